This design comes from an exercise in tuning for small area, a short achievable clock period and few clock cycles on the open sky130 flow, not from production work.
Where RTL was checked, it was by simulation tests only, not by an equivalence proof against the original.
Runs are listed by start time; runs that overlapped did not see each other's results, and the first one shown may already differ from the original design.
The series may have gaps, and a smaller design here may also do less where the tests do not look.
No functional check of the RTL was part of run 1.
Power figures rest on the tool's default switching activity, not on a simulated workload.

<file path="flow/config.mk">
export PLATFORM = sky130hd
export DESIGN_NAME = mvprod_top
export DESIGN_NICKNAME = mvprod_top
export VERILOG_FILES = /design/flow/design.v
export SDC_FILE = /design/flow/constraint.sdc
export NUM_CORES = 4
export LEC_CHECK = 0
export CAP_MARGIN = 20
export CORE_MARGIN = 2
export CORE_UTILIZATION = 40
export PLACE_DENSITY = 0.6
export SLEW_MARGIN = 20
export SYNTH_MEMORY_MAX_BITS = 16384
</file>
<file path="flow/constraint.sdc">
create_clock -name core_clock -period 6.0 [get_ports {clk}]
set_input_delay 1.2000 -clock core_clock [delete_from_list [all_inputs] [get_ports {clk}]]
set_output_delay 1.2000 -clock core_clock [all_outputs]
set_load 0.01 [all_outputs]
</file>
<file path="flow/design.v">
`timescale 1ns / 1ps
`default_nettype none
module WeightROM (
  input wire [4:0] col,
  output logic [31:0][7:0] w
);
  always_comb begin
    case (col)
      5'd0: w = {8'he1, 8'hb2, 8'ha2, 8'hfc, 8'h36, 8'h0d, 8'h2f, 8'h8b, 8'h70, 8'h4d, 8'h09, 8'h42, 8'hc3, 8'h53, 8'hc4, 8'h43, 8'h5e, 8'hdb, 8'h5f, 8'h9e, 8'h4e, 8'hf2, 8'hf0, 8'hdf, 8'h98, 8'hf3, 8'h8c, 8'h2a, 8'h35, 8'h35, 8'h37, 8'h08};
      5'd1: w = {8'hc4, 8'h12, 8'haf, 8'hca, 8'h0b, 8'h87, 8'h59, 8'h1d, 8'h73, 8'hec, 8'h3d, 8'h6b, 8'h62, 8'h9d, 8'h08, 8'h39, 8'h05, 8'h6c, 8'haf, 8'h87, 8'he6, 8'hc9, 8'h8d, 8'h99, 8'h8a, 8'h47, 8'h0d, 8'h8b, 8'had, 8'hde, 8'hc9, 8'h7a};
      5'd2: w = {8'h70, 8'h46, 8'ha7, 8'h4e, 8'hf8, 8'h9f, 8'h95, 8'hfb, 8'hd3, 8'hb2, 8'hdf, 8'h24, 8'h48, 8'hbd, 8'h20, 8'h65, 8'hfd, 8'h50, 8'h04, 8'h3f, 8'hdb, 8'h45, 8'h58, 8'h07, 8'hc2, 8'hf6, 8'h10, 8'h2f, 8'hc0, 8'h0d, 8'he6, 8'he0};
      5'd3: w = {8'hef, 8'hb2, 8'h96, 8'he5, 8'h75, 8'hbe, 8'h89, 8'h8a, 8'hd0, 8'had, 8'h5c, 8'hd7, 8'h68, 8'h31, 8'hd2, 8'hb6, 8'h0f, 8'h74, 8'h7e, 8'h9c, 8'h20, 8'hc9, 8'h25, 8'h0f, 8'hb1, 8'hba, 8'h58, 8'h54, 8'h0c, 8'he0, 8'h5a, 8'h00};
      5'd4: w = {8'he5, 8'h09, 8'h8e, 8'h82, 8'h0b, 8'hf0, 8'hdc, 8'h1e, 8'hd1, 8'he7, 8'he8, 8'h94, 8'h6f, 8'h1a, 8'h9f, 8'hf5, 8'h8f, 8'h6b, 8'hd4, 8'h4e, 8'hf4, 8'hea, 8'h74, 8'he9, 8'h08, 8'h84, 8'h3b, 8'hda, 8'h35, 8'h37, 8'h74, 8'h9b};
      5'd5: w = {8'h51, 8'h5c, 8'h55, 8'h03, 8'h69, 8'h04, 8'h1a, 8'hc7, 8'h17, 8'hae, 8'hbe, 8'h8b, 8'h6e, 8'ha3, 8'h3b, 8'hde, 8'h87, 8'h1d, 8'h54, 8'h41, 8'h3f, 8'h4b, 8'hd7, 8'ha5, 8'h19, 8'h59, 8'hca, 8'hc5, 8'h87, 8'h00, 8'haa, 8'ha4};
      5'd6: w = {8'h76, 8'hab, 8'h02, 8'hb8, 8'hdc, 8'h72, 8'he5, 8'h8b, 8'hfc, 8'h61, 8'h89, 8'hcb, 8'h64, 8'h65, 8'h92, 8'hcc, 8'h1a, 8'h93, 8'hf2, 8'h2d, 8'hf5, 8'h30, 8'hc3, 8'h7c, 8'h53, 8'h57, 8'h57, 8'h30, 8'h32, 8'hab, 8'h9f, 8'h3e};
      5'd7: w = {8'h98, 8'hb6, 8'hee, 8'hc3, 8'h5d, 8'h29, 8'h4c, 8'haa, 8'h10, 8'he8, 8'h1e, 8'h90, 8'h8b, 8'h4e, 8'h7c, 8'h04, 8'h45, 8'hb2, 8'h19, 8'h78, 8'h69, 8'hdd, 8'he9, 8'h6c, 8'h9e, 8'h99, 8'h97, 8'h66, 8'h0b, 8'h4d, 8'he1, 8'h37};
      5'd8: w = {8'h59, 8'h9b, 8'h75, 8'h3e, 8'h5e, 8'ha5, 8'h85, 8'hb4, 8'he4, 8'h15, 8'h4a, 8'h97, 8'h7c, 8'hf1, 8'h3a, 8'h0a, 8'h7b, 8'h5a, 8'h86, 8'hf6, 8'h31, 8'hbd, 8'hd4, 8'h14, 8'h22, 8'h12, 8'h8a, 8'hb3, 8'h32, 8'h77, 8'h16, 8'ha9};
      5'd9: w = {8'h74, 8'h67, 8'ha8, 8'hef, 8'h03, 8'hc9, 8'h42, 8'hf2, 8'hb8, 8'ha1, 8'h49, 8'h65, 8'he2, 8'he7, 8'h03, 8'h1b, 8'h10, 8'ha5, 8'h7c, 8'h5b, 8'heb, 8'hd4, 8'hb2, 8'h87, 8'h76, 8'h5c, 8'hf9, 8'hc1, 8'h5b, 8'h96, 8'h9b, 8'hff};
      5'd10: w = {8'h91, 8'hdc, 8'h99, 8'h58, 8'he3, 8'h75, 8'hde, 8'h54, 8'h52, 8'hb5, 8'hcb, 8'ha7, 8'h5d, 8'h2f, 8'h1f, 8'hfa, 8'h40, 8'h94, 8'hed, 8'h8b, 8'h9d, 8'h26, 8'ha7, 8'h99, 8'h71, 8'h79, 8'h0b, 8'h6f, 8'h7c, 8'he6, 8'hd6, 8'h41};
      5'd11: w = {8'hb8, 8'h74, 8'hfa, 8'h10, 8'h1c, 8'h49, 8'h72, 8'hb6, 8'hbb, 8'h2b, 8'h5f, 8'h74, 8'hf6, 8'h3f, 8'h7d, 8'hbc, 8'he8, 8'h07, 8'h4f, 8'h0a, 8'hf6, 8'h30, 8'hbf, 8'h97, 8'h40, 8'hf6, 8'h53, 8'h59, 8'hfa, 8'h0b, 8'hf7, 8'hbc};
      5'd12: w = {8'h5e, 8'h9e, 8'h3f, 8'h85, 8'hb4, 8'h2b, 8'h83, 8'hc0, 8'hce, 8'hc0, 8'ha7, 8'hb9, 8'h36, 8'hfc, 8'hc3, 8'he4, 8'hbd, 8'hcd, 8'h90, 8'h33, 8'h4f, 8'h59, 8'h2f, 8'h1a, 8'hdb, 8'h86, 8'h12, 8'h7c, 8'hbe, 8'h3b, 8'hc5, 8'h63};
      5'd13: w = {8'hed, 8'h24, 8'h6e, 8'h52, 8'hde, 8'h69, 8'hd3, 8'h15, 8'h64, 8'hca, 8'ha3, 8'h90, 8'h06, 8'h94, 8'h80, 8'hc7, 8'hee, 8'hc3, 8'h37, 8'ha0, 8'hb9, 8'h7f, 8'h55, 8'h42, 8'h7d, 8'hd7, 8'h1d, 8'h60, 8'hbb, 8'hb0, 8'h1d, 8'hca};
      5'd14: w = {8'hde, 8'h57, 8'h29, 8'hbc, 8'hbf, 8'h69, 8'h27, 8'h7c, 8'hea, 8'h9e, 8'h59, 8'h23, 8'hef, 8'h52, 8'h43, 8'h2c, 8'h20, 8'h3b, 8'h94, 8'h02, 8'hfc, 8'h93, 8'h8c, 8'h92, 8'hbb, 8'h51, 8'hdf, 8'h76, 8'h8d, 8'hef, 8'hbd, 8'hc2};
      5'd15: w = {8'h6d, 8'h9d, 8'h33, 8'h1c, 8'h33, 8'h75, 8'had, 8'h2a, 8'h41, 8'hea, 8'h46, 8'hc9, 8'h8b, 8'hc2, 8'ha1, 8'h99, 8'h20, 8'ha2, 8'he1, 8'h1e, 8'h6a, 8'h38, 8'hd3, 8'h96, 8'h83, 8'h8d, 8'h40, 8'hd3, 8'h02, 8'h66, 8'h73, 8'h60};
      5'd16: w = {8'hbb, 8'hf7, 8'hde, 8'h9a, 8'hd1, 8'h44, 8'h91, 8'h5b, 8'h00, 8'h7d, 8'h74, 8'h33, 8'h49, 8'h4b, 8'h5b, 8'h3d, 8'h79, 8'h01, 8'h25, 8'hcc, 8'h9f, 8'h23, 8'h01, 8'h3a, 8'he0, 8'hb4, 8'h60, 8'hb3, 8'hf6, 8'hbf, 8'hb6, 8'h25};
      5'd17: w = {8'h40, 8'hee, 8'h42, 8'h40, 8'h8f, 8'hb1, 8'hc9, 8'ha2, 8'hd1, 8'hcc, 8'h09, 8'hfb, 8'he1, 8'h30, 8'h0f, 8'he2, 8'hf4, 8'h59, 8'hb6, 8'ha7, 8'h2c, 8'h52, 8'h3b, 8'hb0, 8'h19, 8'h1b, 8'hb3, 8'h09, 8'hd7, 8'he7, 8'h04, 8'h7c};
      5'd18: w = {8'ha5, 8'h85, 8'h90, 8'hf7, 8'hb6, 8'h43, 8'h89, 8'hec, 8'h7c, 8'hae, 8'hd5, 8'hd0, 8'h6e, 8'h22, 8'h7e, 8'h54, 8'h1b, 8'hea, 8'h18, 8'h37, 8'he4, 8'h37, 8'h7d, 8'h71, 8'h4f, 8'hc5, 8'h65, 8'h74, 8'h14, 8'h08, 8'hb9, 8'h71};
      5'd19: w = {8'hd5, 8'h02, 8'he6, 8'hea, 8'h8c, 8'hc4, 8'h92, 8'h21, 8'hfb, 8'h1c, 8'hdf, 8'hd4, 8'hc2, 8'h3b, 8'h16, 8'he2, 8'h8b, 8'he1, 8'h7c, 8'h57, 8'h50, 8'h87, 8'h99, 8'h4c, 8'h53, 8'h18, 8'h23, 8'h1c, 8'he9, 8'h4d, 8'hd6, 8'h1e};
      5'd20: w = {8'hb8, 8'h08, 8'hac, 8'h2d, 8'h28, 8'h08, 8'h0a, 8'h1a, 8'hf1, 8'h4b, 8'h92, 8'h5f, 8'hcc, 8'h03, 8'haa, 8'h8f, 8'hfb, 8'hbd, 8'h16, 8'h11, 8'h25, 8'hc8, 8'he4, 8'hac, 8'h8a, 8'he0, 8'hf4, 8'h2a, 8'he8, 8'h9d, 8'hb6, 8'hef};
      5'd21: w = {8'hcf, 8'h68, 8'hdc, 8'ha8, 8'h8b, 8'h14, 8'hc3, 8'h72, 8'h38, 8'h98, 8'h3b, 8'h1f, 8'h1d, 8'hf0, 8'hf6, 8'h55, 8'h04, 8'h48, 8'h07, 8'h8e, 8'h51, 8'he5, 8'hd3, 8'hdd, 8'h67, 8'h9a, 8'h7b, 8'h66, 8'h79, 8'h96, 8'h7e, 8'h77};
      5'd22: w = {8'h4a, 8'h08, 8'h9d, 8'h3e, 8'h4e, 8'hc7, 8'h95, 8'had, 8'hc2, 8'h4b, 8'hc1, 8'h64, 8'haf, 8'h9f, 8'hd4, 8'h65, 8'had, 8'h1e, 8'h59, 8'hbc, 8'h16, 8'h91, 8'hc7, 8'h39, 8'h77, 8'hcd, 8'haf, 8'hea, 8'h5d, 8'h7e, 8'h14, 8'h4a};
      5'd23: w = {8'h45, 8'h6c, 8'hb4, 8'h56, 8'h4c, 8'hdf, 8'h69, 8'h09, 8'h9c, 8'h3b, 8'h1c, 8'h34, 8'hb8, 8'hca, 8'h1f, 8'h50, 8'h86, 8'hef, 8'h6a, 8'h41, 8'heb, 8'h60, 8'hd2, 8'h2f, 8'hab, 8'h12, 8'h94, 8'h20, 8'h74, 8'hb0, 8'hfe, 8'hee};
      5'd24: w = {8'h89, 8'ha4, 8'h31, 8'h51, 8'h27, 8'h7d, 8'h7e, 8'hc7, 8'hf5, 8'hba, 8'h89, 8'hda, 8'h5e, 8'h18, 8'h49, 8'h78, 8'h7e, 8'hda, 8'hfd, 8'h09, 8'h69, 8'ha9, 8'h10, 8'h13, 8'he9, 8'h87, 8'h78, 8'h4b, 8'h96, 8'h68, 8'h08, 8'hdf};
      5'd25: w = {8'hf3, 8'h8e, 8'h93, 8'h40, 8'hca, 8'h91, 8'hef, 8'h44, 8'h9a, 8'hf9, 8'h20, 8'ha2, 8'hde, 8'h03, 8'h39, 8'ha8, 8'hb0, 8'h11, 8'h84, 8'h80, 8'h87, 8'h35, 8'h4d, 8'hf7, 8'hbb, 8'h1b, 8'h8e, 8'h56, 8'h3f, 8'h3c, 8'h92, 8'hef};
      5'd26: w = {8'h12, 8'h25, 8'h49, 8'heb, 8'hfa, 8'ha5, 8'hd2, 8'h98, 8'h20, 8'h5d, 8'h0e, 8'h09, 8'h1e, 8'h92, 8'h71, 8'h0f, 8'h6f, 8'h21, 8'h7f, 8'h48, 8'h8c, 8'h53, 8'h5a, 8'h66, 8'he5, 8'hb2, 8'h85, 8'h6d, 8'hfb, 8'had, 8'he1, 8'h8b};
      5'd27: w = {8'h13, 8'h52, 8'hb0, 8'hff, 8'hfc, 8'hc5, 8'h8c, 8'hc6, 8'h20, 8'hb3, 8'hff, 8'h80, 8'h7c, 8'h72, 8'hd8, 8'ha1, 8'h8f, 8'hd0, 8'he1, 8'h9a, 8'hab, 8'hd4, 8'h22, 8'hce, 8'hf4, 8'h22, 8'h34, 8'h86, 8'hd7, 8'heb, 8'hda, 8'h9c};
      5'd28: w = {8'h41, 8'hf5, 8'h79, 8'h3b, 8'hb2, 8'h9e, 8'hbd, 8'hde, 8'h6e, 8'h9a, 8'h6d, 8'h0b, 8'h39, 8'hf4, 8'hfd, 8'hfc, 8'h24, 8'hc7, 8'h54, 8'h00, 8'h0c, 8'h2d, 8'h96, 8'h83, 8'hd3, 8'h97, 8'h3e, 8'h47, 8'hba, 8'hc1, 8'h4a, 8'hdb};
      5'd29: w = {8'hb8, 8'ha6, 8'hc1, 8'hc4, 8'h07, 8'h3c, 8'h6a, 8'hdd, 8'hd2, 8'h84, 8'h3f, 8'h89, 8'h00, 8'hed, 8'h7f, 8'h18, 8'hfe, 8'hba, 8'hf3, 8'he8, 8'hd9, 8'h4a, 8'hc5, 8'h57, 8'h26, 8'he0, 8'hbc, 8'h9c, 8'h83, 8'h88, 8'h07, 8'ha7};
      5'd30: w = {8'h29, 8'h19, 8'h04, 8'h22, 8'h67, 8'hf7, 8'h19, 8'hef, 8'h27, 8'h2c, 8'hb2, 8'hb6, 8'h2d, 8'h64, 8'ha2, 8'h07, 8'h55, 8'h95, 8'hda, 8'hd1, 8'h27, 8'hff, 8'h55, 8'h7c, 8'h61, 8'ha8, 8'hc4, 8'h9f, 8'hc3, 8'h01, 8'h30, 8'hb6};
      5'd31: w = {8'ha3, 8'ha0, 8'haf, 8'h56, 8'h1c, 8'h07, 8'h22, 8'h00, 8'hd0, 8'he9, 8'hf9, 8'h8e, 8'h2d, 8'h4f, 8'hd9, 8'he1, 8'h41, 8'h7e, 8'h67, 8'h20, 8'h25, 8'hb5, 8'h92, 8'h61, 8'h88, 8'h1d, 8'h2a, 8'hef, 8'hf8, 8'h21, 8'h68, 8'hf2};
      default: w = '0;
    endcase
  end
endmodule
`default_nettype wire
`timescale 1ns / 1ps
`default_nettype none
module mvprod_top (
  input  wire       clk,
  input  wire       rst,
  input  wire       in_wr,
  input  wire [7:0] in_data,
  input  wire       start,
  output logic      out_valid,
  output logic [7:0] out_data,
  output logic      out_last
);
  logic       xv;
  logic [7:0] x;
  logic       st;
  logic [4:0] col;
  logic [31:0][7:0] w;
  logic [31:0][7:0] acc;
  logic [31:0][7:0] osh;
  logic [4:0] ocnt;
  WeightROM rom (.col(col), .w(w));
  always_ff @(posedge clk) begin
    x <= in_data;
    if (rst) begin
      xv <= 1'b0;
      st <= 1'b0;
      col <= '0;
      out_valid <= 1'b0;
      out_last <= 1'b0;
      ocnt <= '0;
    end else begin
      xv <= in_wr;
      st <= start;
      if (xv) col <= col + 5'd1;
      if (st) begin
        out_valid <= 1'b1;
        out_last <= 1'b0;
        ocnt <= '0;
      end else begin
        if (ocnt == 5'd31) out_valid <= 1'b0;
        out_last <= out_valid && ocnt == 5'd30;
        ocnt <= ocnt + {4'd0, out_valid};
      end
    end
  end
  always_ff @(posedge clk) begin
    for (int r = 0; r < 32; r++) begin
      if (xv) acc[r] <= (col == 5'd0 ? 8'd0 : acc[r]) + w[r] * x;
      osh[r] <= st ? acc[r] : (r == 31 ? acc[r] : osh[r+1]);
    end
  end
  assign out_data = osh[0];
endmodule
`default_nettype wire
</file>
<file path="flow/run.sh">
#!/bin/bash
# synth_recipe.tcl (not shown) runs the flow's synth.tcl, then flattens the netlist and writes it again
# the make line also repeats each setting of config.mk as NAME=value (left out here)
make -C /OpenROAD-flow-scripts/flow DESIGN_CONFIG=/design/flow/config.mk WORK_HOME=/design/flow/orfs CLKGATE_MAP_FILE= SYNTH_SCRIPT=/design/flow/synth_recipe.tcl finish
</file>
==> results of run 1 <==
[area by class of cell]
type	count	area, µm²	share of cell area (%)
Antenna cell	13	32.5	0.0438
Sequential cell	790	18400	24.8
Timing Repair Buffer	450	3910	5.27
Multi-Input combinational cell	4832	42100	56.6
Inverter	1030	3880	5.22
Clock inverter	45	412	0.554
Tap cell	2189	2740	3.69
Clock buffer	139	2860	3.84
[through the flow]
step                power, µW  cells  hold slack (ns)
finish                  23400   9488            0.366
global route            25100   9477            0.375
CTS                     23600   9475            0.368
detailed placement      17400   9291            0.358
global placement        17200   9291            0.352
floorplan               14800   7057            0.339
[worst max path at each step]
stage / from / to / slack [ns] / cells after the start
floorplan: col[0] / acc[223] / 0.44 / 24
global placement: rst / w[45] / 0.92 / 10
detailed placement: col[1] / acc[127] / 0.90 / 19
CTS: col[1] / acc[127] / 0.86 / 19
global route: col[1] / acc[167] / 0.56 / 18
finish: col[1] / w[5] / 0.61 / 13
[logic make-up after synthesis]
| logic type | Yosys count | synth area share (%) |
|---|---|---|
| buffers and inverters | 1435 | 8.79 |
| adder cells (fa/ha/maj) | 1148 | 28.2 |
| flip-flops | 790 | 27.8 |
| XOR/XNOR | 560 | 7.95 |
| AND/OR/NAND/NOR | 1922 | 13.2 |
| multiplexers | 269 | 4.58 |
| AO/OA/AOI/OAI | 933 | 9.46 |
[registers in the layout, indices dropped and copies added (netlist names)]
name / count
x: 8
xv: 1
out_last: 1
osh: 256
w: 256
acc: 256
st: 1
ocnt: 5
out_valid: 1
col: 5
[power groups by stage]
stage / clock network, µW / registers (µW) / logic [µW]
2_1_floorplan: 0 / 7530 / 7230
3_3_place_gp: 0 / 8000 / 9170
3_5_place_dp: 0 / 8000 / 9420
4_1_cts: 6170 / 7910 / 9550
5_1_grt: 6370 / 8010 / 10700
6_report: 6010 / 7910 / 9490
[routing by layer]
metal / track usage (%) / vias to the layer above / routed length [µm]
li1: - / 23100 / -
met1: 41.9 / 26600 / 111000
met2: 46.1 / 2433 / 111000
met3: 7.77 / 711 / 23400
met4: 17.2 / 22 / 17100
met5: 0 / - / 152
[cells in the mapped netlist (all sizes together) (68+ instances only)]
| library cell | count |
|---|---|
| nor3 | 78 |
| nand2 | 1162 |
| xor2 | 124 |
| a21o | 68 |
| inv | 1028 |
| clkbuf | 226 |
| fa | 576 |
| xnor2 | 411 |
| dfxtp | 534 |
| edfxtp | 256 |
| ha | 572 |
| mux2 | 249 |
| o21ai | 176 |
| buf | 179 |
| nor2 | 147 |
| a21oi | 264 |
| and2 | 419 |
==> impl_summary.log, run 1 <==
INFO  metric mostFrequentLayoutCells = 1154 x sky130_fd_sc_hd__nand2_1, 1024 x sky130_fd_sc_hd__inv_1, 576 x sky130_fd_sc_hd__fa_1, 571 x sky130_fd_sc_hd__ha_1, 524 x sky130_fd_sc_hd__dfxtp_1
INFO  metric drtAntennaViolNets = 0
INFO  metric cp-end-kind = flip-flop
INFO  metric cts_setup_buffers = 0
INFO  metric portBuffers = 21
INFO  metric power_switching_share = between 30 and 40%
INFO  metric drtIter0Drc = roughly 5400
INFO  metric gp_congestion = 1.12
INFO  metric vias = around 53000
INFO  metric postLayoutCoreUtil = ~45%
INFO  metric dpl_cell_area = roughly 71000 µm²
INFO  metric synth.net_count = approximately 8200
INFO  metric cts.repair.resized = 0
INFO  metric seq_area_frac_synth = 27.8%
INFO  metric synth_seq_cells = 790
INFO  metric power_per_cell_area = about 310 nW/µm²
INFO  metric worstPathCellList = inv_1 > ha_1 > mux2i_1 > or2_1 > inv_2 > buf_4 > ha_1 > buf_4 > inv_1 > buf_4 > nor2_1 > o41ai_1 > buf_4
INFO  metric power_leakage = 0.0340 µW
INFO  metric synthesized_instance_count = ~7100
INFO  metric peakVddDrop = about 0.26 mV
INFO  metric mappedNetlistArea = ~66000 µm²
INFO  metric worst_path_dominant_cell_family = buffers and inverters
INFO  metric power.internal = between 15000 and 20000 µW
INFO  metric num_io_pins = 22
INFO  metric cts_max_path_buffers = 3
INFO  metric layout_area_growth_over_synthesis = 12.2%
INFO  metric placeableCoreArea = 165000 µm²
INFO  metric layout-drive-gt1-share = 12.9%
INFO  metric setup-tns-final = 0 ns
INFO  metric timing.max_slew.rel_slack = 18.2%
INFO  metric ctsHtreeMaxLevel = 3
INFO  metric initial_core_utilization = between 40% and 50%
INFO  metric postLayoutSetupSlackWorst = about 0.6 ns
INFO  metric die_w = 411 µm
INFO  metric holdBufCountCts = 0
INFO  metric synthDominantAreaCellType = sky130_fd_sc_hd__fa_1
INFO  metric insertion_delay = 0.77 ns
INFO  metric reg2reg_depth = 13
INFO  metric synth_cell_types = 113
INFO  metric finalClockSkew = ~0.038 ns
INFO  metric final_design_area_no_fill = between 70000 and 80000 µm²
INFO  metric rsz0062_at_grt = no
INFO  metric r2r_setup_slack = roughly 0.61 ns
INFO  metric fillCellCount = about 16000
INFO  metric yosysWarningCount = 2
INFO  metric grt_first_pass_wirelength = just under 400000 µm
INFO  metric critical-path-max-stage-delay = 0.71 ns
INFO  metric cts.sink_count = 790
INFO  metric timing.setup.critical_path_class = flip-flop to flip-flop
INFO  metric crit_buf_inv = 7
INFO  metric asyncSetResetFlopFracSynth = 0%
INFO  metric p_switching = slightly above 8000 µW
INFO  metric seq_power_share = roughly 34%
INFO  metric total_routed_length = between 200000 and 300000 µm
INFO  metric maxClockFrequency = between 0.15 and 0.2 GHz
INFO  metric finalNetCount = roughly 8400
INFO  metric die-height = 411 µm
INFO  metric critPathRequiredTime = ~6.7 ns
INFO  metric cp_max_fo = 11
INFO  metric final_common_cell = sky130_fd_sc_hd__nand2_1
INFO  metric grt_remaining_overflow = 0
INFO  metric grt_start_max_net_pins = 142
INFO  metric floorplan_die_area = ~170000 µm²
INFO  metric cap_viol_max_count = 0
INFO  metric element_type_at_the_critical_path_start = flip-flop
INFO  metric setup_viol = 0
INFO  metric cpMostUsedCell = sky130_fd_sc_hd__buf_4
INFO  metric clock_power_share = 25.7%
INFO  metric timing.final.crit_period = ~5.4 ns
INFO  metric timing.critical_path.slowest_stage_cell = sky130_fd_sc_hd__o41ai_1
INFO  metric final-max-slew-violation-count = 0
INFO  metric worstHoldStart = acc[248]
INFO  metric vias_per_cell = 5.57
INFO  metric worst_pin_slew = around 1.2 ns
INFO  metric final_hold_viol_count = 0
INFO  metric status = timing/DRC/antenna clean
INFO  metric yosysTopAreaCellShare = between 10% and 20%
INFO  metric timing.critical_path.arrival = around 6.1 ns
INFO  metric firstDrtPassIters = 8
INFO  metric synth-edff-count = between 200 and 300
INFO  metric cell_types_occupying_the_most_area_after_synthesis = sky130_fd_sc_hd__fa_1 17%, sky130_fd_sc_hd__dfxtp_1 16%, sky130_fd_sc_hd__edfxtp_1 12%, sky130_fd_sc_hd__ha_1 11%, sky130_fd_sc_hd__nand2_1 6.5%
INFO  metric hold_class = flip-flop to flip-flop
INFO  metric wire_per_inst = 27.7 µm
INFO  metric worstHoldEndpoint = osh[248]
INFO  metric detail_route.drc_violations = 0
INFO  metric rows = approximately 150
INFO  metric timing.rr.end = w[5]
INFO  metric number_of_antenna_violations_at_the_first_check_in_global_routing = 23
INFO  metric clk_root_buffer_cell = sky130_fd_sc_hd__clkbuf_16
INFO  metric comb_power_share = about two fifths
INFO  metric cts_tree = yes
INFO  metric cts.reportedPaths.clkPinSlew = 0.06 ns
INFO  metric timing.hold.worst_path_depth = 0
INFO  metric post_synth.cell_area_avg = approximately 9.4 µm²
INFO  metric preCtsSetupSlack = 0.897 ns
INFO  metric critical_path.reg2reg.startpoint = col[1]
INFO  metric synth_ff_type = sky130_fd_sc_hd__dfxtp_1
INFO  metric period_share = between 80 and 90%
INFO  metric global_route_usage_over_all_layers = 31.3%
INFO  metric cts_inserted_buffers = 97
INFO  metric first_global_vias = ~54000
INFO  metric half_perimeter_wire_length_after_detailed_placement = 194000 µm
==> run 2, diff against run 1 <==
==> flow/design.v (replaced) <==
`timescale 1ns / 1ps
`default_nettype none
module WeightROM (
  input wire [4:0] col,
  output logic [31:0][7:0] w
);
  localparam logic [31:0] T_0_0 = 32'h37351790;
  assign w[0][0] = T_0_0[col];
  localparam logic [31:0] T_0_1 = 32'hf7f872d2;
  assign w[0][1] = T_0_1[col];
  localparam logic [31:0] T_0_2 = 32'h6bbb0ae0;
  assign w[0][2] = T_0_2[col];
  localparam logic [31:0] T_0_3 = 32'h1fda2b53;
  assign w[0][3] = T_0_3[col];
  localparam logic [31:0] T_0_4 = 32'hd92e0ad2;
  assign w[0][4] = T_0_4[col];
  localparam logic [31:0] T_0_5 = 32'he2b79be6;
  assign w[0][5] = T_0_5[col];
  localparam logic [31:0] T_0_6 = 32'h93f6f606;
  assign w[0][6] = T_0_6[col];
  localparam logic [31:0] T_0_7 = 32'hff906b34;
  assign w[0][7] = T_0_7[col];
  localparam logic [31:0] T_1_0 = 32'h2404fac3;
  assign w[1][0] = T_1_0[col];
  localparam logic [31:0] T_1_1 = 32'h3ab98f6d;
  assign w[1][1] = T_1_1[col];
  localparam logic [31:0] T_1_2 = 32'h20fb7d55;
  assign w[1][2] = T_1_2[col];
  localparam logic [31:0] T_1_3 = 32'h99a4626a;
  assign w[1][3] = T_1_3[col];
  localparam logic [31:0] T_1_4 = 32'h4afdef59;
  assign w[1][4] = T_1_4[col];
  localparam logic [31:0] T_1_5 = 32'hc4b5c8b5;
  assign w[1][5] = T_1_5[col];
  localparam logic [31:0] T_1_6 = 32'h9ca89c9e;
  assign w[1][6] = T_1_6[col];
  localparam logic [31:0] T_1_7 = 32'h0e9d5ee6;
  assign w[1][7] = T_1_7[col];
  localparam logic [31:0] T_2_0 = 32'hdc1b59d5;
  assign w[2][0] = T_2_0[col];
  localparam logic [31:0] T_2_1 = 32'h0863df52;
  assign w[2][1] = T_2_1[col];
  localparam logic [31:0] T_2_2 = 32'h067bc797;
  assign w[2][2] = T_2_2[col];
  localparam logic [31:0] T_2_3 = 32'h2f5d58c6;
  assign w[2][3] = T_2_3[col];
  localparam logic [31:0] T_2_4 = 32'h02f13313;
  assign w[2][4] = T_2_4[col];
  localparam logic [31:0] T_2_5 = 32'h8fc3f559;
  assign w[2][5] = T_2_5[col];
  localparam logic [31:0] T_2_6 = 32'h194ac58a;
  assign w[2][6] = T_2_6[col];
  localparam logic [31:0] T_2_7 = 32'h3cb3664a;
  assign w[2][7] = T_2_7[col];
  localparam logic [31:0] T_3_0 = 32'h6e6a62b3;
  assign w[3][0] = T_3_0[col];
  localparam logic [31:0] T_3_1 = 32'h7f03bbe0;
  assign w[3][1] = T_3_1[col];
  localparam logic [31:0] T_3_2 = 32'h0bc7543b;
  assign w[3][2] = T_3_2[col];
  localparam logic [31:0] T_3_3 = 32'h96787e8a;
  assign w[3][3] = T_3_3[col];
  localparam logic [31:0] T_3_4 = 32'h9fe73f51;
  assign w[3][4] = T_3_4[col];
  localparam logic [31:0] T_3_5 = 32'h96b93d53;
  assign w[3][5] = T_3_5[col];
  localparam logic [31:0] T_3_6 = 32'hccfb0e04;
  assign w[3][6] = T_3_6[col];
  localparam logic [31:0] T_3_7 = 32'hfd1b7826;
  assign w[3][7] = T_3_7[col];
  localparam logic [31:0] T_4_0 = 32'hd5038f26;
  assign w[4][0] = T_4_0[col];
  localparam logic [31:0] T_4_1 = 32'hdb71c597;
  assign w[4][1] = T_4_1[col];
  localparam logic [31:0] T_4_2 = 32'hfe2c54ac;
  assign w[4][2] = T_4_2[col];
  localparam logic [31:0] T_4_3 = 32'he55a1c17;
  assign w[4][3] = T_4_3[col];
  localparam logic [31:0] T_4_4 = 32'h620dd958;
  assign w[4][4] = T_4_4[col];
  localparam logic [31:0] T_4_5 = 32'h84f575c5;
  assign w[4][5] = T_4_5[col];
  localparam logic [31:0] T_4_6 = 32'h9764feb8;
  assign w[4][6] = T_4_6[col];
  localparam logic [31:0] T_4_7 = 32'he8418332;
  assign w[4][7] = T_4_7[col];
  localparam logic [31:0] T_5_0 = 32'h046e6ed2;
  assign w[5][0] = T_5_0[col];
  localparam logic [31:0] T_5_1 = 32'h926a5df0;
  assign w[5][1] = T_5_1[col];
  localparam logic [31:0] T_5_2 = 32'h7ed460c3;
  assign w[5][2] = T_5_2[col];
  localparam logic [31:0] T_5_3 = 32'hb360673b;
  assign w[5][3] = T_5_3[col];
  localparam logic [31:0] T_5_4 = 32'h39b27adc;
  assign w[5][4] = T_5_4[col];
  localparam logic [31:0] T_5_5 = 32'hb97f0210;
  assign w[5][5] = T_5_5[col];
  localparam logic [31:0] T_5_6 = 32'h4135ca68;
  assign w[5][6] = T_5_6[col];
  localparam logic [31:0] T_5_7 = 32'h66d243a1;
  assign w[5][7] = T_5_7[col];
  localparam logic [31:0] T_6_0 = 32'h9346e4e3;
  assign w[6][0] = T_6_0[col];
  localparam logic [31:0] T_6_1 = 32'h1fa2394f;
  assign w[6][1] = T_6_1[col];
  localparam logic [31:0] T_6_2 = 32'h9145ba56;
  assign w[6][2] = T_6_2[col];
  localparam logic [31:0] T_6_3 = 32'hc26a86a8;
  assign w[6][3] = T_6_3[col];
  localparam logic [31:0] T_6_4 = 32'h96ab6fed;
  assign w[6][4] = T_6_4[col];
  localparam logic [31:0] T_6_5 = 32'h6c110c0d;
  assign w[6][5] = T_6_5[col];
  localparam logic [31:0] T_6_6 = 32'h20546e67;
  assign w[6][6] = T_6_6[col];
  localparam logic [31:0] T_6_7 = 32'h7575b89d;
  assign w[6][7] = T_6_7[col];
  localparam logic [31:0] T_7_0 = 32'h57eef468;
  assign w[7][0] = T_7_0[col];
  localparam logic [31:0] T_7_1 = 32'h32fcd3c6;
  assign w[7][1] = T_7_1[col];
  localparam logic [31:0] T_7_2 = 32'h2c642280;
  assign w[7][2] = T_7_2[col];
  localparam logic [31:0] T_7_3 = 32'h839670b3;
  assign w[7][3] = T_7_3[col];
  localparam logic [31:0] T_7_4 = 32'h1a4a76e9;
  assign w[7][4] = T_7_4[col];
  localparam logic [31:0] T_7_5 = 32'h6fe16708;
  assign w[7][5] = T_7_5[col];
  localparam logic [31:0] T_7_6 = 32'h5d6d3e44;
  assign w[7][6] = T_7_6[col];
  localparam logic [31:0] T_7_7 = 32'h9f91d08f;
  assign w[7][7] = T_7_7[col];
  localparam logic [31:0] T_8_0 = 32'hb3e40e3f;
  assign w[8][0] = T_8_0[col];
  localparam logic [31:0] T_8_1 = 32'h3f81fa0d;
  assign w[8][1] = T_8_1[col];
  localparam logic [31:0] T_8_2 = 32'h6eb88bed;
  assign w[8][2] = T_8_2[col];
  localparam logic [31:0] T_8_3 = 32'h48f914db;
  assign w[8][3] = T_8_3[col];
  localparam logic [31:0] T_8_4 = 32'h6367dd43;
  assign w[8][4] = T_8_4[col];
  localparam logic [31:0] T_8_5 = 32'hc6d700f0;
  assign w[8][5] = T_8_5[col];
  localparam logic [31:0] T_8_6 = 32'hee2c20d1;
  assign w[8][6] = T_8_6[col];
  localparam logic [31:0] T_8_7 = 32'h1a32ce33;
  assign w[8][7] = T_8_7[col];
  localparam logic [31:0] T_9_0 = 32'h626fbcea;
  assign w[9][0] = T_9_0[col];
  localparam logic [31:0] T_9_1 = 32'h9ce29e60;
  assign w[9][1] = T_9_1[col];
  localparam logic [31:0] T_9_2 = 32'h72547d3a;
  assign w[9][2] = T_9_2[col];
  localparam logic [31:0] T_9_3 = 32'h060e5886;
  assign w[9][3] = T_9_3[col];
  localparam logic [31:0] T_9_4 = 32'hd5aeab35;
  assign w[9][4] = T_9_4[col];
  localparam logic [31:0] T_9_5 = 32'h08161e99;
  assign w[9][5] = T_9_5[col];
  localparam logic [31:0] T_9_6 = 32'h66f4a1f5;
  assign w[9][6] = T_9_6[col];
  localparam logic [31:0] T_9_7 = 32'hb0f8cfe3;
  assign w[9][7] = T_9_7[col];
  localparam logic [31:0] T_10_0 = 32'hd76d71ae;
  assign w[10][0] = T_10_0[col];
  localparam logic [31:0] T_10_1 = 32'h640f6431;
  assign w[10][1] = T_10_1[col];
  localparam logic [31:0] T_10_2 = 32'hda2c2784;
  assign w[10][2] = T_10_2[col];
  localparam logic [31:0] T_10_3 = 32'h7110b1ba;
  assign w[10][3] = T_10_3[col];
  localparam logic [31:0] T_10_4 = 32'hce46fbc1;
  assign w[10][4] = T_10_4[col];
  localparam logic [31:0] T_10_5 = 32'hd3a5ad51;
  assign w[10][5] = T_10_5[col];
  localparam logic [31:0] T_10_6 = 32'h6cb232bf;
  assign w[10][6] = T_10_6[col];
  localparam logic [31:0] T_10_7 = 32'hc978439b;
  assign w[10][7] = T_10_7[col];
  localparam logic [31:0] T_11_0 = 32'hebb137e4;
  assign w[11][0] = T_11_0[col];
  localparam logic [31:0] T_11_1 = 32'h4ac19a27;
  assign w[11][1] = T_11_1[col];
  localparam logic [31:0] T_11_2 = 32'hd6575c73;
  assign w[11][2] = T_11_2[col];
  localparam logic [31:0] T_11_3 = 32'h3d83f6a5;
  assign w[11][3] = T_11_3[col];
  localparam logic [31:0] T_11_4 = 32'h20696d74;
  assign w[11][4] = T_11_4[col];
  localparam logic [31:0] T_11_5 = 32'hc996ebfa;
  assign w[11][5] = T_11_5[col];
  localparam logic [31:0] T_11_6 = 32'h21acdad7;
  assign w[11][6] = T_11_6[col];
  localparam logic [31:0] T_11_7 = 32'h2e856e56;
  assign w[11][7] = T_11_7[col];
  localparam logic [31:0] T_12_0 = 32'h419e1666;
  assign w[12][0] = T_12_0[col];
  localparam logic [31:0] T_12_1 = 32'h082edf17;
  assign w[12][1] = T_12_1[col];
  localparam logic [31:0] T_12_2 = 32'h006f815f;
  assign w[12][2] = T_12_2[col];
  localparam logic [31:0] T_12_3 = 32'h2d618edd;
  assign w[12][3] = T_12_3[col];
  localparam logic [31:0] T_12_4 = 32'h485c938d;
  assign w[12][4] = T_12_4[col];
  localparam logic [31:0] T_12_5 = 32'ha04631c4;
  assign w[12][5] = T_12_5[col];
  localparam logic [31:0] T_12_6 = 32'h648903b0;
  assign w[12][6] = T_12_6[col];
  localparam logic [31:0] T_12_7 = 32'h6a63250b;
  assign w[12][7] = T_12_7[col];
  localparam logic [31:0] T_13_0 = 32'had61ac83;
  assign w[13][0] = T_13_0[col];
  localparam logic [31:0] T_13_1 = 32'he4b2294b;
  assign w[13][1] = T_13_1[col];
  localparam logic [31:0] T_13_2 = 32'h973b6f3f;
  assign w[13][2] = T_13_2[col];
  localparam logic [31:0] T_13_3 = 32'h45cc0e8b;
  assign w[13][3] = T_13_3[col];
  localparam logic [31:0] T_13_4 = 32'h755e72f9;
  assign w[13][4] = T_13_4[col];
  localparam logic [31:0] T_13_5 = 32'had8ba64a;
  assign w[13][5] = T_13_5[col];
  localparam logic [31:0] T_13_6 = 32'hfdc88e79;
  assign w[13][6] = T_13_6[col];
  localparam logic [31:0] T_13_7 = 32'h6b02d552;
  assign w[13][7] = T_13_7[col];
  localparam logic [31:0] T_14_0 = 32'h569b7a71;
  assign w[14][0] = T_14_0[col];
  localparam logic [31:0] T_14_1 = 32'hb1c4e9d1;
  assign w[14][1] = T_14_1[col];
  localparam logic [31:0] T_14_2 = 32'hd0d01e2a;
  assign w[14][2] = T_14_2[col];
  localparam logic [31:0] T_14_3 = 32'ha1f65133;
  assign w[14][3] = T_14_3[col];
  localparam logic [31:0] T_14_4 = 32'heb5245ed;
  assign w[14][4] = T_14_4[col];
  localparam logic [31:0] T_14_5 = 32'ha49cc29a;
  assign w[14][5] = T_14_5[col];
  localparam logic [31:0] T_14_6 = 32'h99ae311f;
  assign w[14][6] = T_14_6[col];
  localparam logic [31:0] T_14_7 = 32'h799cb6c1;
  assign w[14][7] = T_14_7[col];
  localparam logic [31:0] T_15_0 = 32'hcc5d11be;
  assign w[15][0] = T_15_0[col];
  localparam logic [31:0] T_15_1 = 32'h2d9c2179;
  assign w[15][1] = T_15_1[col];
  localparam logic [31:0] T_15_2 = 32'h7de230bf;
  assign w[15][2] = T_15_2[col];
  localparam logic [31:0] T_15_3 = 32'h2d5d395d;
  assign w[15][3] = T_15_3[col];
  localparam logic [31:0] T_15_4 = 32'h63171345;
  assign w[15][4] = T_15_4[col];
  localparam logic [31:0] T_15_5 = 32'h3753f904;
  assign w[15][5] = T_15_5[col];
  localparam logic [31:0] T_15_6 = 32'he5132d85;
  assign w[15][6] = T_15_6[col];
  localparam logic [31:0] T_15_7 = 32'h2ada3834;
  assign w[15][7] = T_15_7[col];
  localparam logic [31:0] T_16_0 = 32'hcc71a217;
  assign w[16][0] = T_16_0[col];
  localparam logic [31:0] T_16_1 = 32'h441a2729;
  assign w[16][1] = T_16_1[col];
  localparam logic [31:0] T_16_2 = 32'h547578fc;
  assign w[16][2] = T_16_2[col];
  localparam logic [31:0] T_16_3 = 32'h3711cf62;
  assign w[16][3] = T_16_3[col];
  localparam logic [31:0] T_16_4 = 32'h31a58e3a;
  assign w[16][4] = T_16_4[col];
  localparam logic [31:0] T_16_5 = 32'h9b4b5c1e;
  assign w[16][5] = T_16_5[col];
  localparam logic [31:0] T_16_6 = 32'h91ee3475;
  assign w[16][6] = T_16_6[col];
  localparam logic [31:0] T_16_7 = 32'h9a1abc78;
  assign w[16][7] = T_16_7[col];
  localparam logic [31:0] T_17_0 = 32'hb783de30;
  assign w[17][0] = T_17_0[col];
  localparam logic [31:0] T_17_1 = 32'h60bf5778;
  assign w[17][1] = T_17_1[col];
  localparam logic [31:0] T_17_2 = 32'h30ee0c91;
  assign w[17][2] = T_17_2[col];
  localparam logic [31:0] T_17_3 = 32'hbb970db2;
  assign w[17][3] = T_17_3[col];
  localparam logic [31:0] T_17_4 = 32'hbeed0df8;
  assign w[17][4] = T_17_4[col];
  localparam logic [31:0] T_17_5 = 32'h763489a4;
  assign w[17][5] = T_17_5[col];
  localparam logic [31:0] T_17_6 = 32'hbd655889;
  assign w[17][6] = T_17_6[col];
  localparam logic [31:0] T_17_7 = 32'hd870b059;
  assign w[17][7] = T_17_7[col];
  localparam logic [31:0] T_18_0 = 32'ha2590f6f;
  assign w[18][0] = T_18_0[col];
  localparam logic [31:0] T_18_1 = 32'h8eddceb1;
  assign w[18][1] = T_18_1[col];
  localparam logic [31:0] T_18_2 = 32'hf0403ec6;
  assign w[18][2] = T_18_2[col];
  localparam logic [31:0] T_18_3 = 32'ha1c91c96;
  assign w[18][3] = T_18_3[col];
  localparam logic [31:0] T_18_4 = 32'h1d6a791f;
  assign w[18][4] = T_18_4[col];
  localparam logic [31:0] T_18_5 = 32'h782e1f6c;
  assign w[18][5] = T_18_5[col];
  localparam logic [31:0] T_18_6 = 32'hf8a1d3c1;
  assign w[18][6] = T_18_6[col];
  localparam logic [31:0] T_18_7 = 32'h34e0b326;
  assign w[18][7] = T_18_7[col];
  localparam logic [31:0] T_19_0 = 32'hd063c491;
  assign w[19][0] = T_19_0[col];
  localparam logic [31:0] T_19_1 = 32'h074cfab3;
  assign w[19][1] = T_19_1[col];
  localparam logic [31:0] T_19_2 = 32'hcf747d70;
  assign w[19][2] = T_19_2[col];
  localparam logic [31:0] T_19_3 = 32'hdff5c5bc;
  assign w[19][3] = T_19_3[col];
  localparam logic [31:0] T_19_4 = 32'h1fa01d00;
  assign w[19][4] = T_19_4[col];
  localparam logic [31:0] T_19_5 = 32'hd8c65b7a;
  assign w[19][5] = T_19_5[col];
  localparam logic [31:0] T_19_6 = 32'h0b1f4f7f;
  assign w[19][6] = T_19_6[col];
  localparam logic [31:0] T_19_7 = 32'h02daca81;
  assign w[19][7] = T_19_7[col];
  localparam logic [31:0] T_20_0 = 32'h3433d76a;
  assign w[20][0] = T_20_0[col];
  localparam logic [31:0] T_20_1 = 32'hd333456b;
  assign w[20][1] = T_20_1[col];
  localparam logic [31:0] T_20_2 = 32'hc0f80f1c;
  assign w[20][2] = T_20_2[col];
  localparam logic [31:0] T_20_3 = 32'hb5329062;
  assign w[20][3] = T_20_3[col];
  localparam logic [31:0] T_20_4 = 32'h41bf3998;
  assign w[20][4] = T_20_4[col];
  localparam logic [31:0] T_20_5 = 32'h42c35e06;
  assign w[20][5] = T_20_5[col];
  localparam logic [31:0] T_20_6 = 32'h015e8a4b;
  assign w[20][6] = T_20_6[col];
  localparam logic [31:0] T_20_7 = 32'heb0eb5f8;
  assign w[20][7] = T_20_7[col];
  localparam logic [31:0] T_21_0 = 32'hb96e7e47;
  assign w[21][0] = T_21_0[col];
  localparam logic [31:0] T_21_1 = 32'h6c38bda4;
  assign w[21][1] = T_21_1[col];
  localparam logic [31:0] T_21_2 = 32'h3c8d98ae;
  assign w[21][2] = T_21_2[col];
  localparam logic [31:0] T_21_3 = 32'hbdaa4fff;
  assign w[21][3] = T_21_3[col];
  localparam logic [31:0] T_21_4 = 32'he8bd48ae;
  assign w[21][4] = T_21_4[col];
  localparam logic [31:0] T_21_5 = 32'hfa213032;
  assign w[21][5] = T_21_5[col];
  localparam logic [31:0] T_21_6 = 32'h984dcf1c;
  assign w[21][6] = T_21_6[col];
  localparam logic [31:0] T_21_7 = 32'hc95c3474;
  assign w[21][7] = T_21_7[col];
  localparam logic [31:0] T_22_0 = 32'h8ed10f59;
  assign w[22][0] = T_22_0[col];
  localparam logic [31:0] T_22_1 = 32'h19d4e834;
  assign w[22][1] = T_22_1[col];
  localparam logic [31:0] T_22_2 = 32'h640f453b;
  assign w[22][2] = T_22_2[col];
  localparam logic [31:0] T_22_3 = 32'hd7ffe8ab;
  assign w[22][3] = T_22_3[col];
  localparam logic [31:0] T_22_4 = 32'h1fa94504;
  assign w[22][4] = T_22_4[col];
  localparam logic [31:0] T_22_5 = 32'hcb858efe;
  assign w[22][5] = T_22_5[col];
  localparam logic [31:0] T_22_6 = 32'h8653b0d3;
  assign w[22][6] = T_22_6[col];
  localparam logic [31:0] T_22_7 = 32'hbb26f6be;
  assign w[22][7] = T_22_7[col];
  localparam logic [31:0] T_23_0 = 32'h411a8836;
  assign w[23][0] = T_23_0[col];
  localparam logic [31:0] T_23_1 = 32'h72485c26;
  assign w[23][1] = T_23_1[col];
  localparam logic [31:0] T_23_2 = 32'h51843160;
  assign w[23][2] = T_23_2[col];
  localparam logic [31:0] T_23_3 = 32'h12ac5a40;
  assign w[23][3] = T_23_3[col];
  localparam logic [31:0] T_23_4 = 32'ha3be0eff;
  assign w[23][4] = T_23_4[col];
  localparam logic [31:0] T_23_5 = 32'h5d3c6b43;
  assign w[23][5] = T_23_5[col];
  localparam logic [31:0] T_23_6 = 32'hb15ef55f;
  assign w[23][6] = T_23_6[col];
  localparam logic [31:0] T_23_7 = 32'ha3da5b5c;
  assign w[23][7] = T_23_7[col];
  localparam logic [31:0] T_24_0 = 32'h61c92067;
  assign w[24][0] = T_24_0[col];
  localparam logic [31:0] T_24_1 = 32'h59338afd;
  assign w[24][1] = T_24_1[col];
  localparam logic [31:0] T_24_2 = 32'h7b446d32;
  assign w[24][2] = T_24_2[col];
  localparam logic [31:0] T_24_3 = 32'h74d5c0df;
  assign w[24][3] = T_24_3[col];
  localparam logic [31:0] T_24_4 = 32'h34316f16;
  assign w[24][4] = T_24_4[col];
  localparam logic [31:0] T_24_5 = 32'h406ecb84;
  assign w[24][5] = T_24_5[col];
  localparam logic [31:0] T_24_6 = 32'h7b255624;
  assign w[24][6] = T_24_6[col];
  localparam logic [31:0] T_24_7 = 32'h7d461bed;
  assign w[24][7] = T_24_7[col];
  localparam logic [31:0] T_25_0 = 32'h52e7f14f;
  assign w[25][0] = T_25_0[col];
  localparam logic [31:0] T_25_1 = 32'ha7387e21;
  assign w[25][1] = T_25_1[col];
  localparam logic [31:0] T_25_2 = 32'h1b40c5d5;
  assign w[25][2] = T_25_2[col];
  localparam logic [31:0] T_25_3 = 32'h7b9684bb;
  assign w[25][3] = T_25_3[col];
  localparam logic [31:0] T_25_4 = 32'h55492c36;
  assign w[25][4] = T_25_4[col];
  localparam logic [31:0] T_25_5 = 32'hb380c841;
  assign w[25][5] = T_25_5[col];
  localparam logic [31:0] T_25_6 = 32'h27a22ed2;
  assign w[25][6] = T_25_6[col];
  localparam logic [31:0] T_25_7 = 32'h1e6fb55c;
  assign w[25][7] = T_25_7[col];
  localparam logic [31:0] T_26_0 = 32'hcfc6ff87;
  assign w[26][0] = T_26_0[col];
  localparam logic [31:0] T_26_1 = 32'hd0c4104e;
  assign w[26][1] = T_26_1[col];
  localparam logic [31:0] T_26_2 = 32'hfde9852f;
  assign w[26][2] = T_26_2[col];
  localparam logic [31:0] T_26_3 = 32'h31907a8d;
  assign w[26][3] = T_26_3[col];
  localparam logic [31:0] T_26_4 = 32'h73a2845c;
  assign w[26][4] = T_26_4[col];
  localparam logic [31:0] T_26_5 = 32'h6502f5d8;
  assign w[26][5] = T_26_5[col];
  localparam logic [31:0] T_26_6 = 32'h49cdee50;
  assign w[26][6] = T_26_6[col];
  localparam logic [31:0] T_26_7 = 32'h5eca031e;
  assign w[26][7] = T_26_7[col];
  localparam logic [31:0] T_27_0 = 32'h6123c6ba;
  assign w[27][0] = T_27_0[col];
  localparam logic [31:0] T_27_1 = 32'h7766e713;
  assign w[27][1] = T_27_1[col];
  localparam logic [31:0] T_27_2 = 32'he9ce79c9;
  assign w[27][2] = T_27_2[col];
  localparam logic [31:0] T_27_3 = 32'h8efa69f6;
  assign w[27][3] = T_27_3[col];
  localparam logic [31:0] T_27_4 = 32'h9c05f9cd;
  assign w[27][4] = T_27_4[col];
  localparam logic [31:0] T_27_5 = 32'h5d14d42d;
  assign w[27][5] = T_27_5[col];
  localparam logic [31:0] T_27_6 = 32'h4ec125ec;
  assign w[27][6] = T_27_6[col];
  localparam logic [31:0] T_27_7 = 32'h1e2f7444;
  assign w[27][7] = T_27_7[col];
  localparam logic [31:0] T_28_0 = 32'h1d1412a8;
  assign w[28][0] = T_28_0[col];
  localparam logic [31:0] T_28_1 = 32'hdccd23b6;
  assign w[28][1] = T_28_1[col];
  localparam logic [31:0] T_28_2 = 32'ha8d4d30d;
  assign w[28][2] = T_28_2[col];
  localparam logic [31:0] T_28_3 = 32'h1c79c747;
  assign w[28][3] = T_28_3[col];
  localparam logic [31:0] T_28_4 = 32'h99c5ed41;
  assign w[28][4] = T_28_4[col];
  localparam logic [31:0] T_28_5 = 32'h5c7c4349;
  assign w[28][5] = T_28_5[col];
  localparam logic [31:0] T_28_6 = 32'haf8e268f;
  assign w[28][6] = T_28_6[col];
  localparam logic [31:0] T_28_7 = 32'h2c2d52db;
  assign w[28][7] = T_28_7[col];
  localparam logic [31:0] T_29_0 = 32'hb740d526;
  assign w[29][0] = T_29_0[col];
  localparam logic [31:0] T_29_1 = 32'h820bb8df;
  assign w[29][1] = T_29_1[col];
  localparam logic [31:0] T_29_2 = 32'hc0f931be;
  assign w[29][2] = T_29_2[col];
  localparam logic [31:0] T_29_3 = 32'h94717e92;
  assign w[29][3] = T_29_3[col];
  localparam logic [31:0] T_29_4 = 32'h1be59d28;
  assign w[29][4] = T_29_4[col];
  localparam logic [31:0] T_29_5 = 32'h9998fb87;
  assign w[29][5] = T_29_5[col];
  localparam logic [31:0] T_29_6 = 32'h342b29a0;
  assign w[29][6] = T_29_6[col];
  localparam logic [31:0] T_29_7 = 32'haafd0e9f;
  assign w[29][7] = T_29_7[col];
  localparam logic [31:0] T_30_0 = 32'h5405c350;
  assign w[30][0] = T_30_0[col];
  localparam logic [31:0] T_30_1 = 32'h2a0b53cf;
  assign w[30][1] = T_30_1[col];
  localparam logic [31:0] T_30_2 = 32'h3787fea4;
  assign w[30][2] = T_30_2[col];
  localparam logic [31:0] T_30_3 = 32'h42f29570;
  assign w[30][3] = T_30_3[col];
  localparam logic [31:0] T_30_4 = 32'h5801ddab;
  assign w[30][4] = T_30_4[col];
  localparam logic [31:0] T_30_5 = 32'hb5a32ac9;
  assign w[30][5] = T_30_5[col];
  localparam logic [31:0] T_30_6 = 32'h18a34e24;
  assign w[30][6] = T_30_6[col];
  localparam logic [31:0] T_30_7 = 32'hb30795c9;
  assign w[30][7] = T_30_7[col];
  localparam logic [31:0] T_31_0 = 32'hdbada539;
  assign w[31][0] = T_31_0[col];
  localparam logic [31:0] T_31_1 = 32'h8e615048;
  assign w[31][1] = T_31_1[col];
  localparam logic [31:0] T_31_2 = 32'h00acf25a;
  assign w[31][2] = T_31_2[col];
  localparam logic [31:0] T_31_3 = 32'h6171f988;
  assign w[31][3] = T_31_3[col];
  localparam logic [31:0] T_31_4 = 32'h2e195fe4;
  assign w[31][4] = T_31_4[col];
  localparam logic [31:0] T_31_5 = 32'he215aa5d;
  assign w[31][5] = T_31_5[col];
  localparam logic [31:0] T_31_6 = 32'h12eaf37f;
  assign w[31][6] = T_31_6[col];
  localparam logic [31:0] T_31_7 = 32'ha33d6c9b;
  assign w[31][7] = T_31_7[col];
endmodule
`default_nettype wire
`timescale 1ns / 1ps
`default_nettype none
module MacRow (
  input  wire clk_in,
  input  wire clr,
  input  wire [7:0] x1,
  input  wire [7:0] x3,
  input  wire [7:0] w,
  output logic [7:0] nacc
);
  wire [7:0] x2 = {x1[6:0], 1'b0};
  wire [7:0] a = nacc | {8{clr}};
  wire s01 = w[0] & ~w[1];
  wire s02 = ~w[0] & w[1];
  wire s03 = w[0] & w[1];
  wire [7:0] p0 = ~(({8{s01}} & x1[7:0]) | ({8{s02}} & x2[7:0]) | ({8{s03}} & x3[7:0]));
  wire s11 = w[2] & ~w[3];
  wire s12 = ~w[2] & w[3];
  wire s13 = w[2] & w[3];
  wire [5:0] p1 = ~(({6{s11}} & x1[5:0]) | ({6{s12}} & x2[5:0]) | ({6{s13}} & x3[5:0]));
  wire s21 = w[4] & ~w[5];
  wire s22 = ~w[4] & w[5];
  wire s23 = w[4] & w[5];
  wire [3:0] p2 = ~(({4{s21}} & x1[3:0]) | ({4{s22}} & x2[3:0]) | ({4{s23}} & x3[3:0]));
  wire s31 = w[6] & ~w[7];
  wire s32 = ~w[6] & w[7];
  wire s33 = w[6] & w[7];
  wire [1:0] p3 = ~(({2{s31}} & x1[1:0]) | ({2{s32}} & x2[1:0]) | ({2{s33}} & x3[1:0]));
  wire t1 = ~(a[0] ^ p0[0]);
  wire t2 = a[0] | p0[0];
  wire t3 = a[1] ^ p0[1] ^ t2;
  wire t4 = (a[1] & p0[1]) | (a[1] & t2) | (p0[1] & t2);
  wire t5 = a[2] ^ p0[2] ^ p1[0];
  wire t6 = (a[2] & p0[2]) | (a[2] & p1[0]) | (p0[2] & p1[0]);
  wire t7 = ~(t5 ^ t4);
  wire t8 = t5 | t4;
  wire t9 = a[3] ^ p0[3] ^ p1[1];
  wire t10 = (a[3] & p0[3]) | (a[3] & p1[1]) | (p0[3] & p1[1]);
  wire t11 = t6 ^ t9 ^ t8;
  wire t12 = (t6 & t9) | (t6 & t8) | (t9 & t8);
  wire t13 = a[4] ^ p0[4] ^ p1[2];
  wire t14 = (a[4] & p0[4]) | (a[4] & p1[2]) | (p0[4] & p1[2]);
  wire t15 = p2[0] ^ t10 ^ t13;
  wire t16 = (p2[0] & t10) | (p2[0] & t13) | (t10 & t13);
  wire t17 = ~(t15 ^ t12);
  wire t18 = t15 | t12;
  wire t19 = a[5] ^ p0[5] ^ p1[3];
  wire t20 = (a[5] & p0[5]) | (a[5] & p1[3]) | (p0[5] & p1[3]);
  wire t21 = p2[1] ^ t14 ^ t19;
  wire t22 = (p2[1] & t14) | (p2[1] & t19) | (t14 & t19);
  wire t23 = t16 ^ t21 ^ t18;
  wire t24 = (t16 & t21) | (t16 & t18) | (t21 & t18);
  wire t25 = a[6] ^ p0[6] ^ p1[4];
  wire t26 = (a[6] & p0[6]) | (a[6] & p1[4]) | (p0[6] & p1[4]);
  wire t27 = p2[2] ^ p3[0] ^ t20;
  wire t28 = (p2[2] & p3[0]) | (p2[2] & t20) | (p3[0] & t20);
  wire t29 = t25 ^ t27 ^ t22;
  wire t30 = (t25 & t27) | (t25 & t22) | (t27 & t22);
  wire t31 = ~(t29 ^ t24);
  wire t32 = t29 | t24;
  wire t33 = a[7] ^ p0[7] ^ p1[5];
  wire t34 = p2[3] ^ p3[1] ^ t26;
  wire t35 = t33 ^ t28 ^ t34;
  wire t36 = t35 ^ t30 ^ t32;
  wire [7:0] nxt = {t36, t31, t23, t17, t11, t7, t3, t1};
  always_ff @(posedge clk_in) nacc <= nxt;
endmodule
`default_nettype wire
`timescale 1ns / 1ps
`default_nettype none
module MVProd (
  input  wire clk_in,
  input  wire clr,
  input  wire [7:0] x1,
  input  wire [7:0] x3,
  input  wire [31:0][7:0] w,
  output logic [31:0][7:0] nacc
);
  for (genvar r = 0; r < 32; r++) begin : g_row
    MacRow row (.clk_in(clk_in), .clr(clr), .x1(x1), .x3(x3), .w(w[r]), .nacc(nacc[r]));
  end
endmodule
`default_nettype wire
`timescale 1ns / 1ps
`default_nettype none
module mvprod_top (
  input  wire       clk,
  input  wire       rst,
  input  wire       in_wr,
  input  wire [7:0] in_data,
  input  wire       start,
  output logic      out_valid,
  output logic [7:0] out_data,
  output logic      out_last
);
  logic [4:0] wcnt;             
  logic       clr;              
  logic [7:0] x1, x3;           
  logic [31:0][7:0] wcol, w;    
  logic       st;
  logic [31:0][7:0] nacc;        
  logic [31:0][7:0] osh;
  logic [4:0] ocnt;
  WeightROM rom (.col(wcnt), .w(wcol));
  always_ff @(posedge clk) begin
    x1 <= (in_wr && !rst) ? in_data : 8'd0;
    x3 <= (in_wr && !rst) ? in_data + {in_data[6:0], 1'b0} : 8'd0;
    clr <= in_wr && !rst && wcnt == 5'd0;
    w <= wcol;
    if (rst) begin
      wcnt <= '0;
      st <= 1'b0;
      out_valid <= 1'b0;
      out_last <= 1'b0;
      ocnt <= '0;
    end else begin
      if (in_wr) wcnt <= wcnt + 5'd1;
      st <= start;
      if (st) begin
        out_valid <= 1'b1;
        out_last <= 1'b0;
        ocnt <= '0;
      end else begin
        if (ocnt == 5'd31) out_valid <= 1'b0;
        out_last <= out_valid && ocnt == 5'd30;
        ocnt <= ocnt + {4'd0, out_valid};
      end
    end
  end
  MVProd rows (.clk_in(clk), .clr(clr), .x1(x1), .x3(x3), .w(w), .nacc(nacc));
  always_ff @(posedge clk) begin
    for (int r = 0; r < 32; r++)
      osh[r] <= st ? nacc[r] : (r == 31 ? nacc[r] : osh[r+1]);
  end
  assign out_data = ~osh[0];    
endmodule
`default_nettype wire
--- a/flow/config.mk
+++ b/flow/config.mk
@@ -6,4 +6,5 @@
 export NUM_CORES = 4
 export LEC_CHECK = 0
+export ABC_AREA = 1
 export CAP_MARGIN = 20
 export CORE_MARGIN = 2
==> impl_summary.log, run 2 <==
INFO  metric clk_root_buffer_cell = sky130_fd_sc_hd__clkbuf_16
INFO  metric timing.max_slew.rel_slack = 18.6% (+0.39 points)
INFO  metric worst_pin_slew = 1.21 ns (-0.00925 ns)
INFO  metric synth.net_count = 7847 (-4.5%)
INFO  metric gp_congestion = 1.17 (+5.0%)
INFO  metric cts_max_path_buffers = 3 (unchanged)
INFO  metric cp_max_fo = 47 (+36)
INFO  metric insertion_delay = 0.74 ns (-0.03 ns)
INFO  metric layout-drive-gt1-share = 6.76% (-6.2 points)
INFO  metric worst_path_dominant_cell_family = adder cells
INFO  metric synth_cell_types = 54 (-52%)
INFO  metric synth_seq_cells = 797 (+0.89%)
INFO  metric global_route_usage_over_all_layers = 38.9% (+7.6 points)
INFO  metric comb_power_share = 36.8% (-3.7 points)
INFO  metric post_synth.cell_area_avg = 7.32 µm² (-22%)
INFO  metric cell_types_occupying_the_most_area_after_synthesis = sky130_fd_sc_hd__dfxtp_1 30%, sky130_fd_sc_hd__fa_1 14%, sky130_fd_sc_hd__nand2_1 13%, sky130_fd_sc_hd__inv_1 9.5%, sky130_fd_sc_hd__nand3_1 4.2%
INFO  metric power_leakage = 0.0301 µW (-12%)
INFO  metric worstPathCellList = clkinv_2 > buf_4 > o22ai_1 > a21oi_1 > fa_1 > inv_1 > ha_1 > inv_1 > fa_1 > inv_1 > ha_1 > inv_1 > fa_1 > inv_1 > ha_1 > xor2_1 > or2_2 > nand3_1 > nand2_1 > nand2_1 > nand2_1 > nand2_1 > nand2_1
INFO  metric holdBufCountCts = 0 (unchanged)
INFO  metric finalClockSkew = 0.0475 ns (+0.00961 ns)
INFO  metric portBuffers = 21 (unchanged)
INFO  metric number_of_antenna_violations_at_the_first_check_in_global_routing = 42 (+83%)
INFO  metric firstDrtPassIters = 6 (-2)
INFO  metric clock_power_share = 27.9% (+2.2 points)
INFO  metric cts.repair.resized = 0 (unchanged)
INFO  metric seq_area_frac_synth = 29.9% (+2.2 points)
INFO  metric rows = 133 (-11%)
INFO  metric num_io_pins = 22 (unchanged)
INFO  metric cts_setup_buffers = 0 (unchanged)
INFO  metric cts_tree = yes
INFO  metric hold_class = flip-flop to flip-flop
INFO  metric synth_ff_type = sky130_fd_sc_hd__dfxtp_1
INFO  metric drtAntennaViolNets = 0 (unchanged)
INFO  metric r2r_setup_slack = 1.32 ns (+0.71 ns)
INFO  metric power_per_cell_area = 389 nW/µm² (+24%)
INFO  metric die-height = 369 µm (-10%)
INFO  metric cts.reportedPaths.clkPinSlew = 0.06 ns (about the same)
INFO  metric die_w = 369 µm (-10%)
INFO  metric half_perimeter_wire_length_after_detailed_placement = 202000 µm (+4.3%)
INFO  metric setup-tns-final = 0 ns (unchanged)
INFO  metric timing.setup.critical_path_class = flip-flop to flip-flop
INFO  metric peakVddDrop = 0.297 mV (+14%)
INFO  metric yosysWarningCount = 2 (unchanged)
INFO  metric power_switching_share = 39.4% (+4.0 points)
INFO  metric timing.final.crit_period = 4.68 ns (-0.712 ns)
INFO  metric wire_per_inst = 29.7 µm (+7.3%)
INFO  metric critPathRequiredTime = 6.63 ns (-0.09 ns)
INFO  metric final_common_cell = sky130_fd_sc_hd__nand2_1
INFO  metric rsz0062_at_grt = no
INFO  metric total_routed_length = 269000 µm (+2.4%)
INFO  metric maxClockFrequency = 0.214 GHz (+15%)
INFO  metric timing.critical_path.arrival = 5.31 ns (-0.80 ns)
INFO  metric cap_viol_max_count = 0 (unchanged)
INFO  metric asyncSetResetFlopFracSynth = 0% (unchanged)
INFO  metric postLayoutSetupSlackWorst = 1.32 ns (+0.712 ns)
INFO  metric first_global_vias = 49500 (-9.0%)
INFO  metric p_switching = 9060 µW (+9.5%)
INFO  metric grt_start_max_net_pins = 140 (-1.4%)
INFO  metric crit_buf_inv = 7 (unchanged)
INFO  metric period_share = 78.0% (-12 points)
INFO  metric timing.critical_path.slowest_stage_cell = sky130_fd_sc_hd__dfxtp_4
INFO  metric synthesized_instance_count = 7286 (+3.2%)
INFO  metric preCtsSetupSlack = 1.41 ns (+0.511 ns)
INFO  metric synth-edff-count = 0 (-100%)
INFO  metric cts_inserted_buffers = 94 (-3.1%)
INFO  metric finalNetCount = 7773 (-7.0%)
INFO  metric drtIter0Drc = 5988 (+11%)
INFO  metric mostFrequentLayoutCells = 1783 x sky130_fd_sc_hd__nand2_1, 1350 x sky130_fd_sc_hd__inv_1, 777 x sky130_fd_sc_hd__dfxtp_1, 585 x sky130_fd_sc_hd__nor2_1, 444 x sky130_fd_sc_hd__nand3_1
INFO  metric grt_first_pass_wirelength = 373000 µm (-3.0%)
INFO  metric placeableCoreArea = 132000 µm² (-20%)
INFO  metric cp-end-kind = flip-flop
INFO  metric mappedNetlistArea = 53300 µm² (-19%)
INFO  metric power.internal = 13900 µW (-7.8%)
INFO  metric synthDominantAreaCellType = sky130_fd_sc_hd__dfxtp_1
INFO  metric p_total = 23000 µW (-1.7%)
INFO  metric cts.sink_count = 797 (+0.89%)
INFO  metric fillCellCount = 13500 (-15%)
INFO  metric critical-path-max-stage-delay = 0.72 ns (about the same)
INFO  metric synth.top_cells.by_count = 1783 x sky130_fd_sc_hd__nand2_1, 1351 x sky130_fd_sc_hd__inv_1, 797 x sky130_fd_sc_hd__dfxtp_1
INFO  metric layout_area_growth_over_synthesis = 11.0%
INFO  metric synth.most_common_cell = sky130_fd_sc_hd__nand2_1
INFO  metric final_hold_viol_count = 0 (unchanged)
INFO  metric element_type_at_the_critical_path_start = flip-flop
INFO  metric status = timing/DRC/antenna clean
INFO  metric floorplan_die_area = 136000 µm² (-19%)
INFO  metric vias = 51600 (-2.3%)
INFO  metric vias_per_cell = 5.70 (+2.4%)
INFO  metric yosysTopAreaCellShare = 29.9% (+13 points)
INFO  metric seq_power_share = 35.3% (+1.5 points)
INFO  metric grt_remaining_overflow = 0 (unchanged)
INFO  metric detail_route.drc_violations = 0 (unchanged)
INFO  metric setup_viol = 0 (unchanged)
INFO  metric final-max-slew-violation-count = 0 (unchanged)
INFO  metric initial_core_utilization = 40.4% (+0.22 points)
INFO  metric ctsHtreeMaxLevel = 3 (unchanged)
[run 2: changes by cell type in the layout (fill, tap and decap cells not counted), sizes merged, moves of 369 or more]
| cell | before | now |
|---|---|---|
| nor2 | 147 | 625 |
| nand3 | 48 | 444 |
| and2 | 419 | 0 |
| nand2 | 1162 | 1803 |
| xnor2 | 411 | 42 |
| ha | 572 | 164 |
[run 2: metrics by stage]
step           hold slack, ns  cells  util (%)  instance area, µm²
2_1_floorplan           0.323   7286         -               53300
3_3_place_gp            0.336   8870      42.2               55600
3_5_place_dp            0.336   8870      42.2               55600
4_1_cts                 0.349   9044      44.8               59100
5_1_grt                 0.351   9045      44.8               59100
6_report                0.345   9058      44.9               59100
[run 2: cell families after synthesis]
family / count (synthesis) / share of synthesized area (%)
simple gates: 2983 / 23.0
buf+inv: 1764 / 13.1
compound gates: 1036 / 13.1
flops: 797 / 29.9
fa+ha+maj: 549 / 18.3
xor+xnor: 157 / 2.59
[run 2: power by group through the flow]
| stage | clock network [µW] | logic, µW | registers, µW |
|---|---|---|---|
| final | 6420 | 8470 | 8120 |
| after detailed placement | 0 | 8360 | 8200 |
| after CTS | 6520 | 8420 | 8100 |
| after global routing | 6720 | 9630 | 8270 |
| after floorplan | 0 | 5840 | 7760 |
| after global placement | 0 | 8200 | 8170 |
[run 2: area by class of cell]
class	count	area, µm²	area share (%)
clock buffers	127	2680	4.53
diodes	13	32.5	0.0550
multi-input cells	4725	30300	51.3
repair buffers	196	1820	3.08
flip-flops and latches	797	16000	27.1
clock inverters	47	798	1.35
inverters	1398	5270	8.90
well taps	1755	2200	3.71
[run 2: worst reg2reg max path: stages, from the launching register on]
cell and delay, ns:
sky130_fd_sc_hd__dfxtp_4 0.72, sky130_fd_sc_hd__clkinv_2 0.33, sky130_fd_sc_hd__buf_4 0.42, sky130_fd_sc_hd__o22ai_1 0.35, sky130_fd_sc_hd__a21oi_1 0.09, sky130_fd_sc_hd__fa_1 0.49, sky130_fd_sc_hd__inv_1 0.07, sky130_fd_sc_hd__ha_1 0.15
sky130_fd_sc_hd__inv_1 0.05, sky130_fd_sc_hd__fa_1 0.35, sky130_fd_sc_hd__inv_1 0.06, sky130_fd_sc_hd__ha_1 0.13, sky130_fd_sc_hd__inv_1 0.05, sky130_fd_sc_hd__fa_1 0.35, sky130_fd_sc_hd__inv_1 0.06, sky130_fd_sc_hd__ha_1 0.16
sky130_fd_sc_hd__xor2_1 0.07, sky130_fd_sc_hd__or2_2 0.29, sky130_fd_sc_hd__nand3_1 0.12, sky130_fd_sc_hd__nand2_1 0.07, sky130_fd_sc_hd__nand2_1 0.07, sky130_fd_sc_hd__nand2_1 0.05, sky130_fd_sc_hd__nand2_1 0.05, sky130_fd_sc_hd__nand2_1 0.05
[run 2: worst paths after layout]
check	start	endpoint	cells after the start
worst max-delay path	x1[1]	rows.g_row[20].row.nacc[7]	23
worst max register to register	x1[1]	rows.g_row[20].row.nacc[7]	23
worst min register to register	rows.g_row[31].row.nacc[2]	osh[250]	0
worst min-delay path	rows.g_row[31].row.nacc[2]	osh[250]	0
[run 2: per-layer routing]
metal | vias up | global-route usage, % | part of all wire (%)
met2 | 2998 | 57.8 | 42
met1 | 25000 | 50.6 | 41
li1 | 22900 | - | -
met4 | 34 | 24.3 | 7.1
met3 | 767 | 9.63 | 10
met5 | - | 0 | 0.083
Testbench counts for the RTL of run 2, summed over its fixed seeds: cycles 6,592.
==> run 3, diff against run 2 <==
--- a/flow/config.mk
+++ b/flow/config.mk
@@ -6,9 +6,8 @@
 export NUM_CORES = 4
 export LEC_CHECK = 0
-export ABC_AREA = 1
 export CAP_MARGIN = 20
 export CORE_MARGIN = 2
-export CORE_UTILIZATION = 40
-export PLACE_DENSITY = 0.6
+export CORE_UTILIZATION = 55
+export PLACE_DENSITY = 0.65
 export SLEW_MARGIN = 20
 export SYNTH_MEMORY_MAX_BITS = 16384
==> impl_summary.log, run 3 <==
INFO  metric critPathRequiredTime = 6.58 ns (-0.05 ns)
INFO  metric ctsHtreeMaxLevel = 3 (unchanged)
INFO  metric timing.max_slew.rel_slack = 9.66% (-9.0 points)
INFO  metric grt_remaining_overflow = 0 (unchanged)
INFO  metric gp_congestion = 1.13 (-3.6%)
INFO  metric asyncSetResetFlopFracSynth = 0% (unchanged)
INFO  metric crit_buf_inv = 6 (-1)
INFO  metric cp-end-kind = flip-flop
INFO  metric cell_types_occupying_the_most_area_after_synthesis = sky130_fd_sc_hd__dfxtp_1 29%, sky130_fd_sc_hd__mux2_2 15%, sky130_fd_sc_hd__fa_1 14%, sky130_fd_sc_hd__ha_1 3.7%, sky130_fd_sc_hd__xnor2_1 3.7%
INFO  metric synth_ff_type = sky130_fd_sc_hd__dfxtp_1
INFO  metric finalNetCount = 6087 (-22%)
INFO  metric synth.top_cells.by_count = 797 x sky130_fd_sc_hd__dfxtp_1, 750 x sky130_fd_sc_hd__mux2_2, 537 x sky130_fd_sc_hd__inv_1
INFO  metric cts_tree = yes
INFO  metric final-max-slew-violation-count = 0 (unchanged)
INFO  metric firstDrtPassIters = 8 (+2)
INFO  metric met2_wirelength = 92600 µm (-18%)
INFO  metric cts.reportedPaths.clkPinSlew = 0.06 ns (about the same)
INFO  metric die_w = 321 µm (-13%)
INFO  metric seq_area_frac_synth = 28.8% (-1.1 points)
INFO  metric grt_first_pass_wirelength = 314000 µm (-16%)
INFO  metric timing.critical_path.arrival = 5.06 ns (-0.25 ns)
INFO  metric worst_path_dominant_cell_family = adder cells
INFO  metric cts.sink_count = 797 (unchanged)
INFO  metric synth_cell_types = 78 (+44%)
INFO  metric rows = 116 (-13%)
INFO  metric die-height = 321 µm (-13%)
INFO  metric wire_per_inst = 31.4 µm (+5.8%)
INFO  metric synthesized_instance_count = 5801 (-20%)
INFO  metric yosysTopAreaCellShare = 28.8% (-1.1 points)
INFO  metric mappedNetlistArea = 55400 µm² (+3.9%)
INFO  metric first_global_vias = 44200 (-11%)
INFO  metric timing.rr.end = rows.g_row[15].row.nacc[7]
INFO  metric period_share = 74.6% (-3.4 points)
INFO  metric maxClockFrequency = 0.223 GHz (+4.5%)
INFO  metric combinational_family_with_the_most_area_after_synthesis = adder cells
INFO  metric finalClockSkew = 0.0275 ns (-0.0200 ns)
INFO  metric drtAntennaViolNets = 0 (unchanged)
INFO  metric worst_pin_slew = 1.35 ns (+0.138 ns)
INFO  metric postLayoutCoreUtil = 59.1% (+14 points)
INFO  metric timing.critical_path.slowest_stage_cell = sky130_fd_sc_hd__dfxtp_4
INFO  metric vias = 44500 (-14%)
INFO  metric worstHoldStart = rows.g_row[31].row.nacc[5]
INFO  metric critical_path.reg2reg.startpoint = x1[1]
INFO  metric multiplexer_area_fraction_after_synthesis = 15.7% (+16 points)
INFO  metric highest-signal-layer = met5
INFO  metric cp_max_fo = 64 (+36%)
INFO  metric portBuffers = 21 (unchanged)
INFO  metric xor_xnor_cell_area_share_of_the_yosys_netlist = 4.19% (+1.6 points)
INFO  metric cpMostUsedCell = sky130_fd_sc_hd__inv_1
INFO  metric element_type_at_the_critical_path_start = flip-flop
INFO  metric yosysWarningCount = 2 (unchanged)
INFO  metric cts.repair.resized = 0 (unchanged)
INFO  metric compound_cell_area_share_of_the_yosys_netlist = 15.3% (+2.2 points)
INFO  metric r2r_setup_slack = 1.52 ns (+0.20 ns)
INFO  metric synth-edff-count = 0 (unchanged)
INFO  metric final_common_cell = sky130_fd_sc_hd__dfxtp_1
INFO  metric floorplan_die_area = 103000 µm² (-24%)
INFO  metric final_hold_viol_count = 0 (unchanged)
INFO  metric preCtsSetupSlack = 1.61 ns (+0.205 ns)
INFO  metric timing.setup.critical_path_class = flip-flop to flip-flop
INFO  metric layout_area_growth_over_synthesis = 6.75%
INFO  metric half_perimeter_wire_length_after_detailed_placement = 153000 µm (-24%)
INFO  metric cts_inserted_buffers = 89 (-5.3%)
INFO  metric worstHoldEndpoint = osh[253]
INFO  metric hold_class = flip-flop to flip-flop
INFO  metric cts_max_path_buffers = 3 (unchanged)
INFO  metric detail_route.drc_violations = 0 (unchanged)
INFO  metric rsz0062_at_grt = no
INFO  metric setup-tns-final = 0 ns (unchanged)
INFO  metric synth.net_count = 6362 (-19%)
INFO  metric synth-adder-area-share = 17.6% (-0.68 points)
INFO  metric timing.hold.worst_path_depth = 0 (unchanged)
INFO  metric synthDominantAreaCellType = sky130_fd_sc_hd__dfxtp_1
INFO  metric number_of_antenna_violations_at_the_first_check_in_global_routing = 24 (-43%)
INFO  metric total_routed_length = 217000 µm (-19%)
INFO  metric cap_viol_max_count = 0 (unchanged)
INFO  metric status = timing/DRC/antenna clean
INFO  metric insertion_delay = 0.69 ns (-0.05 ns)
INFO  metric power_leakage = 0.0251 µW (-16%)
INFO  metric critical-path-max-stage-delay = 0.90 ns (+0.18 ns)
INFO  metric setup_viol = 0 (unchanged)
INFO  metric global_route_usage_over_all_layers = 41.8% (+2.9 points)
INFO  metric num_io_pins = 22 (unchanged)
INFO  metric peakVddDrop = 0.371 mV (+25%)
INFO  metric initial_core_utilization = 55.4% (+15 points)
INFO  metric power_per_cell_area = 369 nW/µm² (-5.3%)
INFO  metric worstPathCellList = buf_4 > mux2_2 > a22oi_1 > fa_1 > inv_1 > ha_1 > inv_1 > fa_1 > inv_1 > ha_1 > inv_1 > fa_1 > inv_1 > ha_1 > xor2_1 > xnor2_1 > xnor2_1 > xnor2_1
INFO  metric synth.most_common_cell = sky130_fd_sc_hd__dfxtp_1
INFO  metric postLayoutSetupSlackWorst = 1.52 ns (+0.202 ns)
INFO  metric synth_seq_cells = 797 (unchanged)
INFO  metric vias_per_cell = 6.44 (+13%)
INFO  metric drtIter0Drc = 5116 (-15%)
INFO  metric grt_start_max_net_pins = 130 (-7.1%)
INFO  metric layout-drive-gt1-share = 23.2% (+16 points)
INFO  metric cts_setup_buffers = 0 (unchanged)
INFO  metric clk_root_buffer_cell = sky130_fd_sc_hd__clkbuf_16
INFO  metric met3_wirelength = 22400 µm (-17%)
INFO  metric mostFrequentLayoutCells = 778 x sky130_fd_sc_hd__dfxtp_1, 750 x sky130_fd_sc_hd__mux2_2, 536 x sky130_fd_sc_hd__inv_1, 385 x sky130_fd_sc_hd__fa_1, 356 x sky130_fd_sc_hd__nor2_1
INFO  metric post_synth.cell_area_avg = 9.55 µm² (+30%)
INFO  metric synth_simple_gate_area_share = 10.2% (-13 points)
INFO  metric timing.final.crit_period = 4.48 ns (-0.202 ns)
INFO  metric reg2reg_depth = 18 (-22%)
INFO  metric placeableCoreArea = 100000 µm² (-24%)
INFO  metric route.layer.met1.wl = 88000 µm (-20%)
INFO  metric holdBufCountCts = 0 (unchanged)
run 3: cell count changes after synthesis, sizes merged, moves of 111 or more:
cell   change
a22o     +190
and2     +112
nor2     -263
nand2   -1483
o22ai    -129
or2      +111
xnor2    +189
mux2     +762
nand3    -384
inv      -854
a22oi    +262
run 3: how the worst max path moves through the flow:
stage                     startpoint                         end  slack, ns  cells after the start
after floorplan                x1[1]  rows.g_row[20].row.nacc[7]       2.25                     21
after global placement         x1[1]  rows.g_row[15].row.nacc[7]       1.68                     18
after detailed placement       x1[1]  rows.g_row[12].row.nacc[7]       1.61                     18
after CTS                      x1[1]  rows.g_row[15].row.nacc[7]       1.60                     18
after global routing           x1[1]  rows.g_row[12].row.nacc[7]       1.19                     18
final                          x1[1]  rows.g_row[15].row.nacc[7]       1.52                     18
run 3: stage by stage:
stage	instances	power, µW	cell area (µm²)	hold WS [ns]
5_1_grt	6895	23100	59100	0.354
3_3_place_gp	6732	15700	56000	0.330
6_report	6907	21800	59100	0.346
4_1_cts	6893	21800	59100	0.348
3_5_place_dp	6732	16000	56000	0.331
2_1_floorplan	5801	13600	55400	0.323
run 3: power by group:
part,switching [µW],internal [µW],total [µW],leakage (µW)
combinational,4030,3470,7500,0.0170
clock,2310,3390,5700,0.00150
sequential,1280,7310,8580,0.00667
run 3: cell families (layout without fill, tap and decap cells):
kind of cell,after synthesis,count (layout)
adders and majority gates,549,549
xor gates and xnor gates,265,265
AOI/OAI and AO/OA,1187,1187
buffers and inverters,1048,843
and+or+nand+nor,1186,1186
DFF,797,797
other,0,13
muxes,769,769
run 3: layer usage:
layer / GRT usage (%) / vias to the layer above
met5: 0 / -
met4: 22.8 / 14
met3: 12.0 / 649
met2: 61.8 / 2551
met1: 54.9 / 22200
li1: - / 19100
run 3: cell type report:
cell class / instances / area (µm²)
antenna: 13 / 32.5
clock buffer: 127 / 2610
clock inverter: 34 / 455
fill: 8477 / 40900
inverter: 540 / 2030
multi-input combinational: 3956 / 34900
sequential: 797 / 16000
tap: 1298 / 1620
timing repair buffer: 142 / 1400
==> run 4: too many edits to list; what changed since run 3 <==
flow/design.v: 657 -> 2398 lines; modules unchanged: 0
  WeightROM: edited, 517 -> 2142 lines, shown in part
  G_a31oi: new, 3 lines
  G_inv: new, 3 lines
  G_nand2: new, 3 lines
  G_nand2b: new, 3 lines
  G_nand3: new, 3 lines
  G_nand4: new, 3 lines
  G_nor2: new, 3 lines
  G_o21ai: new, 3 lines
  G_o22ai: new, 3 lines
  FullAdd: new, 4 lines
  Xor2: new, 3 lines
  Xnor2: new, 3 lines
  Nand2: new, 3 lines
  Or2: new, 3 lines
  DigitDecode: new, 5 lines
  SelectN: new, 3 lines
  MacTree: new, 127 lines
  MVProd: edited, 12 -> 13 lines
  mvprod_top: edited, 51 -> 53 lines
  removed: MacRow
==> module WeightROM as of run 4, first 117 of 2142 lines <==
module WeightROM (col, w);
  input wire [4:0] col;
  output wire [255:0] w;
  wire _0000_;
  wire _0001_;
  wire _0002_;
  wire _0003_;
  wire _0004_;
  wire _0005_;
  wire _0006_;
  wire _0007_;
  wire _0008_;
  wire _0009_;
  wire _0010_;
  wire _0011_;
  wire _0012_;
  wire _0013_;
  wire _0014_;
  wire _0015_;
  wire _0016_;
  wire _0017_;
  wire _0018_;
  wire _0019_;
  wire _0020_;
  wire _0021_;
  wire _0022_;
  wire _0023_;
  wire _0024_;
  wire _0025_;
  wire _0026_;
  wire _0027_;
  wire _0028_;
  wire _0029_;
  wire _0030_;
  wire _0031_;
  wire _0032_;
  wire _0033_;
  wire _0034_;
  wire _0035_;
  wire _0036_;
  wire _0037_;
  wire _0038_;
  wire _0039_;
  wire _0040_;
  wire _0041_;
  wire _0042_;
  wire _0043_;
  wire _0044_;
  wire _0045_;
  wire _0046_;
  wire _0047_;
  wire _0048_;
  wire _0049_;
  wire _0050_;
  wire _0051_;
  wire _0052_;
  wire _0053_;
  wire _0054_;
  wire _0055_;
  wire _0056_;
  wire _0057_;
  wire _0058_;
  wire _0059_;
  wire _0060_;
  wire _0061_;
  wire _0062_;
  wire _0063_;
  wire _0064_;
  wire _0065_;
  wire _0066_;
  wire _0067_;
  wire _0068_;
  wire _0069_;
  wire _0070_;
  wire _0071_;
  wire _0072_;
  wire _0073_;
  wire _0074_;
  wire _0075_;
  wire _0076_;
  wire _0077_;
  wire _0078_;
  wire _0079_;
  wire _0080_;
  wire _0081_;
  wire _0082_;
  wire _0083_;
  wire _0084_;
  wire _0085_;
  wire _0086_;
  wire _0087_;
  wire _0088_;
  wire _0089_;
  wire _0090_;
  wire _0091_;
  wire _0092_;
  wire _0093_;
  wire _0094_;
  wire _0095_;
  wire _0096_;
  wire _0097_;
  wire _0098_;
  wire _0099_;
  wire _0100_;
  wire _0101_;
  wire _0102_;
  wire _0103_;
  wire _0104_;
  wire _0105_;
  wire _0106_;
  wire _0107_;
  wire _0108_;
  wire _0109_;
  wire _0110_;
  wire _0111_;
  wire _0112_;
  wire _0113_;
==> module G_a31oi as of run 4 <==
module G_a31oi (input wire A1, input wire A2, input wire A3, input wire B1, output wire Y);
  assign Y = (~A1&~B1) | (~A2&~B1) | (~A3&~B1);
endmodule
==> module G_inv as of run 4 <==
module G_inv (input wire A, output wire Y);
  assign Y = (~A);
endmodule
==> module G_nand2 as of run 4 <==
module G_nand2 (input wire A, input wire B, output wire Y);
  assign Y = (~A) | (~B);
endmodule
==> module G_nand2b as of run 4 <==
module G_nand2b (input wire A_N, input wire B, output wire Y);
  assign Y = (A_N) | (~B);
endmodule
==> module G_nand3 as of run 4 <==
module G_nand3 (input wire A, input wire B, input wire C, output wire Y);
  assign Y = (~A) | (~B) | (~C);
endmodule
==> module G_nand4 as of run 4 <==
module G_nand4 (input wire A, input wire B, input wire C, input wire D, output wire Y);
  assign Y = (~A) | (~B) | (~C) | (~D);
endmodule
==> module G_nor2 as of run 4 <==
module G_nor2 (input wire A, input wire B, output wire Y);
  assign Y = (~A&~B);
endmodule
==> module G_o21ai as of run 4 <==
module G_o21ai (input wire A1, input wire A2, input wire B1, output wire Y);
  assign Y = (~A1&~A2) | (~B1);
endmodule
==> module G_o22ai as of run 4 <==
module G_o22ai (input wire A1, input wire A2, input wire B1, input wire B2, output wire Y);
  assign Y = (~B1&~B2) | (~A1&~A2);
endmodule
==> module FullAdd as of run 4 <==
module FullAdd (input wire a, input wire b, input wire c, output wire s, output wire co);
  assign s = a ^ b ^ c;
  assign co = (a & b) | (a & c) | (b & c);
endmodule
==> module Xor2 as of run 4 <==
module Xor2 (input wire a, input wire b, output wire y);
  assign y = a ^ b;
endmodule
==> module Xnor2 as of run 4 <==
module Xnor2 (input wire a, input wire b, output wire y);
  assign y = ~(a ^ b);
endmodule
==> module Nand2 as of run 4 <==
module Nand2 (input wire a, input wire b, output wire y);
  assign y = ~(a & b);
endmodule
==> module Or2 as of run 4 <==
module Or2 (input wire a, input wire b, output wire y);
  assign y = a | b;
endmodule
==> module DigitDecode as of run 4 <==
module DigitDecode (input wire w0, input wire w1, output wire s1, output wire s2, output wire s3);
  assign s1 = w0 & ~w1;
  assign s2 = ~w0 & w1;
  assign s3 = w0 & w1;
endmodule
==> module SelectN as of run 4 <==
module SelectN (input wire s1, input wire s2, input wire s3, input wire a1, input wire a2, input wire a3, output wire y);
  assign y = ~((s1 & a1) | (s2 & a2) | (s3 & a3));
endmodule
==> module MacTree as of run 4 <==
module MacTree (
  input  wire [7:0] nacc,
  input  wire clr,
  input  wire [7:0] w,
  input  wire [7:0] x1,
  input  wire [7:0] x2,
  input  wire [7:0] x3,
  output wire [7:0] nnxt
);
  wire na0;
  Or2 u1 (.a(nacc[0]), .b(clr), .y(na0));
  wire na1;
  Or2 u2 (.a(nacc[1]), .b(clr), .y(na1));
  wire na2;
  Or2 u3 (.a(nacc[2]), .b(clr), .y(na2));
  wire na3;
  Or2 u4 (.a(nacc[3]), .b(clr), .y(na3));
  wire na4;
  Or2 u5 (.a(nacc[4]), .b(clr), .y(na4));
  wire na5;
  Or2 u6 (.a(nacc[5]), .b(clr), .y(na5));
  wire na6;
  Or2 u7 (.a(nacc[6]), .b(clr), .y(na6));
  wire na7;
  Or2 u8 (.a(nacc[7]), .b(clr), .y(na7));
  wire s01, s02, s03;
  DigitDecode u9 (.w0(w[0]), .w1(w[1]), .s1(s01), .s2(s02), .s3(s03));
  wire np0_0;
  Nand2 u10 (.a(w[0]), .b(x1[0]), .y(np0_0));
  wire np0_1;
  SelectN u11 (.s1(s01), .s2(s02), .s3(s03), .a1(x1[1]), .a2(x2[1]), .a3(x3[1]), .y(np0_1));
  wire np0_2;
  SelectN u12 (.s1(s01), .s2(s02), .s3(s03), .a1(x1[2]), .a2(x2[2]), .a3(x3[2]), .y(np0_2));
  wire np0_3;
  SelectN u13 (.s1(s01), .s2(s02), .s3(s03), .a1(x1[3]), .a2(x2[3]), .a3(x3[3]), .y(np0_3));
  wire np0_4;
  SelectN u14 (.s1(s01), .s2(s02), .s3(s03), .a1(x1[4]), .a2(x2[4]), .a3(x3[4]), .y(np0_4));
  wire np0_5;
  SelectN u15 (.s1(s01), .s2(s02), .s3(s03), .a1(x1[5]), .a2(x2[5]), .a3(x3[5]), .y(np0_5));
  wire np0_6;
  SelectN u16 (.s1(s01), .s2(s02), .s3(s03), .a1(x1[6]), .a2(x2[6]), .a3(x3[6]), .y(np0_6));
  wire np0_7;
  SelectN u17 (.s1(s01), .s2(s02), .s3(s03), .a1(x1[7]), .a2(x2[7]), .a3(x3[7]), .y(np0_7));
  wire s11, s12, s13;
  DigitDecode u18 (.w0(w[2]), .w1(w[3]), .s1(s11), .s2(s12), .s3(s13));
  wire np1_0;
  Nand2 u19 (.a(w[2]), .b(x1[0]), .y(np1_0));
  wire np1_1;
  SelectN u20 (.s1(s11), .s2(s12), .s3(s13), .a1(x1[1]), .a2(x2[1]), .a3(x3[1]), .y(np1_1));
  wire np1_2;
  SelectN u21 (.s1(s11), .s2(s12), .s3(s13), .a1(x1[2]), .a2(x2[2]), .a3(x3[2]), .y(np1_2));
  wire np1_3;
  SelectN u22 (.s1(s11), .s2(s12), .s3(s13), .a1(x1[3]), .a2(x2[3]), .a3(x3[3]), .y(np1_3));
  wire np1_4;
  SelectN u23 (.s1(s11), .s2(s12), .s3(s13), .a1(x1[4]), .a2(x2[4]), .a3(x3[4]), .y(np1_4));
  wire np1_5;
  SelectN u24 (.s1(s11), .s2(s12), .s3(s13), .a1(x1[5]), .a2(x2[5]), .a3(x3[5]), .y(np1_5));
  wire s21, s22, s23;
  DigitDecode u25 (.w0(w[4]), .w1(w[5]), .s1(s21), .s2(s22), .s3(s23));
  wire np2_0;
  Nand2 u26 (.a(w[4]), .b(x1[0]), .y(np2_0));
  wire np2_1;
  SelectN u27 (.s1(s21), .s2(s22), .s3(s23), .a1(x1[1]), .a2(x2[1]), .a3(x3[1]), .y(np2_1));
  wire np2_2;
  SelectN u28 (.s1(s21), .s2(s22), .s3(s23), .a1(x1[2]), .a2(x2[2]), .a3(x3[2]), .y(np2_2));
  wire np2_3;
  SelectN u29 (.s1(s21), .s2(s22), .s3(s23), .a1(x1[3]), .a2(x2[3]), .a3(x3[3]), .y(np2_3));
  wire np3_0;
  Nand2 u30 (.a(w[6]), .b(x1[0]), .y(np3_0));
  wire np3_1;
  Nand2 u31 (.a(w[6]), .b(x1[1]), .y(np3_1));
  wire np3_2;
  Nand2 u32 (.a(w[7]), .b(x1[0]), .y(np3_2));
  wire t2;
  Xnor2 u33 (.a(na0), .b(np0_0), .y(nnxt[0]));
  Or2 u34 (.a(na0), .b(np0_0), .y(t2));
  wire t4;
  FullAdd u35 (.a(na1), .b(np0_1), .c(t2), .s(nnxt[1]), .co(t4));
  wire t5, t6;
  FullAdd u36 (.a(na2), .b(np0_2), .c(np1_0), .s(t5), .co(t6));
  wire t8;
  Xnor2 u37 (.a(t5), .b(t4), .y(nnxt[2]));
  Or2 u38 (.a(t5), .b(t4), .y(t8));
  wire t9, t10;
  FullAdd u39 (.a(na3), .b(np0_3), .c(np1_1), .s(t9), .co(t10));
  wire t12;
  FullAdd u40 (.a(t6), .b(t9), .c(t8), .s(nnxt[3]), .co(t12));
  wire t13, t14;
  FullAdd u41 (.a(na4), .b(np0_4), .c(np1_2), .s(t13), .co(t14));
  wire t15, t16;
  FullAdd u42 (.a(np2_0), .b(t10), .c(t13), .s(t15), .co(t16));
  wire t18;
  Xnor2 u43 (.a(t15), .b(t12), .y(nnxt[4]));
  Or2 u44 (.a(t15), .b(t12), .y(t18));
  wire t19, t20;
  FullAdd u45 (.a(na5), .b(np0_5), .c(np1_3), .s(t19), .co(t20));
  wire t21, t22;
  FullAdd u46 (.a(np2_1), .b(t14), .c(t19), .s(t21), .co(t22));
  wire t24;
  FullAdd u47 (.a(t16), .b(t21), .c(t18), .s(nnxt[5]), .co(t24));
  wire t25, t26;
  FullAdd u48 (.a(na6), .b(np3_0), .c(np0_6), .s(t25), .co(t26));
  wire t27, t28;
  FullAdd u49 (.a(np1_4), .b(np2_2), .c(t20), .s(t27), .co(t28));
  wire t29, t30;
  FullAdd u50 (.a(t25), .b(t27), .c(t22), .s(t29), .co(t30));
  wire t32;
  Xnor2 u51 (.a(t29), .b(t24), .y(nnxt[6]));
  Or2 u52 (.a(t29), .b(t24), .y(t32));
  wire t33;
  Xor2 u53 (.a(na7), .b(np3_1), .y(t33));
  wire t34;
  Xor2 u54 (.a(np3_2), .b(np0_7), .y(t34));
  wire t35;
  Xor2 u55 (.a(np1_5), .b(np2_3), .y(t35));
  wire t36;
  Xor2 u56 (.a(t33), .b(t34), .y(t36));
  wire t37;
  Xor2 u57 (.a(t35), .b(t26), .y(t37));
  wire t38;
  Xor2 u58 (.a(t36), .b(t37), .y(t38));
  wire t39;
  Xor2 u59 (.a(t38), .b(t28), .y(t39));
  wire t40;
  Xor2 u60 (.a(t39), .b(t30), .y(t40));
  Xnor2 u61 (.a(t40), .b(t32), .y(nnxt[7]));
endmodule
==> module MVProd as of run 4 <==
module MVProd (
  input  wire clr,
  input  wire [7:0] x1,
  input  wire [7:0] x3,
  input  wire [31:0][7:0] w,
  input  wire [31:0][7:0] nacc,
  output wire [31:0][7:0] nnxt
);
  wire [7:0] x2 = {x1[6:0], 1'b0};
  for (genvar r = 0; r < 32; r++) begin : g_row
    MacTree row (.nacc(nacc[r]), .clr(clr), .w(w[r]), .x1(x1), .x2(x2), .x3(x3), .nnxt(nnxt[r]));
  end
endmodule
==> module mvprod_top, changes in run 4 <==
@@ -14,6 +14,7 @@
   logic [31:0][7:0] wcol, w;    
   logic       st;
-  logic [31:0][7:0] nacc;        
-  logic [31:0][7:0] osh;
+  logic [31:0][7:0] nacc;       
+  logic [31:0][7:0] nnxt;
+  logic [31:0][7:0] osh;        
   logic [4:0] ocnt;
   WeightROM rom (.col(wcnt), .w(wcol));
@@ -43,9 +44,10 @@
     end
   end
-  MVProd rows (.clk_in(clk), .clr(clr), .x1(x1), .x3(x3), .w(w), .nacc(nacc));
+  MVProd rows (.clr(clr), .x1(x1), .x3(x3), .w(w), .nacc(nacc), .nnxt(nnxt));
   always_ff @(posedge clk) begin
+    nacc <= nnxt;
     for (int r = 0; r < 32; r++)
       osh[r] <= st ? nacc[r] : (r == 31 ? nacc[r] : osh[r+1]);
   end
-  assign out_data = ~osh[0];    
+  assign out_data = ~osh[0];
 endmodule
--- a/flow/config.mk
+++ b/flow/config.mk
@@ -8,6 +8,10 @@
 export CAP_MARGIN = 20
 export CORE_MARGIN = 2
-export CORE_UTILIZATION = 55
-export PLACE_DENSITY = 0.65
+export CORE_UTILIZATION = 70
+export CTS_CLUSTER_DIAMETER = 60
+export CTS_CLUSTER_SIZE = 30
+export PLACE_DENSITY = 0.75
+export SETUP_SLACK_MARGIN = 2.6
 export SLEW_MARGIN = 20
+export SYNTH_HIERARCHICAL = 1
 export SYNTH_MEMORY_MAX_BITS = 16384
==> impl_summary.log, run 4 <==
INFO  metric clk_root_buffer_cell = sky130_fd_sc_hd__clkbuf_16
INFO  metric grt_start_max_net_pins = around 130
INFO  metric post_synth.cell_area_avg = 10.4 µm² (+8.8%)
INFO  metric mappedNetlistArea = 46900 µm² (-15%)
INFO  metric error_line = [ERROR GRT-0116] Global routing finished with congestion. Check the congestion regions in the DRC Viewer.
INFO  metric half_perimeter_wire_length_after_detailed_placement = 136000 µm (-11%)
INFO  metric yosysWarningCount = 7 (+5)
INFO  metric die-height = 263 µm (-18%)
INFO  metric grt_remaining_overflow = 9
INFO  metric initial_core_utilization = 71.0% (+16 points)
INFO  metric gp_congestion = 1.60 (+41%)
INFO  metric rows = 94 (-19%)
INFO  metric status = did not finish
INFO  metric place_inst = 5461 (-19%)
INFO  metric flow.stopped_at = global routing (5_1_grt)
INFO  metric holdBufCountCts = 0 (unchanged)
INFO  metric portBuffers = 21 (unchanged)
INFO  metric synthesized_instance_count = 4512 (-22%)
INFO  metric cts_max_path_buffers = 3 (unchanged)
INFO  metric synth.net_count = 4919 (-23%)
INFO  metric cts_inserted_buffers = 53 (-40%)
INFO  metric cts.sink_count = 797 (unchanged)
INFO  metric first_global_vias = around 50000
INFO  metric die_w = 263 µm (-18%)
INFO  metric preCtsSetupSlack = 2.16 ns (+0.547 ns)
INFO  metric ctsHtreeMaxLevel = 2 (-1)
INFO  metric grt_first_pass_wirelength = roughly 350000 µm
INFO  metric global_route_usage_over_all_layers = 70.5%
INFO  metric num_io_pins = 22 (unchanged)
run 4: timing repair:
action / in CTS
pin swaps: 94
gates cloned: 11
endpoints found under the setup margin: 123
buffers inserted: 81
resized for setup: 61
run 4: layer usage:
layer	GRT usage (%)	GRT overflow
met1	72.7	0
met3	53.5	1
met4	65.2	5
met2	88.3	3
met5	24.9	0
run 4: worst max-delay path by stage:
stage,endpoint,startpoint,slack (ns),depth (start not counted)
floorplan,nacc[103],x3[0],2.07,9
global placement,w[31],wcnt[3],2.00,13
detailed placement,w[31],wcnt[3],2.16,13
CTS,nacc[143],x1[2],2.52,11
run 4: per-stage QoR:
| stage | area, µm² | utilization (%) |
|---|---|---|
| global placement | 49100 | 74.4 |
| CTS | 52400 | 79.5 |
| detailed placement | 49100 | 74.4 |
| floorplan | 47100 | - |
run 4: power groups by stage:
stage | Combinational [µW] | Sequential, µW | Clock (µW)
floorplan | 5740 | 7960 | 0
global placement | 7000 | 8310 | 0
detailed placement | 7430 | 8430 | 0
CTS | 7980 | 8360 | 4070
Testbench counts for the RTL of run 4, summed over its fixed seeds: cycles 6,592.
--- run 5: outline of the changes from run 4 ---
flow/design.v: 2398 -> 2692 lines; modules unchanged: 18
  WeightROM: edited, 2142 -> 4 lines
  RomGroup0: new, 1214 lines, shown in part
  RomGroup1: new, 1212 lines, not shown
  G_a22oi: new, 3 lines
  G_mux2i: new, 3 lines
  G_o31ai: new, 3 lines
  removed: G_nand2b
==> module WeightROM as of run 5 <==
module WeightROM (input wire [4:0] col, output wire [31:0][7:0] w);
  RomGroup0 u_group0 (.col(col), .w(w[15:0]));
  RomGroup1 u_group1 (.col(col), .w(w[31:16]));
endmodule
==> module RomGroup0 as of run 5, first 117 of 1214 lines <==
module RomGroup0 (col, w);
  input wire [4:0] col;
  output wire [127:0] w;
  wire _0000_;
  wire _0001_;
  wire _0002_;
  wire _0003_;
  wire _0004_;
  wire _0005_;
  wire _0006_;
  wire _0007_;
  wire _0008_;
  wire _0009_;
  wire _0010_;
  wire _0011_;
  wire _0012_;
  wire _0013_;
  wire _0014_;
  wire _0015_;
  wire _0016_;
  wire _0017_;
  wire _0018_;
  wire _0019_;
  wire _0020_;
  wire _0021_;
  wire _0022_;
  wire _0023_;
  wire _0024_;
  wire _0025_;
  wire _0026_;
  wire _0027_;
  wire _0028_;
  wire _0029_;
  wire _0030_;
  wire _0031_;
  wire _0032_;
  wire _0033_;
  wire _0034_;
  wire _0035_;
  wire _0036_;
  wire _0037_;
  wire _0038_;
  wire _0039_;
  wire _0040_;
  wire _0041_;
  wire _0042_;
  wire _0043_;
  wire _0044_;
  wire _0045_;
  wire _0046_;
  wire _0047_;
  wire _0048_;
  wire _0049_;
  wire _0050_;
  wire _0051_;
  wire _0052_;
  wire _0053_;
  wire _0054_;
  wire _0055_;
  wire _0056_;
  wire _0057_;
  wire _0058_;
  wire _0059_;
  wire _0060_;
  wire _0061_;
  wire _0062_;
  wire _0063_;
  wire _0064_;
  wire _0065_;
  wire _0066_;
  wire _0067_;
  wire _0068_;
  wire _0069_;
  wire _0070_;
  wire _0071_;
  wire _0072_;
  wire _0073_;
  wire _0074_;
  wire _0075_;
  wire _0076_;
  wire _0077_;
  wire _0078_;
  wire _0079_;
  wire _0080_;
  wire _0081_;
  wire _0082_;
  wire _0083_;
  wire _0084_;
  wire _0085_;
  wire _0086_;
  wire _0087_;
  wire _0088_;
  wire _0089_;
  wire _0090_;
  wire _0091_;
  wire _0092_;
  wire _0093_;
  wire _0094_;
  wire _0095_;
  wire _0096_;
  wire _0097_;
  wire _0098_;
  wire _0099_;
  wire _0100_;
  wire _0101_;
  wire _0102_;
  wire _0103_;
  wire _0104_;
  wire _0105_;
  wire _0106_;
  wire _0107_;
  wire _0108_;
  wire _0109_;
  wire _0110_;
  wire _0111_;
  wire _0112_;
  wire _0113_;
==> module G_a22oi as of run 5 <==
module G_a22oi (input wire A1, input wire A2, input wire B1, input wire B2, output wire Y);
  assign Y = (~A1&~B1) | (~A1&~B2) | (~A2&~B1) | (~A2&~B2);
endmodule
==> module G_mux2i as of run 5 <==
module G_mux2i (input wire A0, input wire A1, input wire S, output wire Y);
  assign Y = (~A0&~S) | (~A1&S);
endmodule
==> module G_o31ai as of run 5 <==
module G_o31ai (input wire A1, input wire A2, input wire A3, input wire B1, output wire Y);
  assign Y = (~A1&~A2&~A3) | (~B1);
endmodule
--- a/flow/config.mk
+++ b/flow/config.mk
@@ -8,8 +8,8 @@
 export CAP_MARGIN = 20
 export CORE_MARGIN = 2
-export CORE_UTILIZATION = 70
+export CORE_UTILIZATION = 55
 export CTS_CLUSTER_DIAMETER = 60
 export CTS_CLUSTER_SIZE = 30
-export PLACE_DENSITY = 0.75
+export PLACE_DENSITY = 0.65
 export SETUP_SLACK_MARGIN = 2.6
 export SLEW_MARGIN = 20
==> impl_summary.log, run 5 <==
INFO  metric status = timing/DRC/antenna clean
INFO  metric cap_viol_max_count = 0
INFO  metric cts_inserted_buffers = 74 (+40%)
INFO  metric die-height = 301 µm (+15%)
INFO  metric timing.critical_path.slowest_stage_cell = sky130_fd_sc_hd__a222oi_1
INFO  metric critPathRequiredTime = roughly 6.6 ns
INFO  metric finalNetCount = between 5000 and 6000
INFO  metric cts_tree = yes
INFO  metric synth.net_count = 5059 (+2.8%)
INFO  metric peakVddDrop = approximately 0.4 mV
INFO  metric rsz0062_at_grt = yes
INFO  metric number_of_antenna_violations_at_the_first_check_in_global_routing = 15
INFO  metric num_io_pins = 22 (unchanged)
INFO  metric comb_power_share = roughly two fifths
INFO  metric element_type_at_the_critical_path_start = flip-flop
INFO  metric power.internal = 14000 µW
INFO  metric worst_path_dominant_cell_family = adder cells
INFO  metric vias_per_cell = about 7
INFO  metric synthesized_instance_count = 4652 (+3.1%)
INFO  metric cp-end-kind = flip-flop
INFO  metric detail_route.drc_violations = 0
INFO  metric grt_first_pass_wirelength = 284000 µm
INFO  metric holdBufCountCts = 0 (unchanged)
INFO  metric grt_start_max_net_pins = 110
INFO  metric firstDrtPassIters = 17
INFO  metric floorplan_die_area = 90600 µm²
INFO  metric timing.setup.critical_path_class = flip-flop to flip-flop
INFO  metric first_global_vias = 41400
INFO  metric rows = 108 (+15%)
INFO  metric cts_max_path_buffers = 3 (unchanged)
INFO  metric seq_power_share = about 38%
INFO  metric cts.reportedPaths.clkPinSlew = 0.10 ns
INFO  metric cts.sink_count = 797 (unchanged)
INFO  metric half_perimeter_wire_length_after_detailed_placement = 133000 µm (-2.1%)
INFO  metric timing.rr.end = nacc[215]
INFO  metric postLayoutCoreUtil = between 60% and 70%
INFO  metric hold_class = flip-flop to flip-flop
INFO  metric highest-signal-layer = met5
INFO  metric timing.critical_path.arrival = between 4 and 5 ns
INFO  metric post_synth.cell_area_avg = 10.4 µm² (+0.42%)
INFO  metric portBuffers = 21 (unchanged)
INFO  metric grt_remaining_overflow = 0
INFO  metric mostFrequentLayoutCells = 776 x sky130_fd_sc_hd__dfxtp_1, 480 x sky130_fd_sc_hd__a222oi_1, 444 x sky130_fd_sc_hd__nor2_1, 431 x sky130_fd_sc_hd__nand2_1, 382 x sky130_fd_sc_hd__or2_1
INFO  metric final_hold_viol_count = 0
INFO  metric timing.hold.worst_path_depth = 0
INFO  metric r2r_setup_slack = around 2.4 ns
INFO  metric period_share = ~60%
INFO  metric final_design_area_no_fill = roughly 55000 µm²
INFO  metric power_per_cell_area = ~400 nW/µm²
INFO  metric drtIter0Drc = slightly below 10000
INFO  metric p_switching = just over 8000 µW
INFO  metric clock_power_share = a little under a quarter
INFO  metric layout_area_growth_over_synthesis = 13.9%
INFO  metric setup_viol = 0
INFO  metric gp_congestion = 1.10 (-32%)
INFO  metric layout-drive-gt1-share = a little over a fifth
INFO  metric yosysWarningCount = 7 (unchanged)
INFO  metric drtAntennaViolNets = 0
INFO  metric met3_wirelength = approximately 29000 µm
INFO  metric final-max-slew-violation-count = 0
INFO  metric route.layer.met1.wl = between 80000 and 90000 µm
INFO  metric vias = 42700
INFO  metric critical-path-max-stage-delay = roughly 0.56 ns
INFO  metric power_leakage = slightly below 0.02 µW
INFO  metric setup-tns-final = 0 ns
INFO  metric total_routed_length = approximately 200000 µm
INFO  metric global_route_usage_over_all_layers = approximately 43%
INFO  metric finalClockSkew = 0.0466 ns
INFO  metric timing.final.crit_period = 3.59 ns
INFO  metric dpl_cell_area = 51200 µm² (+4.2%)
INFO  metric p_total = 22200 µW
INFO  metric ctsHtreeMaxLevel = 3 (+1)
INFO  metric final_worst_hold_slack = between 0.3 and 0.4 ns
INFO  metric mappedNetlistArea = 48500 µm² (+3.5%)
INFO  metric wire_per_inst = roughly 33 µm
INFO  metric insertion_delay = around 0.68 ns
INFO  metric reg2reg_depth = 9
INFO  metric met2_wirelength = between 80000 and 90000 µm
INFO  metric timing.max_slew.rel_slack = 23.2%
INFO  metric final_common_cell = sky130_fd_sc_hd__dfxtp_1
INFO  metric worstHoldStart = nacc[255]
INFO  metric worst_pin_slew = 1.15 ns
INFO  metric maxClockFrequency = between 0.2 and 0.3 GHz
INFO  metric crit_buf_inv = 2
INFO  metric worstPathCellList = buf_8 > buf_16 > a222oi_1 > fa_1 > fa_1 > or2_1 > fa_2 > or2_1 > xnor2_1
INFO  metric worstHoldEndpoint = osh[255]
INFO  metric initial_core_utilization = 55.7% (-15 points)
INFO  metric placeableCoreArea = approximately 87000 µm²
INFO  metric cp_max_fo = 28
INFO  metric power_switching_share = 36.8%
INFO  metric clk_root_buffer_cell = sky130_fd_sc_hd__clkbuf_16
INFO  metric critical_path.reg2reg.startpoint = x1[2]
INFO  metric die_w = 301 µm (+15%)
-- run 5: worst max-delay path by stage --
| stage | start | to | slack (ns) | cells past startpoint |
|---|---|---|---|---|
| after floorplan | x3[0] | nacc[103] | 2.07 | 9 |
| after global placement | clr | nacc[7] | 2.14 | 9 |
| after detailed placement | clr | nacc[7] | 2.06 | 9 |
| after CTS | x1[2] | nacc[207] | 2.50 | 9 |
| after global routing | x1[2] | nacc[223] | 2.40 | 11 |
| final | x1[2] | nacc[215] | 2.41 | 9 |
-- run 5: per-stage QoR --
stage,setup WS [ns],instances
final,2.41,6120
after global routing,2.40,6117
after CTS,2.50,6058
after detailed placement,2.06,5884
after global placement,2.14,5884
after floorplan,2.07,4652
-- run 5: area by class of cell --
cell class                      count  area (µm²)
Sequential cell                   797       16000
Clock inverter                     53         677
Inverter                          225         848
Multi-Input combinational cell   3599       31800
Fill cell                        6852       31900
Tap cell                         1155        1450
Timing Repair Buffer              204        2450
Antenna cell                        4        10.0
Clock buffer                       83        1990
-- run 5: power by group through the flow --
stage / clock [µW] / combinational (µW) / sequential (µW)
finish: 5150 / 8580 / 8430
global route: 5370 / 9170 / 8560
CTS: 5200 / 8160 / 8390
detailed placement: 0 / 7880 / 8500
global placement: 0 / 7620 / 8440
floorplan: 0 / 6000 / 7960
-- run 5: metal layers --
layer	vias to the layer above	track usage, %
met5	-	0
li1	17400	-
met4	12	19.8
met2	3662	60.7
met3	760	13.1
met1	20800	59.5
-- run 5: timing repair --
action	CTS	global route
gates cloned	6	4
endpoints found under the setup margin	103	38
pin swaps	20	99
buffers inserted	32	54
gates resized for setup	12	36
Testbench counts for the RTL of run 5, summed over its fixed seeds: cycles 6,592.
==> run 6, diff against run 5 <==
--- a/flow/design.v
+++ b/flow/design.v
@@ -2498,5 +2498,7 @@
   input  wire [7:0] x2,
   input  wire [7:0] x3,
-  output wire [7:0] nnxt
+  output wire [7:0] nnxt,
+  input  wire [1:0] ncar,
+  output wire [1:0] nco
 );
   wire na0;
@@ -2574,52 +2576,55 @@
   Xnor2 u37 (.a(t5), .b(t4), .y(nnxt[2]));
   Or2 u38 (.a(t5), .b(t4), .y(t8));
-  wire t9, t10;
-  FullAdd u39 (.a(na3), .b(np0_3), .c(np1_1), .s(t9), .co(t10));
-  wire t12;
-  FullAdd u40 (.a(t6), .b(t9), .c(t8), .s(nnxt[3]), .co(t12));
+  wire t9;
+  FullAdd u39 (.a(na3), .b(np0_3), .c(np1_1), .s(t9), .co(nco[0]));
+  FullAdd u40 (.a(t6), .b(t9), .c(t8), .s(nnxt[3]), .co(nco[1]));
+  wire nc0;
+  Or2 u41 (.a(ncar[0]), .b(clr), .y(nc0));
+  wire nc1;
+  Or2 u42 (.a(ncar[1]), .b(clr), .y(nc1));
   wire t13, t14;
-  FullAdd u41 (.a(na4), .b(np0_4), .c(np1_2), .s(t13), .co(t14));
+  FullAdd u43 (.a(na4), .b(nc0), .c(nc1), .s(t13), .co(t14));
   wire t15, t16;
-  FullAdd u42 (.a(np2_0), .b(t10), .c(t13), .s(t15), .co(t16));
+  FullAdd u44 (.a(np0_4), .b(np1_2), .c(np2_0), .s(t15), .co(t16));
   wire t18;
-  Xnor2 u43 (.a(t15), .b(t12), .y(nnxt[4]));
-  Or2 u44 (.a(t15), .b(t12), .y(t18));
+  Xnor2 u45 (.a(t13), .b(t15), .y(nnxt[4]));
+  Or2 u46 (.a(t13), .b(t15), .y(t18));
   wire t19, t20;
-  FullAdd u45 (.a(na5), .b(np0_5), .c(np1_3), .s(t19), .co(t20));
+  FullAdd u47 (.a(na5), .b(np0_5), .c(np1_3), .s(t19), .co(t20));
   wire t21, t22;
-  FullAdd u46 (.a(np2_1), .b(t14), .c(t19), .s(t21), .co(t22));
+  FullAdd u48 (.a(np2_1), .b(t14), .c(t16), .s(t21), .co(t22));
   wire t24;
-  FullAdd u47 (.a(t16), .b(t21), .c(t18), .s(nnxt[5]), .co(t24));
+  FullAdd u49 (.a(t19), .b(t18), .c(t21), .s(nnxt[5]), .co(t24));
   wire t25, t26;
-  FullAdd u48 (.a(na6), .b(np3_0), .c(np0_6), .s(t25), .co(t26));
+  FullAdd u50 (.a(na6), .b(np3_0), .c(np0_6), .s(t25), .co(t26));
   wire t27, t28;
-  FullAdd u49 (.a(np1_4), .b(np2_2), .c(t20), .s(t27), .co(t28));
+  FullAdd u51 (.a(np1_4), .b(np2_2), .c(t20), .s(t27), .co(t28));
   wire t29, t30;
-  FullAdd u50 (.a(t25), .b(t27), .c(t22), .s(t29), .co(t30));
+  FullAdd u52 (.a(t25), .b(t22), .c(t27), .s(t29), .co(t30));
   wire t32;
-  Xnor2 u51 (.a(t29), .b(t24), .y(nnxt[6]));
-  Or2 u52 (.a(t29), .b(t24), .y(t32));
+  Xnor2 u53 (.a(t24), .b(t29), .y(nnxt[6]));
+  Or2 u54 (.a(t24), .b(t29), .y(t32));
   wire t33;
-  Xor2 u53 (.a(na7), .b(np3_1), .y(t33));
+  Xor2 u55 (.a(na7), .b(np3_1), .y(t33));
   wire t34;
-  Xor2 u54 (.a(np3_2), .b(np0_7), .y(t34));
+  Xor2 u56 (.a(np3_2), .b(np0_7), .y(t34));
   wire t35;
-  Xor2 u55 (.a(np1_5), .b(np2_3), .y(t35));
+  Xor2 u57 (.a(np1_5), .b(np2_3), .y(t35));
   wire t36;
-  Xor2 u56 (.a(t33), .b(t34), .y(t36));
+  Xor2 u58 (.a(t33), .b(t34), .y(t36));
   wire t37;
-  Xor2 u57 (.a(t35), .b(t26), .y(t37));
+  Xor2 u59 (.a(t35), .b(t26), .y(t37));
   wire t38;
-  Xor2 u58 (.a(t36), .b(t37), .y(t38));
+  Xor2 u60 (.a(t36), .b(t37), .y(t38));
   wire t39;
-  Xor2 u59 (.a(t38), .b(t28), .y(t39));
+  Xor2 u61 (.a(t38), .b(t28), .y(t39));
   wire t40;
-  Xor2 u60 (.a(t39), .b(t30), .y(t40));
-  Xnor2 u61 (.a(t40), .b(t32), .y(nnxt[7]));
+  Xor2 u62 (.a(t39), .b(t30), .y(t40));
+  Xnor2 u63 (.a(t40), .b(t32), .y(nnxt[7]));
 endmodule
 `default_nettype wire
 `timescale 1ns / 1ps
 `default_nettype none
-module MVProd (
+module MVProd #(parameter NC = 2) (
   input  wire clr,
   input  wire [7:0] x1,
@@ -2627,9 +2632,12 @@
   input  wire [31:0][7:0] w,
   input  wire [31:0][7:0] nacc,
-  output wire [31:0][7:0] nnxt
+  input  wire [31:0][NC-1:0] ncar,
+  output wire [31:0][7:0] nnxt,
+  output wire [31:0][NC-1:0] nco
 );
   wire [7:0] x2 = {x1[6:0], 1'b0};
   for (genvar r = 0; r < 32; r++) begin : g_row
-    MacTree row (.nacc(nacc[r]), .clr(clr), .w(w[r]), .x1(x1), .x2(x2), .x3(x3), .nnxt(nnxt[r]));
+    MacTree row (.nacc(nacc[r]), .ncar(ncar[r]), .clr(clr), .w(w[r]), .x1(x1), .x2(x2), .x3(x3),
+                 .nnxt(nnxt[r]), .nco(nco[r]));
   end
 endmodule
@@ -2647,4 +2655,6 @@
   output logic      out_last
 );
+  localparam NC = 2;
+  localparam CUT = 4;
   logic [4:0] wcnt;             
   logic       clr;              
@@ -2652,8 +2662,16 @@
   logic [31:0][7:0] wcol, w;    
   logic       st;
-  logic [31:0][7:0] nacc;       
-  logic [31:0][7:0] nnxt;
-  logic [31:0][7:0] osh;        
+  logic [31:0][7:0] nacc, nnxt;
+  logic [31:0][NC-1:0] ncar, nco;
+  logic [31:1][NC+7:0] osh;     
+  logic [7:0] osh0;             
   logic [4:0] ocnt;
+  function automatic logic [7:0] row_sum(input logic [NC+7:0] v);
+    logic [7:0] s;
+    s = ~v[7:0];
+    for (integer i = 0; i < NC; i = i + 1)
+      if (!v[8+i]) s = s + (8'd1 << CUT);
+    row_sum = s;
+  endfunction
   WeightROM rom (.col(wcnt), .w(wcol));
   always_ff @(posedge clk) begin
@@ -2682,11 +2700,13 @@
     end
   end
-  MVProd rows (.clr(clr), .x1(x1), .x3(x3), .w(w), .nacc(nacc), .nnxt(nnxt));
+  MVProd #(.NC(NC)) rows (.clr(clr), .x1(x1), .x3(x3), .w(w), .nacc(nacc), .ncar(ncar), .nnxt(nnxt), .nco(nco));
   always_ff @(posedge clk) begin
     nacc <= nnxt;
-    for (int r = 0; r < 32; r++)
-      osh[r] <= st ? nacc[r] : (r == 31 ? nacc[r] : osh[r+1]);
+    ncar <= nco;
+    osh0 <= row_sum(st ? {ncar[0], nacc[0]} : osh[1]);
+    for (int r = 1; r < 32; r++)
+      osh[r] <= st ? {ncar[r], nacc[r]} : (r == 31 ? {ncar[r], nacc[r]} : osh[r+1]);
   end
-  assign out_data = ~osh[0];
+  assign out_data = osh0;
 endmodule
 `default_nettype wire
--- a/flow/config.mk
+++ b/flow/config.mk
@@ -12,5 +12,5 @@
 export CTS_CLUSTER_SIZE = 30
 export PLACE_DENSITY = 0.65
-export SETUP_SLACK_MARGIN = 2.6
+export SETUP_SLACK_MARGIN = 3.0
 export SLEW_MARGIN = 20
 export SYNTH_HIERARCHICAL = 1
==> impl_summary.log, run 6 <==
INFO  metric status = timing/DRC/antenna clean
INFO  metric final_design_area_no_fill = 59100 µm² (+6.9%)
INFO  metric worstPathCellList = clkinvlp_4 > nor2_2 > inv_1 > nor2_1 > nor2_1 > a31oi_1
INFO  metric number_of_antenna_violations_at_the_first_check_in_global_routing = 15 (unchanged)
INFO  metric power_leakage = 0.0202 µW (+3.1%)
INFO  metric rows = 112 (+3.7%)
INFO  metric number_of_flip_flops_in_the_largest_register = 310
INFO  metric cp-end-kind = flip-flop
INFO  metric post_synth.cell_area_avg = 10.5 µm² (+0.64%)
INFO  metric timing.critical_path.arrival = 3.67 ns (-0.52 ns)
INFO  metric power.internal = 14700 µW (+5.1%)
INFO  metric ff_latch_area = 18500 µm² (+16%)
INFO  metric cts_tree = yes
INFO  metric postLayoutSetupSlackWorst = 2.85 ns (+0.442 ns)
INFO  metric cpMostUsedCell = sky130_fd_sc_hd__nor2_1
INFO  metric crit_buf_inv = 2 (unchanged)
INFO  metric synthesized_instance_count = 4930 (+6.0%)
INFO  metric power_per_cell_area = 390 nW/µm² (-2.6%)
INFO  metric cts_max_path_buffers = 3 (unchanged)
INFO  metric critical-path-max-stage-delay = 0.64 ns (+0.08 ns)
INFO  metric peakVddDrop = 0.363 mV (-9.8%)
INFO  metric wire_per_inst = 33.3 µm (about the same)
INFO  metric portBuffers = 21 (unchanged)
INFO  metric mostFrequentLayoutCells = 898 x sky130_fd_sc_hd__dfxtp_1, 480 x sky130_fd_sc_hd__a222oi_1, 443 x sky130_fd_sc_hd__or2_1, 436 x sky130_fd_sc_hd__nand2_1, 432 x sky130_fd_sc_hd__nor2_1
INFO  metric die-height = 311 µm (+3.2%)
INFO  metric yosysWarningCount = 7 (unchanged)
INFO  metric final_hold_viol_count = 0 (unchanged)
INFO  metric worst_pin_slew = 1.18 ns (+0.0292 ns)
INFO  metric clock_power_share = 25.0% (+1.8 points)
INFO  metric cap_viol_max_count = 0 (unchanged)
INFO  metric num_io_pins = 22 (unchanged)
INFO  metric multi_input_area = 32700 µm² (+2.7%)
INFO  metric rsz0062_at_grt = yes
INFO  metric clk_root_buffer_cell = sky130_fd_sc_hd__clkbuf_16
INFO  metric final-max-slew-violation-count = 0 (unchanged)
INFO  metric preCtsSetupSlack = 2.57 ns (+0.511 ns)
INFO  metric hold_class = flip-flop to flip-flop
INFO  metric detail_route.drc_violations = 0 (unchanged)
INFO  metric timing.critical_path.slowest_stage_cell = sky130_fd_sc_hd__a31oi_1
INFO  metric power_switching_share = 36.2% (-0.55 points)
INFO  metric finalClockSkew = 0.0506 ns (+0.00406 ns)
INFO  metric worstSetupStartpoint = wcnt[3]
INFO  metric grt_first_pass_wirelength = 289000 µm (+1.7%)
INFO  metric final_worst_hold_slack = 0.350 ns (+0.0000500 ns)
INFO  metric layout-drive-gt1-share = 23.3% (+2.1 points)
INFO  metric setup_viol = 0 (unchanged)
INFO  metric timing.final.crit_period = 3.15 ns (-0.442 ns)
INFO  metric p_switching = 8350 µW (+2.6%)
INFO  metric layout_area_growth_over_synthesis = 14.2%
INFO  metric mappedNetlistArea = 51800 µm² (+6.7%)
INFO  metric initial_core_utilization = 55.5% (-0.22 points)
INFO  metric finalNetCount = 5578 (+5.1%)
INFO  metric critPathRequiredTime = 6.52 ns (-0.08 ns)
INFO  metric vias = 44600 (+4.6%)
INFO  metric worstSetupPathDepth = 6 (-3)
INFO  metric comb_power_share = 34.4% (-4.3 points)
INFO  metric floorplan_die_area = 96600 µm² (+6.6%)
INFO  metric element_type_at_the_critical_path_start = flip-flop
INFO  metric timing.hold.worst_path_depth = 0 (unchanged)
INFO  metric global_route_usage_over_all_layers = 40.2% (-2.5 points)
INFO  metric gp_congestion = 1.12 (+2.1%)
INFO  metric die_w = 311 µm (+3.2%)
INFO  metric ctsHtreeMaxLevel = 3 (unchanged)
INFO  metric drtAntennaViolNets = 0 (unchanged)
INFO  metric seq_power_share = 40.5% (+2.5 points)
INFO  metric dpl_cell_area = 54500 µm² (+6.6%)
INFO  metric critical_path.reg2reg.startpoint = wcnt[3]
INFO  metric cts_inserted_buffers = 77 (+4.1%)
INFO  metric insertion_delay = 0.69 ns (about the same)
INFO  metric grt_remaining_overflow = 0 (unchanged)
INFO  metric setup-tns-final = 0 ns (unchanged)
INFO  metric cts.sink_count = 923 (+16%)
INFO  metric period_share = 52.5% (-7.4 points)
INFO  metric synth.net_count = 5339 (+5.5%)
INFO  metric grt_start_max_net_pins = 161 (+46%)
INFO  metric worst_path_dominant_cell_family = simple AND/OR/NAND/NOR gates
INFO  metric largest_register = osh
INFO  metric timing.max_slew.rel_slack = 21.3% (-1.9 points)
INFO  metric reg2reg_depth = 6 (-3)
INFO  metric fillCellCount = 7559 (+10%)
INFO  metric firstDrtPassIters = 17 (unchanged)
INFO  metric half_perimeter_wire_length_after_detailed_placement = 138000 µm (+3.8%)
INFO  metric placeableCoreArea = 93300 µm² (+7.1%)
INFO  metric first_global_vias = 42300 (+2.2%)
INFO  metric drtIter0Drc = 10400 (+5.6%)
INFO  metric final_common_cell = sky130_fd_sc_hd__dfxtp_1
INFO  metric total_routed_length = 216000 µm (+6.1%)
INFO  metric maxClockFrequency = 0.317 GHz (+14%)
INFO  metric cp_max_fo = 18 (-36%)
INFO  metric vias_per_cell = 6.88 (-1.4%)
INFO  metric worstHoldStart = nacc[255]
INFO  metric timing.setup.critical_path_class = flip-flop to flip-flop
INFO  metric cts.reportedPaths.clkPinSlew = 0.09 ns (about the same)
[run 6: cell types whose count changed in the layout (fill, tap and decap cells not counted), moves of 8 or more]
cell	change
sky130_fd_sc_hd__mux2_2	+219
sky130_fd_sc_hd__mux2_4	-166
sky130_fd_sc_hd__dfxtp_1	+122
sky130_fd_sc_hd__fa_1	-68
sky130_fd_sc_hd__fa_2	+68
sky130_fd_sc_hd__or2_1	+61
sky130_fd_sc_hd__nor2b_1	-23
sky130_fd_sc_hd__nor2b_2	+23
sky130_fd_sc_hd__nor2_2	+14
sky130_fd_sc_hd__nor2_1	-12
sky130_fd_sc_hd__buf_4	-11
sky130_fd_sc_hd__clkbuf_16	+11
sky130_fd_sc_hd__inv_1	-8
sky130_fd_sc_hd__mux2i_1	+8
[run 6: repair_timing]
| action | 4_1_cts | 5_1_grt |
|---|---|---|
| hold buffers | 0 | 0 |
| gates resized for setup | 27 | 85 |
| cloned | 0 | 17 |
| endpoints found under the setup margin | 93 | 78 |
| setup buffers | 23 | 46 |
| pin swaps | 0 | 36 |
[run 6: layer usage]
layer	up-vias	global-route usage, %	routed length (µm)
met3	855	11.7	31500
li1	18300	-	-
met4	18	18.6	13800
met1	21800	57.3	85000
met5	-	0	117
met2	3738	56.2	86000
[run 6: worst paths after layout]
path | endpoint | slack, ns
min | osh[307] | 0.35
min reg2reg | osh[307] | 0.35
max reg2reg | w[242] | 2.85
max | w[242] | 2.85
[run 6: per-stage QoR]
step / utilization, % / power (µW) / instances
floorplan: - / 14500 / 4930
global placement: 58.4 / 16500 / 6258
detailed placement: 58.4 / 16800 / 6258
CTS: 62.0 / 22700 / 6424
global route: 63.3 / 24100 / 6488
finish: 63.3 / 23100 / 6492
[run 6: power groups by stage]
stage | clock [µW] | sequential, µW | combinational [µW]
floorplan | 0 | 8930 | 5570
global placement | 0 | 9350 | 7140
detailed placement | 0 | 9420 | 7350
CTS | 5810 | 9290 | 7560
global route | 6040 | 9500 | 8580
finish | 5780 | 9350 | 7950
[run 6: layout make-up]
type	count	share of cell area [%]
clock inverter	61	1.58
tap	1254	2.66
antenna	5	0.0212
sequential	923	31.4
inverter	221	1.45
timing repair buffer	199	4.20
clock buffer	82	3.38
multi-input combinational	3747	55.3
Testbench counts for the RTL of run 6, summed over its fixed seeds: cycles 6,592.
==> run 7, diff against run 6 <==
--- a/flow/config.mk
+++ b/flow/config.mk
@@ -9,6 +9,7 @@
 export CORE_MARGIN = 2
 export CORE_UTILIZATION = 55
-export CTS_CLUSTER_DIAMETER = 60
-export CTS_CLUSTER_SIZE = 30
+export CTS_BUF_LIST = sky130_fd_sc_hd__clkbuf_8
+export CTS_CLUSTER_DIAMETER = 50
+export CTS_CLUSTER_SIZE = 20
 export PLACE_DENSITY = 0.65
 export SETUP_SLACK_MARGIN = 3.0
==> impl_summary.log, run 7 <==
INFO  metric status = timing/DRC/antenna clean
INFO  metric cp-end-kind = flip-flop
INFO  metric finalClockSkew = 0.0461 ns (-0.00448 ns)
INFO  metric timing.final.crit_period = 3.16 ns (+0.0134 ns)
INFO  metric cp_max_fo = 18 (unchanged)
INFO  metric num_io_pins = 22 (unchanged)
INFO  metric grt_first_pass_wirelength = 290000 µm (+0.43%)
INFO  metric maxClockFrequency = 0.316 GHz (-0.42%)
INFO  metric portBuffers = 21 (unchanged)
INFO  metric rows = 112 (unchanged)
INFO  metric ff_latch_area = 18600 µm² (about the same)
INFO  metric vias_per_cell = 6.83 (-0.72%)
INFO  metric final_design_area_no_fill = 58500 µm² (-0.95%)
INFO  metric final-max-slew-violation-count = 0 (unchanged)
INFO  metric global_route_usage_over_all_layers = 40.5% (+0.25 points)
INFO  metric wire_per_inst = 32.6 µm (-2.2%)
INFO  metric number_of_antenna_violations_at_the_first_check_in_global_routing = 18 (+3)
INFO  metric vias = 44600 (-0.17%)
INFO  metric setup_viol = 0 (unchanged)
INFO  metric peakVddDrop = 0.321 mV (-11%)
INFO  metric element_type_at_the_critical_path_start = flip-flop
INFO  metric grt_start_max_net_pins = 149 (-7.5%)
INFO  metric worst_pin_slew = 1.21 ns (+0.0294 ns)
INFO  metric period_share = 52.7% (+0.22 points)
INFO  metric number_of_flip_flops_in_the_largest_register = 310 (unchanged)
INFO  metric ctsHtreeMaxLevel = 3 (unchanged)
INFO  metric non_filler_cells_in_the_finished_layout = 6528 (+0.55%)
INFO  metric mostFrequentLayoutCells = 895 x sky130_fd_sc_hd__dfxtp_1, 480 x sky130_fd_sc_hd__a222oi_1, 436 x sky130_fd_sc_hd__nand2_1, 434 x sky130_fd_sc_hd__nor2_1, 433 x sky130_fd_sc_hd__or2_1
INFO  metric fillCellCount = 7639 (+1.1%)
INFO  metric cts_tree = yes
INFO  metric cts_max_path_buffers = 3 (unchanged)
INFO  metric post_synth.cell_area_avg = 10.5 µm² (unchanged)
INFO  metric setup-tns-final = 0 ns (unchanged)
INFO  metric largest_register = osh
INFO  metric grt.busiest_layer = met1
INFO  metric first_global_vias = 42300 (-0.035%)
INFO  metric floorplan_die_area = 96600 µm² (unchanged)
INFO  metric grt_use_met3 = 11.4% (-0.23 points)
INFO  metric cts.reportedPaths.clkPinSlew = 0.10 ns (about the same)
INFO  metric clk_root_buffer_cell = sky130_fd_sc_hd__clkbuf_8
INFO  metric die-height = 311 µm (unchanged)
INFO  metric cap_viol_max_count = 0 (unchanged)
INFO  metric multi_input_area = 32700 µm² (+0.11%)
INFO  metric yosysWarningCount = 7 (unchanged)
INFO  metric synth.net_count = 5339 (unchanged)
INFO  metric layout_area_growth_over_synthesis = 13.1%
INFO  metric timing.critical_path.arrival = 3.79 ns (+0.12 ns)
INFO  metric holdBufCountCts = 0 (unchanged)
INFO  metric initial_core_utilization = 55.5% (unchanged)
INFO  metric cts_inserted_buffers = 103 (+34%)
INFO  metric drtIter0Drc = 10200 (-1.4%)
INFO  metric hold_class = flip-flop to flip-flop
INFO  metric r2r_setup_slack = 2.84 ns (about the same)
INFO  metric insertion_delay = 0.82 ns (+0.13 ns)
INFO  metric dpl_cell_area = 54500 µm² (unchanged)
INFO  metric timing.max_slew.rel_slack = 19.3% (-2.0 points)
INFO  metric detail_route.drc_violations = 0 (unchanged)
INFO  metric grt_util_met1 = 57.9% (+0.67 points)
INFO  metric total_routed_length = 213000 µm (-1.7%)
INFO  metric final_common_cell = sky130_fd_sc_hd__dfxtp_1
INFO  metric firstDrtPassIters = 14 (-3)
INFO  metric die_w = 311 µm (unchanged)
INFO  metric grt_remaining_overflow = 0 (unchanged)
INFO  metric place_inst = 6258 (unchanged)
INFO  metric finalNetCount = 5588 (+0.18%)
INFO  metric use_met2 = 56.7% (+0.50 points)
INFO  metric drtAntennaViolNets = 0 (unchanged)
INFO  metric gp_congestion = 1.12 (unchanged)
INFO  metric mappedNetlistArea = 51800 µm² (unchanged)
INFO  metric final_hold_viol_count = 0 (unchanged)
INFO  metric layout-drive-gt1-share = 24.0% (+0.75 points)
INFO  metric timing.setup.critical_path_class = flip-flop to flip-flop
INFO  metric critPathRequiredTime = 6.62 ns (+0.10 ns)
INFO  metric power_per_cell_area = 382 nW/µm² (-2.1%)
INFO  metric half_perimeter_wire_length_after_detailed_placement = 138000 µm (unchanged)
INFO  metric rsz0062_at_grt = yes
INFO  metric synthesized_instance_count = 4930 (unchanged)
INFO  metric placeableCoreArea = 93300 µm² (unchanged)
INFO  metric cts.sink_count = 923 (unchanged)
INFO  metric power_leakage = 0.0200 µW (-0.91%)
-- run 7: metal layers --
metal  wire length [µm]  vias to the layer above
li1                   -                    18300
met2              85900                     3701
met5                 56                        -
met1              84300                    21800
met4              11800                       12
met3              30800                      757
-- run 7: stage by stage --
step,hold WS [ns],utilization (%),total power (µW),setup slack [ns]
2_1_floorplan,0.324,-,14500,2.51
3_3_place_gp,0.329,58.4,16500,2.17
3_5_place_dp,0.331,58.4,16800,2.57
4_1_cts,0.346,61.7,22000,2.93
5_1_grt,0.356,62.7,23500,2.93
6_report,0.350,62.7,22400,2.84
-- run 7: layout make-up --
cell class | instances | area share, %
antenna | 5 | 0.0214
timing repair buffer | 183 | 3.79
clock buffer | 110 | 2.59
clock inverter | 85 | 1.84
tap | 1254 | 2.68
multi-input combinational | 3747 | 55.9
inverter | 221 | 1.46
sequential | 923 | 31.7
-- run 7: repair_timing --
action | in CTS | in global routing
gates resized for setup | 43 | 85
setup endpoints to repair | 101 | 70
pin swaps | 3 | 59
buffers inserted | 24 | 31
cloned | 2 | 13
-- run 7: final timing paths --
path / from / end / cells after the start
worst max-delay path: wcnt[3] / w[242] / 6
worst min-delay path: nacc[255] / osh[307] / 0
worst max register to register: wcnt[3] / w[242] / 6
worst min register to register: nacc[255] / osh[307] / 0
-- run 7: worst max-delay path, stage by stage (launching register included) --
cell and delay, ns:
sky130_fd_sc_hd__dfxtp_2 0.39, sky130_fd_sc_hd__clkinvlp_4 0.46, sky130_fd_sc_hd__nor2_2 0.59, sky130_fd_sc_hd__inv_1 0.17
sky130_fd_sc_hd__nor2_1 0.41, sky130_fd_sc_hd__nor2_1 0.32, sky130_fd_sc_hd__a31oi_1 0.63
-- run 7: where the power goes --
part           switching (µW)  internal (µW)  leakage [µW]
Sequential               1130           8220       0.00770
Clock                    2980           2140       0.00128
Combinational            4250           3670        0.0110
Total                    8350          14000        0.0200
==> run 8, diff against run 7 <==
--- a/flow/config.mk
+++ b/flow/config.mk
@@ -9,9 +9,8 @@
 export CORE_MARGIN = 2
 export CORE_UTILIZATION = 55
-export CTS_BUF_LIST = sky130_fd_sc_hd__clkbuf_8
-export CTS_CLUSTER_DIAMETER = 50
-export CTS_CLUSTER_SIZE = 20
+export CTS_CLUSTER_DIAMETER = 60
+export CTS_CLUSTER_SIZE = 30
 export PLACE_DENSITY = 0.65
-export SETUP_SLACK_MARGIN = 3.0
+export SETUP_SLACK_MARGIN = 3.2
 export SLEW_MARGIN = 20
 export SYNTH_HIERARCHICAL = 1
==> impl_summary.log, run 8 <==
INFO  metric status = timing/DRC/antenna clean
INFO  metric timing.final.crit_period = 3.27 ns (+0.101 ns)
INFO  metric finalClockSkew = 0.0477 ns (+0.00159 ns)
INFO  metric die-height = 311 µm (unchanged)
INFO  metric period_share = 54.4% (+1.7 points)
INFO  metric ctsHtreeMaxLevel = 3 (unchanged)
INFO  metric portBuffers = 21 (unchanged)
INFO  metric grt_remaining_overflow = 0 (unchanged)
INFO  metric timing.critical_path.arrival = 3.87 ns (+0.08 ns)
INFO  metric placeableCoreArea = 93300 µm² (unchanged)
INFO  metric power_per_cell_area = 389 nW/µm² (+1.7%)
INFO  metric final_hold_viol_count = 0 (unchanged)
INFO  metric final-max-slew-violation-count = 0 (unchanged)
INFO  metric rsz0062_at_grt = yes
INFO  metric grt_first_pass_wirelength = 331000 µm (+14%)
INFO  metric cp-end-kind = flip-flop
INFO  metric half_perimeter_wire_length_after_detailed_placement = 138000 µm (+0.33%)
INFO  metric post_synth.cell_area_avg = 10.5 µm² (unchanged)
INFO  metric postLayoutSetupSlackWorst = 2.73 ns (-0.101 ns)
INFO  metric mostFrequentLayoutCells = 900 x sky130_fd_sc_hd__dfxtp_1, 480 x sky130_fd_sc_hd__a222oi_1, 436 x sky130_fd_sc_hd__nand2_1, 418 x sky130_fd_sc_hd__or2_1, 417 x sky130_fd_sc_hd__nor2_1
INFO  metric largest_register = osh
INFO  metric vias_per_cell = 7.10 (+4.0%)
INFO  metric total_routed_length = 246000 µm (+15%)
INFO  metric mappedNetlistArea = 51800 µm² (unchanged)
INFO  metric gp_congestion = 1.09 (-2.9%)
INFO  metric grt_start_max_net_pins = 141 (-5.4%)
INFO  metric cts_tree = yes
INFO  metric timing.setup.critical_path_class = flip-flop to flip-flop
INFO  metric cts.sink_count = 923 (unchanged)
INFO  metric yosysWarningCount = 7 (unchanged)
INFO  metric drtIter0Drc = 11500 (+12%)
INFO  metric fillCellCount = 7066 (-7.5%)
INFO  metric r2r_setup_slack = 2.73 ns (-0.10 ns)
INFO  metric rows = 112 (unchanged)
INFO  metric timing.max_slew.rel_slack = 30.4% (+11 points)
INFO  metric critPathRequiredTime = 6.60 ns (-0.02 ns)
INFO  metric maxClockFrequency = 0.306 GHz (-3.1%)
INFO  metric cp_max_fo = 8 (-10)
INFO  metric worst_pin_slew = 1.04 ns (-0.167 ns)
INFO  metric detail_route.drc_violations = 0 (unchanged)
INFO  metric p_total = 23900 µW (+6.9%)
INFO  metric finalNetCount = 5713 (+2.2%)
INFO  metric num_io_pins = 22 (unchanged)
INFO  metric final_common_cell = sky130_fd_sc_hd__dfxtp_1
INFO  metric initial_core_utilization = 55.5% (unchanged)
INFO  metric power_leakage = 0.0214 µW (+6.8%)
INFO  metric cts_inserted_buffers = 80 (-22%)
INFO  metric setup-tns-final = 0 ns (unchanged)
INFO  metric element_type_at_the_critical_path_start = flip-flop
INFO  metric vias = 47100 (+5.7%)
INFO  metric number_of_antenna_violations_at_the_first_check_in_global_routing = 25 (+7)
INFO  metric preCtsSetupSlack = 2.35 ns (-0.219 ns)
INFO  metric floorplan_die_area = 96600 µm² (unchanged)
INFO  metric number_of_flip_flops_in_the_largest_register = 310 (unchanged)
INFO  metric setup_viol = 0 (unchanged)
INFO  metric ff_latch_area = 18500 µm² (about the same)
INFO  metric synth.net_count = 5339 (unchanged)
INFO  metric wire_per_inst = 37.0 µm (+14%)
INFO  metric synthesized_instance_count = 4930 (unchanged)
INFO  metric first_global_vias = 45400 (+7.2%)
INFO  metric layout_area_growth_over_synthesis = 18.9%
INFO  metric cap_viol_max_count = 0 (unchanged)
INFO  metric insertion_delay = 0.72 ns (-0.10 ns)
INFO  metric layout-drive-gt1-share = 26.7% (+2.7 points)
INFO  metric die_w = 311 µm (unchanged)
INFO  metric cts_max_path_buffers = 3 (unchanged)
INFO  metric clk_root_buffer_cell = sky130_fd_sc_hd__clkbuf_16
INFO  metric firstDrtPassIters = 17 (+3)
INFO  metric multi_input_area = 33000 µm² (+0.76%)
INFO  metric hold_class = flip-flop to flip-flop
INFO  metric global_route_usage_over_all_layers = 47.6% (+7.1 points)
INFO  metric drtAntennaViolNets = 0 (unchanged)
INFO  metric postLayoutCoreUtil = 65.9% (+3.2 points)
INFO  metric cts.reportedPaths.clkPinSlew = 0.10 ns (about the same)
INFO  metric peakVddDrop = 0.291 mV (-9.3%)
==> run 8: routing by layer <==
layer  global-route usage (%)  routed length [µm]
met4                     27.8               20100
met1                     62.1               90300
met2                     66.3               96800
met5                        0                 196
met3                     19.1               38300
==> run 8: final cells by class <==
type / count / area share (%)
antenna: 11 / 0.0447
clock buffer: 88 / 3.39
clock inverter: 59 / 1.32
inverter: 221 / 1.39
multi-input combinational: 3747 / 53.6
sequential: 923 / 30.1
tap: 1254 / 2.55
timing repair buffer: 331 / 7.58
==> run 8: final timing paths <==
check                           depth (start not counted)        end      start
worst min register to register                          0   osh[301]  nacc[249]
worst max-delay path                                    9  nacc[223]      x1[4]
worst min-delay path                                    0   osh[301]  nacc[249]
worst max register to register                          9  nacc[223]      x1[4]
==> run 8: timing repair <==
| item | 4_1_cts | 5_1_grt |
|---|---|---|
| buffers inserted | 120 | 45 |
| pin swaps | 193 | 140 |
| hold buffers | 0 | 0 |
| cloned | 39 | 16 |
| setup endpoints to repair | 274 | 177 |
| gates resized for setup | 189 | 103 |
==> run 8: power by group <==
group	leakage [µW]	internal, µW	switching (µW)	total, µW
sequential	0.00770	8220	1140	9360
combinational	0.0123	4120	4710	8840
clock	0.00140	2820	2900	5720
total	0.0214	15200	8750	23900
==> run 8: metrics by stage <==
step | std cells | hold slack (ns) | instance area [µm²]
floorplan | 4930 | 0.324 | 52200
global placement | 6256 | 0.328 | 54500
detailed placement | 6256 | 0.329 | 54500
CTS | 6562 | 0.347 | 60400
global route | 6627 | 0.349 | 61500
finish | 6634 | 0.349 | 61500
==> run 8: worst max-delay path, cell delays in order (launching register included) <==
cell and delay (ns):
sky130_fd_sc_hd__dfxtp_4 0.37, sky130_fd_sc_hd__buf_6 0.12, sky130_fd_sc_hd__buf_12 0.14, sky130_fd_sc_hd__buf_16 0.18, sky130_fd_sc_hd__a222oi_1 0.66, sky130_fd_sc_hd__fa_2 0.36, sky130_fd_sc_hd__fa_1 0.45, sky130_fd_sc_hd__fa_1 0.47
sky130_fd_sc_hd__or2_1 0.25, sky130_fd_sc_hd__xnor2_1 0.13
==> run 9: too many edits to list; what changed since run 8 <==
flow/design.v: 2712 -> 3099 lines; modules unchanged: 21
  WeightROM: edited, 4 -> 6 lines
  RomGroup0: edited, 1214 -> 704 lines, not shown
  RomGroup1: edited, 1212 -> 736 lines, shown in part
  RomGroup2: new, 676 lines
  RomGroup3: new, 692 lines, not shown
  G_nand2b: new, 3 lines
==> module WeightROM as of run 9 <==
module WeightROM (input wire [4:0] col, output wire [31:0][7:0] w);
  RomGroup0 u_group0 (.col(col), .w(w[7:0]));
  RomGroup1 u_group1 (.col(col), .w(w[15:8]));
  RomGroup2 u_group2 (.col(col), .w(w[23:16]));
  RomGroup3 u_group3 (.col(col), .w(w[31:24]));
endmodule
==> module RomGroup1 as of run 9, first 126 of 736 lines <==
module RomGroup1 (col, w);
  input wire [4:0] col;
  output wire [63:0] w;
  wire _000_;
  wire _001_;
  wire _002_;
  wire _003_;
  wire _004_;
  wire _005_;
  wire _006_;
  wire _007_;
  wire _008_;
  wire _009_;
  wire _010_;
  wire _011_;
  wire _012_;
  wire _013_;
  wire _014_;
  wire _015_;
  wire _016_;
  wire _017_;
  wire _018_;
  wire _019_;
  wire _020_;
  wire _021_;
  wire _022_;
  wire _023_;
  wire _024_;
  wire _025_;
  wire _026_;
  wire _027_;
  wire _028_;
  wire _029_;
  wire _030_;
  wire _031_;
  wire _032_;
  wire _033_;
  wire _034_;
  wire _035_;
  wire _036_;
  wire _037_;
  wire _038_;
  wire _039_;
  wire _040_;
  wire _041_;
  wire _042_;
  wire _043_;
  wire _044_;
  wire _045_;
  wire _046_;
  wire _047_;
  wire _048_;
  wire _049_;
  wire _050_;
  wire _051_;
  wire _052_;
  wire _053_;
  wire _054_;
  wire _055_;
  wire _056_;
  wire _057_;
  wire _058_;
  wire _059_;
  wire _060_;
  wire _061_;
  wire _062_;
  wire _063_;
  wire _064_;
  wire _065_;
  wire _066_;
  wire _067_;
  wire _068_;
  wire _069_;
  wire _070_;
  wire _071_;
  wire _072_;
  wire _073_;
  wire _074_;
  wire _075_;
  wire _076_;
  wire _077_;
  wire _078_;
  wire _079_;
  wire _080_;
  wire _081_;
  wire _082_;
  wire _083_;
  wire _084_;
  wire _085_;
  wire _086_;
  wire _087_;
  wire _088_;
  wire _089_;
  wire _090_;
  wire _091_;
  wire _092_;
  wire _093_;
  wire _094_;
  wire _095_;
  wire _096_;
  wire _097_;
  wire _098_;
  wire _099_;
  wire _100_;
  wire _101_;
  wire _102_;
  wire _103_;
  wire _104_;
  wire _105_;
  wire _106_;
  wire _107_;
  wire _108_;
  wire _109_;
  wire _110_;
  wire _111_;
  wire _112_;
  wire _113_;
  wire _114_;
  wire _115_;
  wire _116_;
  wire _117_;
  wire _118_;
  wire _119_;
  wire _120_;
  wire _121_;
  wire _122_;
==> module RomGroup2 as of run 9 <==
module RomGroup2 (col, w);
  input wire [4:0] col;
  output wire [63:0] w;
  wire _000_;
  wire _001_;
  wire _002_;
  wire _003_;
  wire _004_;
  wire _005_;
  wire _006_;
  wire _007_;
  wire _008_;
  wire _009_;
  wire _010_;
  wire _011_;
  wire _012_;
  wire _013_;
  wire _014_;
  wire _015_;
  wire _016_;
  wire _017_;
  wire _018_;
  wire _019_;
  wire _020_;
  wire _021_;
  wire _022_;
  wire _023_;
  wire _024_;
  wire _025_;
  wire _026_;
  wire _027_;
  wire _028_;
  wire _029_;
  wire _030_;
  wire _031_;
  wire _032_;
  wire _033_;
  wire _034_;
  wire _035_;
  wire _036_;
  wire _037_;
  wire _038_;
  wire _039_;
  wire _040_;
  wire _041_;
  wire _042_;
  wire _043_;
  wire _044_;
  wire _045_;
  wire _046_;
  wire _047_;
  wire _048_;
  wire _049_;
  wire _050_;
  wire _051_;
  wire _052_;
  wire _053_;
  wire _054_;
  wire _055_;
  wire _056_;
  wire _057_;
  wire _058_;
  wire _059_;
  wire _060_;
  wire _061_;
  wire _062_;
  wire _063_;
  wire _064_;
  wire _065_;
  wire _066_;
  wire _067_;
  wire _068_;
  wire _069_;
  wire _070_;
  wire _071_;
  wire _072_;
  wire _073_;
  wire _074_;
  wire _075_;
  wire _076_;
  wire _077_;
  wire _078_;
  wire _079_;
  wire _080_;
  wire _081_;
  wire _082_;
  wire _083_;
  wire _084_;
  wire _085_;
  wire _086_;
  wire _087_;
  wire _088_;
  wire _089_;
  wire _090_;
  wire _091_;
  wire _092_;
  wire _093_;
  wire _094_;
  wire _095_;
  wire _096_;
  wire _097_;
  wire _098_;
  wire _099_;
  wire _100_;
  wire _101_;
  wire _102_;
  wire _103_;
  wire _104_;
  wire _105_;
  wire _106_;
  wire _107_;
  wire _108_;
  wire _109_;
  wire _110_;
  wire _111_;
  wire _112_;
  wire _113_;
  wire _114_;
  wire _115_;
  wire _116_;
  wire _117_;
  wire _118_;
  wire _119_;
  wire _120_;
  wire _121_;
  wire _122_;
  wire _123_;
  wire _124_;
  wire _125_;
  wire _126_;
  wire _127_;
  wire _128_;
  wire _129_;
  wire _130_;
  wire _131_;
  wire _132_;
  wire _133_;
  wire _134_;
  wire _135_;
  wire _136_;
  wire _137_;
  wire _138_;
  wire _139_;
  wire _140_;
  wire _141_;
  wire _142_;
  wire _143_;
  wire _144_;
  wire _145_;
  wire _146_;
  wire _147_;
  wire _148_;
  wire _149_;
  wire _150_;
  wire _151_;
  wire _152_;
  wire _153_;
  wire _154_;
  wire _155_;
  wire _156_;
  wire _157_;
  wire _158_;
  wire _159_;
  wire _160_;
  wire _161_;
  wire _162_;
  wire _163_;
  wire _164_;
  wire _165_;
  wire _166_;
  wire _167_;
  wire _168_;
  wire _169_;
  wire _170_;
  wire _171_;
  wire _172_;
  wire _173_;
  wire _174_;
  wire _175_;
  wire _176_;
  wire _177_;
  wire _178_;
  wire _179_;
  wire _180_;
  wire _181_;
  wire _182_;
  wire _183_;
  wire _184_;
  wire _185_;
  wire _186_;
  wire _187_;
  wire _188_;
  wire _189_;
  wire _190_;
  wire _191_;
  wire _192_;
  wire _193_;
  wire _194_;
  wire _195_;
  wire _196_;
  wire _197_;
  wire _198_;
  wire _199_;
  wire _200_;
  wire _201_;
  wire _202_;
  wire _203_;
  wire _204_;
  wire _205_;
  wire _206_;
  wire _207_;
  wire _208_;
  wire _209_;
  wire _210_;
  wire _211_;
  wire _212_;
  wire _213_;
  wire _214_;
  wire _215_;
  wire _216_;
  wire _217_;
  wire _218_;
  wire _219_;
  wire _220_;
  wire _221_;
  wire _222_;
  wire _223_;
  wire _224_;
  wire _225_;
  wire _226_;
  wire _227_;
  wire _228_;
  wire _229_;
  wire _230_;
  wire _231_;
  wire _232_;
  wire _233_;
  wire _234_;
  wire _235_;
  wire _236_;
  wire _237_;
  wire _238_;
  wire _239_;
  wire _240_;
  wire _241_;
  wire _242_;
  wire _243_;
  wire _244_;
  wire _245_;
  wire _246_;
  wire _247_;
  wire _248_;
  wire _249_;
  wire _250_;
  wire _251_;
  wire _252_;
  wire _253_;
  wire _254_;
  wire _255_;
  wire _256_;
  wire _257_;
  wire _258_;
  wire _259_;
  wire _260_;
  wire _261_;
  wire _262_;
  wire _263_;
  wire _264_;
  wire _265_;
  wire _266_;
  wire _267_;
  wire _268_;
  wire _269_;
  wire _270_;
  wire _271_;
  wire _272_;
  wire _273_;
  wire _274_;
  wire _275_;
  wire _276_;
  wire _277_;
  wire _278_;
  wire _279_;
  wire _280_;
  wire _281_;
  wire _282_;
  wire _283_;
  wire _284_;
  wire _285_;
  wire _286_;
  wire _287_;
  wire _288_;
  wire _289_;
  wire _290_;
  wire _291_;
  wire _292_;
  wire _293_;
  wire _294_;
  wire _295_;
  wire _296_;
  wire _297_;
  wire _298_;
  wire _299_;
  wire _300_;
  wire _301_;
  wire _302_;
  wire _303_;
  G_inv _304_ (.A(col[0]), .Y(_275_));
  G_nor2 _305_ (.A(col[2]), .B(_275_), .Y(_276_));
  G_inv _306_ (.A(col[2]), .Y(_277_));
  G_nor2 _307_ (.A(col[0]), .B(_277_), .Y(_278_));
  G_nor2 _308_ (.A(_276_), .B(_278_), .Y(_279_));
  G_inv _309_ (.A(col[1]), .Y(_280_));
  G_nor2 _310_ (.A(col[0]), .B(_280_), .Y(_281_));
  G_nor2 _311_ (.A(col[3]), .B(_281_), .Y(_282_));
  G_nand2 _312_ (.A(_279_), .B(_282_), .Y(_283_));
  G_nor2 _313_ (.A(_275_), .B(_277_), .Y(_284_));
  G_inv _314_ (.A(col[3]), .Y(_285_));
  G_nor2 _315_ (.A(col[0]), .B(col[1]), .Y(_286_));
  G_nor2 _316_ (.A(_285_), .B(_286_), .Y(_287_));
  G_inv _317_ (.A(_287_), .Y(_288_));
  G_o21ai _318_ (.A1(_284_), .A2(_288_), .B1(_283_), .Y(_289_));
  G_o21ai _319_ (.A1(col[0]), .A2(col[4]), .B1(_289_), .Y(w[62]));
  G_inv _320_ (.A(_281_), .Y(_290_));
  G_nor2 _321_ (.A(col[1]), .B(col[2]), .Y(_291_));
  G_nor2 _322_ (.A(col[3]), .B(_291_), .Y(_292_));
  G_nand2 _323_ (.A(_290_), .B(_292_), .Y(_293_));
  G_inv _324_ (.A(col[4]), .Y(_294_));
  G_inv _325_ (.A(_279_), .Y(_295_));
  G_nand2 _326_ (.A(_295_), .B(_294_), .Y(_296_));
  G_o21ai _327_ (.A1(col[4]), .A2(_292_), .B1(_296_), .Y(_297_));
  G_nand2 _328_ (.A(_297_), .B(_293_), .Y(_298_));
  G_nor2 _329_ (.A(_280_), .B(_277_), .Y(_299_));
  G_nor2 _330_ (.A(_291_), .B(_299_), .Y(_300_));
  G_inv _331_ (.A(_300_), .Y(_301_));
  G_nor2 _332_ (.A(_275_), .B(_280_), .Y(_302_));
  G_inv _333_ (.A(_302_), .Y(_303_));
  G_nor2 _334_ (.A(_277_), .B(_303_), .Y(_000_));
  G_inv _335_ (.A(_000_), .Y(_001_));
  G_o21ai _336_ (.A1(col[0]), .A2(_301_), .B1(_001_), .Y(_002_));
  G_nor2 _337_ (.A(col[2]), .B(_280_), .Y(_003_));
  G_nor2 _338_ (.A(_285_), .B(_003_), .Y(_004_));
  G_inv _339_ (.A(_004_), .Y(_005_));
  G_o21ai _340_ (.A1(_275_), .A2(_005_), .B1(col[4]), .Y(_006_));
  G_inv _341_ (.A(_006_), .Y(_007_));
  G_o21ai _342_ (.A1(col[3]), .A2(_300_), .B1(_007_), .Y(_008_));
  G_o21ai _343_ (.A1(_002_), .A2(_298_), .B1(_008_), .Y(w[61]));
  G_nor2 _344_ (.A(col[0]), .B(col[2]), .Y(_009_));
  G_nor2 _345_ (.A(_009_), .B(_302_), .Y(_010_));
  G_nor2 _346_ (.A(_010_), .B(_005_), .Y(_011_));
  G_inv _347_ (.A(_011_), .Y(_012_));
  G_nor2 _348_ (.A(col[3]), .B(_275_), .Y(_013_));
  G_nor2 _349_ (.A(col[2]), .B(_281_), .Y(_014_));
  G_nor2 _350_ (.A(col[3]), .B(_299_), .Y(_015_));
  G_inv _351_ (.A(_015_), .Y(_016_));
  G_nor2 _352_ (.A(_014_), .B(_016_), .Y(_017_));
  G_nor2 _353_ (.A(_013_), .B(_017_), .Y(_018_));
  G_nor2 _354_ (.A(_285_), .B(_277_), .Y(_019_));
  G_inv _355_ (.A(_019_), .Y(_020_));
  G_nand2 _356_ (.A(_286_), .B(col[3]), .Y(_021_));
  G_nand2 _357_ (.A(_020_), .B(_021_), .Y(_022_));
  G_inv _358_ (.A(_022_), .Y(_023_));
  G_nor2 _359_ (.A(col[4]), .B(_023_), .Y(_024_));
  G_a31oi _360_ (.A1(_007_), .A2(_012_), .A3(_018_), .B1(_024_), .Y(w[60]));
  G_inv _361_ (.A(_278_), .Y(_025_));
  G_nor2 _362_ (.A(col[1]), .B(_277_), .Y(_026_));
  G_nand2 _363_ (.A(_026_), .B(col[3]), .Y(_027_));
  G_nand2 _364_ (.A(_027_), .B(_021_), .Y(_028_));
  G_nand2 _365_ (.A(_028_), .B(_025_), .Y(_029_));
  G_nor2 _366_ (.A(_285_), .B(_280_), .Y(_030_));
  G_nor2 _367_ (.A(_294_), .B(_030_), .Y(_031_));
  G_nor2 _368_ (.A(col[3]), .B(_003_), .Y(_032_));
  G_inv _369_ (.A(_032_), .Y(_033_));
  G_nor2 _370_ (.A(_284_), .B(_033_), .Y(_034_));
  G_inv _371_ (.A(_034_), .Y(_035_));
  G_nand3 _372_ (.A(_035_), .B(_029_), .C(_031_), .Y(_036_));
  G_o21ai _373_ (.A1(_282_), .A2(_296_), .B1(_036_), .Y(w[59]));
  G_nor2 _374_ (.A(col[3]), .B(_277_), .Y(_037_));
  G_nor2 _375_ (.A(_286_), .B(_302_), .Y(_038_));
  G_nand2 _376_ (.A(_038_), .B(_037_), .Y(_039_));
  G_nor2 _377_ (.A(col[4]), .B(_028_), .Y(_040_));
  G_nor2 _378_ (.A(col[0]), .B(_032_), .Y(_041_));
  G_nor2 _379_ (.A(col[2]), .B(_285_), .Y(_042_));
  G_inv _380_ (.A(_042_), .Y(_043_));
  G_nor2 _381_ (.A(_280_), .B(_043_), .Y(_044_));
  G_inv _382_ (.A(_044_), .Y(_045_));
  G_nand2 _383_ (.A(_045_), .B(_041_), .Y(_046_));
  G_inv _384_ (.A(_013_), .Y(_047_));
  G_inv _385_ (.A(_299_), .Y(_048_));
  G_nor2 _386_ (.A(_047_), .B(_048_), .Y(_049_));
  G_nor2 _387_ (.A(_294_), .B(_049_), .Y(_050_));
  G_a22oi _388_ (.A1(_040_), .A2(_039_), .B1(_046_), .B2(_050_), .Y(w[58]));
  G_nor2 _389_ (.A(col[3]), .B(col[1]), .Y(_051_));
  G_inv _390_ (.A(_009_), .Y(_052_));
  G_nand2 _391_ (.A(_052_), .B(_051_), .Y(_053_));
  G_nand2 _392_ (.A(_053_), .B(col[4]), .Y(_054_));
  G_inv _393_ (.A(_054_), .Y(_055_));
  G_nand2 _394_ (.A(_052_), .B(_285_), .Y(_056_));
  G_nor2 _395_ (.A(_056_), .B(_000_), .Y(_057_));
  G_o21ai _396_ (.A1(_010_), .A2(_057_), .B1(_055_), .Y(_058_));
  G_o21ai _397_ (.A1(_275_), .A2(_005_), .B1(_294_), .Y(_059_));
  G_inv _398_ (.A(_037_), .Y(_060_));
  G_inv _399_ (.A(_291_), .Y(_061_));
  G_nor2 _400_ (.A(col[1]), .B(_275_), .Y(_062_));
  G_a31oi _401_ (.A1(_060_), .A2(_061_), .A3(_047_), .B1(_062_), .Y(_063_));
  G_o21ai _402_ (.A1(_059_), .A2(_063_), .B1(_058_), .Y(w[57]));
  G_inv _403_ (.A(_282_), .Y(_064_));
  G_nor2 _404_ (.A(_279_), .B(_064_), .Y(_065_));
  G_nor2 _405_ (.A(col[0]), .B(_285_), .Y(_066_));
  G_inv _406_ (.A(_066_), .Y(_067_));
  G_o21ai _407_ (.A1(_067_), .A2(_300_), .B1(col[4]), .Y(_068_));
  G_nor2 _408_ (.A(_068_), .B(_065_), .Y(_069_));
  G_nor2 _409_ (.A(_302_), .B(_018_), .Y(_070_));
  G_o21ai _410_ (.A1(_285_), .A2(_303_), .B1(_294_), .Y(_071_));
  G_nor2 _411_ (.A(_071_), .B(_070_), .Y(_072_));
  G_nor2 _412_ (.A(_069_), .B(_072_), .Y(w[56]));
  G_nor2 _413_ (.A(_285_), .B(_281_), .Y(_073_));
  G_nor2 _414_ (.A(_294_), .B(_073_), .Y(_074_));
  G_inv _415_ (.A(_038_), .Y(_075_));
  G_nor2 _416_ (.A(_016_), .B(_075_), .Y(_076_));
  G_inv _417_ (.A(_076_), .Y(_077_));
  G_inv _418_ (.A(_276_), .Y(_078_));
  G_nand2 _419_ (.A(_037_), .B(_281_), .Y(_079_));
  G_nand3 _420_ (.A(_079_), .B(_078_), .C(_061_), .Y(_080_));
  G_nor2 _421_ (.A(col[4]), .B(_062_), .Y(_081_));
  G_inv _422_ (.A(_081_), .Y(_082_));
  G_nor2 _423_ (.A(_013_), .B(_082_), .Y(_083_));
  G_a22oi _424_ (.A1(_080_), .A2(_083_), .B1(_077_), .B2(_074_), .Y(w[55]));
  G_inv _425_ (.A(_026_), .Y(_084_));
  G_nand2 _426_ (.A(_276_), .B(col[1]), .Y(_085_));
  G_nand3 _427_ (.A(_085_), .B(_025_), .C(_084_), .Y(_086_));
  G_nor2 _428_ (.A(_288_), .B(_086_), .Y(_087_));
  G_o21ai _429_ (.A1(_034_), .A2(_087_), .B1(col[4]), .Y(_088_));
  G_nor2 _430_ (.A(col[4]), .B(_277_), .Y(_089_));
  G_nand2 _431_ (.A(_073_), .B(_089_), .Y(_090_));
  G_inv _432_ (.A(_003_), .Y(_091_));
  G_nand2 _433_ (.A(_026_), .B(_275_), .Y(_092_));
  G_a31oi _434_ (.A1(_092_), .A2(col[3]), .A3(_091_), .B1(col[4]), .Y(_093_));
  G_inv _435_ (.A(_286_), .Y(_094_));
  G_nand2 _436_ (.A(_300_), .B(_094_), .Y(_095_));
  G_nand2 _437_ (.A(_093_), .B(_095_), .Y(_096_));
  G_nand3 _438_ (.A(_088_), .B(_090_), .C(_096_), .Y(w[54]));
  G_inv _439_ (.A(_030_), .Y(_097_));
  G_nand2 _440_ (.A(_001_), .B(_027_), .Y(_098_));
  G_nor2 _441_ (.A(col[0]), .B(_026_), .Y(_099_));
  G_o22ai _442_ (.A1(_278_), .A2(_097_), .B1(_099_), .B2(_098_), .Y(_100_));
  G_o21ai _443_ (.A1(_292_), .A2(_100_), .B1(_294_), .Y(_101_));
  G_nor2 _444_ (.A(_285_), .B(_276_), .Y(_102_));
  G_nand2 _445_ (.A(_300_), .B(_102_), .Y(_103_));
  G_inv _446_ (.A(_103_), .Y(_104_));
  G_nor2 _447_ (.A(_294_), .B(_104_), .Y(_105_));
  G_inv _448_ (.A(_105_), .Y(_106_));
  G_o21ai _449_ (.A1(_057_), .A2(_106_), .B1(_101_), .Y(w[53]));
  G_nor2 _450_ (.A(col[2]), .B(_290_), .Y(_107_));
  G_o21ai _451_ (.A1(col[2]), .A2(_038_), .B1(col[4]), .Y(_108_));
  G_nor2 _452_ (.A(_026_), .B(_067_), .Y(_109_));
  G_o31ai _453_ (.A1(_107_), .A2(col[4]), .A3(_109_), .B1(_108_), .Y(_110_));
  G_nor2 _454_ (.A(_286_), .B(_020_), .Y(_111_));
  G_nor2 _455_ (.A(col[3]), .B(_286_), .Y(_112_));
  G_inv _456_ (.A(_112_), .Y(_113_));
  G_o21ai _457_ (.A1(col[2]), .A2(_113_), .B1(col[4]), .Y(_114_));
  G_nor2 _458_ (.A(_111_), .B(_114_), .Y(_115_));
  G_o21ai _459_ (.A1(col[3]), .A2(col[0]), .B1(_115_), .Y(_116_));
  G_nand2 _460_ (.A(_116_), .B(_110_), .Y(w[52]));
  G_nor2 _461_ (.A(_291_), .B(_056_), .Y(_117_));
  G_nor2 _462_ (.A(_294_), .B(_117_), .Y(_118_));
  G_nor2 _463_ (.A(_275_), .B(_301_), .Y(_119_));
  G_nor2 _464_ (.A(_111_), .B(_071_), .Y(_120_));
  G_nand2 _465_ (.A(_282_), .B(_025_), .Y(_121_));
  G_a22oi _466_ (.A1(_118_), .A2(_119_), .B1(_120_), .B2(_121_), .Y(w[51]));
  G_inv _467_ (.A(_109_), .Y(_122_));
  G_nand2 _468_ (.A(_282_), .B(_048_), .Y(_123_));
  G_inv _469_ (.A(_062_), .Y(_124_));
  G_nor2 _470_ (.A(_277_), .B(_124_), .Y(_125_));
  G_inv _471_ (.A(_125_), .Y(_126_));
  G_a31oi _472_ (.A1(_126_), .A2(col[3]), .A3(_290_), .B1(_037_), .Y(_127_));
  G_nor2 _473_ (.A(_294_), .B(_127_), .Y(_128_));
  G_a31oi _474_ (.A1(_294_), .A2(_122_), .A3(_123_), .B1(_128_), .Y(w[50]));
  G_inv _475_ (.A(_017_), .Y(_129_));
  G_inv _476_ (.A(_119_), .Y(_130_));
  G_nand2 _477_ (.A(_130_), .B(_292_), .Y(_131_));
  G_inv _478_ (.A(_284_), .Y(_132_));
  G_a31oi _479_ (.A1(_075_), .A2(col[3]), .A3(_132_), .B1(_294_), .Y(_133_));
  G_a22oi _480_ (.A1(_129_), .A2(_120_), .B1(_131_), .B2(_133_), .Y(w[49]));
  G_nor2 _481_ (.A(_299_), .B(_113_), .Y(_134_));
  G_nor2 _482_ (.A(col[3]), .B(_000_), .Y(_135_));
  G_inv _483_ (.A(_135_), .Y(_136_));
  G_nor2 _484_ (.A(_076_), .B(_136_), .Y(_137_));
  G_o21ai _485_ (.A1(_042_), .A2(_137_), .B1(_294_), .Y(_138_));
  G_o21ai _486_ (.A1(_013_), .A2(_022_), .B1(_303_), .Y(_139_));
  G_nand2 _487_ (.A(_139_), .B(col[4]), .Y(_140_));
  G_o21ai _488_ (.A1(_134_), .A2(_140_), .B1(_138_), .Y(w[48]));
  G_inv _489_ (.A(_068_), .Y(_141_));
  G_inv _490_ (.A(_107_), .Y(_142_));
  G_nor2 _491_ (.A(col[4]), .B(_026_), .Y(_143_));
  G_nand2 _492_ (.A(_142_), .B(_143_), .Y(_144_));
  G_inv _493_ (.A(_144_), .Y(_145_));
  G_nor2 _494_ (.A(_302_), .B(_060_), .Y(_146_));
  G_inv _495_ (.A(_146_), .Y(_147_));
  G_nor2 _496_ (.A(_285_), .B(_303_), .Y(_148_));
  G_inv _497_ (.A(_292_), .Y(_149_));
  G_nor2 _498_ (.A(_284_), .B(_149_), .Y(_150_));
  G_nor2 _499_ (.A(_148_), .B(_150_), .Y(_151_));
  G_a22oi _500_ (.A1(_141_), .A2(_151_), .B1(_145_), .B2(_147_), .Y(w[47]));
  G_o21ai _501_ (.A1(col[2]), .A2(_051_), .B1(_294_), .Y(_152_));
  G_a31oi _502_ (.A1(_285_), .A2(col[2]), .A3(_286_), .B1(_152_), .Y(_153_));
  G_nand2 _503_ (.A(_075_), .B(_037_), .Y(_154_));
  G_nand3 _504_ (.A(_154_), .B(_124_), .C(_122_), .Y(_155_));
  G_a22oi _505_ (.A1(_097_), .A2(_153_), .B1(_155_), .B2(col[4]), .Y(w[46]));
  G_o21ai _506_ (.A1(_285_), .A2(_009_), .B1(col[4]), .Y(_156_));
  G_a31oi _507_ (.A1(_078_), .A2(_051_), .A3(_025_), .B1(_156_), .Y(_157_));
  G_a31oi _508_ (.A1(_294_), .A2(_084_), .A3(_053_), .B1(_157_), .Y(w[45]));
  G_nand2 _509_ (.A(_047_), .B(_294_), .Y(_158_));
  G_nor2 _510_ (.A(_158_), .B(_134_), .Y(_159_));
  G_inv _511_ (.A(_010_), .Y(_160_));
  G_nor2 _512_ (.A(_026_), .B(_160_), .Y(_161_));
  G_inv _513_ (.A(_161_), .Y(_162_));
  G_a31oi _514_ (.A1(_162_), .A2(_067_), .A3(_043_), .B1(_294_), .Y(_163_));
  G_o22ai _515_ (.A1(_279_), .A2(_097_), .B1(_159_), .B2(_163_), .Y(w[44]));
  G_inv _516_ (.A(_090_), .Y(_164_));
  G_nand2 _517_ (.A(_162_), .B(col[3]), .Y(_165_));
  G_a31oi _518_ (.A1(_165_), .A2(col[4]), .A3(_047_), .B1(_164_), .Y(w[43]));
  G_nand2 _519_ (.A(_160_), .B(_005_), .Y(_166_));
  G_nor2 _520_ (.A(_020_), .B(_038_), .Y(_167_));
  G_nor2 _521_ (.A(_302_), .B(_167_), .Y(_168_));
  G_a22oi _522_ (.A1(_159_), .A2(_168_), .B1(_105_), .B2(_166_), .Y(w[42]));
  G_o21ai _523_ (.A1(_275_), .A2(_300_), .B1(_287_), .Y(_169_));
  G_a31oi _524_ (.A1(_048_), .A2(_292_), .A3(_052_), .B1(_294_), .Y(_170_));
  G_a22oi _525_ (.A1(_169_), .A2(_170_), .B1(_165_), .B2(_297_), .Y(w[41]));
  G_nor2 _526_ (.A(_285_), .B(_026_), .Y(_171_));
  G_inv _527_ (.A(_171_), .Y(_172_));
  G_nand2 _528_ (.A(_075_), .B(_032_), .Y(_173_));
  G_o21ai _529_ (.A1(_075_), .A2(_172_), .B1(_173_), .Y(_174_));
  G_nand3 _530_ (.A(_012_), .B(_294_), .C(_293_), .Y(_175_));
  G_o21ai _531_ (.A1(_294_), .A2(_174_), .B1(_175_), .Y(w[40]));
  G_inv _532_ (.A(_117_), .Y(_176_));
  G_inv _533_ (.A(_115_), .Y(_177_));
  G_nor2 _534_ (.A(_281_), .B(_043_), .Y(_178_));
  G_nor2 _535_ (.A(_178_), .B(_177_), .Y(_179_));
  G_nor2 _536_ (.A(_104_), .B(_011_), .Y(_180_));
  G_a31oi _537_ (.A1(_180_), .A2(_294_), .A3(_176_), .B1(_179_), .Y(w[39]));
  G_a31oi _538_ (.A1(_045_), .A2(_275_), .A3(_033_), .B1(_295_), .Y(_181_));
  G_o21ai _539_ (.A1(_060_), .A2(_303_), .B1(_143_), .Y(_182_));
  G_o22ai _540_ (.A1(_041_), .A2(_182_), .B1(_156_), .B2(_181_), .Y(w[38]));
  G_nor2 _541_ (.A(col[3]), .B(_026_), .Y(_183_));
  G_nand3 _542_ (.A(_142_), .B(_078_), .C(_183_), .Y(_184_));
  G_nor2 _543_ (.A(_284_), .B(_063_), .Y(_185_));
  G_nor2 _544_ (.A(col[4]), .B(_185_), .Y(_186_));
  G_a31oi _545_ (.A1(col[4]), .A2(_162_), .A3(_184_), .B1(_186_), .Y(w[37]));
  G_nor2 _546_ (.A(_278_), .B(_302_), .Y(_187_));
  G_nand3 _547_ (.A(_187_), .B(_067_), .C(_020_), .Y(_188_));
  G_nand2 _548_ (.A(_019_), .B(col[1]), .Y(_189_));
  G_a31oi _549_ (.A1(_188_), .A2(_290_), .A3(_189_), .B1(col[4]), .Y(_190_));
  G_a31oi _550_ (.A1(_141_), .A2(_047_), .A3(_016_), .B1(_190_), .Y(w[36]));
  G_inv _551_ (.A(_167_), .Y(_191_));
  G_a31oi _552_ (.A1(_032_), .A2(_094_), .A3(_303_), .B1(col[4]), .Y(_192_));
  G_a22oi _553_ (.A1(_191_), .A2(_192_), .B1(_180_), .B2(_055_), .Y(w[35]));
  G_a31oi _554_ (.A1(_176_), .A2(col[4]), .A3(_048_), .B1(_153_), .Y(w[34]));
  G_nand2b _555_ (.A_N(_002_), .B(_285_), .Y(_193_));
  G_inv _556_ (.A(_051_), .Y(_194_));
  G_nand2 _557_ (.A(_095_), .B(col[3]), .Y(_195_));
  G_nand3 _558_ (.A(_195_), .B(col[4]), .C(_194_), .Y(_196_));
  G_inv _559_ (.A(_196_), .Y(_197_));
  G_a31oi _560_ (.A1(_193_), .A2(_294_), .A3(_122_), .B1(_197_), .Y(w[33]));
  G_a31oi _561_ (.A1(_132_), .A2(col[3]), .A3(_303_), .B1(col[4]), .Y(_198_));
  G_nand2 _562_ (.A(_191_), .B(_056_), .Y(_199_));
  G_nand2 _563_ (.A(_199_), .B(_154_), .Y(_200_));
  G_a22oi _564_ (.A1(_194_), .A2(_105_), .B1(_200_), .B2(_198_), .Y(w[32]));
  G_o21ai _565_ (.A1(_284_), .A2(_113_), .B1(_021_), .Y(_201_));
  G_nor2 _566_ (.A(_285_), .B(_187_), .Y(_202_));
  G_nor2 _567_ (.A(_294_), .B(_202_), .Y(_203_));
  G_nand3 _568_ (.A(_203_), .B(_052_), .C(_126_), .Y(_204_));
  G_o21ai _569_ (.A1(_144_), .A2(_201_), .B1(_204_), .Y(w[31]));
  G_o22ai _570_ (.A1(_284_), .A2(_016_), .B1(_074_), .B2(_098_), .Y(w[30]));
  G_inv _571_ (.A(_202_), .Y(_205_));
  G_o21ai _572_ (.A1(_277_), .A2(_067_), .B1(_294_), .Y(_206_));
  G_nor2 _573_ (.A(_178_), .B(_206_), .Y(_207_));
  G_inv _574_ (.A(_207_), .Y(_208_));
  G_nor2 _575_ (.A(_057_), .B(_208_), .Y(_209_));
  G_o21ai _576_ (.A1(col[2]), .A2(_038_), .B1(_183_), .Y(_210_));
  G_a31oi _577_ (.A1(col[4]), .A2(_205_), .A3(_210_), .B1(_209_), .Y(w[29]));
  G_nand3 _578_ (.A(_116_), .B(_021_), .C(_045_), .Y(w[28]));
  G_a31oi _579_ (.A1(col[3]), .A2(_078_), .A3(_084_), .B1(_298_), .Y(_211_));
  G_a31oi _580_ (.A1(col[0]), .A2(col[4]), .A3(_127_), .B1(_211_), .Y(w[27]));
  G_o21ai _581_ (.A1(_026_), .A2(_064_), .B1(_027_), .Y(_212_));
  G_nor2 _582_ (.A(_062_), .B(_043_), .Y(_213_));
  G_inv _583_ (.A(_213_), .Y(_214_));
  G_nor2 _584_ (.A(_277_), .B(_302_), .Y(_215_));
  G_nor2 _585_ (.A(col[4]), .B(_215_), .Y(_216_));
  G_a22oi _586_ (.A1(_214_), .A2(_216_), .B1(_212_), .B2(col[4]), .Y(w[26]));
  G_nor2 _587_ (.A(_019_), .B(_148_), .Y(_217_));
  G_nand3 _588_ (.A(_217_), .B(_194_), .C(_132_), .Y(_218_));
  G_nand2 _589_ (.A(_218_), .B(_294_), .Y(_219_));
  G_o21ai _590_ (.A1(_081_), .A2(_218_), .B1(_219_), .Y(w[25]));
  G_a31oi _591_ (.A1(_303_), .A2(col[3]), .A3(_025_), .B1(_294_), .Y(_220_));
  G_nand3 _592_ (.A(_154_), .B(_220_), .C(_091_), .Y(_221_));
  G_o31ai _593_ (.A1(_276_), .A2(_082_), .A3(_201_), .B1(_221_), .Y(w[24]));
  G_nand2 _594_ (.A(_075_), .B(_004_), .Y(_222_));
  G_nor2 _595_ (.A(_286_), .B(_060_), .Y(_223_));
  G_nor2 _596_ (.A(_223_), .B(_106_), .Y(_224_));
  G_a31oi _597_ (.A1(_222_), .A2(_077_), .A3(_081_), .B1(_224_), .Y(w[23]));
  G_nand2 _598_ (.A(_184_), .B(_195_), .Y(_225_));
  G_nor2 _599_ (.A(col[4]), .B(_225_), .Y(_226_));
  G_a31oi _600_ (.A1(col[4]), .A2(_283_), .A3(_217_), .B1(_226_), .Y(w[22]));
  G_o22ai _601_ (.A1(_277_), .A2(_288_), .B1(_064_), .B2(_119_), .Y(_227_));
  G_nand2 _602_ (.A(_086_), .B(col[3]), .Y(_228_));
  G_nor2 _603_ (.A(_294_), .B(_134_), .Y(_229_));
  G_a22oi _604_ (.A1(_228_), .A2(_229_), .B1(_227_), .B2(_294_), .Y(w[21]));
  G_nor2 _605_ (.A(_003_), .B(_288_), .Y(_230_));
  G_a31oi _606_ (.A1(_285_), .A2(_275_), .A3(_048_), .B1(_230_), .Y(_231_));
  G_nand3 _607_ (.A(_231_), .B(col[4]), .C(_001_), .Y(_232_));
  G_o31ai _608_ (.A1(col[4]), .A2(_223_), .A3(_087_), .B1(_232_), .Y(w[20]));
  G_nor2 _609_ (.A(_275_), .B(_061_), .Y(_233_));
  G_o21ai _610_ (.A1(_233_), .A2(_193_), .B1(_093_), .Y(_234_));
  G_o21ai _611_ (.A1(_054_), .A2(_185_), .B1(_234_), .Y(w[19]));
  G_nand3 _612_ (.A(_064_), .B(col[2]), .C(col[4]), .Y(_235_));
  G_o22ai _613_ (.A1(_123_), .A2(_233_), .B1(_026_), .B2(_023_), .Y(_236_));
  G_o21ai _614_ (.A1(col[4]), .A2(_236_), .B1(_235_), .Y(w[18]));
  G_o21ai _615_ (.A1(_284_), .A2(_113_), .B1(_040_), .Y(_237_));
  G_nand2 _616_ (.A(_140_), .B(_237_), .Y(w[17]));
  G_inv _617_ (.A(_137_), .Y(_238_));
  G_a22oi _618_ (.A1(_039_), .A2(_089_), .B1(_238_), .B2(_007_), .Y(w[16]));
  G_nor2 _619_ (.A(col[4]), .B(_164_), .Y(_239_));
  G_a22oi _620_ (.A1(_203_), .A2(_147_), .B1(_238_), .B2(_239_), .Y(w[15]));
  G_nor2 _621_ (.A(_276_), .B(_136_), .Y(_240_));
  G_nand2 _622_ (.A(_240_), .B(_092_), .Y(_241_));
  G_nor2 _623_ (.A(_004_), .B(_010_), .Y(_242_));
  G_a31oi _624_ (.A1(_242_), .A2(_025_), .A3(_290_), .B1(_206_), .Y(_243_));
  G_a31oi _625_ (.A1(_241_), .A2(col[4]), .A3(_165_), .B1(_243_), .Y(w[14]));
  G_nand2 _626_ (.A(_075_), .B(_171_), .Y(_244_));
  G_inv _627_ (.A(_183_), .Y(_245_));
  G_o21ai _628_ (.A1(_107_), .A2(_245_), .B1(_244_), .Y(_246_));
  G_a22oi _629_ (.A1(_297_), .A2(_244_), .B1(col[4]), .B2(_246_), .Y(w[13]));
  G_o21ai _630_ (.A1(_213_), .A2(_117_), .B1(_294_), .Y(_247_));
  G_nor2 _631_ (.A(_069_), .B(_197_), .Y(_248_));
  G_nand2 _632_ (.A(_248_), .B(_247_), .Y(w[12]));
  G_o21ai _633_ (.A1(_099_), .A2(_033_), .B1(_214_), .Y(_249_));
  G_nor2 _634_ (.A(col[4]), .B(_249_), .Y(_250_));
  G_nand2 _635_ (.A(_130_), .B(_015_), .Y(_251_));
  G_a31oi _636_ (.A1(_251_), .A2(_001_), .A3(_074_), .B1(_250_), .Y(w[11]));
  G_nand2 _637_ (.A(_027_), .B(col[4]), .Y(_252_));
  G_nor2 _638_ (.A(_112_), .B(_252_), .Y(_253_));
  G_a31oi _639_ (.A1(_173_), .A2(_294_), .A3(_045_), .B1(_253_), .Y(w[10]));
  G_nand2 _640_ (.A(_086_), .B(_285_), .Y(_254_));
  G_nand2 _641_ (.A(_177_), .B(_303_), .Y(_255_));
  G_a22oi _642_ (.A1(_198_), .A2(_254_), .B1(_255_), .B2(_064_), .Y(w[9]));
  G_nor2 _643_ (.A(_097_), .B(_279_), .Y(_256_));
  G_nor2 _644_ (.A(_149_), .B(_000_), .Y(_257_));
  G_nand3 _645_ (.A(_029_), .B(_294_), .C(_245_), .Y(_258_));
  G_o31ai _646_ (.A1(_294_), .A2(_256_), .A3(_257_), .B1(_258_), .Y(w[8]));
  G_o21ai _647_ (.A1(_030_), .A2(_295_), .B1(col[4]), .Y(_259_));
  G_nand2 _648_ (.A(_206_), .B(_090_), .Y(_260_));
  G_o21ai _649_ (.A1(_030_), .A2(_086_), .B1(_260_), .Y(_261_));
  G_o21ai _650_ (.A1(_099_), .A2(_259_), .B1(_261_), .Y(w[7]));
  G_nor2 _651_ (.A(_144_), .B(_240_), .Y(_262_));
  G_a31oi _652_ (.A1(col[4]), .A2(_113_), .A3(_222_), .B1(_262_), .Y(w[6]));
  G_o21ai _653_ (.A1(_080_), .A2(_167_), .B1(col[4]), .Y(_263_));
  G_o21ai _654_ (.A1(_281_), .A2(_295_), .B1(_039_), .Y(_264_));
  G_o21ai _655_ (.A1(_059_), .A2(_264_), .B1(_263_), .Y(w[5]));
  G_nor2 _656_ (.A(_028_), .B(_259_), .Y(_265_));
  G_nor2 _657_ (.A(col[4]), .B(_100_), .Y(_266_));
  G_nor2 _658_ (.A(_265_), .B(_266_), .Y(w[4]));
  G_a22oi _659_ (.A1(_220_), .A2(_094_), .B1(_172_), .B2(_192_), .Y(w[3]));
  G_o21ai _660_ (.A1(col[0]), .A2(_291_), .B1(col[4]), .Y(_267_));
  G_nor2 _661_ (.A(_267_), .B(_240_), .Y(_268_));
  G_a31oi _662_ (.A1(_294_), .A2(_149_), .A3(_228_), .B1(_268_), .Y(w[2]));
  G_o21ai _663_ (.A1(col[0]), .A2(_097_), .B1(col[4]), .Y(_269_));
  G_nor2 _664_ (.A(_269_), .B(_065_), .Y(_270_));
  G_a31oi _665_ (.A1(_131_), .A2(_205_), .A3(_210_), .B1(col[4]), .Y(_271_));
  G_nor2 _666_ (.A(_270_), .B(_271_), .Y(w[1]));
  G_inv _667_ (.A(_059_), .Y(_272_));
  G_nand2 _668_ (.A(_240_), .B(_091_), .Y(_273_));
  G_a22oi _669_ (.A1(_272_), .A2(_251_), .B1(_273_), .B2(_031_), .Y(w[0]));
  G_nor2 _670_ (.A(_150_), .B(_208_), .Y(_274_));
  G_a31oi _671_ (.A1(_204_), .A2(_007_), .A3(_012_), .B1(_274_), .Y(w[63]));
endmodule
==> module G_nand2b as of run 9 <==
module G_nand2b (input wire A_N, input wire B, output wire Y);
  assign Y = (A_N) | (~B);
endmodule
--- a/flow/config.mk
+++ b/flow/config.mk
@@ -9,8 +9,9 @@
 export CORE_MARGIN = 2
 export CORE_UTILIZATION = 55
-export CTS_CLUSTER_DIAMETER = 60
-export CTS_CLUSTER_SIZE = 30
+export CTS_BUF_LIST = sky130_fd_sc_hd__clkbuf_8
+export CTS_CLUSTER_DIAMETER = 50
+export CTS_CLUSTER_SIZE = 20
 export PLACE_DENSITY = 0.65
-export SETUP_SLACK_MARGIN = 3.2
+export SETUP_SLACK_MARGIN = 3.1
 export SLEW_MARGIN = 20
 export SYNTH_HIERARCHICAL = 1
==> impl_summary.log, run 9 <==
INFO  metric clk_root_buffer_cell = sky130_fd_sc_hd__clkbuf_8
INFO  metric comb_power_share = 35.9% (-1.0 points)
INFO  metric first_global_vias = 43400 (-4.4%)
INFO  metric timing.max_slew.rel_slack = 35.3% (+4.8 points)
INFO  metric cts_max_path_buffers = 3 (unchanged)
INFO  metric grt_first_pass_wirelength = 279000 µm (-16%)
INFO  metric critical_path.reg2reg.startpoint = x1[2]
INFO  metric grt_start_max_net_pins = 113 (-20%)
INFO  metric clock_power_share = 22.2% (-1.7 points)
INFO  metric floorplan_die_area = 97700 µm² (+1.1%)
INFO  metric placeableCoreArea = 94700 µm² (+1.5%)
INFO  metric ctsHtreeMaxLevel = 3 (unchanged)
INFO  metric fillCellCount = 7791 (+10%)
INFO  metric mostFrequentLayoutCells = 899 x sky130_fd_sc_hd__dfxtp_1, 498 x sky130_fd_sc_hd__nor2_1, 480 x sky130_fd_sc_hd__a222oi_1, 436 x sky130_fd_sc_hd__or2_1, 428 x sky130_fd_sc_hd__nand2_1
INFO  metric setup_viol = 0 (unchanged)
INFO  metric portBuffers = 21 (unchanged)
INFO  metric p_total = 22100 µW (-7.6%)
INFO  metric cp-end-kind = flip-flop
INFO  metric cts.sink_count = 923 (unchanged)
INFO  metric cts_inserted_buffers = 98 (+23%)
INFO  metric drtIter0Drc = 10900 (-5.2%)
INFO  metric rows = 113 (+0.89%)
INFO  metric period_share = 51.3% (-3.1 points)
INFO  metric worst_path_dominant_cell_family = adder cells
INFO  metric postLayoutSetupSlackWorst = 2.92 ns (+0.187 ns)
INFO  metric reg2reg_depth = 8 (-1)
INFO  metric cts.reportedPaths.clkPinSlew = 0.11 ns (about the same)
INFO  metric final_common_cell = sky130_fd_sc_hd__dfxtp_1
INFO  metric layout-drive-gt1-share = 23.9% (-2.8 points)
INFO  metric holdBufCountCts = 0 (unchanged)
INFO  metric hold_class = flip-flop to flip-flop
INFO  metric synth.net_count = 5526 (+3.5%)
INFO  metric wire_per_inst = 30.6 µm (-17%)
INFO  metric power_per_cell_area = 366 nW/µm² (-5.9%)
INFO  metric multi_input_area = 33200 µm² (+0.76%)
INFO  metric element_type_at_the_critical_path_start = flip-flop
INFO  metric critPathRequiredTime = 6.72 ns (+0.12 ns)
INFO  metric timing.setup.critical_path_class = flip-flop to flip-flop
INFO  metric cap_viol_max_count = 0 (unchanged)
INFO  metric worstSetupStartpoint = x1[2]
INFO  metric worstPathCellList = buf_12 > buf_16 > a222oi_1 > fa_2 > or2_1 > fa_2 > or2_1 > xnor2_1
INFO  metric worstSetupEndpoint = nacc[183]
INFO  metric rsz0062_at_grt = yes
INFO  metric power_leakage = 0.0209 µW (-2.2%)
INFO  metric die-height = 313 µm (+0.57%)
INFO  metric largest_register = osh
INFO  metric critical-path-max-stage-delay = 0.55 ns (-0.11 ns)
INFO  metric power_switching_share = 36.8% (+0.24 points)
INFO  metric half_perimeter_wire_length_after_detailed_placement = 119000 µm (-14%)
INFO  metric seq_power_share = 42.0% (+2.9 points)
INFO  metric number_of_flip_flops_in_the_largest_register = 310 (unchanged)
INFO  metric die_w = 313 µm (+0.57%)
INFO  metric num_io_pins = 22 (unchanged)
INFO  metric preCtsSetupSlack = 2.30 ns (-0.0573 ns)
INFO  metric final_hold_viol_count = 0 (unchanged)
INFO  metric status = timing/DRC/antenna clean
INFO  metric setup-tns-final = 0 ns (unchanged)
INFO  metric final_worst_hold_slack = 0.347 ns (-0.00194 ns)
INFO  metric grt_remaining_overflow = 0 (unchanged)
INFO  metric insertion_delay = 0.82 ns (+0.10 ns)
INFO  metric crit_buf_inv = 2 (-1)
INFO  metric finalClockSkew = 0.0599 ns (+0.0122 ns)
INFO  metric ff_latch_area = 18600 µm² (about the same)
INFO  metric detail_route.drc_violations = 0 (unchanged)
INFO  metric mappedNetlistArea = 52400 µm² (+1.2%)
INFO  metric initial_core_utilization = 55.3% (-0.19 points)
INFO  metric timing.final.crit_period = 3.08 ns (-0.187 ns)
INFO  metric worstSetupPathDepth = 8 (-1)
INFO  metric firstDrtPassIters = 14 (-3)
INFO  metric global_route_usage_over_all_layers = 37.9% (-9.6 points)
INFO  metric vias = 45500 (-3.4%)
INFO  metric gp_congestion = 1.05 (-3.8%)
INFO  metric number_of_antenna_violations_at_the_first_check_in_global_routing = 11 (-56%)
INFO  metric synthesized_instance_count = 5117 (+3.8%)
INFO  metric worst_pin_slew = 0.971 ns (-0.0727 ns)
INFO  metric timing.rr.end = nacc[183]
INFO  metric vias_per_cell = 6.71 (-5.5%)
INFO  metric cp_max_fo = 17 (+9)
INFO  metric timing.critical_path.slowest_stage_cell = sky130_fd_sc_hd__fa_2
INFO  metric layout_area_growth_over_synthesis = 15.4%
INFO  metric yosysWarningCount = 7 (unchanged)
INFO  metric cts_tree = yes
INFO  metric place_inst = 6422 (+2.7%)
INFO  metric total_routed_length = 208000 µm (-15%)
INFO  metric post_synth.cell_area_avg = 10.2 µm² (-2.5%)
INFO  metric drtAntennaViolNets = 0 (unchanged)
INFO  metric r2r_setup_slack = 2.92 ns (+0.19 ns)
INFO  metric finalNetCount = 5836 (+2.2%)
INFO  metric peakVddDrop = 0.355 mV (+22%)
INFO  metric timing.critical_path.arrival = 3.80 ns (-0.07 ns)
INFO  metric maxClockFrequency = 0.325 GHz (+6.1%)
INFO  metric non_filler_cells_in_the_finished_layout = 6782 (+2.2%)
INFO  metric power.internal = 14000 µW (-8.0%)
INFO  metric final-max-slew-violation-count = 0 (unchanged)
INFO  metric p_switching = 8140 µW (-7.0%)
## run 9: worst min path at each step
stage	start	end	slack [ns]	cells after the start
6_report	nacc[250]	osh[302]	0.35	0
5_1_grt	nacc[248]	osh[300]	0.36	0
2_1_floorplan	nacc[248]	osh[300]	0.32	0
4_1_cts	nacc[248]	osh[300]	0.35	0
3_5_place_dp	nacc[248]	osh[300]	0.33	0
3_3_place_gp	nacc[248]	osh[300]	0.32	0
## run 9: layout make-up
class	instances	area share (%)
Antenna cell	5	0.0207
Clock buffer	102	2.32
Clock inverter	83	1.68
Inverter	273	1.74
Multi-Input combinational cell	3882	55.0
Sequential cell	923	30.7
Tap cell	1265	2.62
Timing Repair Buffer	248	5.92
Timing Repair inverter	1	0.00828
## run 9: repair_timing
item                                    CTS  global route
gates cloned                              7            28
pin swaps                                 3           111
buffers inserted                         56            78
resized for setup                        62           100
endpoints found under the hold margin     0             0
endpoints found under the setup margin  199            83
## run 9: power by group through the flow
| stage | Combinational, µW | Clock (µW) | Sequential, µW |
|---|---|---|---|
| final | 7920 | 4900 | 9280 |
| after global routing | 8590 | 5200 | 9440 |
| after global placement | 7020 | 0 | 9380 |
| after CTS | 7470 | 4950 | 9250 |
| after detailed placement | 7180 | 0 | 9420 |
| after floorplan | 5610 | 0 | 8930 |
## run 9: per-layer routing
layer | part of all wire [%] | GRT usage [%] | up-vias
met4 | 6.5 | 20.0 | 4
met3 | 14 | 9.20 | 835
met2 | 42 | 55.8 | 3748
li1 | - | - | 19100
met1 | 38 | 51.8 | 21900
met5 | 0.012 | 0 | -
## run 9: metrics by stage
stage / util, % / area (µm²)
global route: 63.8 / 60400
global placement: 58.1 / 55000
CTS: 61.9 / 58600
detailed placement: 58.1 / 55000
floorplan: - / 52900
finish: 63.8 / 60400
Testbench counts for the RTL of run 9, summed over its fixed seeds: cycles 6,592.
==> run 10, diff against run 9 <==
==> flow/design.v: back to that of run 6 <==
--- a/flow/config.mk
+++ b/flow/config.mk
@@ -13,5 +13,5 @@
 export CTS_CLUSTER_SIZE = 20
 export PLACE_DENSITY = 0.65
-export SETUP_SLACK_MARGIN = 3.1
+export SETUP_SLACK_MARGIN = 2.9
 export SLEW_MARGIN = 20
 export SYNTH_HIERARCHICAL = 1
==> impl_summary.log, run 10 <==
INFO  metric status = timing/DRC/antenna clean
INFO  metric number_of_antenna_violations_at_the_first_check_in_global_routing = 22 (+11)
INFO  metric gp_congestion = 1.13 (+8.3%)
INFO  metric global_route_usage_over_all_layers = 40.3% (+2.4 points)
INFO  metric grt_first_pass_wirelength = 289000 µm (+3.4%)
INFO  metric mostFrequentLayoutCells = 903 x sky130_fd_sc_hd__dfxtp_1, 480 x sky130_fd_sc_hd__a222oi_1, 448 x sky130_fd_sc_hd__nor2_1, 444 x sky130_fd_sc_hd__or2_1, 436 x sky130_fd_sc_hd__nand2_1
INFO  metric total_routed_length = 205000 µm (-1.5%)
INFO  metric post_synth.cell_area_avg = 10.5 µm² (+2.6%)
INFO  metric final_hold_viol_count = 0 (unchanged)
INFO  metric final_common_cell = sky130_fd_sc_hd__dfxtp_1
INFO  metric initial_core_utilization = 55.5% (+0.19 points)
INFO  metric cap_viol_max_count = 0 (unchanged)
INFO  metric cts.sink_count = 923 (unchanged)
INFO  metric p_switching = 7950 µW (-2.3%)
INFO  metric drtAntennaViolNets = 0 (unchanged)
INFO  metric grt_start_max_net_pins = 240 (+110%)
INFO  metric placeableCoreArea = 93300 µm² (-1.5%)
INFO  metric clock_power_share = 22.0% (-0.2 points)
INFO  metric timing.setup.critical_path_class = flip-flop to flip-flop
INFO  metric cts_inserted_buffers = 96 (-2.0%)
INFO  metric layout_area_growth_over_synthesis = 11.5%
INFO  metric rsz0062_at_grt = yes
INFO  metric hold_class = flip-flop to flip-flop
INFO  metric die_w = 311 µm (-0.57%)
INFO  metric critPathRequiredTime = 6.60 ns (-0.12 ns)
INFO  metric power_per_cell_area = 378 nW/µm² (+3.3%)
INFO  metric detail_route.drc_violations = 0 (unchanged)
INFO  metric final-max-slew-violation-count = 0 (unchanged)
INFO  metric cts_tree = yes
INFO  metric power.internal = 13900 µW (-0.77%)
INFO  metric finalNetCount = 5560 (-4.7%)
INFO  metric drtIter0Drc = 9593 (-12%)
INFO  metric insertion_delay = 0.79 ns (-0.03 ns)
INFO  metric clk_root_buffer_cell = sky130_fd_sc_hd__clkbuf_8
INFO  metric synth.net_count = 5339 (-3.4%)
INFO  metric power_leakage = 0.0196 µW (-6.0%)
INFO  metric cp-end-kind = flip-flop
INFO  metric first_global_vias = 42500 (-2.0%)
INFO  metric maxClockFrequency = 0.316 GHz (-2.8%)
INFO  metric fillCellCount = 7744 (-0.60%)
INFO  metric vias = 43700 (-4.0%)
INFO  metric die-height = 311 µm (-0.57%)
INFO  metric power_switching_share = 36.5% (-0.36 points)
INFO  metric cts_max_path_buffers = 3 (unchanged)
INFO  metric cp_max_fo = 40 (+23)
INFO  metric worstPathCellList = buf_6 > nor2_1 > buf_4 > inv_1 > nand2_1 > nand2_1 > inv_1 > nor2_1 > a22oi_2
INFO  metric layout-drive-gt1-share = 21.7% (-2.2 points)
INFO  metric vias_per_cell = 6.73 (+0.30%)
INFO  metric timing.critical_path.slowest_stage_cell = sky130_fd_sc_hd__dfxtp_2
INFO  metric timing.final.crit_period = 3.17 ns (+0.0900 ns)
INFO  metric finalClockSkew = 0.0409 ns (-0.0190 ns)
INFO  metric largest_register = osh
INFO  metric cts.reportedPaths.clkPinSlew = 0.12 ns (about the same)
INFO  metric mappedNetlistArea = 51800 µm² (-1.1%)
INFO  metric timing.critical_path.arrival = 3.77 ns (-0.03 ns)
INFO  metric seq_power_share = 42.5% (+0.5 points)
INFO  metric non_filler_cells_in_the_finished_layout = 6494 (-4.2%)
INFO  metric grt_remaining_overflow = 0 (unchanged)
INFO  metric yosysWarningCount = 7 (unchanged)
INFO  metric holdBufCountCts = 0 (unchanged)
INFO  metric critical-path-max-stage-delay = 0.63 ns (+0.08 ns)
INFO  metric rows = 112 (-0.88%)
INFO  metric synthesized_instance_count = 4930 (-3.7%)
INFO  metric peakVddDrop = 0.360 mV (+1.4%)
INFO  metric number_of_flip_flops_in_the_largest_register = 310 (unchanged)
INFO  metric ctsHtreeMaxLevel = 3 (unchanged)
INFO  metric worst_pin_slew = 1.10 ns (+0.132 ns)
INFO  metric period_share = 52.8% (+1.5 points)
INFO  metric num_io_pins = 22 (unchanged)
INFO  metric firstDrtPassIters = 15 (+1)
INFO  metric portBuffers = 21 (unchanged)
INFO  metric wire_per_inst = 31.5 µm (+2.9%)
INFO  metric reg2reg_depth = 9 (+1)
INFO  metric place_inst = 6264 (-2.5%)
INFO  metric setup_viol = 0 (unchanged)
INFO  metric floorplan_die_area = 96600 µm² (-1.1%)
INFO  metric setup-tns-final = 0 ns (unchanged)
INFO  metric comb_power_share = 35.5% (-0.4 points)
INFO  metric half_perimeter_wire_length_after_detailed_placement = 137000 µm (+15%)
INFO  metric timing.max_slew.rel_slack = 26.2% (-9.1 points)
INFO  metric timing.hold.worst_path_depth = 0 (unchanged)
INFO  metric element_type_at_the_critical_path_start = flip-flop
[run 10: through the flow]
step | util [%] | setup WS (ns) | total power, µW | hold slack, ns | cell area [µm²]
final | 61.9 | 2.83 | 21800 | 0.339 | 57700
after CTS | 61.4 | 2.88 | 21600 | 0.332 | 57300
after detailed placement | 58.3 | 2.38 | 16700 | 0.332 | 54500
after global placement | 58.3 | 2.48 | 16400 | 0.333 | 54500
after floorplan | - | 2.51 | 14500 | 0.324 | 52100
after global routing | 61.9 | 2.85 | 22900 | 0.335 | 57700
[run 10: layout make-up]
cell class              count  area (µm²)  area share, %
clock buffers             104        1430           2.48
diodes                      8        20.0         0.0347
flip-flops and latches    923       18500           32.1
inverters                 221         841           1.46
multi-input cells        3747       32500           56.3
well taps                1254        1570           2.72
repair buffers            162        1910           3.31
clock inverters            75         932           1.61
[run 10: critical path, delay by kind of cell (launching register included)]
kind / cells / cell delay (ns)
buf+inv: 4 / 1.14
simple gates: 4 / 1.06
compound gates: 1 / 0.15
flops: 1 / 0.63
[run 10: final timing paths]
path	startpoint	slack [ns]	endpoint
worst min-delay path	nacc[251]	0.34	osh[303]
worst max-delay path	wcnt[3]	2.83	w[139]
worst min register to register	nacc[251]	0.34	osh[303]
worst max register to register	wcnt[3]	2.83	w[139]
[run 10: repair_timing]
item / 4_1_cts / 5_1_grt
endpoints found under the setup margin: 99 / 78
pin swaps: 0 / 5
resized for setup: 11 / 38
setup buffers: 22 / 11
gates cloned: 0 / 9
[run 10: power by group through the flow]
stage          sequential [µW]  clock [µW]  combinational, µW
4_1_cts                   9240        4860               7520
2_1_floorplan             8930           0               5550
3_5_place_dp              9380           0               7320
3_3_place_gp              9320           0               7130
6_report                  9270        4790               7740
5_1_grt                   9430        5090               8410
[run 10: metal layers]
layer  vias up  wire length [µm]  track usage (%)
li1      18300                 -                -
met5         -                69                0
met3       643             27700             11.7
met1     21400             85500             59.2
met4        12              9740             16.6
met2      3361             81700             55.1
Testbench counts for the RTL of run 10, summed over its fixed seeds: cycles 6,592.

==> separate check: timing with driven ports <==
The flow's constraints put no driver on any port. The routed layouts listed below were extracted and timed again, unchanged, in two steps.
Step 1 (the two cells are an assumption about what drives the block):
set clk [get_ports {clk}]
set_driving_cell -lib_cell sky130_fd_sc_hd__clkbuf_16 $clk
set_driving_cell -lib_cell sky130_fd_sc_hd__buf_2 [delete_from_list [all_inputs] $clk]
Step 2 times the ports against the registers' clock, not the clock port: input delays grow and output delays shrink by t, the midpoint of the rising clock arrivals with the driver on.
Slacks: no drivers / after step 1 / after step 2; pairs: no drivers / after step 1.
run	t, ns	setup WS [ns]	worst hold slack (ns)	worst register clock-pin slew, ns
run 1	0.835	0.607 / 0.607 / 0.544	0.366 / 0.366 / 0.366	0.07 / 0.07
run 2	0.805	1.319 / 1.319 / 1.319	0.345 / 0.345 / 0.345	0.07 / 0.07
run 3	0.754	1.522 / 1.522 / 1.522	0.346 / 0.346 / 0.346	0.07 / 0.07
run 5	0.723	2.406 / 2.406 / 2.406	0.350 / 0.350 / 0.350	0.10 / 0.10
run 6	0.746	2.849 / 2.849 / 2.489	0.350 / 0.350 / 0.350	0.10 / 0.10
run 7	0.859	2.835 / 2.835 / 2.511	0.350 / 0.350 / 0.350	0.11 / 0.11
run 8	0.773	2.734 / 2.734 / 2.567	0.349 / 0.349 / 0.349	0.10 / 0.10
run 9	0.856	2.921 / 2.921 / 2.720	0.347 / 0.347 / 0.347	0.11 / 0.11
run 10	0.841	2.831 / 2.831 / 2.289	0.339 / 0.339 / 0.339	0.12 / 0.12
After both steps setup and hold are still met in every run listed. For run 10, which loses most, drivers alone change the setup slack by 0.000 ns; drivers and shift together by -0.542 ns.
